Source: an optimization exercise on an open RTL-to-GDS flow (aim: small area, a short achievable clock period and few clock cycles). Production flows keep margins and buffers that such runs may drop.
RTL that was checked went through simulation tests only; none was proved equivalent to the original.
Order is by start time. A run may have started before the one above it ended, and the first run may already hold edits.
Some runs may be left out. An edit can pass the tests and still lose a function that they never use.
No functional check of the RTL was part of runs 3 to 6, 9, 11 and 12.
The flow treats the clock pin as an ideal source, which a real chip does not have.
Power figures rest on the tool's default switching activity, not on a simulated workload.

File: design/flow/config.mk
export PLATFORM = sky130hd
export DESIGN_NAME = MIPS
export DESIGN_NICKNAME = MIPS
export VERILOG_FILES = /design/flow/design.v
export SDC_FILE = /design/flow/constraint.sdc
export NUM_CORES = 4
export LEC_CHECK = 0
export CAP_MARGIN = 20
export CORE_MARGIN = 2
export CORE_UTILIZATION = 40
export SLEW_MARGIN = 20
export SYNTH_HIERARCHICAL = 1
File: design/flow/constraint.sdc
create_clock -name core_clock -period 24.0 [get_ports {clk}]
set_input_delay 4.8000 -clock core_clock [delete_from_list [all_inputs] [get_ports {clk}]]
set_output_delay 4.8000 -clock core_clock [all_outputs]
set_load 0.01 [all_outputs]
File: design/flow/design.v
module MIPS(clk, reset, imem_addr, imem_data, dmem_addr, dmem_wdata, dmem_we, dmem_rdata);
	input clk, reset;
	output [31:0] imem_addr;
	input [31:0] imem_data;
	output [31:0] dmem_addr, dmem_wdata;
	output dmem_we;
	input [31:0] dmem_rdata;
	reg [29:0] pc;
	reg [31:0] ir;
	reg        v;      
	assign imem_addr = {pc, 2'b00};
	wire [5:0] op = ir[31:26];
	wire [5:0] fn = ir[5:0];
	wire [4:0] rs = ir[25:21];
	wire [4:0] rt = ir[20:16];
	wire [4:0] rd = ir[15:11];
	wire [15:0] imm = ir[15:0];
	wire rtype  = (op == 6'b000000);
	wire i_add  = rtype & (fn == 6'b100000);
	wire i_sub  = rtype & (fn == 6'b100010);
	wire i_slt  = rtype & (fn == 6'b101010);
	wire i_jr   = rtype & (fn == 6'b001000);
	wire i_lw   = (op == 6'b100011);
	wire i_sw   = (op == 6'b101011);
	wire i_bne  = (op == 6'b000101);
	wire i_xori = (op == 6'b001110);
	wire i_j    = (op == 6'b000010);
	reg [31:0] m_res, m_wdata;
	reg [4:0]  m_rd;
	reg        m_we, m_ld;
	reg [31:0] rf [1:31];
	wire [31:0] wdec = 32'b1 << m_rd;      
	wire [31:0] rs_dec = 32'b1 << rs;
	wire [31:0] rt_dec = 32'b1 << rt;
	wire fwa = |(rs_dec[31:1] & wdec[31:1]);
	wire fwb = |(rt_dec[31:1] & wdec[31:1]);
	wire [31:0] sel_a = {rs_dec[31:1] & ~wdec[31:1], fwa};
	wire [31:0] sel_b = {rt_dec[31:1] & ~wdec[31:1], fwb};
	wire [31:0] src [0:31];
	assign src[0] = m_res;
	genvar g, h;
	generate
		for (g = 1; g < 32; g = g + 1) begin : srcs
			assign src[g] = rf[g];
		end
	endgenerate
	wire [31:0] a, b;
	generate
		for (h = 0; h < 32; h = h + 1) begin : rbit
			wire [10:0] ta, tb;
			for (g = 0; g < 10; g = g + 1) begin : grp
				aoi222 ua (.a0(src[3*g][h]), .s0(sel_a[3*g]), .a1(src[3*g+1][h]), .s1(sel_a[3*g+1]),
				           .a2(src[3*g+2][h]), .s2(sel_a[3*g+2]), .y(ta[g]));
				aoi222 ub (.a0(src[3*g][h]), .s0(sel_b[3*g]), .a1(src[3*g+1][h]), .s1(sel_b[3*g+1]),
				           .a2(src[3*g+2][h]), .s2(sel_b[3*g+2]), .y(tb[g]));
			end
			aoi222 ua (.a0(src[30][h]), .s0(sel_a[30]), .a1(src[31][h]), .s1(sel_a[31]),
			           .a2(1'b0), .s2(1'b0), .y(ta[10]));
			aoi222 ub (.a0(src[30][h]), .s0(sel_b[30]), .a1(src[31][h]), .s1(sel_b[31]),
			           .a2(1'b0), .s2(1'b0), .y(tb[10]));
			assign a[h] = ~&ta;
			assign b[h] = ~&tb;
		end
	endgenerate
	wire        use_imm = i_lw | i_sw;
	wire        do_sub  = i_sub | i_slt;
	wire [31:0] sext    = {{16{imm[15]}}, imm};
	wire [31:0] addb    = use_imm ? sext : (do_sub ? ~b : b);
	wire [31:0] sum     = a + addb + {31'b0, do_sub};
	wire        lt      = (a[31] ^ b[31]) ? a[31] : sum[31];
	wire [31:0] res     = i_xori ? (a ^ {16'b0, imm}) :
	                      i_slt  ? {31'b0, lt} : sum;
	wire        wr_reg  = v & (i_add | i_sub | i_slt | i_xori | i_lw);
	wire [4:0]  dst     = rtype ? rd : rt;
	wire        taken   = v & i_bne & (a != b);
	wire [29:0] pc_seq  = pc + 30'd1;
	wire [29:0] pc_br   = pc + {{14{imm[15]}}, imm};
	wire [29:0] pc_next = (v & i_j)  ? {pc[29:26], ir[25:0]} :
	                      (v & i_jr) ? a[31:2] :
	                      taken      ? pc_br : pc_seq;
	always @(posedge clk) begin
		if (reset) begin
			pc <= 30'd0;
			v  <= 1'b0;
			m_we <= 1'b0;
			m_rd <= 5'd0;
		end else begin
			pc <= pc_next;
			v  <= 1'b1;
			m_we <= v & i_sw;
			m_rd <= wr_reg ? dst : 5'd0;
		end
		ir <= imem_data;
		m_res <= res;
		m_wdata <= b;
		m_ld <= i_lw;
	end
	assign dmem_addr  = m_res;
	assign dmem_wdata = m_wdata;
	assign dmem_we    = m_we;
	wire [31:0] wdata = m_ld ? dmem_rdata : m_res;
	integer j;
	always @(posedge clk)
		for (j = 1; j < 32; j = j + 1)
			if (wdec[j]) rf[j] <= wdata;
endmodule
module aoi222(a0, s0, a1, s1, a2, s2, y);
	input a0, s0, a1, s1, a2, s2;
	output y;
	assign y = ~((a0 & s0) | (a1 & s1) | (a2 & s2));
endmodule
File: design/flow/run.sh
#!/bin/bash
# synth_recipe.tcl (not shown) runs the flow's synth.tcl, then flattens the netlist and writes it again
# the make line also repeats each setting of config.mk as NAME=value (left out here)
make -C /OpenROAD-flow-scripts/flow DESIGN_CONFIG=/design/flow/config.mk WORK_HOME=/design/flow/orfs CLKGATE_MAP_FILE= SYNTH_SCRIPT=/design/flow/synth_recipe.tcl finish
==> flow_summary_export.csv, run 1 <==
group,metric,value,unit
run_status,outcome,"finished clean",
floorplan,count_of_standard_cell_rows,127,
clocking,cts_tree,"done",
clocking,post-cts-setup-buffer-count,0,
timing,final.setup.tns,0,ns
power_and_ir_drop,design_power_total,5340,uW
clocking,cts_repair_resize_count,0,
yosys,cell_count_after_synthesis,3200,
clocking,cts_max_path_buffers,3,
floorplan,io-pin-count,163,
timing,slew_headroom,0.244,
yosys,netlist-cell-type-count,77,
routing,postRouteAntennaNets,0,
yosys,syn_area,0.0480,mm2
timing,min_period_over_period,0.413,
power_and_ir_drop,power_per_cell_area,93.4,mW/mm2
timing,finalHoldViolCount,0,
floorplan,die-area,0.123,mm2
routing,wl,197000,um
setup_path,cp_data_required_time,24.67,ns
floorplan,core,0.119,mm2
power_and_ir_drop,combPwrFrac,0.201,
setup_path,critPathMaxStageDelay,0.88,ns
routing,drc,0,
power_and_ir_drop,power_frac_clock,0.327,
power_and_ir_drop,p_int,3730,uW
global_route,grt_antenna_before_repair,7,
power_and_ir_drop,share_seq_of_total_power,0.472,
routing,drtIter0Drc,9616,
setup_path,setup.worst_path.start_class,"flip-flop",
clocking,cts-htree-levels,3,
timing,finClkSkew,0.0557,ns
setup_path,cp.arrival,10.58,ns
global_route,pin_count_of_the_biggest_net_entering_global_routing,46,
timing,final_number_of_setup_violating_endpoints,0,
cells_and_area,most-common-layout-cells,"sky130_fd_sc_hd__edfxtp_1 (992), sky130_fd_sc_hd__a222oi_1 (704), sky130_fd_sc_hd__clkdlybuf4s50_1 (160), sky130_fd_sc_hd__buf_4 (148), sky130_fd_sc_hd__nand4_1 (141)",
timing,finalCriticalPeriod,9.91,ns
power_and_ir_drop,power.ir.vdd_worst,0.0614,mV
cells_and_area,final_layout_size_suffix_gt1_frac,0.122,
global_route,grt_pass1_vias,36102,
setup_path,crit_type,"flip-flop to flip-flop",
timing,clock.fmax,0.101,GHz
floorplan,initial_core_util,0.402,
cells_and_area,mostFrequentLayoutCell,"sky130_fd_sc_hd__edfxtp_1",
routing,vias,38263,
yosys,ys_async_sr_fraction,0,
routing,wl_per_cell,36.5,um
timing,timing_max_transition_violations_final,0,
yosys,syn_warnings,9,
power_and_ir_drop,power_switching,1610,uW
routing,detailedRoute.firstPassIterationCount,15,
global_route,grt_overflow_total,0,
clocking,postCtsHoldBufs,0,
routing,avgViaCountPerCell,7.08,
setup_path,crit_path_frequent_cell,"sky130_fd_sc_hd__buf_4",
placement,hpwl,123000,um
yosys,ys.flop_type,"sky130_fd_sc_hd__edfxtp_1",
cells_and_area,design.final.nets,3816,
cells_and_area,n_fill_cell,10350,
clocking,clock_latency,0.75,ns
power_and_ir_drop,switching_share,0.301,
clocking,cts_sinks,1126,
hold_path,hold_path_class,"flip-flop to flip-flop",
floorplan,floorplan.die.width,350,um
cells_and_area,area_growth,19.1,%
setup_path,setup.worst_path.end_class,"flip-flop",
placement,buffer_ports.inserted,160,
setup_path,path_max_fanout,35,
floorplan,die_height,350,um
timing,timing_worst_slew_pin_value,1.13,ns
global_route,global_routing_usage_summed_across_all_routing_layers,0.312,
placement,finalWeightedCongestion,0.990,
power_and_ir_drop,p_leak,0.0185,uW
setup_path,critPathTopFamily,"simple AND/OR/NAND/NOR gates",
yosys,count_of_state_elements_after_synthesis,1126,
clocking,number_of_buffers_inserted_during_clock_tree_synthesis,115,
yosys,ys_seq_area_frac,0.677,
timing,rsz0062_at_grt,"no",
clocking,clkSlewWorstSetupHoldPaths,0.06,ns
yosys,avgSynthCellArea,15.0,um2
setup_path,critical_path_buf_inv_count,3,
setup_path,slowest_stage,"sky130_fd_sc_hd__nor3_1",
yosys,synth_edf_count,992,
global_route,grt_first_pass_wirelength,271000,um
job,max_cap_violations,0,
clocking,clock_tree.root_cell,"sky130_fd_sc_hd__clkbuf_16",
-- routing by layer --
metal  up-vias  global-route usage  wire [um]
met2      3322               0.467      85400
met1     18920               0.405      70600
met4         6               0.193      13600
met3       548              0.0803      27600
met5         -             0.00785        165
li1      15467                   -          -
-- path summary, 6_finish.rpt --
kind,startpoint,endpoint,slack (ns),cells after the start
max reg2reg,m_rd[3],pc[29],14.09,32
min,ir[7],pc[7],0.53,2
min reg2reg,ir[7],pc[7],0.53,2
max,m_rd[3],pc[29],14.09,32
-- registers in the layout, indices dropped and copies added (netlist names) --
signal and flops:
v 1, m_ld 1, m_res 32, m_we 1, m_rd 5, m_wdata 32, ir 32, rf 992
pc 30
-- Yosys stat by module, one instance, submodules excluded --
module / flip-flops and latches / cells inside / cell area, um2
MIPS: 1126 / 2496 / 40900
aoi222: 0 / 1 / 10.0
-- tightest hold or removal path, delay by kind of cell (launching register included) --
| kind | cells | cell delay (ns) |
|---|---|---|
| simple gates | 1 | 0.07 |
| compound gates | 1 | 0.05 |
| flops | 1 | 0.36 |
-- cell type report --
class | count | area (um2) | area share
clock buffers | 157 | 3170 | 0.0554
well taps | 1612 | 2020 | 0.0353
diodes | 4 | 10.0 | 0.000175
multi-input cells | 2051 | 16000 | 0.280
flip-flops and latches | 1126 | 32500 | 0.568
repair buffers | 308 | 2710 | 0.0475
inverters | 86 | 323 | 0.00565
clock inverters | 60 | 465 | 0.00814
-- Yosys cell counts (4+ instances only) --
cell type                     n  area [um2]
sky130_fd_sc_hd__o211ai_1     8        60.1
sky130_fd_sc_hd__edfxtp_1   992       29800
sky130_fd_sc_hd__or3_1        7        43.8
sky130_fd_sc_hd__o31ai_1      6        45.0
sky130_fd_sc_hd__and2_1      20         125
sky130_fd_sc_hd__nor3_1     170         851
sky130_fd_sc_hd__a221oi_1     4        35.0
sky130_fd_sc_hd__a211oi_1    25         188
sky130_fd_sc_hd__dfxtp_1    134        2680
sky130_fd_sc_hd__or2_2        9        56.3
sky130_fd_sc_hd__o21ai_1      4        20.0
sky130_fd_sc_hd__a21oi_1     85         425
sky130_fd_sc_hd__nor2b_1      6        37.5
sky130_fd_sc_hd__buf_1       12        45.0
sky130_fd_sc_hd__inv_1       86         323
sky130_fd_sc_hd__nand3b_1     5        37.5
sky130_fd_sc_hd__and4_1       5        43.8
sky130_fd_sc_hd__a2111oi_0    5        43.8
sky130_fd_sc_hd__xor2_1      52         455
sky130_fd_sc_hd__nor4_1      13        81.3
sky130_fd_sc_hd__a222oi_1   704        7050
sky130_fd_sc_hd__a31oi_1     10        62.6
sky130_fd_sc_hd__xnor2_1     75         657
sky130_fd_sc_hd__mux2_2      35         394
sky130_fd_sc_hd__and3_1       7        43.8
sky130_fd_sc_hd__ha_1        59         738
sky130_fd_sc_hd__o21a_1      10        75.1
sky130_fd_sc_hd__nor2_1     143         537
sky130_fd_sc_hd__a21o_1      15         113
sky130_fd_sc_hd__nand3_1     73         365
sky130_fd_sc_hd__nand4_1    141         882
sky130_fd_sc_hd__o22ai_1     17         106
sky130_fd_sc_hd__clkbuf_1    50         188
sky130_fd_sc_hd__o21ai_0     60         300
sky130_fd_sc_hd__nand2_1     63         236
sky130_fd_sc_hd__nand2b_1    15        93.8
sky130_fd_sc_hd__mux2i_1      6        60.1
sky130_fd_sc_hd__o21bai_1     8        60.1
-- power by group through the flow --
| stage | sequential (uW) | clock (uW) | combinational [uW] |
|---|---|---|---|
| 5_1_grt | 2520 | 1830 | 1110 |
| 3_5_place_dp | 2560 | 0 | 1030 |
| 4_1_cts | 2520 | 1750 | 1040 |
| 2_1_floorplan | 2530 | 0 | 524 |
| 3_3_place_gp | 2560 | 0 | 1020 |
| 6_report | 2520 | 1750 | 1070 |
-- logic make-up after synthesis --
logic type / Yosys count / synth area share
other: 1 / 0.0000781
AOI/OAI and AO/OA: 1003 / 0.188
adders and majority gates: 62 / 0.0166
DFF: 1126 / 0.677
and+or+nand+nor: 688 / 0.0739
buffers and inverters: 152 / 0.0121
muxes: 41 / 0.00946
xor gates and xnor gates: 127 / 0.0232
-- per-stage QoR --
stage / worst slack (ns) / cells / hold slack (ns) / cell area (um2) / utilization
floorplan: 14.81 / 3329 / 0.456 / 48500 / -
global placement: 14.51 / 5183 / 0.519 / 53500 / 0.448
detailed placement: 14.49 / 5183 / 0.514 / 53500 / 0.448
CTS: 14.49 / 5400 / 0.530 / 57100 / 0.478
global route: 13.84 / 5401 / 0.559 / 57200 / 0.478
finish: 14.09 / 5404 / 0.533 / 57200 / 0.478
Testbench counts, summed over its fixed seeds: cycles 63,693.
==> inputs of run 2 (changes only) <==
==> design/flow/config.mk (replaced) <==
export PLATFORM = sky130hd
export DESIGN_NAME = MIPS
export DESIGN_NICKNAME = MIPS
export VERILOG_FILES = /design/flow/design.v
export SDC_FILE = /design/flow/constraint.sdc
export NUM_CORES = 4
export LEC_CHECK = 0
export CAP_MARGIN = 70
export CORE_MARGIN = 2
export CORE_UTILIZATION = 40
export SLEW_MARGIN = 70
export SYNTH_HIERARCHICAL = 1
==> run 2 against run 1 <==
Compared with the run above:
- still clean on timing, DRC and antenna
- global-route usage grew 0.42 points
- first-iteration DRC count increased by 6.0%
- sequential power is essentially flat
- register-to-register slack improved by 1.1 ns
- via count is 1.7% higher
- final area rose by 3.3%
- setup slack improved by 1.1 ns
- worst hold slack gained 0.0023 ns
- sequential cell count stayed put
- die area unchanged
- highest routed layer is now met4
==> flow_summary_export.csv, run 2 <==
group,metric,value,unit
yosys,ys_seq_area_frac,0.677,
setup_path,setup.worst_path.end_class,"flip-flop",
global_route,grt_pass1_vias,36761,
power_and_ir_drop,power_per_cell_area,92.5,mW/mm2
floorplan,die-area,0.123,mm2
setup_path,ff2ff_path_depth,30,
timing,final.setup.tns,0,ns
setup_path,setup.worst_path.start_class,"flip-flop",
setup_path,critPathMaxStageDelay,0.61,ns
placement,buffer_ports.inserted,160,
yosys,syn_warnings,9,
routing,drtIter0Drc,10194,
routing,wl,200000,um
yosys,synthesized_area_fraction_occupied_by_ao_oa_aoi_and_oai_cells,0.188,
clocking,post-cts-setup-buffer-count,0,
routing,drc,0,
clocking,cts_tree,"done",
placement,finalWeightedCongestion,0.990,
clocking,cts_repair_resize_count,0,
power_and_ir_drop,combPwrFrac,0.210,
cells_and_area,final_area,0.0591,mm2
clocking,cts_sinks,1126,
power_and_ir_drop,power_switching,1640,uW
routing,wl_per_cell,36.4,um
floorplan,initial_core_util,0.402,
job,max_cap_violations,0,
global_route,pin_count_of_the_biggest_net_entering_global_routing,46,
run_status,outcome,"finished clean",
cells_and_area,largest_register_ff_count,992,
timing,final_number_of_setup_violating_endpoints,0,
clocking,clkSlewWorstSetupHoldPaths,0.06,ns
clocking,clock_latency,0.75,ns
setup_path,slowest_stage,"sky130_fd_sc_hd__clkdlybuf4s50_1",
yosys,ys_async_sr_fraction,0,
cells_and_area,mostFrequentLayoutCell,"sky130_fd_sc_hd__edfxtp_1",
yosys,synth_top_area_cell,"sky130_fd_sc_hd__edfxtp_1",
global_route,grt_first_pass_wirelength,275000,um
yosys,count_of_state_elements_after_synthesis,1126,
yosys,synth_top_area_share,0.621,
hold_path,hold_path_class,"flip-flop to flip-flop",
cells_and_area,final_layout_size_suffix_gt1_frac,0.162,
yosys,post_synth_mux_area_share,0.00946,
yosys,yosys.cell_count.top_type,"sky130_fd_sc_hd__edfxtp_1",
yosys,synth_top_family_by_area,"compound AO/OA/AOI/OAI gates",
global_route,global_routing_usage_summed_across_all_routing_layers,0.316,
power_and_ir_drop,p_leak,0.0193,uW
yosys,netlist-cell-type-count,77,
power_and_ir_drop,share_seq_of_total_power,0.461,
setup_path,critPathTopFamily,"simple AND/OR/NAND/NOR gates",
floorplan,die_height,350,um
yosys,syn_area,0.0480,mm2
setup_path,cp.arrival,9.48,ns
global_route,grt_use_met3,0.0881,
cells_and_area,area_growth,23.0,%
yosys,ys.flop_type,"sky130_fd_sc_hd__edfxtp_1",
cells_and_area,top_register,"rf",
global_route,grt_antenna_before_repair,2,
timing,min_period_over_period,0.367,
timing,finalCriticalPeriod,8.80,ns
setup_path,path_max_fanout,34,
routing,avgViaCountPerCell,7.08,
clocking,clock_tree.root_cell,"sky130_fd_sc_hd__clkbuf_16",
global_route,grt_overflow_total,0,
yosys,yosys-top-cells-count,"sky130_fd_sc_hd__edfxtp_1 (992), sky130_fd_sc_hd__a222oi_1 (704), sky130_fd_sc_hd__nor3_1 (170)",
hold_path,min_from,"ir[7]",
setup_path,crit_type,"flip-flop to flip-flop",
floorplan,io-pin-count,163,
yosys,post_synth_main_area_contributors,"sky130_fd_sc_hd__edfxtp_1 (62%), sky130_fd_sc_hd__a222oi_1 (15%), sky130_fd_sc_hd__dfxtp_1 (5.6%)",
clocking,cts_max_path_buffers,3,
timing,timing_max_transition_violations_final,0,
floorplan,count_of_standard_cell_rows,127,
cells_and_area,design.final.nets,3912,
setup_path,setup.reg_to_reg.worst_slack,15.20,ns
power_and_ir_drop,p_int,3820,uW
clocking,postCtsHoldBufs,0,
yosys,synthSimpleGateAreaFrac,0.0739,
power_and_ir_drop,power.ir.vdd_worst,0.0656,mV
timing,clock.fmax,0.114,GHz
routing,detailedRoute.firstPassIterationCount,14,
setup_path,cp_data_required_time,24.67,ns
hold_path,hold_path_end,"pc[7]",
cells_and_area,most-common-layout-cells,"sky130_fd_sc_hd__edfxtp_1 (992), sky130_fd_sc_hd__a222oi_1 (704), sky130_fd_sc_hd__clkdlybuf4s50_1 (166), sky130_fd_sc_hd__nand4_1 (141), sky130_fd_sc_hd__conb_1 (130)",
global_route,grt.met1_usage,0.409,
setup_path,critical_path_buf_inv_count,4,
yosys,cell_count_after_synthesis,3200,
floorplan,core,0.119,mm2
timing,rsz0062_at_grt,"no",
clocking,cts-htree-levels,3,
placement,hpwl,125000,um
routing,vias,38899,
hold_path,count_of_cells_along_the_worst_hold_path,2,
yosys,synth_edf_count,992,
clocking,number_of_buffers_inserted_during_clock_tree_synthesis,115,
placement,placed_cell_area,0.0549,mm2
global_route,global_route.usage.met2,0.470,
yosys,yosys.area_share.adder,0.0166,
routing,postRouteAntennaNets,0,
timing,finalHoldViolCount,0,
yosys,yosys.area_share.xor_xnor,0.0232,
floorplan,floorplan.die.width,350,um
power_and_ir_drop,power_frac_clock,0.329,
power_and_ir_drop,switching_share,0.301,
global_route,grt.busiest_layer,"met2",
timing,finClkSkew,0.0491,ns
setup_path,timing.rr.end,"pc[29]",
setup_path,regToRegStartpoint,"m_rd[0]",
yosys,avgSynthCellArea,15.0,um2
## run 2: cell count changes in the layout (fill, tap and decap cells not counted), sizes merged, moves of 3 or more
| cell | change |
|---|---|
| diode | -3 |
| bufinv | +3 |
| clkdlybuf4s25 | +7 |
| buf | +74 |
| clkdlybuf4s50 | +6 |
## run 2: layer usage
layer	wire length [um]	vias up	share of wire
met3	28300	604	0.14
met2	86700	3487	0.43
li1	-	15672	-
met1	71200	19136	0.36
met5	0	-	0
met4	13600	0	0.068
## run 2: power groups by stage
stage | sequential [uW] | combinational (uW) | clock, uW
floorplan | 2530 | 524 | 0
CTS | 2510 | 1090 | 1800
finish | 2520 | 1150 | 1790
global route | 2520 | 1190 | 1880
global placement | 2560 | 1020 | 0
detailed placement | 2550 | 1080 | 0
## run 2: per-module statistics from Yosys, one instance, submodules excluded
| module | area, um2 | copies in the design |
|---|---|---|
| MIPS | 40900 | 1 |
| aoi222 | 10.0 | 704 |
## run 2: worst max path at each step
stage	from	to	slack [ns]	cells after the start
2_1_floorplan	m_rd[2]	pc[29]	14.81	35
3_3_place_gp	m_rd[3]	pc[29]	14.51	32
3_5_place_dp	m_rd[0]	pc[26]	15.55	31
4_1_cts	m_rd[0]	pc[29]	15.53	30
5_1_grt	m_rd[4]	pc[26]	14.89	37
6_report	m_rd[0]	pc[29]	15.20	30
## run 2: area by class of cell
| class | instances | area, um2 |
|---|---|---|
| fill | 10246 | 60400 |
| antenna | 1 | 2.50 |
| timing repair buffer | 404 | 3940 |
| inverter | 86 | 328 |
| multi-input combinational | 2051 | 16500 |
| clock buffer | 151 | 3180 |
| sequential | 1126 | 32500 |
| clock inverter | 63 | 552 |
| tap | 1612 | 2020 |
## run 2: kinds of logic (layout without fill, tap and decap cells)
family / count (synthesis) / count (layout)
flip-flops: 1126 / 1126
multiplexers: 41 / 41
AND/OR/NAND/NOR: 688 / 688
XOR/XNOR: 127 / 127
AO/OA/AOI/OAI: 1003 / 1003
buffers and inverters: 152 / 704
adder cells (fa/ha/maj): 62 / 62
other: 1 / 131
## run 2: tightest hold or removal path, stage by stage, from the launching register on
cell,delay [ns]
sky130_fd_sc_hd__dfxtp_1,0.36
sky130_fd_sc_hd__nand2_1,0.08
sky130_fd_sc_hd__a21oi_1,0.05
## run 2: per-stage QoR
stage          hold WS [ns]  worst slack (ns)  utilization  instances  power, uW
6_report              0.535             15.20        0.494       5494       5460
4_1_cts               0.533             15.53        0.491       5469       5400
2_1_floorplan         0.456             14.81            -       3329       3050
3_3_place_gp          0.519             14.51        0.448       5183       3580
5_1_grt               0.566             14.89        0.494       5494       5580
3_5_place_dp          0.518             15.55        0.460       5255       3630
==> inputs of run 3 (changes only) <==
==> design/flow/design.v (replaced) <==
module MIPS(clk, reset, imem_addr, imem_data, dmem_addr, dmem_wdata, dmem_we, dmem_rdata);
	input clk, reset;
	output [31:0] imem_addr;
	input [31:0] imem_data;
	output [31:0] dmem_addr, dmem_wdata;
	output dmem_we;
	input [31:0] dmem_rdata;
	reg [29:0] pc;              
	reg [31:0] ir;              
	reg        v;               
	reg [31:0] m_res, m_wdata;  
	reg [4:0]  m_rd;            
	reg        m_we, m_ld;      
	reg [31:0] rf [1:31];       
	assign imem_addr  = {pc, 2'b00};
	assign dmem_addr  = m_res;
	assign dmem_wdata = m_wdata;
	assign dmem_we    = m_we;
	wire [5:0]  op  = ir[31:26];
	wire [5:0]  fn  = ir[5:0];
	wire [4:0]  rs  = ir[25:21];
	wire [4:0]  rt  = ir[20:16];
	wire [4:0]  rd  = ir[15:11];
	wire [15:0] imm = ir[15:0];
	wire rtype  = (op == 6'b000000);
	wire i_add  = rtype & (fn == 6'b100000);
	wire i_sub  = rtype & (fn == 6'b100010);
	wire i_slt  = rtype & (fn == 6'b101010);
	wire i_jr   = rtype & (fn == 6'b001000);
	wire i_lw   = (op == 6'b100011);
	wire i_sw   = (op == 6'b101011);
	wire i_bne  = (op == 6'b000101);
	wire i_xori = (op == 6'b001110);
	wire i_j    = (op == 6'b000010);
	wire [31:0] rs_dec, rt_dec, wdec;
	dec5 drs (.x(rs),   .y(rs_dec));
	dec5 drt (.x(rt),   .y(rt_dec));
	dec5 dwr (.x(m_rd), .y(wdec));
	wire fwa = (rs == m_rd) & (m_rd != 5'd0);
	wire fwb = (rt == m_rd) & (m_rd != 5'd0);
	wire [31:0] sel_a = {rs_dec[31:1] & ~wdec[31:1], fwa};
	wire [31:0] sel_b = {rt_dec[31:1] & ~wdec[31:1], fwb};
	wire [31:0] src [0:31];
	assign src[0] = m_res;
	genvar g, h;
	generate
		for (g = 1; g < 32; g = g + 1) begin : srcs
			assign src[g] = rf[g];
		end
	endgenerate
	wire [31:0] a, b;
	generate
		for (h = 0; h < 32; h = h + 1) begin : rbit
			wire [10:0] ta, tb;
			for (g = 0; g < 11; g = g + 1) begin : grp
				aoi222 ua (.a0(src[3*g][h]), .s0(sel_a[3*g]), .a1(src[3*g+1][h]), .s1(sel_a[3*g+1]),
				           .a2(g < 10 ? src[3*g+2][h] : 1'b0), .s2(g < 10 ? sel_a[3*g+2] : 1'b0), .y(ta[g]));
				aoi222 ub (.a0(src[3*g][h]), .s0(sel_b[3*g]), .a1(src[3*g+1][h]), .s1(sel_b[3*g+1]),
				           .a2(g < 10 ? src[3*g+2][h] : 1'b0), .s2(g < 10 ? sel_b[3*g+2] : 1'b0), .y(tb[g]));
			end
			nand11 ra (.x(ta), .y(a[h]));
			nand11 rb (.x(tb), .y(b[h]));
		end
	endgenerate
	wire [31:0] res;
	alu32 alu (.a(a), .b(b), .imm(imm), .use_imm(i_lw | i_sw), .do_sub(i_sub | i_slt),
	           .is_xori(i_xori), .is_slt(i_slt), .res(res));
	wire ne;
	neq32 cmp (.a(a), .b(b), .ne(ne));
	wire [29:0] pc_seq, pc_br;
	pcadd pca (.pc(pc), .imm(imm), .seq(pc_seq), .br(pc_br));
	wire s_j   = v & i_j;
	wire s_jr  = v & i_jr;
	wire bnev  = v & i_bne;
	wire s_br  = bnev & ne;
	wire s_seq = ~(s_j | s_jr | s_br);
	wire [29:0] pc_next = ({30{s_j}}   & {pc[29:26], ir[25:0]}) |
	                      ({30{s_jr}}  & a[31:2]) |
	                      ({30{s_br}}  & pc_br) |
	                      ({30{s_seq}} & pc_seq);
	wire       wr_reg = v & (i_add | i_sub | i_slt | i_xori | i_lw);
	wire [4:0] dst    = rtype ? rd : rt;
	always @(posedge clk) begin
		if (reset) begin
			pc   <= 30'd0;
			v    <= 1'b0;
			m_we <= 1'b0;
			m_rd <= 5'd0;
		end else begin
			pc   <= pc_next;
			v    <= 1'b1;
			m_we <= v & i_sw;
			m_rd <= wr_reg ? dst : 5'd0;
		end
		ir      <= imem_data;
		m_res   <= res;
		m_wdata <= b;
		m_ld    <= i_lw;
	end
	wire [31:0] wdata = m_ld ? dmem_rdata : m_res;
	integer j;
	always @(posedge clk)
		for (j = 1; j < 32; j = j + 1)
			if (wdec[j]) rf[j] <= wdata;
endmodule
module dec5(x, y);
	input [4:0] x;
	output [31:0] y;
	assign y = 32'b1 << x;
endmodule
module aoi222(a0, s0, a1, s1, a2, s2, y);
	input a0, s0, a1, s1, a2, s2;
	output y;
	assign y = ~((a0 & s0) | (a1 & s1) | (a2 & s2));
endmodule
module nand11(x, y);
	input [10:0] x;
	output y;
	assign y = ~&x;
endmodule
module alu32(a, b, imm, use_imm, do_sub, is_xori, is_slt, res);
	input [31:0] a, b;
	input [15:0] imm;
	input use_imm, do_sub, is_xori, is_slt;
	output [31:0] res;
	wire [31:0] addb = use_imm ? {{16{imm[15]}}, imm} : (do_sub ? ~b : b);
	wire [31:0] sum  = a + addb + {31'b0, do_sub};
	wire        lt   = (a[31] ^ b[31]) ? a[31] : sum[31];
	assign res = is_xori ? {a[31:16], a[15:0] ^ imm} :
	             is_slt  ? {31'b0, lt} : sum;
endmodule
module neq32(a, b, ne);
	input [31:0] a, b;
	output ne;
	assign ne = |(a ^ b);
endmodule
module pcadd(pc, imm, seq, br);
	input [29:0] pc;
	input [15:0] imm;
	output [29:0] seq, br;
	assign seq = pc + 30'd1;
	assign br  = pc + {{14{imm[15]}}, imm};
endmodule
==> run 3 against run 2 <==
Compared with the run above:
- still clean on timing, DRC and antenna
- largest power group unchanged
- via count increased by 1.4%
- final area increased by 1.2%
- critical endpoint is now dmem_addr[29]
- highest routed layer is now met5
- routed wire length increased by 0.29%
==> flow_summary_export.csv, run 3 <==
group,metric,value,unit
cells_and_area,mostFrequentLayoutCell,"sky130_fd_sc_hd__edfxtp_1",
clocking,cts_sinks,1126,
setup_path,path_max_fanout,4,
clocking,clkSlewWorstSetupHoldPaths,0.06,ns
setup_path,critical_path_buf_inv_count,1,
yosys,cell_count_after_synthesis,3317,
setup_path,regToRegStartpoint,"m_rd[3]",
placement,post-place-ws,17.75,ns
clocking,number_of_buffers_inserted_during_clock_tree_synthesis,116,
clocking,clock_latency,0.74,ns
floorplan,core,0.122,mm2
floorplan,io-pin-count,163,
placement,buffer_ports.inserted,160,
power_and_ir_drop,power_per_cell_area,87.6,mW/mm2
floorplan,die_height,354,um
timing,final.setup.tns,0,ns
power_and_ir_drop,combPwrFrac,0.166,
setup_path,cp_data_required_time,19.20,ns
routing,wl,200000,um
power_and_ir_drop,p_leak,0.0194,uW
routing,postRouteAntennaNets,0,
timing,finClkSkew,0.0382,ns
yosys,syn_warnings,9,
timing,min_period_over_period,0.283,
floorplan,floorplan.die.width,354,um
timing,timing_max_transition_violations_final,0,
timing,rsz0062_at_grt,"no",
clocking,cts_tree,"done",
global_route,global_routing_usage_summed_across_all_routing_layers,0.308,
global_route,grt_overflow_total,0,
hold_path,count_of_cells_along_the_worst_hold_path,2,
power_and_ir_drop,power.ir.vdd_worst,0.0824,mV
routing,vias,39449,
setup_path,timing.rr.end,"m_res[24]",
global_route,grt_first_pass_wirelength,276000,um
power_and_ir_drop,switching_share,0.287,
placement,finalWeightedCongestion,0.973,
clocking,cts-htree-levels,3,
global_route,grt_antenna_before_repair,8,
cells_and_area,final_area,0.0597,mm2
power_and_ir_drop,power_switching,1500,uW
setup_path,crit_type,"flip-flop to output pin",
placement,place.detailed.instances,5303,
clocking,cts_max_path_buffers,3,
setup_path,cp_cell_sequence,"clkdlybuf4s50_1",
power_and_ir_drop,p_int,3730,uW
power_and_ir_drop,design_power_total,5230,uW
floorplan,die-area,0.125,mm2
floorplan,initial_core_util,0.403,
clocking,cts_repair_resize_count,0,
routing,detailedRoute.firstPassIterationCount,13,
global_route,grt_pass1_vias,37417,
timing,finalCriticalPeriod,6.80,ns
placement,placed_cell_area,0.0555,mm2
clocking,post-cts-setup-buffer-count,0,
yosys,syn_area,0.0490,mm2
cells_and_area,design.final.nets,3948,
routing,wl_per_cell,36.1,um
clocking,postCtsHoldBufs,0,
routing,drc,0,
power_and_ir_drop,share_seq_of_total_power,0.484,
setup_path,cp.arrival,2.00,ns
job,max_cap_violations,0,
timing,finalHoldViolCount,0,
cells_and_area,most-common-layout-cells,"sky130_fd_sc_hd__edfxtp_1 (992), sky130_fd_sc_hd__a222oi_1 (704), sky130_fd_sc_hd__nand4_1 (183), sky130_fd_sc_hd__clkdlybuf4s50_1 (161), sky130_fd_sc_hd__nand2_1 (134)",
yosys,avgSynthCellArea,14.8,um2
setup_path,setup.reg_to_reg.worst_slack,17.80,ns
cells_and_area,area_growth,21.8,%
setup_path,critPathTopFamily,"buffers and inverters",
run_status,outcome,"finished clean",
timing,postLayoutSetupSlackWorst,17.20,ns
timing,slew_headroom,0.664,
cells_and_area,instances_no_fill,5544,
setup_path,critPathMaxStageDelay,0.68,ns
setup_path,setup.worst_path.start_class,"flip-flop",
hold_path,hold_path_class,"flip-flop to flip-flop",
cells_and_area,largest_register_ff_count,992,
cells_and_area,final_layout_size_suffix_gt1_frac,0.145,
global_route,pin_count_of_the_biggest_net_entering_global_routing,50,
setup_path,setup.worst_path.end_class,"output pin",
power_and_ir_drop,power_frac_clock,0.350,
routing,avgViaCountPerCell,7.12,
timing,final_number_of_setup_violating_endpoints,0,
hold_path,hold_path_end,"m_ld",
setup_path,ff2ff_path_depth,21,
placement,hpwl,120000,um
clocking,clock_tree.root_cell,"sky130_fd_sc_hd__clkbuf_16",
timing,timing_worst_slew_pin_value,0.504,ns
routing,drtIter0Drc,10177,
hold_path,min_from,"ir[31]",
timing,clock.fmax,0.147,GHz
setup_path,slowest_stage,"sky130_fd_sc_hd__clkdlybuf4s50_1",
cells_and_area,top_register,"rf",
floorplan,count_of_standard_cell_rows,128,
## run 3: per-stage QoR
stage | hold slack (ns) | util
after floorplan | 0.474 | -
after global placement | 0.552 | 0.447
after detailed placement | 0.548 | 0.456
after CTS | 0.566 | 0.487
after global routing | 0.599 | 0.491
final | 0.572 | 0.491
## run 3: layout make-up
cell class	instances	area, um2
Antenna cell	1	2.50
Inverter	22	82.6
Sequential cell	1126	32500
Tap cell	1625	2030
Multi-Input combinational cell	2230	17600
Timing Repair Buffer	323	3640
Clock inverter	62	623
Clock buffer	155	3210
Fill cell	10364	62000
## run 3: power by group through the flow
stage | Combinational [uW] | Sequential [uW] | Clock (uW)
finish | 866 | 2530 | 1830
global route | 903 | 2530 | 1910
CTS | 835 | 2520 | 1840
detailed placement | 831 | 2560 | 0
global placement | 800 | 2570 | 0
floorplan | 410 | 2510 | 0
## run 3: how the worst max path moves through the flow
stage	slack, ns	depth (start not counted)	start	end
2_1_floorplan	17.36	19	m_rd[0]	m_res[24]
3_3_place_gp	17.63	21	m_rd[3]	m_res[24]
3_5_place_dp	17.75	5	reset	m_rd[2]
4_1_cts	17.23	1	m_res[29]	dmem_addr[29]
5_1_grt	17.17	1	m_res[29]	dmem_addr[29]
6_report	17.20	1	m_res[29]	dmem_addr[29]
## run 3: layer usage
layer  vias to the layer above  wire length, um  track usage
li1                      15914                -            -
met1                     19524            72000        0.395
met2                      3407            84900        0.444
met3                       598            30400        0.111
met4                         6            13000        0.187
met5                         -               45      0.00453
==> inputs of run 4 (changes only) <==
--- a/design/flow/design.v
+++ b/design/flow/design.v
@@ -32,14 +32,9 @@
 	wire i_bne  = (op == 6'b000101);
 	wire i_xori = (op == 6'b001110);
 	wire i_j    = (op == 6'b000010);
-	wire [31:0] rs_dec, rt_dec, wdec;
-	dec5 drs (.x(rs),   .y(rs_dec));
-	dec5 drt (.x(rt),   .y(rt_dec));
+	reg  [31:0] sel_a, sel_b;
+	wire [31:0] wdec;
 	dec5 dwr (.x(m_rd), .y(wdec));
-	wire fwa = (rs == m_rd) & (m_rd != 5'd0);
-	wire fwb = (rt == m_rd) & (m_rd != 5'd0);
-	wire [31:0] sel_a = {rs_dec[31:1] & ~wdec[31:1], fwa};
-	wire [31:0] sel_b = {rt_dec[31:1] & ~wdec[31:1], fwb};
 	wire [31:0] src [0:31];
 	assign src[0] = m_res;
 	genvar g, h;
@@ -80,6 +75,15 @@
 	                      ({30{s_seq}} & pc_seq);
 	wire       wr_reg = v & (i_add | i_sub | i_slt | i_xori | i_lw);
 	wire [4:0] dst    = rtype ? rd : rt;
+	wire [4:0] rd_n   = wr_reg ? dst : 5'd0;    
+	wire [31:0] nrs_dec, nrt_dec, ndst_dec;
+	dec5 dns (.x(imem_data[25:21]), .y(nrs_dec));
+	dec5 dnt (.x(imem_data[20:16]), .y(nrt_dec));
+	dec5 dnd (.x(rd_n), .y(ndst_dec));
+	wire        fwa_n   = (imem_data[25:21] == rd_n) & (rd_n != 5'd0);
+	wire        fwb_n   = (imem_data[20:16] == rd_n) & (rd_n != 5'd0);
+	wire [31:0] sel_a_n = {nrs_dec[31:1] & ~ndst_dec[31:1], fwa_n};
+	wire [31:0] sel_b_n = {nrt_dec[31:1] & ~ndst_dec[31:1], fwb_n};
 	always @(posedge clk) begin
 		if (reset) begin
 			pc   <= 30'd0;
@@ -90,8 +94,10 @@
 			pc   <= pc_next;
 			v    <= 1'b1;
 			m_we <= v & i_sw;
-			m_rd <= wr_reg ? dst : 5'd0;
+			m_rd <= rd_n;
 		end
+		sel_a   <= sel_a_n;
+		sel_b   <= sel_b_n;
 		ir      <= imem_data;
 		m_res   <= res;
 		m_wdata <= b;
@@ -124,10 +130,44 @@
 	input use_imm, do_sub, is_xori, is_slt;
 	output [31:0] res;
 	wire [31:0] addb = use_imm ? {{16{imm[15]}}, imm} : (do_sub ? ~b : b);
-	wire [31:0] sum  = a + addb + {31'b0, do_sub};
+	wire [31:0] sum;
+	add32 add (.a(a), .b(addb), .cin(do_sub), .s(sum));
 	wire        lt   = (a[31] ^ b[31]) ? a[31] : sum[31];
 	assign res = is_xori ? {a[31:16], a[15:0] ^ imm} :
 	             is_slt  ? {31'b0, lt} : sum;
+endmodule
+module add32(a, b, cin, s);
+	input [31:0] a, b;
+	input cin;
+	output [31:0] s;
+	bkadd #(.N(32)) bk (.a(a), .b(b), .cin(cin), .s(s));
+endmodule
+module bkadd(a, b, cin, s);
+	parameter N = 32;
+	input [N-1:0] a, b;
+	input cin;
+	output [N-1:0] s;
+	wire [N-1:0] g [0:9];
+	wire [N-1:0] p [0:9];
+	assign g[0] = (a & b) | ((a ^ b) & {{(N-1){1'b0}}, cin});
+	assign p[0] = a ^ b;
+	genvar t, i;
+	generate
+		for (t = 1; t <= 9; t = t + 1) begin : lv
+			localparam integer L  = (t <= 5) ? t - 1 : 9 - t;
+			for (i = 0; i < N; i = i + 1) begin : b
+				if ((t <= 5 && ((i + 1) % (2 << L)) == 0) ||
+				    (t > 5 && ((i + 1) % (2 << L)) == (1 << L) && i >= (2 << L))) begin : op
+					assign g[t][i] = g[t-1][i] | (p[t-1][i] & g[t-1][i-(1<<L)]);
+					assign p[t][i] = p[t-1][i] & p[t-1][i-(1<<L)];
+				end else begin : pass
+					assign g[t][i] = g[t-1][i];
+					assign p[t][i] = p[t-1][i];
+				end
+			end
+		end
+	endgenerate
+	assign s = p[0] ^ {g[9][N-2:0], cin};
 endmodule
 module neq32(a, b, ne);
 	input [31:0] a, b;
@@ -138,6 +178,7 @@
 	input [29:0] pc;
 	input [15:0] imm;
 	output [29:0] seq, br;
+	wire [29:0] off = {{14{imm[15]}}, imm};
+	bkadd #(.N(30)) bk (.a(pc), .b(off), .cin(1'b0), .s(br));
 	assign seq = pc + 30'd1;
-	assign br  = pc + {{14{imm[15]}}, imm};
 endmodule
==> run 4 against run 3 <==
Compared with the run above:
- maximum frequency grew 0.73%
- sequential cell count grew 64
- combinational power down 4.2%
- power is 2.2% higher
- clock power increased by 4%
- final area grew 0.59%
- count of clock-buffer cells in the layout is 10 lower
- die area rose by 2.0%
- largest power group unchanged
==> flow_summary_export.csv, run 4 <==
group,metric,value,unit
floorplan,die-area,0.128,mm2
global_route,grt_antenna_before_repair,14,
global_route,grt_overflow_total,0,
setup_path,critPathMaxStageDelay,0.62,ns
power_and_ir_drop,switching_share,0.277,
global_route,pin_count_of_the_biggest_net_entering_global_routing,49,
run_status,outcome,"finished clean",
cells_and_area,top_register,"rf",
global_route,grt_first_pass_wirelength,270000,um
floorplan,die_height,358,um
clocking,cts-htree-levels,3,
setup_path,slowest_stage,"sky130_fd_sc_hd__clkdlybuf4s50_1",
setup_path,setup.worst_path.end_class,"output pin",
power_and_ir_drop,combPwrFrac,0.155,
power_and_ir_drop,p_int,3870,uW
placement,place.detailed.instances,5267,
power_and_ir_drop,power.ir.vdd_worst,0.0635,mV
clocking,clock_tree.root_cell,"sky130_fd_sc_hd__clkbuf_16",
job,max_cap_violations,0,
routing,detailedRoute.firstPassIterationCount,12,
routing,drc,0,
setup_path,crit_type,"flip-flop to output pin",
routing,avgViaCountPerCell,6.97,
cells_and_area,design.final.nets,3912,
clocking,clkSlewWorstSetupHoldPaths,0.06,ns
clocking,cts_max_path_buffers,3,
floorplan,initial_core_util,0.404,
power_and_ir_drop,power_switching,1480,uW
cells_and_area,area_growth,20.0,%
power_and_ir_drop,p_leak,0.0199,uW
placement,buffer_ports.inserted,160,
routing,postRouteAntennaNets,0,
floorplan,core,0.124,mm2
timing,clock.fmax,0.148,GHz
global_route,global_routing_usage_summed_across_all_routing_layers,0.295,
cells_and_area,final_layout_size_suffix_gt1_frac,0.126,
timing,finalCriticalPeriod,6.75,ns
clocking,number_of_buffers_inserted_during_clock_tree_synthesis,118,
clocking,cts_repair_resize_count,0,
clocking,postCtsHoldBufs,0,
setup_path,cp_data_required_time,19.20,ns
cells_and_area,mostFrequentLayoutCell,"sky130_fd_sc_hd__edfxtp_1",
timing,finalHoldViolCount,0,
yosys,cell_count_after_synthesis,3266,
cells_and_area,instances_no_fill,5502,
cells_and_area,most-common-layout-cells,"sky130_fd_sc_hd__edfxtp_1 (992), sky130_fd_sc_hd__a222oi_1 (712), sky130_fd_sc_hd__dfxtp_1 (195), sky130_fd_sc_hd__clkdlybuf4s50_1 (158), sky130_fd_sc_hd__nor2_1 (155)",
yosys,avgSynthCellArea,15.3,um2
yosys,syn_area,0.0501,mm2
cells_and_area,largest_register_ff_count,992,
timing,final_number_of_setup_violating_endpoints,0,
placement,hpwl,115000,um
yosys,syn_warnings,11,
power_and_ir_drop,power_per_cell_area,89.0,mW/mm2
setup_path,cp.arrival,1.95,ns
floorplan,floorplan.die.width,358,um
timing,min_period_over_period,0.281,
power_and_ir_drop,share_seq_of_total_power,0.487,
clocking,cts_tree,"done",
global_route,grt_pass1_vias,36423,
routing,vias,38352,
timing,timing_max_transition_violations_final,0,
power_and_ir_drop,power_frac_clock,0.358,
routing,drtIter0Drc,9270,
setup_path,critPathTopFamily,"buffers and inverters",
clocking,clock_latency,0.75,ns
routing,wl_per_cell,35.5,um
clocking,post-cts-setup-buffer-count,0,
power_and_ir_drop,design_power_total,5350,uW
setup_path,critical_path_buf_inv_count,1,
timing,final.setup.tns,0,ns
timing,rsz0062_at_grt,"no",
routing,wl,196000,um
setup_path,setup.worst_path.start_class,"flip-flop",
clocking,cts_sinks,1190,
floorplan,io-pin-count,163,
setup_path,cp_cell_sequence,"clkdlybuf4s50_1",
setup_path,path_max_fanout,4,
cells_and_area,n_fill_cell,10644,
placement,finalWeightedCongestion,0.926,
hold_path,hold_path_class,"flip-flop to flip-flop",
timing,finClkSkew,0.0340,ns
floorplan,count_of_standard_cell_rows,129,
[run 4: power by group through the flow]
| stage | combinational [uW] | sequential (uW) | clock [uW] |
|---|---|---|---|
| floorplan | 365 | 2630 | 0 |
| global placement | 755 | 2650 | 0 |
| detailed placement | 792 | 2640 | 0 |
| CTS | 795 | 2600 | 1920 |
| global route | 866 | 2600 | 2000 |
| finish | 830 | 2600 | 1910 |
[run 4: routing by layer]
metal / up-vias / part of all wire / track usage
li1: 15572 / - / -
met4: 8 / 0.050 / 0.151
met3: 494 / 0.15 / 0.0811
met5: - / 0.00022 / 0
met2: 3162 / 0.44 / 0.445
met1: 19116 / 0.36 / 0.391
[run 4: final cells by class]
cell class | count | area [um2] | area share
Clock inverter | 79 | 888 | 0.0148
Antenna cell | 3 | 7.51 | 0.000125
Sequential cell | 1190 | 33800 | 0.562
Inverter | 56 | 210 | 0.00350
Timing Repair Buffer | 303 | 3260 | 0.0543
Multi-Input combinational cell | 2089 | 16800 | 0.279
Clock buffer | 145 | 3120 | 0.0520
Tap cell | 1637 | 2050 | 0.0341
[run 4: worst paths after layout]
check | end | start | slack (ns) | depth (start not counted)
worst max-delay path | dmem_addr[25] | m_res[25] | 17.25 | 1
worst min-delay path | pc[21] | ir[21] | 0.49 | 2
worst max register to register | m_res[0] | sel_b[17] | 17.92 | 22
worst min register to register | pc[21] | ir[21] | 0.49 | 2
[run 4: through the flow]
step / setup slack [ns] / utilization / cell area, um2 / hold slack (ns)
after global placement: 17.34 / 0.444 / 55100 / 0.479
after CTS: 17.25 / 0.484 / 59900 / 0.490
after global routing: 17.24 / 0.485 / 60100 / 0.518
after floorplan: 18.24 / - / 50500 / 0.441
final: 17.25 / 0.485 / 60100 / 0.490
after detailed placement: 17.34 / 0.451 / 55900 / 0.480
==> inputs of run 5 (changes only) <==
==> design/flow/flow/run.sh (new file) <==
#!/bin/bash
set -euo pipefail
bash standard.sh BUFFER_PORTS_ARGS="-buffer_cell sky130_fd_sc_hd__buf_4" finish > standard_flow.log 2>&1
==> design/flow/standard.sh (new file) <==
#!/bin/bash
# synth_recipe.tcl (not shown) runs the flow's synth.tcl, then flattens the netlist and writes it again
# the make line also repeats each setting of config.mk as NAME=value (left out here)
make -C /OpenROAD-flow-scripts/flow DESIGN_CONFIG=/design/flow/config.mk WORK_HOME=/design/flow/orfs CLKGATE_MAP_FILE= SYNTH_SCRIPT=/design/flow/synth_recipe.tcl "${@:-finish}"
removed: design/flow/run.sh
==> run 5 against run 4 <==
Compared with the run above:
- still clean on timing, DRC and antenna
- non-clock buffer count decreased by 6
- combinational power decreased by 2.9%
- synthesized area unchanged
- core utilization decreased by 0.19 points
- via count increased by 0.35%
- setup slack improved by 0.41 ns
- global-route usage increased by 0.19 points
- routed wire length increased by 0.30%
- sequential share of layout area increased by 0.22 points
- clock power increased by 3%
- sequential cell count unchanged
- sequential power about the same
- critical path type unchanged
- largest cell class unchanged
==> flow_summary_export.csv, run 5 <==
group,metric,value,unit
timing,finalCriticalPeriod,6.33,ns
job,max_cap_violations,0,
run_status,outcome,"finished clean",
floorplan,initial_core_util,0.404,
power_and_ir_drop,power_per_cell_area,89.8,mW/mm2
floorplan,die_height,358,um
cells_and_area,top_register,"rf",
floorplan,floorplan.die.width,358,um
timing,finalHoldViolCount,0,
cells_and_area,most-common-layout-cells,"sky130_fd_sc_hd__edfxtp_1 (992), sky130_fd_sc_hd__a222oi_1 (712), sky130_fd_sc_hd__dfxtp_1 (196), sky130_fd_sc_hd__buf_4 (183), sky130_fd_sc_hd__nor2_1 (155)",
routing,postRouteAntennaNets,0,
setup_path,critical_path_buf_inv_count,1,
floorplan,count_of_standard_cell_rows,129,
placement,hpwl,115000,um
cells_and_area,n_fill_cell,10620,
timing,min_period_over_period,0.264,
clocking,cts_sinks,1190,
global_route,grt_first_pass_wirelength,270000,um
setup_path,setup.worst_path.start_class,"flip-flop",
timing,final_number_of_setup_violating_endpoints,0,
global_route,global_routing_usage_summed_across_all_routing_layers,0.297,
routing,drc,0,
cells_and_area,design.final.nets,3920,
timing,rsz0062_at_grt,"no",
setup_path,path_max_fanout,8,
global_route,grt_pass1_vias,36606,
clocking,clock_latency,0.78,ns
floorplan,core,0.124,mm2
clocking,postCtsHoldBufs,0,
floorplan,die-area,0.128,mm2
power_and_ir_drop,combPwrFrac,0.150,
power_and_ir_drop,p_int,3860,uW
clocking,cts_max_path_buffers,3,
yosys,syn_area,0.0501,mm2
clocking,cts-htree-levels,4,
timing,postLayoutSetupSlackWorst,17.67,ns
clocking,post-cts-setup-buffer-count,0,
hold_path,hold_path_class,"flip-flop to flip-flop",
timing,finClkSkew,0.0300,ns
routing,wl_per_cell,35.6,um
timing,clock.fmax,0.158,GHz
timing,timing_max_transition_violations_final,0,
setup_path,cp_data_required_time,19.20,ns
routing,avgViaCountPerCell,6.98,
power_and_ir_drop,power_switching,1510,uW
routing,wl,196000,um
cells_and_area,register_area,0.0338,mm2
clocking,number_of_buffers_inserted_during_clock_tree_synthesis,132,
setup_path,critPathTopFamily,"flip-flops",
timing,final.setup.tns,0,ns
clocking,clkSlewWorstSetupHoldPaths,0.06,ns
cells_and_area,final_layout_size_suffix_gt1_frac,0.166,
setup_path,crit_type,"flip-flop to output pin",
setup_path,critPathMaxStageDelay,0.57,ns
power_and_ir_drop,p_leak,0.0202,uW
placement,buffer_ports.inserted,160,
routing,drtIter0Drc,9320,
cells_and_area,instances_no_fill,5512,
clocking,cts_repair_resize_count,0,
global_route,grt_overflow_total,0,
routing,vias,38486,
setup_path,cp.arrival,1.53,ns
placement,finalWeightedCongestion,0.914,
cells_and_area,mostFrequentLayoutCell,"sky130_fd_sc_hd__edfxtp_1",
setup_path,slowest_stage,"sky130_fd_sc_hd__dfxtp_1",
setup_path,cp_cell_sequence,"buf_4",
placement,place.detailed.instances,5260,
clocking,cts_tree,"done",
global_route,pin_count_of_the_biggest_net_entering_global_routing,39,
cells_and_area,multi_input_area,0.0168,mm2
yosys,avgSynthCellArea,15.3,um2
power_and_ir_drop,power.ir.vdd_worst,0.0770,mV
clocking,clock_tree.root_cell,"sky130_fd_sc_hd__clkbuf_16",
yosys,syn_warnings,11,
power_and_ir_drop,power_frac_clock,0.365,
placement,post-place-ws,17.95,ns
cells_and_area,largest_register_ff_count,992,
power_and_ir_drop,share_seq_of_total_power,0.485,
setup_path,setup.worst_path.end_class,"output pin",
global_route,grt_antenna_before_repair,24,
routing,detailedRoute.firstPassIterationCount,11,
cells_and_area,area_growth,19.5,%
floorplan,io-pin-count,163,
power_and_ir_drop,switching_share,0.281,
yosys,cell_count_after_synthesis,3266,
run 5: cell type report:
cell class                      count  area share
Clock buffer                      166      0.0590
Tap cell                         1637      0.0342
Antenna cell                        5    0.000209
Multi-Input combinational cell   2089       0.281
Timing Repair Buffer              297      0.0480
Inverter                           56     0.00351
Sequential cell                  1190       0.564
Clock inverter                     72      0.0105
run 5: path summary, 6_finish.rpt:
path	slack (ns)	cells after the start	to	startpoint
setup reg to reg	17.91	22	m_res[0]	sel_b[6]
hold reg to reg	0.52	2	pc[21]	ir[21]
hold / removal	0.52	2	pc[21]	ir[21]
setup / recovery	17.67	1	imem_addr[6]	pc[4]
run 5: power groups by stage:
| stage | Sequential (uW) | Clock [uW] | Combinational (uW) |
|---|---|---|---|
| 3_3_place_gp | 2650 | 0 | 735 |
| 4_1_cts | 2600 | 1970 | 773 |
| 2_1_floorplan | 2630 | 0 | 365 |
| 5_1_grt | 2610 | 2050 | 842 |
| 6_report | 2610 | 1960 | 806 |
| 3_5_place_dp | 2640 | 0 | 770 |
run 5: layer usage:
layer | vias to the layer above | global-route usage | part of all wire
li1 | 15588 | - | -
met1 | 19090 | 0.386 | 0.36
met2 | 3215 | 0.445 | 0.44
met3 | 579 | 0.0872 | 0.14
met4 | 14 | 0.171 | 0.056
met5 | - | 0 | 0.00044
run 5: metrics by stage:
step	cell area [um2]	power [uW]	util	hold WS [ns]
floorplan	50500	3000	-	0.441
global placement	54600	3380	0.441	0.495
detailed placement	55500	3420	0.447	0.499
CTS	59600	5350	0.481	0.508
global route	59800	5500	0.483	0.530
finish	59800	5370	0.483	0.518
==> inputs of run 6 (changes only) <==
--- a/design/flow/design.v
+++ b/design/flow/design.v
@@ -6,14 +6,16 @@
 	output dmem_we;
 	input [31:0] dmem_rdata;
 	reg [29:0] pc;              
+	reg [29:0] pcn;             
 	reg [31:0] ir;              
 	reg        v;               
 	reg [31:0] m_res, m_wdata;  
+	reg [31:0] m_addr;          
 	reg [4:0]  m_rd;            
 	reg        m_we, m_ld;      
 	reg [31:0] rf [1:31];       
 	assign imem_addr  = {pc, 2'b00};
-	assign dmem_addr  = m_res;
+	assign dmem_addr  = m_addr;
 	assign dmem_wdata = m_wdata;
 	assign dmem_we    = m_we;
 	wire [5:0]  op  = ir[31:26];
@@ -46,15 +48,15 @@
 	wire [31:0] a, b;
 	generate
 		for (h = 0; h < 32; h = h + 1) begin : rbit
-			wire [10:0] ta, tb;
-			for (g = 0; g < 11; g = g + 1) begin : grp
+			wire [9:0] ta, tb;
+			for (g = 0; g < 10; g = g + 1) begin : grp
 				aoi222 ua (.a0(src[3*g][h]), .s0(sel_a[3*g]), .a1(src[3*g+1][h]), .s1(sel_a[3*g+1]),
-				           .a2(g < 10 ? src[3*g+2][h] : 1'b0), .s2(g < 10 ? sel_a[3*g+2] : 1'b0), .y(ta[g]));
+				           .a2(src[3*g+2][h]), .s2(sel_a[3*g+2]), .y(ta[g]));
 				aoi222 ub (.a0(src[3*g][h]), .s0(sel_b[3*g]), .a1(src[3*g+1][h]), .s1(sel_b[3*g+1]),
-				           .a2(g < 10 ? src[3*g+2][h] : 1'b0), .s2(g < 10 ? sel_b[3*g+2] : 1'b0), .y(tb[g]));
+				           .a2(src[3*g+2][h]), .s2(sel_b[3*g+2]), .y(tb[g]));
 			end
-			nand11 ra (.x(ta), .y(a[h]));
-			nand11 rb (.x(tb), .y(b[h]));
+			rdtail ra (.t(ta), .a0(src[30][h]), .s0(sel_a[30]), .a1(src[31][h]), .s1(sel_a[31]), .y(a[h]));
+			rdtail rb (.t(tb), .a0(src[30][h]), .s0(sel_b[30]), .a1(src[31][h]), .s1(sel_b[31]), .y(b[h]));
 		end
 	endgenerate
 	wire [31:0] res;
@@ -63,13 +65,14 @@
 	wire ne;
 	neq32 cmp (.a(a), .b(b), .ne(ne));
 	wire [29:0] pc_seq, pc_br;
-	pcadd pca (.pc(pc), .imm(imm), .seq(pc_seq), .br(pc_br));
+	wire [29:0] pci = ~pcn;
+	pcadd pca (.pc(pci), .imm(imm), .seq(pc_seq), .br(pc_br));
 	wire s_j   = v & i_j;
 	wire s_jr  = v & i_jr;
 	wire bnev  = v & i_bne;
 	wire s_br  = bnev & ne;
 	wire s_seq = ~(s_j | s_jr | s_br);
-	wire [29:0] pc_next = ({30{s_j}}   & {pc[29:26], ir[25:0]}) |
+	wire [29:0] pc_next = ({30{s_j}}   & {pci[29:26], ir[25:0]}) |
 	                      ({30{s_jr}}  & a[31:2]) |
 	                      ({30{s_br}}  & pc_br) |
 	                      ({30{s_seq}} & pc_seq);
@@ -87,11 +90,15 @@
 	always @(posedge clk) begin
 		if (reset) begin
 			pc   <= 30'd0;
+			pcn  <= ~30'd0;
+			m_addr <= 32'd0;
 			v    <= 1'b0;
 			m_we <= 1'b0;
 			m_rd <= 5'd0;
 		end else begin
 			pc   <= pc_next;
+			pcn  <= ~pc_next;
+			m_addr <= res;
 			v    <= 1'b1;
 			m_we <= v & i_sw;
 			m_rd <= rd_n;
@@ -119,10 +126,11 @@
 	output y;
 	assign y = ~((a0 & s0) | (a1 & s1) | (a2 & s2));
 endmodule
-module nand11(x, y);
-	input [10:0] x;
+module rdtail(t, a0, s0, a1, s1, y);
+	input [9:0] t;
+	input a0, s0, a1, s1;
 	output y;
-	assign y = ~&x;
+	assign y = ~&t | (a0 & s0) | (a1 & s1);
 endmodule
 module alu32(a, b, imm, use_imm, do_sub, is_xori, is_slt, res);
 	input [31:0] a, b;
@@ -140,34 +148,37 @@
 	input [31:0] a, b;
 	input cin;
 	output [31:0] s;
-	bkadd #(.N(32)) bk (.a(a), .b(b), .cin(cin), .s(s));
+	wire [31:0] p = a ^ b;
+	wire [31:0] c;
+	bkprefix #(.N(32)) pf (.g(a & b), .p(p), .cin(cin), .c(c));
+	assign s = p ^ c;
 endmodule
-module bkadd(a, b, cin, s);
+module bkprefix(g, p, cin, c);
 	parameter N = 32;
-	input [N-1:0] a, b;
+	input [N-1:0] g, p;
 	input cin;
-	output [N-1:0] s;
-	wire [N-1:0] g [0:9];
-	wire [N-1:0] p [0:9];
-	assign g[0] = (a & b) | ((a ^ b) & {{(N-1){1'b0}}, cin});
-	assign p[0] = a ^ b;
+	output [N-1:0] c;
+	wire [N:0] gg [0:11];
+	wire [N:0] pp [0:11];
+	assign gg[0] = {g, cin};
+	assign pp[0] = {p, 1'b0};
 	genvar t, i;
 	generate
-		for (t = 1; t <= 9; t = t + 1) begin : lv
-			localparam integer L  = (t <= 5) ? t - 1 : 9 - t;
-			for (i = 0; i < N; i = i + 1) begin : b
-				if ((t <= 5 && ((i + 1) % (2 << L)) == 0) ||
-				    (t > 5 && ((i + 1) % (2 << L)) == (1 << L) && i >= (2 << L))) begin : op
-					assign g[t][i] = g[t-1][i] | (p[t-1][i] & g[t-1][i-(1<<L)]);
-					assign p[t][i] = p[t-1][i] & p[t-1][i-(1<<L)];
+		for (t = 1; t <= 11; t = t + 1) begin : lv
+			localparam integer L = (t <= 6) ? t - 1 : 11 - t;
+			for (i = 0; i <= N; i = i + 1) begin : b
+				if ((t <= 6 && ((i + 1) % (2 << L)) == 0) ||
+				    (t > 6 && ((i + 1) % (2 << L)) == (1 << L) && i >= (2 << L))) begin : op
+					assign gg[t][i] = gg[t-1][i] | (pp[t-1][i] & gg[t-1][i-(1<<L)]);
+					assign pp[t][i] = pp[t-1][i] & pp[t-1][i-(1<<L)];
 				end else begin : pass
-					assign g[t][i] = g[t-1][i];
-					assign p[t][i] = p[t-1][i];
+					assign gg[t][i] = gg[t-1][i];
+					assign pp[t][i] = pp[t-1][i];
 				end
 			end
 		end
 	endgenerate
-	assign s = p[0] ^ {g[9][N-2:0], cin};
+	assign c = gg[11][N-1:0];
 endmodule
 module neq32(a, b, ne);
 	input [31:0] a, b;
@@ -179,6 +190,9 @@
 	input [15:0] imm;
 	output [29:0] seq, br;
 	wire [29:0] off = {{14{imm[15]}}, imm};
-	bkadd #(.N(30)) bk (.a(pc), .b(off), .cin(1'b0), .s(br));
+	wire [29:0] p = pc ^ off;
+	wire [29:0] c;
+	bkprefix #(.N(30)) pf (.g(pc & off), .p(p), .cin(1'b0), .c(c));
+	assign br = p ^ c;
 	assign seq = pc + 30'd1;
 endmodule
==> design/flow/flow/run.sh (replaced) <==
#!/bin/bash
set -euo pipefail
bash standard.sh BUFFER_PORTS_ARGS="-buffer_cell sky130_fd_sc_hd__buf_2" finish > standard_flow.log 2>&1
==> design/flow/config.mk (replaced) <==
export PLATFORM = sky130hd
export DESIGN_NAME = MIPS
export DESIGN_NICKNAME = MIPS
export VERILOG_FILES = /design/flow/design.v
export SDC_FILE = /design/flow/constraint.sdc
export NUM_CORES = 4
export LEC_CHECK = 0
export CAP_MARGIN = 50
export CORE_MARGIN = 2
export CORE_UTILIZATION = 40
export CTS_CLUSTER_DIAMETER = 100
export CTS_CLUSTER_SIZE = 25
export SLEW_MARGIN = 50
export SYNTH_HIERARCHICAL = 1
==> run 6 against run 5 <==
Compared with the run above:
- count of clock-buffer cells in the layout fell by 70
- critical endpoint is now dmem_addr[1]
- power fell by 12%
- first-iteration DRC count rose by 5.7%
- sequential power rose by 5%
- highest routed layer unchanged
- setup slack got worse by 0.037 ns
- final cell count fell by 0.15%
- largest cell class unchanged
- register-to-register slack improved by 0.26 ns
==> flow_summary_export.csv, run 6 <==
group,metric,value,unit
run_status,outcome,"finished clean",
clocking,clkSlewWorstSetupHoldPaths,0.10,ns
power_and_ir_drop,power.ir.vdd_worst,0.0749,mV
power_and_ir_drop,power_frac_clock,0.254,
routing,wl,209000,um
clocking,post-cts-setup-buffer-count,0,
clocking,clock_tree.root_cell,"sky130_fd_sc_hd__clkbuf_16",
timing,finalHoldViolCount,0,
global_route,grt_overflow_total,0,
clocking,cts_max_path_buffers,3,
timing,finalCriticalPeriod,6.37,ns
floorplan,core,0.129,mm2
cells_and_area,largest_register_ff_count,992,
clocking,cts_sinks,1252,
timing,timing_max_transition_violations_final,0,
routing,avgViaCountPerCell,7.13,
timing,timing_worst_slew_pin_value,0.844,ns
routing,vias,39234,
cells_and_area,design.final.nets,3838,
power_and_ir_drop,share_seq_of_total_power,0.580,
timing,clock.fmax,0.157,GHz
job,max_cap_violations,0,
floorplan,die_height,364,um
setup_path,cp_cell_sequence,"buf_2",
cells_and_area,finalCoreUtilization,0.447,
routing,detailedRoute.firstPassIterationCount,13,
floorplan,io-pin-count,163,
global_route,pin_count_of_the_biggest_net_entering_global_routing,97,
placement,buffer_ports.inserted,160,
routing,wl_per_cell,38.0,um
floorplan,floorplan.die.width,364,um
hold_path,hold_path_class,"flip-flop to flip-flop",
clocking,cts_tree,"done",
clocking,postCtsHoldBufs,0,
setup_path,cp_data_required_time,19.20,ns
routing,drc,0,
placement,finalWeightedCongestion,0.900,
routing,drtIter0Drc,9855,
routing,postRouteAntennaNets,0,
cells_and_area,mostFrequentLayoutCell,"sky130_fd_sc_hd__edfxtp_1",
setup_path,critPathMaxStageDelay,0.59,ns
power_and_ir_drop,power_per_cell_area,82.0,mW/mm2
placement,hpwl,120000,um
global_route,global_routing_usage_summed_across_all_routing_layers,0.305,
yosys,avgSynthCellArea,15.1,um2
yosys,syn_area,0.0518,mm2
timing,finClkSkew,0.0740,ns
cells_and_area,final_layout_size_suffix_gt1_frac,0.147,
clocking,cts-htree-levels,2,
cells_and_area,most-common-layout-cells,"sky130_fd_sc_hd__edfxtp_1 (992), sky130_fd_sc_hd__a222oi_1 (640), sky130_fd_sc_hd__nand2_1 (224), sky130_fd_sc_hd__dfxtp_1 (223), sky130_fd_sc_hd__nor2_1 (160)",
setup_path,setup.worst_path.start_class,"flip-flop",
floorplan,count_of_standard_cell_rows,132,
timing,min_period_over_period,0.265,
global_route,grt_first_pass_wirelength,283000,um
floorplan,die-area,0.132,mm2
setup_path,setup.worst_path.end_class,"output pin",
clocking,cts_repair_resize_count,0,
yosys,syn_warnings,11,
cells_and_area,top_register,"rf",
cells_and_area,final_area,0.0576,mm2
floorplan,initial_core_util,0.402,
global_route,grt_antenna_before_repair,8,
clocking,clock_latency,0.77,ns
setup_path,crit_type,"flip-flop to output pin",
placement,placed_cell_area,0.0557,mm2
power_and_ir_drop,combPwrFrac,0.166,
setup_path,critPathTopFamily,"flip-flops",
power_and_ir_drop,p_int,3340,uW
setup_path,critical_path_buf_inv_count,1,
power_and_ir_drop,power_switching,1380,uW
setup_path,path_max_fanout,1,
power_and_ir_drop,switching_share,0.292,
timing,rsz0062_at_grt,"no",
setup_path,cp.arrival,1.57,ns
timing,final_number_of_setup_violating_endpoints,0,
yosys,cell_count_after_synthesis,3428,
global_route,grt_pass1_vias,36968,
clocking,number_of_buffers_inserted_during_clock_tree_synthesis,59,
cells_and_area,area_growth,11.3,%
timing,final.setup.tns,0,ns
timing,slew_headroom,0.437,
power_and_ir_drop,p_leak,0.0197,uW
setup_path,slowest_stage,"sky130_fd_sc_hd__dfxtp_1",
-- run 6: power by group through the flow --
stage | Combinational [uW] | Sequential [uW] | Clock, uW
after global placement | 743 | 2780 | 0
after detailed placement | 749 | 2780 | 0
after floorplan | 393 | 2750 | 0
after CTS | 753 | 2730 | 1210
after global routing | 811 | 2740 | 1280
final | 785 | 2740 | 1200
-- run 6: worst paths after layout --
kind	end	cells after the start	from	slack (ns)
worst min-delay path	m_we	2	v	0.54
worst max-delay path	dmem_addr[1]	1	m_addr[1]	17.63
worst max register to register	m_addr[28]	18	sel_b[12]	18.17
worst min register to register	m_we	2	v	0.54
-- run 6: per-layer routing --
layer  part of all wire  track usage  vias up
met5           0.000053            0        -
met4              0.068        0.180        2
li1                   -            -    15629
met1               0.36        0.399    19500
met3               0.16        0.101      585
met2               0.42        0.442     3518
-- run 6: layout make-up --
| type | count | area, um2 |
|---|---|---|
| fill | 11407 | 71300 |
| sequential | 1252 | 35000 |
| multi-input combinational | 2076 | 16600 |
| tap | 1742 | 2180 |
| timing repair buffer | 282 | 1860 |
| clock buffer | 96 | 1620 |
| clock inverter | 13 | 201 |
| inverter | 38 | 143 |
| antenna | 5 | 12.5 |
-- run 6: metrics by stage --
stage / hold slack, ns / setup slack [ns] / power (uW) / std cells
after floorplan: 0.473 / 18.29 / 3140 / 3430
after global placement: 0.529 / 17.90 / 3520 / 5381
after detailed placement: 0.530 / 18.12 / 3530 / 5386
after CTS: 0.545 / 17.70 / 4690 / 5495
after global routing: 0.574 / 17.66 / 4830 / 5499
final: 0.537 / 17.63 / 4720 / 5504
-- run 6: worst reg2reg max path, stage by stage, from the launching register on --
cell	delay, ns
sky130_fd_sc_hd__dfxtp_1	0.32
sky130_fd_sc_hd__buf_4	0.30
sky130_fd_sc_hd__a222oi_1	0.51
sky130_fd_sc_hd__nand4_1	0.45
sky130_fd_sc_hd__or4_4	0.67
sky130_fd_sc_hd__xnor2_1	0.52
sky130_fd_sc_hd__o21ai_1	0.12
sky130_fd_sc_hd__ha_1	0.37
sky130_fd_sc_hd__a21oi_1	0.16
sky130_fd_sc_hd__o21ai_0	0.11
sky130_fd_sc_hd__a32oi_1	0.51
sky130_fd_sc_hd__a211oi_1	0.19
sky130_fd_sc_hd__o21ai_0	0.31
sky130_fd_sc_hd__nand2_1	0.17
sky130_fd_sc_hd__a21o_1	0.22
sky130_fd_sc_hd__xor2_1	0.12
sky130_fd_sc_hd__nand2b_1	0.06
sky130_fd_sc_hd__o21ai_0	0.48
sky130_fd_sc_hd__nor2b_1	0.21
==> inputs of run 7 (changes only) <==
--- a/design/flow/design.v
+++ b/design/flow/design.v
@@ -6,16 +6,14 @@
 	output dmem_we;
 	input [31:0] dmem_rdata;
 	reg [29:0] pc;              
-	reg [29:0] pcn;             
 	reg [31:0] ir;              
 	reg        v;               
 	reg [31:0] m_res, m_wdata;  
-	reg [31:0] m_addr;          
 	reg [4:0]  m_rd;            
 	reg        m_we, m_ld;      
 	reg [31:0] rf [1:31];       
 	assign imem_addr  = {pc, 2'b00};
-	assign dmem_addr  = m_addr;
+	assign dmem_addr  = m_res;
 	assign dmem_wdata = m_wdata;
 	assign dmem_we    = m_we;
 	wire [5:0]  op  = ir[31:26];
@@ -65,14 +63,13 @@
 	wire ne;
 	neq32 cmp (.a(a), .b(b), .ne(ne));
 	wire [29:0] pc_seq, pc_br;
-	wire [29:0] pci = ~pcn;
-	pcadd pca (.pc(pci), .imm(imm), .seq(pc_seq), .br(pc_br));
+	pcadd pca (.pc(pc), .imm(imm), .seq(pc_seq), .br(pc_br));
 	wire s_j   = v & i_j;
 	wire s_jr  = v & i_jr;
 	wire bnev  = v & i_bne;
 	wire s_br  = bnev & ne;
 	wire s_seq = ~(s_j | s_jr | s_br);
-	wire [29:0] pc_next = ({30{s_j}}   & {pci[29:26], ir[25:0]}) |
+	wire [29:0] pc_next = ({30{s_j}}   & {pc[29:26], ir[25:0]}) |
 	                      ({30{s_jr}}  & a[31:2]) |
 	                      ({30{s_br}}  & pc_br) |
 	                      ({30{s_seq}} & pc_seq);
@@ -90,15 +87,11 @@
 	always @(posedge clk) begin
 		if (reset) begin
 			pc   <= 30'd0;
-			pcn  <= ~30'd0;
-			m_addr <= 32'd0;
 			v    <= 1'b0;
 			m_we <= 1'b0;
 			m_rd <= 5'd0;
 		end else begin
 			pc   <= pc_next;
-			pcn  <= ~pc_next;
-			m_addr <= res;
 			v    <= 1'b1;
 			m_we <= v & i_sw;
 			m_rd <= rd_n;
==> run 7 against run 6 <==
Compared with the run above:
- still clean on timing, DRC and antenna
- sequential share of layout area barely moved
- global-route usage barely moved
- final area fell by 3.6%
- count of clock-buffer cells in the layout fell by 2
- worst hold slack improved by 0.0081 ns
==> flow_summary_export.csv, run 7 <==
group,metric,value,unit
yosys,syn_area,0.0500,mm2
timing,finalCriticalPeriod,6.41,ns
routing,drtIter0Drc,9888,
setup_path,crit_type,"flip-flop to output pin",
job,max_cap_violations,0,
timing,finalHoldViolCount,0,
setup_path,cp_cell_sequence,"buf_2",
setup_path,path_max_fanout,4,
cells_and_area,largest_register_ff_count,992,
routing,detailedRoute.firstPassIterationCount,12,
global_route,grt_antenna_before_repair,6,
placement,hpwl,115000,um
setup_path,cp_data_required_time,19.20,ns
timing,min_period_over_period,0.267,
clocking,clock_tree.root_cell,"sky130_fd_sc_hd__clkbuf_16",
cells_and_area,area_growth,11.1,%
power_and_ir_drop,power.ir.vdd_worst,0.0890,mV
timing,rsz0062_at_grt,"no",
timing,whs,0.545,ns
clocking,clock_latency,0.73,ns
floorplan,io-pin-count,163,
yosys,cell_count_after_synthesis,3261,
hold_path,hold_path_class,"flip-flop to flip-flop",
routing,detailroute.wirelength.met3,33400,um
timing,slew_headroom,0.461,
global_route,pin_count_of_the_biggest_net_entering_global_routing,50,
clocking,cts-htree-levels,2,
clocking,cts_max_path_buffers,3,
clocking,clkSlewWorstSetupHoldPaths,0.12,ns
run_status,outcome,"finished clean",
timing,clock.fmax,0.156,GHz
timing,finClkSkew,0.0463,ns
global_route,global_routing_usage_summed_across_all_routing_layers,0.305,
setup_path,setup.worst_path.end_class,"output pin",
timing,timing_max_transition_violations_final,0,
routing,drc,0,
floorplan,core,0.124,mm2
setup_path,cp.arrival,1.61,ns
clocking,number_of_buffers_inserted_during_clock_tree_synthesis,54,
cells_and_area,final_layout_size_suffix_gt1_frac,0.151,
cells_and_area,top_register,"rf",
placement,buffer_ports.inserted,160,
setup_path,slowest_stage,"sky130_fd_sc_hd__dfxtp_1",
clocking,cts_sinks,1190,
clocking,postCtsHoldBufs,0,
floorplan,count_of_standard_cell_rows,129,
cells_and_area,design.final.nets,3667,
placement,finalWeightedCongestion,0.922,
setup_path,setup.worst_path.start_class,"flip-flop",
setup_path,critical_path_buf_inv_count,1,
floorplan,die-area,0.128,mm2
yosys,avgSynthCellArea,15.3,um2
global_route,grt_overflow_total,0,
routing,vias,38035,
cells_and_area,antennaDiodeCount,0,
floorplan,initial_core_util,0.404,
setup_path,critPathMaxStageDelay,0.66,ns
global_route,grt_first_pass_wirelength,274000,um
timing,final_number_of_setup_violating_endpoints,0,
routing,wl_met1,73400,um
timing,timing_worst_slew_pin_value,0.809,ns
yosys,syn_warnings,11,
power_and_ir_drop,p_leak,0.0186,uW
cells_and_area,mostFrequentLayoutCell,"sky130_fd_sc_hd__edfxtp_1",
power_and_ir_drop,power_per_cell_area,80.7,mW/mm2
global_route,grt_pass1_vias,35422,
clocking,cts_tree,"done",
cells_and_area,most-common-layout-cells,"sky130_fd_sc_hd__edfxtp_1 (992), sky130_fd_sc_hd__a222oi_1 (648), sky130_fd_sc_hd__nand2_1 (167), sky130_fd_sc_hd__dfxtp_1 (162)",
clocking,post-cts-setup-buffer-count,0,
floorplan,die_height,358,um
routing,wl,203000,um
routing,highest-signal-layer,"met4",
routing,postRouteAntennaNets,0,
setup_path,critPathTopFamily,"flip-flops",
routing,met2RoutedLength,83600,um
floorplan,floorplan.die.width,358,um
timing,final.setup.tns,0,ns
routing,wl_per_cell,38.8,um
routing,avgViaCountPerCell,7.29,
clocking,cts_repair_resize_count,0,
[run 7: area by class of cell]
type | count | area (um2)
sequential | 1190 | 33800
timing repair buffer | 281 | 1890
clock buffer | 94 | 1510
multi-input combinational | 2004 | 16200
inverter | 7 | 26.3
tap | 1637 | 2050
fill | 10879 | 68200
clock inverter | 7 | 121
[run 7: per-stage QoR]
stage / total power (uW) / instance area [um2] / cells / util / setup WS, ns
floorplan: 3010 / 50000 / 3263 / - / 18.24
global placement: 3370 / 53600 / 5107 / 0.433 / 17.85
detailed placement: 3380 / 53800 / 5113 / 0.434 / 17.88
CTS: 4450 / 55400 / 5214 / 0.448 / 17.65
global route: 4580 / 55600 / 5220 / 0.449 / 17.58
finish: 4480 / 55600 / 5220 / 0.449 / 17.59
[run 7: worst paths after layout]
check	startpoint	end	slack, ns	cells past startpoint
max	m_res[7]	dmem_addr[7]	17.59	1
min reg2reg	pc[29]	pc[29]	0.55	2
min	pc[29]	pc[29]	0.55	2
max reg2reg	sel_b[12]	m_res[0]	18.67	18
[run 7: routing by layer]
layer | vias up | GRT usage
met5 | - | 0
met4 | 0 | 0.160
met3 | 552 | 0.0976
met2 | 3576 | 0.431
met1 | 18769 | 0.417
li1 | 15138 | -
[run 7: power by group]
group          internal (uW)  total, uW  switching [uW]
clock network            441       1110             667
registers               2530       2630            94.2
logic                    192        746             554
Testbench counts for the RTL of run 7, summed over its fixed seeds: cycles 63,693.
==> inputs of run 8 (changes only) <==
==> design/flow/flow/run.sh (replaced) <==
#!/bin/bash
set -euo pipefail
bash standard.sh BUFFER_PORTS_ARGS="-buffer_cell sky130_fd_sc_hd__buf_2" \
  POST_CTS_TCL="$PWD/flow/upsize_out.tcl" finish > standard_flow.log 2>&1
==> design/flow/flow/upsize_out.tcl (new file) <==
# POST_CTS hook: the flip-flops that drive output ports (through their port
# buffers) get the strongest drive of their cell type, since their wires to
# the pins are long; then the placement is legalized again.
proc net_driver_inst {net} {
  foreach it [$net getITerms] {
    if {[$it isOutputSignal]} { return [$it getInst] }
  }
  return ""
}
set n 0
set block [ord::get_db_block]
foreach bt [$block getBTerms] {
  if {[$bt getIoType] ne "OUTPUT"} { continue }
  set buf [net_driver_inst [$bt getNet]]
  if {$buf eq ""} { continue }
  foreach it [$buf getITerms] {
    if {![$it isInputSignal]} { continue }
    set src [net_driver_inst [$it getNet]]
    if {$src eq ""} { continue }
    set ref [[$src getMaster] getName]
    if {[regexp {^sky130_fd_sc_hd__dfxtp_[12]$} $ref]} {
      replace_cell [$src getName] sky130_fd_sc_hd__dfxtp_4
      incr n
    }
  }
}
puts "upsize_out: $n output flip-flops upsized"
detailed_placement
check_placement -verbose
--- a/design/flow/config.mk
+++ b/design/flow/config.mk
@@ -7,8 +7,9 @@
 export LEC_CHECK = 0
 export CAP_MARGIN = 50
 export CORE_MARGIN = 2
-export CORE_UTILIZATION = 40
+export CORE_UTILIZATION = 60
 export CTS_CLUSTER_DIAMETER = 100
 export CTS_CLUSTER_SIZE = 25
+export PLACE_DENSITY = 0.72
 export SLEW_MARGIN = 50
 export SYNTH_HIERARCHICAL = 1
==> run 8 against run 7 <==
Compared with the run above:
- still clean
- maximum frequency increased by 4.0%
- final cell count down 11%
- synthesized area unchanged
- final area fell by 0.57%
- power fell by 1.1%
- die area fell by 33%
- critical endpoint is now dmem_addr[13]
- largest cell class unchanged
- largest power group unchanged
- highest routed layer is now met5
==> flow_summary_export.csv, run 8 <==
group,metric,value,unit
timing,slew_headroom,0.420,
yosys,cell_count_after_synthesis,3261,
global_route,pin_count_of_the_biggest_net_entering_global_routing,50,
floorplan,floorplan.die.width,293,um
yosys,avgSynthCellArea,15.3,um2
timing,clock.fmax,0.162,GHz
timing,timing_worst_slew_pin_value,0.868,ns
cells_and_area,top_register,"rf",
setup_path,setup.worst_path.end_class,"output pin",
setup_path,worst_setup_path_startpoint,"m_res[13]",
routing,wl,210000,um
timing,whs,0.531,ns
cells_and_area,final_layout_size_suffix_gt1_frac,0.169,
yosys,syn_area,0.0500,mm2
timing,finalCriticalPeriod,6.17,ns
clocking,cts_sinks,1190,
clocking,clkSlewWorstSetupHoldPaths,0.10,ns
clocking,cts_tree,"done",
cells_and_area,design.final.nets,3674,
floorplan,io-pin-count,163,
setup_path,critPathMaxStageDelay,0.48,ns
cells_and_area,area_growth,10.5,%
routing,avgViaCountPerCell,8.74,
power_and_ir_drop,p_leak,0.0187,uW
timing,final_number_of_setup_violating_endpoints,0,
run_status,outcome,"finished clean",
placement,buffer_ports.inserted,160,
hold_path,min_from,"pc[29]",
timing,timing_max_transition_violations_final,0,
yosys,syn_warnings,11,
floorplan,core,0.0822,mm2
setup_path,ff2ff_path_depth,17,
routing,vias,40777,
power_and_ir_drop,power.ir.vdd_worst,0.126,mV
timing,rsz0062_at_grt,"no",
setup_path,total_number_of_cells_along_the_worst_setup_path,1,
placement,finalWeightedCongestion,0.957,
floorplan,die-area,0.0856,mm2
routing,postRouteAntennaNets,0,
floorplan,die_height,293,um
hold_path,hold_path_class,"flip-flop to flip-flop",
global_route,global_routing_usage_summed_across_all_routing_layers,0.475,
setup_path,setup.worst_path.start_class,"flip-flop",
setup_path,cp.arrival,1.37,ns
global_route,grt_antenna_before_repair,7,
setup_path,setup.reg_to_reg.worst_slack,18.38,ns
routing,drc,0,
setup_path,critical_path.endpoint,"dmem_addr[13]",
cells_and_area,mostFrequentLayoutCell,"sky130_fd_sc_hd__edfxtp_1",
cells_and_area,largest_register_ff_count,992,
floorplan,initial_core_util,0.608,
clocking,clock_latency,0.71,ns
timing,final.setup.tns,0,ns
setup_path,crit_type,"flip-flop to output pin",
setup_path,regToRegStartpoint,"ir[26]",
setup_path,timing.rr.end,"m_res[0]",
routing,wl_per_cell,45.0,um
setup_path,path_max_fanout,4,
setup_path,slowest_stage,"sky130_fd_sc_hd__dfxtp_4",
timing,finalHoldViolCount,0,
placement,hpwl,115000,um
routing,drtIter0Drc,13159,
setup_path,critical_path_buf_inv_count,1,
setup_path,critPathTopFamily,"flip-flops",
timing,min_period_over_period,0.257,
global_route,grt_pass1_vias,38982,
job,max_cap_violations,0,
cells_and_area,n_fill_cell,5734,
floorplan,count_of_standard_cell_rows,105,
power_and_ir_drop,power_per_cell_area,80.2,mW/mm2
timing,finClkSkew,0.0422,ns
cells_and_area,most-common-layout-cells,"sky130_fd_sc_hd__edfxtp_1 (992), sky130_fd_sc_hd__a222oi_1 (648), sky130_fd_sc_hd__nand2_1 (167), sky130_fd_sc_hd__nor2_1 (160), sky130_fd_sc_hd__buf_2 (160)",
global_route,grt_overflow_total,0,
routing,detailedRoute.firstPassIterationCount,17,
global_route,grt_first_pass_wirelength,284000,um
setup_path,cp_data_required_time,19.20,ns
setup_path,cp_cell_sequence,"buf_2",
-- run 8: how the worst min path moves through the flow --
stage             end  slack (ns)  cells after the start
5_1_grt        pc[29]        0.56                      2
3_5_place_dp   pc[29]        0.53                      2
2_1_floorplan  pc[21]        0.44                      2
3_3_place_gp   pc[29]        0.51                      2
6_report       pc[29]        0.53                      2
-- run 8: metrics by stage --
step	area (um2)	std cells	setup slack (ns)	total power, uW	utilization
after floorplan	50000	3263	18.24	3010	-
after global placement	52900	4546	17.85	3290	0.644
after detailed placement	53200	4556	17.88	3320	0.647
after global routing	55200	4659	17.88	4500	0.672
final	55200	4663	17.83	4430	0.672
-- run 8: routing by layer --
layer	wire, um	up-vias	part of all wire	GRT usage
li1	-	15165	-	-
met1	63000	19288	0.30	0.590
met2	83800	5113	0.40	0.656
met3	44400	1199	0.21	0.232
met4	18400	12	0.088	0.318
met5	333	-	0.0016	0.00908
-- run 8: report_power, final --
group	switching, uW	internal (uW)	total (uW)
clock	651	434	1080
sequential	85.0	2550	2640
combinational	518	194	712
total	1250	3180	4430
-- run 8: final cells by class --
| class | count | area, um2 | share of cell area |
|---|---|---|---|
| diodes | 4 | 10.0 | 0.000181 |
| well taps | 1070 | 1340 | 0.0242 |
| multi-input cells | 2004 | 16200 | 0.293 |
| clock buffers | 92 | 1490 | 0.0270 |
| flip-flops and latches | 1190 | 34100 | 0.617 |
| repair buffers | 288 | 2020 | 0.0365 |
| inverters | 7 | 26.3 | 0.000476 |
| clock inverters | 8 | 81.3 | 0.00147 |
==> inputs of run 9 (changes only) <==
--- a/design/flow/design.v
+++ b/design/flow/design.v
@@ -32,9 +32,15 @@
 	wire i_bne  = (op == 6'b000101);
 	wire i_xori = (op == 6'b001110);
 	wire i_j    = (op == 6'b000010);
-	reg  [31:0] sel_a, sel_b;
-	wire [31:0] wdec;
-	dec5 dwr (.x(m_rd), .y(wdec));
+	wire [31:0] rs_dec, rt_dec, wdec, mdec;
+	dec5 drs (.x(rs),   .y(rs_dec));
+	dec5 drt (.x(rt),   .y(rt_dec));
+	dec5 dwr (.x(m_rd), .y(wdec));    
+	dec5n dmr (.x(m_rd), .y(mdec));   
+	wire fwa = (rs == m_rd) & (m_rd != 5'd0);
+	wire fwb = (rt == m_rd) & (m_rd != 5'd0);
+	wire [31:0] sel_a = {rs_dec[31:1] & mdec[31:1], fwa};
+	wire [31:0] sel_b = {rt_dec[31:1] & mdec[31:1], fwb};
 	wire [31:0] src [0:31];
 	assign src[0] = m_res;
 	genvar g, h;
@@ -75,15 +81,6 @@
 	                      ({30{s_seq}} & pc_seq);
 	wire       wr_reg = v & (i_add | i_sub | i_slt | i_xori | i_lw);
 	wire [4:0] dst    = rtype ? rd : rt;
-	wire [4:0] rd_n   = wr_reg ? dst : 5'd0;    
-	wire [31:0] nrs_dec, nrt_dec, ndst_dec;
-	dec5 dns (.x(imem_data[25:21]), .y(nrs_dec));
-	dec5 dnt (.x(imem_data[20:16]), .y(nrt_dec));
-	dec5 dnd (.x(rd_n), .y(ndst_dec));
-	wire        fwa_n   = (imem_data[25:21] == rd_n) & (rd_n != 5'd0);
-	wire        fwb_n   = (imem_data[20:16] == rd_n) & (rd_n != 5'd0);
-	wire [31:0] sel_a_n = {nrs_dec[31:1] & ~ndst_dec[31:1], fwa_n};
-	wire [31:0] sel_b_n = {nrt_dec[31:1] & ~ndst_dec[31:1], fwb_n};
 	always @(posedge clk) begin
 		if (reset) begin
 			pc   <= 30'd0;
@@ -94,10 +91,8 @@
 			pc   <= pc_next;
 			v    <= 1'b1;
 			m_we <= v & i_sw;
-			m_rd <= rd_n;
+			m_rd <= wr_reg ? dst : 5'd0;
 		end
-		sel_a   <= sel_a_n;
-		sel_b   <= sel_b_n;
 		ir      <= imem_data;
 		m_res   <= res;
 		m_wdata <= b;
@@ -113,6 +108,11 @@
 	input [4:0] x;
 	output [31:0] y;
 	assign y = 32'b1 << x;
+endmodule
+module dec5n(x, y);
+	input [4:0] x;
+	output [31:0] y;
+	assign y = ~(32'b1 << x);
 endmodule
 module aoi222(a0, s0, a1, s1, a2, s2, y);
 	input a0, s0, a1, s1, a2, s2;
--- a/design/flow/config.mk
+++ b/design/flow/config.mk
@@ -7,9 +7,8 @@
 export LEC_CHECK = 0
 export CAP_MARGIN = 50
 export CORE_MARGIN = 2
-export CORE_UTILIZATION = 60
+export CORE_UTILIZATION = 40
 export CTS_CLUSTER_DIAMETER = 100
 export CTS_CLUSTER_SIZE = 25
-export PLACE_DENSITY = 0.72
 export SLEW_MARGIN = 50
 export SYNTH_HIERARCHICAL = 1
==> run 9 against run 8 <==
Compared with the run above:
- still clean on timing, DRC and antenna
- non-clock buffer count is 10 lower
- sequential power is 4% lower
- clock skew is 0.035 ns higher
- clock power hardly changed
- sequential cell count is 64 lower
- global-route usage is 17 points lower
- critical path type is now flip-flop to flip-flop
- critical endpoint is now m_res[0]
- largest cell class unchanged
==> flow_summary_export.csv, run 9 <==
group,metric,value,unit
setup_path,setup.reg_to_reg.worst_slack,17.46,ns
setup_path,timing.rr.end,"m_res[0]",
setup_path,setup.worst_path.end_class,"flip-flop",
power_and_ir_drop,power_frac_clock,0.247,
floorplan,initial_core_util,0.404,
cells_and_area,instances_no_fill,5090,
routing,wl_per_cell,38.4,um
yosys,cell_count_after_synthesis,3163,
hold_path,hold_path_class,"flip-flop to flip-flop",
power_and_ir_drop,combPwrFrac,0.174,
setup_path,path_max_fanout,32,
hold_path,min_from,"ir[29]",
timing,min_period_over_period,0.272,
run_status,outcome,"finished clean",
yosys,syn_warnings,11,
routing,detailedRoute.firstPassIterationCount,14,
routing,avgViaCountPerCell,7.32,
power_and_ir_drop,power_per_cell_area,80.8,mW/mm2
power_and_ir_drop,switching_share,0.297,
cells_and_area,final_area,0.0543,mm2
global_route,pin_count_of_the_biggest_net_entering_global_routing,49,
hold_path,hold_path_end,"m_we",
floorplan,count_of_standard_cell_rows,127,
clocking,clock_latency,0.76,ns
placement,placed_cell_area,0.0522,mm2
power_and_ir_drop,share_seq_of_total_power,0.578,
floorplan,io-pin-count,163,
global_route,grt_overflow_total,0,
cells_and_area,most-common-layout-cells,"sky130_fd_sc_hd__edfxtp_1 (992), sky130_fd_sc_hd__a222oi_1 (640), sky130_fd_sc_hd__nand4_1 (182), sky130_fd_sc_hd__nand2_1 (176), sky130_fd_sc_hd__buf_2 (160)",
setup_path,ff2ff_path_depth,22,
routing,detailroute.wirelength.met3,28700,um
setup_path,cp_cell_sequence,"nor2b_1, nand2_1, and2_2, buf_4, a222oi_1, nand4_1, or4_4, xor2_1, nor2_1, nor2_1, ha_1, inv_1, nor4_1, a32oi_1, a211oi_1, o21ai_0, a31o_2, a21oi_1, xor2_1, nor2_1, o211ai_1, a22o_1",
routing,met2RoutedLength,84200,um
job,max_cap_violations,0,
placement,place.detailed.instances,4989,
routing,drc,0,
floorplan,core,0.120,mm2
timing,rsz0062_at_grt,"no",
setup_path,crit_type,"flip-flop to flip-flop",
cells_and_area,design.final.nets,3563,
power_and_ir_drop,power_switching,1300,uW
routing,postRouteAntennaNets,0,
timing,finalHoldViolCount,0,
global_route,global_routing_usage_summed_across_all_routing_layers,0.301,
cells_and_area,top_register,"rf",
placement,hpwl,114000,um
power_and_ir_drop,p_leak,0.0180,uW
placement,buffer_ports.inserted,160,
routing,wl,195000,um
timing,timing_worst_slew_pin_value,0.785,ns
setup_path,cp_data_required_time,24.69,ns
cells_and_area,largest_register_ff_count,992,
routing,highest-signal-layer,"met5",
setup_path,critPathMaxStageDelay,0.65,ns
setup_path,critPathTopFamily,"simple AND/OR/NAND/NOR gates",
setup_path,setup.worst_path.start_class,"flip-flop",
setup_path,regToRegStartpoint,"m_rd[4]",
cells_and_area,final_layout_size_suffix_gt1_frac,0.182,
power_and_ir_drop,design_power_total,4390,uW
yosys,syn_area,0.0486,mm2
timing,final.setup.tns,0,ns
clocking,cts_sinks,1126,
global_route,grt_pass1_vias,34634,
routing,wl_met1,71300,um
timing,whs,0.573,ns
floorplan,die-area,0.124,mm2
cells_and_area,antennaDiodeCount,0,
hold_path,count_of_cells_along_the_worst_hold_path,1,
setup_path,cp.arrival,7.23,ns
placement,finalWeightedCongestion,0.993,
global_route,grt_antenna_before_repair,9,
timing,clock.fmax,0.153,GHz
routing,drtIter0Drc,9964,
setup_path,crit_path_frequent_cell,"sky130_fd_sc_hd__nor2_1",
cells_and_area,area_growth,11.8,%
cells_and_area,mostFrequentLayoutCell,"sky130_fd_sc_hd__edfxtp_1",
yosys,avgSynthCellArea,15.4,um2
clocking,cts_tree,"done",
timing,finalCriticalPeriod,6.54,ns
routing,vias,37272,
timing,finClkSkew,0.0775,ns
floorplan,floorplan.die.width,352,um
power_and_ir_drop,p_int,3080,uW
global_route,grt_first_pass_wirelength,267000,um
timing,slew_headroom,0.476,
timing,final_number_of_setup_violating_endpoints,0,
timing,timing_max_transition_violations_final,0,
setup_path,slowest_stage,"sky130_fd_sc_hd__or4_4",
clocking,clkSlewWorstSetupHoldPaths,0.11,ns
setup_path,critical_path_buf_inv_count,2,
floorplan,die_height,352,um
power_and_ir_drop,power.ir.vdd_worst,0.101,mV
-- run 9: per-layer routing --
| layer | global-route usage | vias to the layer above |
|---|---|---|
| met2 | 0.448 | 3363 |
| met1 | 0.403 | 18645 |
| met4 | 0.148 | 4 |
| met3 | 0.0839 | 447 |
| met5 | 0 | - |
| li1 | - | 14813 |
-- run 9: how the worst max path moves through the flow --
stage / from / end / depth (start not counted)
2_1_floorplan: m_rd[1] / m_res[26] / 18
3_3_place_gp: m_rd[1] / m_res[0] / 22
3_5_place_dp: m_rd[4] / m_res[0] / 22
5_1_grt: m_rd[4] / m_res[0] / 22
6_report: m_rd[4] / m_res[0] / 22
-- run 9: power by group through the flow --
stage | Combinational, uW | Sequential [uW] | Clock (uW)
after floorplan | 378 | 2510 | 0
final | 765 | 2540 | 1080
after global routing | 789 | 2540 | 1150
after detailed placement | 730 | 2550 | 0
after global placement | 723 | 2560 | 0
-- run 9: layout make-up --
cell class	count	area, um2
timing repair buffer	278	1760
clock inverter	9	139
clock buffer	89	1480
inverter	6	22.5
sequential	1126	32800
fill	10631	65800
tap	1612	2020
multi-input combinational	1970	16100
-- run 9: metrics by stage --
step | worst slack, ns | utilization
6_report | 17.46 | 0.452
5_1_grt | 17.25 | 0.452
3_5_place_dp | 17.80 | 0.435
3_3_place_gp | 17.92 | 0.434
2_1_floorplan | 17.92 | -
==> inputs of run 10 (changes only) <==
--- a/design/flow/design.v
+++ b/design/flow/design.v
@@ -32,15 +32,9 @@
 	wire i_bne  = (op == 6'b000101);
 	wire i_xori = (op == 6'b001110);
 	wire i_j    = (op == 6'b000010);
-	wire [31:0] rs_dec, rt_dec, wdec, mdec;
-	dec5 drs (.x(rs),   .y(rs_dec));
-	dec5 drt (.x(rt),   .y(rt_dec));
-	dec5 dwr (.x(m_rd), .y(wdec));    
-	dec5n dmr (.x(m_rd), .y(mdec));   
-	wire fwa = (rs == m_rd) & (m_rd != 5'd0);
-	wire fwb = (rt == m_rd) & (m_rd != 5'd0);
-	wire [31:0] sel_a = {rs_dec[31:1] & mdec[31:1], fwa};
-	wire [31:0] sel_b = {rt_dec[31:1] & mdec[31:1], fwb};
+	reg  [31:0] sel_a, sel_b;
+	wire [31:0] wdec;
+	dec5 dwr (.x(m_rd), .y(wdec));
 	wire [31:0] src [0:31];
 	assign src[0] = m_res;
 	genvar g, h;
@@ -81,6 +75,15 @@
 	                      ({30{s_seq}} & pc_seq);
 	wire       wr_reg = v & (i_add | i_sub | i_slt | i_xori | i_lw);
 	wire [4:0] dst    = rtype ? rd : rt;
+	wire [4:0] rd_n   = wr_reg ? dst : 5'd0;    
+	wire [31:0] nrs_dec, nrt_dec, ndst_dec;
+	dec5 dns (.x(imem_data[25:21]), .y(nrs_dec));
+	dec5 dnt (.x(imem_data[20:16]), .y(nrt_dec));
+	dec5 dnd (.x(rd_n), .y(ndst_dec));
+	wire        fwa_n   = (imem_data[25:21] == rd_n) & (rd_n != 5'd0);
+	wire        fwb_n   = (imem_data[20:16] == rd_n) & (rd_n != 5'd0);
+	wire [31:0] sel_a_n = {nrs_dec[31:1] & ~ndst_dec[31:1], fwa_n};
+	wire [31:0] sel_b_n = {nrt_dec[31:1] & ~ndst_dec[31:1], fwb_n};
 	always @(posedge clk) begin
 		if (reset) begin
 			pc   <= 30'd0;
@@ -91,8 +94,10 @@
 			pc   <= pc_next;
 			v    <= 1'b1;
 			m_we <= v & i_sw;
-			m_rd <= wr_reg ? dst : 5'd0;
+			m_rd <= rd_n;
 		end
+		sel_a   <= sel_a_n;
+		sel_b   <= sel_b_n;
 		ir      <= imem_data;
 		m_res   <= res;
 		m_wdata <= b;
@@ -108,11 +113,6 @@
 	input [4:0] x;
 	output [31:0] y;
 	assign y = 32'b1 << x;
-endmodule
-module dec5n(x, y);
-	input [4:0] x;
-	output [31:0] y;
-	assign y = ~(32'b1 << x);
 endmodule
 module aoi222(a0, s0, a1, s1, a2, s2, y);
 	input a0, s0, a1, s1, a2, s2;
==> run 10 against run 9 <==
Compared with the run above:
- still clean on timing, DRC and antenna
- die area increased by 2.9%
- setup slack improved by 0.36 ns
- worst hold slack got worse by 0.039 ns
- largest cell class unchanged
- largest power group unchanged
==> flow_summary_export.csv, run 10 <==
group,metric,value,unit
yosys,avgSynthCellArea,15.3,um2
timing,finalCriticalPeriod,6.18,ns
placement,hpwl,115000,um
placement,finalWeightedCongestion,0.922,
floorplan,initial_core_util,0.404,
global_route,grt_first_pass_wirelength,274000,um
yosys,syn_area,0.0500,mm2
cells_and_area,most-common-layout-cells,"sky130_fd_sc_hd__edfxtp_1 (992), sky130_fd_sc_hd__a222oi_1 (648), sky130_fd_sc_hd__nand2_1 (167), sky130_fd_sc_hd__nor2_1 (160), sky130_fd_sc_hd__buf_2 (160)",
floorplan,count_of_standard_cell_rows,129,
timing,rsz0062_at_grt,"no",
routing,vias,38007,
run_status,outcome,"finished clean",
floorplan,die_height,358,um
timing,finClkSkew,0.0514,ns
job,max_cap_violations,0,
timing,postLayoutSetupSlackWorst,17.82,ns
global_route,global_routing_usage_summed_across_all_routing_layers,0.305,
hold_path,hold_path_class,"flip-flop to flip-flop",
routing,drtIter0Drc,9521,
timing,timing_worst_slew_pin_value,0.822,ns
power_and_ir_drop,power.ir.vdd_worst,0.0886,mV
global_route,pin_count_of_the_biggest_net_entering_global_routing,50,
yosys,cell_count_after_synthesis,3261,
setup_path,worst_setup_path_startpoint,"m_res[30]",
cells_and_area,top_register,"rf",
setup_path,ff2ff_path_depth,17,
setup_path,cp_data_required_time,19.20,ns
setup_path,critPathTopFamily,"flip-flops",
setup_path,cp.arrival,1.38,ns
cells_and_area,mostFrequentLayoutCell,"sky130_fd_sc_hd__edfxtp_1",
hold_path,hold_path_end,"pc[29]",
setup_path,path_max_fanout,4,
cells_and_area,largest_register_ff_count,992,
placement,place.detailed.instances,5113,
timing,timing_max_transition_violations_final,0,
cells_and_area,area_growth,11.9,%
routing,wl,203000,um
setup_path,setup.worst_path.end_class,"output pin",
setup_path,critical_path_buf_inv_count,1,
placement,buffer_ports.inserted,160,
setup_path,timing.rr.end,"m_res[0]",
routing,detailedRoute.firstPassIterationCount,14,
cells_and_area,instances_no_fill,5225,
clocking,cts_sinks,1190,
floorplan,core,0.124,mm2
setup_path,regToRegStartpoint,"ir[2]",
setup_path,setup.worst_path.start_class,"flip-flop",
clocking,cts_tree,"done",
clocking,clkSlewWorstSetupHoldPaths,0.12,ns
timing,slew_headroom,0.452,
clocking,clock_latency,0.73,ns
setup_path,slowest_stage,"sky130_fd_sc_hd__dfxtp_4",
floorplan,die-area,0.128,mm2
cells_and_area,final_layout_size_suffix_gt1_frac,0.177,
global_route,grt_antenna_before_repair,5,
timing,finalHoldViolCount,0,
floorplan,floorplan.die.width,358,um
power_and_ir_drop,power_per_cell_area,80.5,mW/mm2
timing,clock.fmax,0.162,GHz
hold_path,count_of_cells_along_the_worst_hold_path,2,
setup_path,critPathMaxStageDelay,0.41,ns
setup_path,cp_cell_sequence,"buf_2",
setup_path,crit_type,"flip-flop to output pin",
hold_path,min_from,"pc[29]",
global_route,grt_pass1_vias,35554,
floorplan,io-pin-count,163,
power_and_ir_drop,p_leak,0.0187,uW
placement,post-place-ws,17.88,ns
routing,wl_per_cell,38.8,um
cells_and_area,design.final.nets,3668,
routing,drc,0,
global_route,grt_overflow_total,0,
yosys,syn_warnings,11,
timing,final_number_of_setup_violating_endpoints,0,
setup_path,setup.reg_to_reg.worst_slack,18.66,ns
timing,final.setup.tns,0,ns
routing,postRouteAntennaNets,0,
timing,min_period_over_period,0.258,
routing,avgViaCountPerCell,7.27,
==> run 10: area by class of cell <==
type                    instances  area [um2]
fillers                     10851       67900
flip-flops and latches       1190       34200
multi-input cells            2004       16200
well taps                    1637        2050
repair buffers                282        1900
clock buffers                  94        1510
clock inverters                 7         121
inverters                       7        26.3
diodes                          4        10.0
==> run 10: worst max-delay path by stage <==
stage | to | slack (ns) | depth (start not counted)
floorplan | sel_a[0] | 18.24 | 5
global placement | sel_a[0] | 17.85 | 6
detailed placement | sel_b[0] | 17.88 | 6
global route | dmem_addr[30] | 17.81 | 1
finish | dmem_addr[30] | 17.82 | 1
==> run 10: power breakdown <==
group / internal (uW) / switching (uW) / total (uW)
registers: 2550 / 93.5 / 2650
logic: 193 / 553 / 746
clock network: 441 / 668 / 1110
==> run 10: per-stage QoR <==
stage                     utilization  hold WS [ns]  power [uW]  instance area, um2
after floorplan                     -         0.441        3010               50000
after global placement          0.433         0.529        3370               53600
after detailed placement        0.434         0.543        3380               53800
after global routing            0.452         0.551        4600               55900
final                           0.452         0.534        4500               55900
==> run 10: metal layers <==
layer | routed length (um) | part of all wire | vias up | global-route usage
li1 | - | - | 15151 | -
met1 | 73300 | 0.36 | 18797 | 0.414
met2 | 83400 | 0.41 | 3507 | 0.431
met3 | 33100 | 0.16 | 550 | 0.100
met4 | 12600 | 0.062 | 2 | 0.163
met5 | 130 | 0.00064 | - | 0.00704
Testbench counts for the RTL of run 10, summed over its fixed seeds: cycles 63,693.
==> inputs of run 11 (changes only) <==
--- a/design/flow/design.v
+++ b/design/flow/design.v
@@ -16,6 +16,7 @@
 	assign dmem_addr  = m_res;
 	assign dmem_wdata = m_wdata;
 	assign dmem_we    = m_we;
+	genvar g, h;
 	wire [5:0]  op  = ir[31:26];
 	wire [5:0]  fn  = ir[5:0];
 	wire [4:0]  rs  = ir[25:21];
@@ -32,12 +33,22 @@
 	wire i_bne  = (op == 6'b000101);
 	wire i_xori = (op == 6'b001110);
 	wire i_j    = (op == 6'b000010);
-	reg  [31:0] sel_a, sel_b;
+	reg  [3:0]  a_hi, b_hi;
+	reg  [7:0]  a_lo, b_lo;
+	reg         a_fw, b_fw;
+	wire [31:0] sel_a, sel_b;
+	assign sel_a[0] = a_fw;
+	assign sel_b[0] = b_fw;
+	generate
+		for (g = 1; g < 32; g = g + 1) begin : sels
+			assign sel_a[g] = a_hi[g >> 3] & a_lo[g & 7] & ~a_fw;
+			assign sel_b[g] = b_hi[g >> 3] & b_lo[g & 7] & ~b_fw;
+		end
+	endgenerate
 	wire [31:0] wdec;
 	dec5 dwr (.x(m_rd), .y(wdec));
 	wire [31:0] src [0:31];
 	assign src[0] = m_res;
-	genvar g, h;
 	generate
 		for (g = 1; g < 32; g = g + 1) begin : srcs
 			assign src[g] = rf[g];
@@ -76,14 +87,8 @@
 	wire       wr_reg = v & (i_add | i_sub | i_slt | i_xori | i_lw);
 	wire [4:0] dst    = rtype ? rd : rt;
 	wire [4:0] rd_n   = wr_reg ? dst : 5'd0;    
-	wire [31:0] nrs_dec, nrt_dec, ndst_dec;
-	dec5 dns (.x(imem_data[25:21]), .y(nrs_dec));
-	dec5 dnt (.x(imem_data[20:16]), .y(nrt_dec));
-	dec5 dnd (.x(rd_n), .y(ndst_dec));
 	wire        fwa_n   = (imem_data[25:21] == rd_n) & (rd_n != 5'd0);
 	wire        fwb_n   = (imem_data[20:16] == rd_n) & (rd_n != 5'd0);
-	wire [31:0] sel_a_n = {nrs_dec[31:1] & ~ndst_dec[31:1], fwa_n};
-	wire [31:0] sel_b_n = {nrt_dec[31:1] & ~ndst_dec[31:1], fwb_n};
 	always @(posedge clk) begin
 		if (reset) begin
 			pc   <= 30'd0;
@@ -96,8 +101,12 @@
 			m_we <= v & i_sw;
 			m_rd <= rd_n;
 		end
-		sel_a   <= sel_a_n;
-		sel_b   <= sel_b_n;
+		a_hi    <= 4'b1 << imem_data[25:24];
+		a_lo    <= 8'b1 << imem_data[23:21];
+		b_hi    <= 4'b1 << imem_data[20:19];
+		b_lo    <= 8'b1 << imem_data[18:16];
+		a_fw    <= fwa_n;
+		b_fw    <= fwb_n;
 		ir      <= imem_data;
 		m_res   <= res;
 		m_wdata <= b;
--- a/design/flow/flow/upsize_out.tcl
+++ b/design/flow/flow/upsize_out.tcl
@@ -1,6 +1,7 @@
 # POST_CTS hook: the flip-flops that drive output ports (through their port
-# buffers) get the strongest drive of their cell type, since their wires to
-# the pins are long; then the placement is legalized again.
+# buffers) get the strongest drive of their cell type, and the output port
+# buffers a stronger buffer, since the wires to the pins are long; then the
+# placement is legalized again.
 proc net_driver_inst {net} {
   foreach it [$net getITerms] {
     if {[$it isOutputSignal]} { return [$it getInst] }
@@ -13,6 +14,9 @@
   if {[$bt getIoType] ne "OUTPUT"} { continue }
   set buf [net_driver_inst [$bt getNet]]
   if {$buf eq ""} { continue }
+  if {[[$buf getMaster] getName] eq "sky130_fd_sc_hd__buf_2"} {
+    replace_cell [$buf getName] sky130_fd_sc_hd__buf_4
+  }
   foreach it [$buf getITerms] {
     if {![$it isInputSignal]} { continue }
     set src [net_driver_inst [$it getNet]]
==> run 11 against run 10 <==
Compared with the run above:
- synthesized cell count is 5.3% lower
- worst hold slack worse by 0.0037 ns
- largest cell class unchanged
- final area shrank 2.5%
==> flow_summary_export.csv, run 11 <==
group,metric,value,unit
job,max_cap_violations,0,
power_and_ir_drop,share_seq_of_total_power,0.585,
floorplan,core,0.121,mm2
global_route,grt_pass1_vias,32689,
global_route,grt_antenna_before_repair,6,
cells_and_area,register_area,0.0334,mm2
timing,final.setup.tns,0,ns
timing,timing_worst_slew_pin_value,0.751,ns
cells_and_area,most-common-layout-cells,"sky130_fd_sc_hd__edfxtp_1 (992), sky130_fd_sc_hd__a222oi_1 (670), sky130_fd_sc_hd__buf_4 (204), sky130_fd_sc_hd__nand4_1 (151), sky130_fd_sc_hd__nand2_1 (142)",
timing,timing_max_transition_violations_final,0,
power_and_ir_drop,power_switching,1280,uW
setup_path,crit_type,"flip-flop to flip-flop",
yosys,avgSynthCellArea,15.8,um2
routing,wl_per_cell,35.8,um
floorplan,initial_core_util,0.402,
routing,drtIter0Drc,9174,
setup_path,cp.arrival,6.92,ns
routing,avgViaCountPerCell,7.07,
cells_and_area,n_fill_cell,10720,
setup_path,setup.worst_path.start_class,"flip-flop",
global_route,pin_count_of_the_biggest_net_entering_global_routing,49,
floorplan,die-area,0.125,mm2
cells_and_area,top_register,"rf",
timing,finalHoldViolCount,0,
floorplan,floorplan.die.width,353,um
cells_and_area,instances_no_fill,5034,
setup_path,setup.worst_path.end_class,"flip-flop",
timing,min_period_over_period,0.262,
timing,finalCriticalPeriod,6.28,ns
floorplan,io-pin-count,163,
yosys,cell_count_after_synthesis,3089,
power_and_ir_drop,power_per_cell_area,80.9,mW/mm2
timing,finClkSkew,0.0551,ns
placement,buffer_ports.inserted,160,
cells_and_area,largest_register_ff_count,992,
cells_and_area,final_layout_size_suffix_gt1_frac,0.177,
global_route,grt_first_pass_wirelength,248000,um
power_and_ir_drop,p_leak,0.0182,uW
power_and_ir_drop,combPwrFrac,0.173,
run_status,outcome,"finished clean",
setup_path,cp_data_required_time,24.63,ns
placement,finalWeightedCongestion,1.00,
timing,slew_headroom,0.494,
clocking,clkSlewWorstSetupHoldPaths,0.10,ns
cells_and_area,mostFrequentLayoutCell,"sky130_fd_sc_hd__edfxtp_1",
timing,rsz0062_at_grt,"no",
cells_and_area,area_growth,12.1,%
cells_and_area,multi_input_area,0.0156,mm2
global_route,grt.met1_usage,0.383,
routing,postRouteAntennaNets,0,
clocking,cts_sinks,1152,
cells_and_area,design.final.nets,3491,
timing,clock.fmax,0.159,GHz
power_and_ir_drop,power_frac_clock,0.242,
power_and_ir_drop,switching_share,0.289,
clocking,clock_latency,0.73,ns
floorplan,count_of_standard_cell_rows,128,
global_route,grt_overflow_total,0,
global_route,global_route.usage.met2,0.412,
power_and_ir_drop,p_int,3140,uW
routing,drc,0,
placement,place.detailed.instances,4931,
setup_path,path_max_fanout,41,
hold_path,hold_path_class,"flip-flop to flip-flop",
placement,hpwl,109000,um
global_route,grt_use_met3,0.0571,
yosys,syn_warnings,11,
yosys,syn_area,0.0487,mm2
routing,wl,180000,um
global_route,grt.busiest_layer,"met2",
routing,vias,35574,
clocking,cts_tree,"done",
routing,detailedRoute.firstPassIterationCount,12,
global_route,global_routing_usage_summed_across_all_routing_layers,0.276,
power_and_ir_drop,power.ir.vdd_worst,0.104,mV
floorplan,die_height,353,um
timing,final_number_of_setup_violating_endpoints,0,
==> run 11: worst max-delay path: stages, from the launching register on <==
cell,delay (ns)
sky130_fd_sc_hd__dfxtp_4,0.77
sky130_fd_sc_hd__nor2b_1,0.19
sky130_fd_sc_hd__and2_1,0.20
sky130_fd_sc_hd__buf_4,0.32
sky130_fd_sc_hd__a222oi_1,0.43
sky130_fd_sc_hd__nand4_1,0.40
sky130_fd_sc_hd__or4_4,0.63
sky130_fd_sc_hd__xnor2_1,0.15
sky130_fd_sc_hd__o21ai_1,0.07
sky130_fd_sc_hd__ha_1,0.40
sky130_fd_sc_hd__a21oi_1,0.10
sky130_fd_sc_hd__o21ai_0,0.60
sky130_fd_sc_hd__a22oi_1,0.29
sky130_fd_sc_hd__a211oi_1,0.34
sky130_fd_sc_hd__o21ai_0,0.18
sky130_fd_sc_hd__a31o_2,0.25
sky130_fd_sc_hd__a21oi_1,0.19
sky130_fd_sc_hd__xor2_1,0.27
sky130_fd_sc_hd__nor2_1,0.07
sky130_fd_sc_hd__o211ai_1,0.16
sky130_fd_sc_hd__a22o_1,0.16
==> run 11: routing by layer <==
metal | part of all wire | vias up
met5 | 0.00078 | -
met4 | 0.056 | 6
met3 | 0.14 | 348
met2 | 0.43 | 2892
met1 | 0.37 | 17723
li1 | - | 14605
==> run 11: path summary, 6_finish.rpt <==
kind	startpoint	endpoint	slack, ns	depth (start not counted)
max	b_fw	m_res[0]	17.72	20
min	ir[23]	pc[23]	0.53	2
max reg2reg	b_fw	m_res[0]	17.72	20
min reg2reg	ir[23]	pc[23]	0.53	2
==> run 11: stage by stage <==
| step | hold slack (ns) | cell area (um2) | power, uW | util | setup WS (ns) |
|---|---|---|---|---|---|
| 2_1_floorplan | 0.481 | 48700 | 2940 | - | 18.31 |
| 3_3_place_gp | 0.510 | 52300 | 3320 | 0.431 | 17.80 |
| 3_5_place_dp | 0.512 | 52400 | 3320 | 0.432 | 18.08 |
| 5_1_grt | 0.591 | 54600 | 4520 | 0.450 | 17.54 |
| 6_report | 0.530 | 54600 | 4420 | 0.450 | 17.72 |
==> run 11: power by group through the flow <==
| stage | Sequential, uW | Clock [uW] | Combinational (uW) |
|---|---|---|---|
| 3_3_place_gp | 2600 | 0 | 712 |
| 3_5_place_dp | 2600 | 0 | 719 |
| 2_1_floorplan | 2560 | 0 | 381 |
| 5_1_grt | 2590 | 1140 | 796 |
| 6_report | 2580 | 1070 | 763 |
==> run 11: cell type report <==
cell class | count | share of cell area
Timing Repair Buffer | 272 | 0.0349
Sequential cell | 1152 | 0.611
Inverter | 11 | 0.000757
Clock inverter | 7 | 0.00174
Multi-Input combinational cell | 1872 | 0.287
Tap cell | 1625 | 0.0373
Clock buffer | 91 | 0.0273
Antenna cell | 4 | 0.000183
==> inputs of run 12 (changes only) <==
--- a/design/flow/design.v
+++ b/design/flow/design.v
@@ -68,13 +68,13 @@
 			rdtail rb (.t(tb), .a0(src[30][h]), .s0(sel_b[30]), .a1(src[31][h]), .s1(sel_b[31]), .y(b[h]));
 		end
 	endgenerate
-	wire [31:0] res;
-	alu32 alu (.a(a), .b(b), .imm(imm), .use_imm(i_lw | i_sw), .do_sub(i_sub | i_slt),
-	           .is_xori(i_xori), .is_slt(i_slt), .res(res));
+	wire [31:0] res, sum;
+	alu32 alu (.a(i_bne ? {2'b00, pc} : a), .b(b), .imm(imm), .use_imm(i_lw | i_sw | i_bne),
+	           .do_sub(i_sub | i_slt), .is_xori(i_xori), .is_slt(i_slt), .res(res), .sum(sum));
 	wire ne;
 	neq32 cmp (.a(a), .b(b), .ne(ne));
-	wire [29:0] pc_seq, pc_br;
-	pcadd pca (.pc(pc), .imm(imm), .seq(pc_seq), .br(pc_br));
+	wire [29:0] pc_seq = pc + 30'd1;
+	wire [29:0] pc_br  = sum[29:0];
 	wire s_j   = v & i_j;
 	wire s_jr  = v & i_jr;
 	wire bnev  = v & i_bne;
@@ -134,13 +134,12 @@
 	output y;
 	assign y = ~&t | (a0 & s0) | (a1 & s1);
 endmodule
-module alu32(a, b, imm, use_imm, do_sub, is_xori, is_slt, res);
+module alu32(a, b, imm, use_imm, do_sub, is_xori, is_slt, res, sum);
 	input [31:0] a, b;
 	input [15:0] imm;
 	input use_imm, do_sub, is_xori, is_slt;
-	output [31:0] res;
+	output [31:0] res, sum;
 	wire [31:0] addb = use_imm ? {{16{imm[15]}}, imm} : (do_sub ? ~b : b);
-	wire [31:0] sum;
 	add32 add (.a(a), .b(addb), .cin(do_sub), .s(sum));
 	wire        lt   = (a[31] ^ b[31]) ? a[31] : sum[31];
 	assign res = is_xori ? {a[31:16], a[15:0] ^ imm} :
@@ -187,14 +186,3 @@
 	output ne;
 	assign ne = |(a ^ b);
 endmodule
-module pcadd(pc, imm, seq, br);
-	input [29:0] pc;
-	input [15:0] imm;
-	output [29:0] seq, br;
-	wire [29:0] off = {{14{imm[15]}}, imm};
-	wire [29:0] p = pc ^ off;
-	wire [29:0] c;
-	bkprefix #(.N(30)) pf (.g(pc & off), .p(p), .cin(1'b0), .c(c));
-	assign br = p ^ c;
-	assign seq = pc + 30'd1;
-endmodule
==> run 12 against run 11 <==
Compared with the run above:
- non-clock buffer count is 8 higher
- largest power group unchanged
- setup slack worse by 0.087 ns
- die area is 1.1% lower
- clock skew is 0.0038 ns higher
- routed wire length is 7.1% higher
- power is 1.6% higher
- sequential share of layout area is 0.53 points higher
- worst hold slack better by 0.033 ns
- largest cell class unchanged
- final area is 0.87% lower
==> flow_summary_export.csv, run 12 <==
group,metric,value,unit
setup_path,path_max_fanout,41,
cells_and_area,design.final.nets,3374,
floorplan,die-area,0.123,mm2
setup_path,crit_type,"flip-flop to flip-flop",
hold_path,hold_path_class,"flip-flop to flip-flop",
clocking,clock_latency,0.72,ns
global_route,grt_antenna_before_repair,4,
timing,clock.fmax,0.157,GHz
placement,hpwl,111000,um
timing,whs,0.563,ns
yosys,syn_warnings,10,
yosys,syn_area,0.0482,mm2
routing,drc,0,
placement,post-place-ws,17.63,ns
routing,wl_met1,68800,um
power_and_ir_drop,p_leak,0.0176,uW
setup_path,regToRegStartpoint,"a_fw",
power_and_ir_drop,power.ir.vdd_worst,0.0791,mV
clocking,cts_sinks,1152,
power_and_ir_drop,power_per_cell_area,82.9,mW/mm2
hold_path,count_of_cells_along_the_worst_hold_path,2,
global_route,pin_count_of_the_biggest_net_entering_global_routing,49,
timing,final.setup.tns,0,ns
yosys,cell_count_after_synthesis,3004,
routing,met2RoutedLength,81000,um
routing,detailroute.wirelength.met3,31400,um
global_route,global_routing_usage_summed_across_all_routing_layers,0.302,
yosys,avgSynthCellArea,16.0,um2
routing,wl_per_cell,39.1,um
placement,finalWeightedCongestion,0.901,
routing,postRouteAntennaNets,0,
floorplan,core,0.120,mm2
routing,highest-signal-layer,"met5",
setup_path,cp_data_required_time,24.59,ns
timing,slew_headroom,0.468,
routing,wl,193000,um
setup_path,setup.reg_to_reg.worst_slack,17.63,ns
timing,timing_worst_slew_pin_value,0.798,ns
cells_and_area,top_register,"rf",
floorplan,count_of_standard_cell_rows,127,
placement,buffer_ports.inserted,160,
timing,final_number_of_setup_violating_endpoints,0,
setup_path,setup.worst_path.start_class,"flip-flop",
cells_and_area,largest_register_ff_count,992,
timing,postLayoutSetupSlackWorst,17.63,ns
timing,finalCriticalPeriod,6.37,ns
routing,vias,36134,
setup_path,cp.arrival,6.96,ns
timing,min_period_over_period,0.265,
cells_and_area,most-common-layout-cells,"sky130_fd_sc_hd__edfxtp_1 (992), sky130_fd_sc_hd__a222oi_1 (670), sky130_fd_sc_hd__buf_4 (195), sky130_fd_sc_hd__nand4_1 (147), sky130_fd_sc_hd__nand2_1 (115)",
routing,avgViaCountPerCell,7.32,
cells_and_area,finalCoreUtilization,0.452,
job,max_cap_violations,0,
floorplan,floorplan.die.width,351,um
timing,finalHoldViolCount,0,
cells_and_area,area_growth,12.3,%
setup_path,setup.worst_path.end_class,"flip-flop",
timing,timing_max_transition_violations_final,0,
hold_path,hold_path_end,"m_rd[4]",
routing,detailedRoute.firstPassIterationCount,13,
timing,rsz0062_at_grt,"no",
placement,place.detailed.instances,4829,
setup_path,timing.rr.end,"m_res[0]",
cells_and_area,mostFrequentLayoutCell,"sky130_fd_sc_hd__edfxtp_1",
setup_path,ff2ff_path_depth,20,
cells_and_area,final_layout_size_suffix_gt1_frac,0.189,
clocking,cts_tree,"done",
global_route,grt_pass1_vias,34019,
floorplan,initial_core_util,0.403,
floorplan,io-pin-count,163,
global_route,grt_first_pass_wirelength,261000,um
global_route,grt_overflow_total,0,
clocking,clkSlewWorstSetupHoldPaths,0.10,ns
hold_path,min_from,"ir[20]",
floorplan,die_height,351,um
run_status,outcome,"finished clean",
cells_and_area,instances_no_fill,4933,
routing,drtIter0Drc,10301,
timing,finClkSkew,0.0589,ns
-- run 12: routing by layer --
metal	GRT usage	vias to the layer above
met4	0.160	4
met3	0.104	490
li1	-	14325
met5	0.000392	-
met2	0.438	3220
met1	0.398	18095
-- run 12: worst max-delay path by stage --
stage	startpoint	end	slack (ns)	cells after the start
2_1_floorplan	imem_data[16]	b_fw	18.25	4
3_3_place_gp	imem_data[17]	b_fw	17.61	5
3_5_place_dp	imem_data[17]	b_fw	17.63	5
5_1_grt	a_fw	m_res[0]	17.45	20
6_report	a_fw	m_res[0]	17.63	20
-- run 12: layout make-up --
type	count	area [um2]
fill	10530	65600
timing repair buffer	280	2050
inverter	6	22.5
sequential	1152	33400
multi-input combinational	1782	15000
antenna	2	5.00
clock inverter	7	154
clock buffer	92	1470
tap	1612	2020
-- run 12: where the power goes --
group          total (uW)  switching, uW  internal, uW
sequential           2620            126          2490
clock                1090            642           450
combinational         777            562           215
-- run 12: worst max-delay path, cell delays in order (launching register included) --
cell	delay, ns
sky130_fd_sc_hd__dfxtp_2	0.33
sky130_fd_sc_hd__buf_4	0.57
sky130_fd_sc_hd__nor2b_1	0.17
sky130_fd_sc_hd__and2_1	0.21
sky130_fd_sc_hd__buf_4	0.30
sky130_fd_sc_hd__a222oi_1	0.51
sky130_fd_sc_hd__nand4_1	0.46
sky130_fd_sc_hd__or4_4	0.60
sky130_fd_sc_hd__mux2_2	0.31
sky130_fd_sc_hd__ha_1	0.39
sky130_fd_sc_hd__nand3_1	0.12
sky130_fd_sc_hd__nor4_1	0.29
sky130_fd_sc_hd__a32oi_1	0.12
sky130_fd_sc_hd__a211oi_1	0.32
sky130_fd_sc_hd__o21ai_0	0.16
sky130_fd_sc_hd__a31o_2	0.23
sky130_fd_sc_hd__a21oi_1	0.17
sky130_fd_sc_hd__xor2_1	0.27
sky130_fd_sc_hd__nor2_1	0.07
sky130_fd_sc_hd__o211ai_1	0.21
sky130_fd_sc_hd__a22o_1	0.40
-- run 12: metrics by stage --
step / cell area (um2) / power, uW
floorplan: 48200 / 2950
global placement: 51600 / 3350
detailed placement: 51800 / 3350
global route: 54100 / 4580
finish: 54100 / 4490
==> inputs of run 13 (changes only) <==
--- a/design/flow/design.v
+++ b/design/flow/design.v
@@ -41,8 +41,8 @@
 	assign sel_b[0] = b_fw;
 	generate
 		for (g = 1; g < 32; g = g + 1) begin : sels
-			assign sel_a[g] = a_hi[g >> 3] & a_lo[g & 7] & ~a_fw;
-			assign sel_b[g] = b_hi[g >> 3] & b_lo[g & 7] & ~b_fw;
+			assign sel_a[g] = a_hi[g >> 3] & a_lo[g & 7];
+			assign sel_b[g] = b_hi[g >> 3] & b_lo[g & 7];
 		end
 	endgenerate
 	wire [31:0] wdec;
@@ -68,13 +68,13 @@
 			rdtail rb (.t(tb), .a0(src[30][h]), .s0(sel_b[30]), .a1(src[31][h]), .s1(sel_b[31]), .y(b[h]));
 		end
 	endgenerate
-	wire [31:0] res, sum;
-	alu32 alu (.a(i_bne ? {2'b00, pc} : a), .b(b), .imm(imm), .use_imm(i_lw | i_sw | i_bne),
-	           .do_sub(i_sub | i_slt), .is_xori(i_xori), .is_slt(i_slt), .res(res), .sum(sum));
+	wire [31:0] res;
+	alu32 alu (.a(a), .b(b), .imm(imm), .use_imm(i_lw | i_sw), .do_sub(i_sub | i_slt),
+	           .is_xori(i_xori), .is_slt(i_slt), .res(res));
 	wire ne;
 	neq32 cmp (.a(a), .b(b), .ne(ne));
-	wire [29:0] pc_seq = pc + 30'd1;
-	wire [29:0] pc_br  = sum[29:0];
+	wire [29:0] pc_seq, pc_br;
+	pcadd pca (.pc(pc), .imm(imm), .seq(pc_seq), .br(pc_br));
 	wire s_j   = v & i_j;
 	wire s_jr  = v & i_jr;
 	wire bnev  = v & i_bne;
@@ -102,9 +102,9 @@
 			m_rd <= rd_n;
 		end
 		a_hi    <= 4'b1 << imem_data[25:24];
-		a_lo    <= 8'b1 << imem_data[23:21];
+		a_lo    <= (8'b1 << imem_data[23:21]) & {8{~fwa_n}};
 		b_hi    <= 4'b1 << imem_data[20:19];
-		b_lo    <= 8'b1 << imem_data[18:16];
+		b_lo    <= (8'b1 << imem_data[18:16]) & {8{~fwb_n}};
 		a_fw    <= fwa_n;
 		b_fw    <= fwb_n;
 		ir      <= imem_data;
@@ -134,12 +134,13 @@
 	output y;
 	assign y = ~&t | (a0 & s0) | (a1 & s1);
 endmodule
-module alu32(a, b, imm, use_imm, do_sub, is_xori, is_slt, res, sum);
+module alu32(a, b, imm, use_imm, do_sub, is_xori, is_slt, res);
 	input [31:0] a, b;
 	input [15:0] imm;
 	input use_imm, do_sub, is_xori, is_slt;
-	output [31:0] res, sum;
+	output [31:0] res;
 	wire [31:0] addb = use_imm ? {{16{imm[15]}}, imm} : (do_sub ? ~b : b);
+	wire [31:0] sum;
 	add32 add (.a(a), .b(addb), .cin(do_sub), .s(sum));
 	wire        lt   = (a[31] ^ b[31]) ? a[31] : sum[31];
 	assign res = is_xori ? {a[31:16], a[15:0] ^ imm} :
@@ -151,17 +152,17 @@
 	output [31:0] s;
 	wire [31:0] p = a ^ b;
 	wire [31:0] c;
-	bkprefix #(.N(32)) pf (.g(a & b), .p(p), .cin(cin), .c(c));
+	bkprefix #(.N(32)) pf (.a(a), .b(b), .p(p), .cin(cin), .c(c));
 	assign s = p ^ c;
 endmodule
-module bkprefix(g, p, cin, c);
+module bkprefix(a, b, p, cin, c);
 	parameter N = 32;
-	input [N-1:0] g, p;
+	input [N-1:0] a, b, p;
 	input cin;
 	output [N-1:0] c;
 	wire [N:0] gg [0:11];
 	wire [N:0] pp [0:11];
-	assign gg[0] = {g, cin};
+	assign gg[0] = {a & b, cin};
 	assign pp[0] = {p, 1'b0};
 	genvar t, i;
 	generate
@@ -186,3 +187,14 @@
 	output ne;
 	assign ne = |(a ^ b);
 endmodule
+module pcadd(pc, imm, seq, br);
+	input [29:0] pc;
+	input [15:0] imm;
+	output [29:0] seq, br;
+	wire [29:0] off = {{14{imm[15]}}, imm};
+	wire [29:0] p = pc ^ off;
+	wire [29:0] c;
+	bkprefix #(.N(30)) pf (.a(pc), .b(off), .p(p), .cin(1'b0), .c(c));
+	assign br = p ^ c;
+	assign seq = pc + 30'd1;
+endmodule
==> run 13 against run 12 <==
Compared with the run above:
- final area grew 2.2%
- power down 0.19%
- final cell count increased by 2.6%
- global-route usage decreased by 1.7 points
- non-clock buffer count unchanged
- register-to-register slack improved by 0.48 ns
- count of clock-buffer cells in the layout increased by 1
- die area increased by 2.2%
- largest cell class unchanged
- largest power group unchanged
==> flow_summary_export.csv, run 13 <==
group,metric,value,unit
floorplan,die_height,355,um
routing,postRouteAntennaNets,0,
setup_path,critPathTopFamily,"flip-flops",
setup_path,setup.worst_path.start_class,"flip-flop",
power_and_ir_drop,design_power_total,4480,uW
timing,rsz0062_at_grt,"no",
job,max_cap_violations,0,
floorplan,io-pin-count,163,
routing,wl,187000,um
cells_and_area,area_growth,12.2,%
timing,finalHoldViolCount,0,
placement,finalWeightedCongestion,0.959,
setup_path,critPathMaxStageDelay,0.46,ns
setup_path,total_number_of_cells_along_the_worst_setup_path,1,
setup_path,worst_setup_path_startpoint,"m_res[28]",
yosys,syn_warnings,11,
setup_path,critical_path_buf_inv_count,1,
cells_and_area,mostFrequentLayoutCell,"sky130_fd_sc_hd__edfxtp_1",
hold_path,hold_path_class,"flip-flop to flip-flop",
setup_path,timing.rr.end,"m_res[0]",
power_and_ir_drop,switching_share,0.290,
cells_and_area,design.final.nets,3456,
power_and_ir_drop,power_switching,1300,uW
global_route,grt_pass1_vias,34221,
timing,timing_worst_slew_pin_value,0.778,ns
setup_path,ff2ff_path_depth,19,
power_and_ir_drop,power_per_cell_area,81.0,mW/mm2
cells_and_area,largest_register_ff_count,992,
timing,finalCriticalPeriod,6.14,ns
routing,detailedRoute.firstPassIterationCount,12,
setup_path,cp_data_required_time,19.20,ns
clocking,cts_sinks,1152,
global_route,global_routing_usage_summed_across_all_routing_layers,0.285,
setup_path,setup.reg_to_reg.worst_slack,18.11,ns
placement,hpwl,109000,um
yosys,cell_count_after_synthesis,3113,
routing,avgViaCountPerCell,7.21,
routing,vias,36481,
timing,timing_max_transition_violations_final,0,
yosys,syn_area,0.0493,mm2
power_and_ir_drop,combPwrFrac,0.177,
timing,final.setup.tns,0,ns
cells_and_area,top_register,"rf",
global_route,grt_overflow_total,0,
setup_path,setup.worst_path.end_class,"output pin",
run_status,outcome,"finished clean",
floorplan,initial_core_util,0.404,
floorplan,count_of_standard_cell_rows,128,
clocking,clock_latency,0.72,ns
hold_path,min_from,"ir[23]",
hold_path,hold_path_end,"pc[23]",
power_and_ir_drop,power_frac_clock,0.247,
timing,final_number_of_setup_violating_endpoints,0,
placement,buffer_ports.inserted,160,
setup_path,cp_cell_sequence,"buf_4",
timing,finClkSkew,0.0514,ns
setup_path,cp.arrival,1.34,ns
setup_path,path_max_fanout,4,
clocking,cts_tree,"done",
global_route,pin_count_of_the_biggest_net_entering_global_routing,49,
global_route,grt_first_pass_wirelength,258000,um
power_and_ir_drop,p_leak,0.0182,uW
routing,drc,0,
setup_path,regToRegStartpoint,"b_lo[5]",
floorplan,die-area,0.126,mm2
timing,min_period_over_period,0.256,
cells_and_area,final_layout_size_suffix_gt1_frac,0.183,
global_route,grt_antenna_before_repair,9,
timing,slew_headroom,0.481,
power_and_ir_drop,share_seq_of_total_power,0.576,
power_and_ir_drop,power.ir.vdd_worst,0.0722,mV
floorplan,core,0.122,mm2
clocking,clkSlewWorstSetupHoldPaths,0.11,ns
routing,wl_per_cell,36.9,um
floorplan,floorplan.die.width,355,um
hold_path,count_of_cells_along_the_worst_hold_path,2,
timing,clock.fmax,0.163,GHz
cells_and_area,most-common-layout-cells,"sky130_fd_sc_hd__edfxtp_1 (992), sky130_fd_sc_hd__a222oi_1 (670), sky130_fd_sc_hd__buf_4 (208), sky130_fd_sc_hd__nand2_1 (155), sky130_fd_sc_hd__nand4_1 (145)",
yosys,avgSynthCellArea,15.8,um2
setup_path,crit_type,"flip-flop to output pin",
setup_path,slowest_stage,"sky130_fd_sc_hd__dfxtp_4",
routing,drtIter0Drc,9170,
power_and_ir_drop,p_int,3180,uW
[run 13: how the worst max path moves through the flow]
stage | end
detailed placement | b_lo[7]
global placement | b_lo[7]
floorplan | b_lo[4]
finish | dmem_addr[28]
global route | dmem_addr[28]
[run 13: stage by stage]
stage	setup WS (ns)	hold WS, ns	cells	area [um2]	utilization
floorplan	17.76	0.481	3115	49300	-
global placement	17.66	0.497	4950	52900	0.433
detailed placement	17.66	0.503	4955	53000	0.434
global route	17.87	0.533	5059	55300	0.453
finish	17.86	0.533	5062	55300	0.453
[run 13: routing by layer]
metal	track usage	vias to the layer above	wire length, um
met3	0.0653	402	27200
li1	-	14733	-
met2	0.419	3091	79800
met4	0.143	8	10600
met1	0.396	18247	69300
met5	0	-	51
[run 13: power by group through the flow]
stage | logic [uW] | registers, uW | clock network (uW)
after detailed placement | 751 | 2600 | 0
after global routing | 830 | 2580 | 1180
after floorplan | 418 | 2560 | 0
final | 795 | 2580 | 1100
after global placement | 740 | 2600 | 0
[run 13: final cells by class]
class | instances | area, um2
well taps | 1625 | 2030
repair buffers | 280 | 2020
clock buffers | 93 | 1520
clock inverters | 8 | 141
diodes | 3 | 7.51
fillers | 10788 | 66800
inverters | 15 | 56.3
flip-flops and latches | 1152 | 33400
multi-input cells | 1886 | 16200
Testbench counts for the RTL of run 13, summed over its fixed seeds: cycles 63,693.
==> inputs of run 14 (changes only) <==
--- a/design/flow/design.v
+++ b/design/flow/design.v
@@ -68,13 +68,13 @@
 			rdtail rb (.t(tb), .a0(src[30][h]), .s0(sel_b[30]), .a1(src[31][h]), .s1(sel_b[31]), .y(b[h]));
 		end
 	endgenerate
-	wire [31:0] res;
-	alu32 alu (.a(a), .b(b), .imm(imm), .use_imm(i_lw | i_sw), .do_sub(i_sub | i_slt),
-	           .is_xori(i_xori), .is_slt(i_slt), .res(res));
+	wire [31:0] res, sum;
+	alu32 alu (.a(i_bne ? {2'b00, pc} : a), .b(b), .imm(imm), .use_imm(i_lw | i_sw | i_bne),
+	           .do_sub(i_sub | i_slt), .is_xori(i_xori), .is_slt(i_slt), .res(res), .sum(sum));
 	wire ne;
 	neq32 cmp (.a(a), .b(b), .ne(ne));
-	wire [29:0] pc_seq, pc_br;
-	pcadd pca (.pc(pc), .imm(imm), .seq(pc_seq), .br(pc_br));
+	wire [29:0] pc_seq = pc + 30'd1;
+	wire [29:0] pc_br  = sum[29:0];
 	wire s_j   = v & i_j;
 	wire s_jr  = v & i_jr;
 	wire bnev  = v & i_bne;
@@ -134,13 +134,12 @@
 	output y;
 	assign y = ~&t | (a0 & s0) | (a1 & s1);
 endmodule
-module alu32(a, b, imm, use_imm, do_sub, is_xori, is_slt, res);
+module alu32(a, b, imm, use_imm, do_sub, is_xori, is_slt, res, sum);
 	input [31:0] a, b;
 	input [15:0] imm;
 	input use_imm, do_sub, is_xori, is_slt;
-	output [31:0] res;
+	output [31:0] res, sum;
 	wire [31:0] addb = use_imm ? {{16{imm[15]}}, imm} : (do_sub ? ~b : b);
-	wire [31:0] sum;
 	add32 add (.a(a), .b(addb), .cin(do_sub), .s(sum));
 	wire        lt   = (a[31] ^ b[31]) ? a[31] : sum[31];
 	assign res = is_xori ? {a[31:16], a[15:0] ^ imm} :
@@ -187,14 +186,3 @@
 	output ne;
 	assign ne = |(a ^ b);
 endmodule
-module pcadd(pc, imm, seq, br);
-	input [29:0] pc;
-	input [15:0] imm;
-	output [29:0] seq, br;
-	wire [29:0] off = {{14{imm[15]}}, imm};
-	wire [29:0] p = pc ^ off;
-	wire [29:0] c;
-	bkprefix #(.N(30)) pf (.a(pc), .b(off), .p(p), .cin(1'b0), .c(c));
-	assign br = p ^ c;
-	assign seq = pc + 30'd1;
-endmodule
==> run 14 against run 13 <==
Compared with the run above:
- still clean on timing, DRC and antenna
- sequential share of layout area is 1.1 points higher
- synthesized cell count decreased by 3.4%
- sequential power about the same
- non-clock buffer count down 7
- count of clock-buffer cells in the layout shrank 3
- clock power down 4%
- maximum frequency fell by 1.1%
- first-iteration DRC count grew 9.8%
- largest power group unchanged
==> flow_summary_export.csv, run 14 <==
group,metric,value,unit
run_status,outcome,"finished clean",
job,max_cap_violations,0,
power_and_ir_drop,power_per_cell_area,82.7,mW/mm2
floorplan,core,0.120,mm2
cells_and_area,final_area,0.0542,mm2
routing,vias,36141,
placement,finalWeightedCongestion,0.912,
floorplan,floorplan.die.width,352,um
global_route,grt_antenna_before_repair,8,
setup_path,setup.worst_path.start_class,"flip-flop",
routing,detailedRoute.firstPassIterationCount,14,
cells_and_area,most-common-layout-cells,"sky130_fd_sc_hd__edfxtp_1 (992), sky130_fd_sc_hd__a222oi_1 (670), sky130_fd_sc_hd__buf_4 (200), sky130_fd_sc_hd__nand4_1 (149), sky130_fd_sc_hd__nand2_1 (137)",
placement,post-place-ws,17.50,ns
setup_path,critPathMaxStageDelay,0.49,ns
setup_path,setup.worst_path.end_class,"output pin",
timing,slew_headroom,0.476,
placement,buffer_ports.inserted,160,
floorplan,io-pin-count,163,
yosys,syn_area,0.0485,mm2
global_route,grt_pass1_vias,33879,
placement,place.detailed.instances,4831,
routing,postRouteAntennaNets,0,
cells_and_area,final_layout_size_suffix_gt1_frac,0.188,
clocking,clkSlewWorstSetupHoldPaths,0.11,ns
yosys,avgSynthCellArea,16.1,um2
cells_and_area,register_area,0.0333,mm2
setup_path,slowest_stage,"sky130_fd_sc_hd__dfxtp_4",
clocking,cts_tree,"done",
setup_path,timing.rr.end,"pc[20]",
cells_and_area,area_growth,11.9,%
setup_path,path_max_fanout,4,
clocking,cts_sinks,1152,
routing,drc,0,
timing,finalHoldViolCount,0,
clocking,clock_latency,0.74,ns
placement,placed_cell_area,0.0521,mm2
setup_path,critical_path_buf_inv_count,1,
setup_path,total_number_of_cells_along_the_worst_setup_path,1,
cells_and_area,design.final.nets,3341,
setup_path,cp.arrival,1.41,ns
placement,hpwl,111000,um
setup_path,cp_cell_sequence,"buf_4",
setup_path,ff2ff_path_depth,18,
timing,timing_worst_slew_pin_value,0.786,ns
cells_and_area,multi_input_area,0.0154,mm2
yosys,syn_warnings,10,
timing,finalCriticalPeriod,6.21,ns
global_route,pin_count_of_the_biggest_net_entering_global_routing,49,
timing,rsz0062_at_grt,"no",
timing,min_period_over_period,0.259,
floorplan,initial_core_util,0.404,
floorplan,die_height,352,um
setup_path,cp_data_required_time,19.20,ns
global_route,grt_overflow_total,0,
cells_and_area,largest_register_ff_count,992,
floorplan,die-area,0.124,mm2
setup_path,critical_path.endpoint,"dmem_addr[0]",
routing,wl,193000,um
routing,drtIter0Drc,10070,
cells_and_area,mostFrequentLayoutCell,"sky130_fd_sc_hd__edfxtp_1",
timing,final_number_of_setup_violating_endpoints,0,
timing,clock.fmax,0.161,GHz
power_and_ir_drop,p_leak,0.0175,uW
timing,postLayoutSetupSlackWorst,17.79,ns
setup_path,crit_type,"flip-flop to output pin",
routing,wl_per_cell,39.0,um
setup_path,setup.reg_to_reg.worst_slack,18.26,ns
timing,finClkSkew,0.0687,ns
global_route,grt_first_pass_wirelength,263000,um
yosys,cell_count_after_synthesis,3008,
routing,avgViaCountPerCell,7.32,
cells_and_area,instances_no_fill,4936,
setup_path,regToRegStartpoint,"b_hi[1]",
setup_path,worst_setup_path_startpoint,"m_res[0]",
timing,final.setup.tns,0,ns
floorplan,count_of_standard_cell_rows,127,
setup_path,critPathTopFamily,"flip-flops",
cells_and_area,n_fill_cell,10586,
timing,timing_max_transition_violations_final,0,
hold_path,hold_path_class,"flip-flop to flip-flop",
global_route,global_routing_usage_summed_across_all_routing_layers,0.298,
power_and_ir_drop,power.ir.vdd_worst,0.0958,mV
cells_and_area,top_register,"rf",
-- run 14: how the worst min path moves through the flow --
stage | startpoint | endpoint | depth (start not counted)
finish | ir[29] | m_we | 2
global placement | ir[29] | m_we | 2
floorplan | ir[16] | m_rd[0] | 2
global route | ir[29] | m_we | 2
detailed placement | ir[29] | m_we | 2
-- run 14: where the power goes --
part | total [uW] | internal, uW | leakage, uW | switching (uW)
combinational | 835 | 248 | 0.00648 | 587
sequential | 2590 | 2490 | 0.0103 | 103
clock | 1060 | 418 | 0.000721 | 639
total | 4490 | 3160 | 0.0175 | 1330
-- run 14: per-stage QoR --
| step | util | hold slack (ns) | total power, uW |
|---|---|---|---|
| floorplan | - | 0.495 | 2990 |
| global placement | 0.433 | 0.552 | 3380 |
| detailed placement | 0.434 | 0.560 | 3380 |
| global route | 0.451 | 0.602 | 4580 |
| finish | 0.452 | 0.581 | 4490 |
-- run 14: layout make-up --
class | count | share of cell area
antenna | 8 | 0.000369
clock buffer | 90 | 0.0266
clock inverter | 6 | 0.00143
inverter | 12 | 0.000830
multi-input combinational | 1783 | 0.283
sequential | 1152 | 0.615
tap | 1612 | 0.0372
timing repair buffer | 273 | 0.0356
-- run 14: tightest hold or removal path, delay by kind of cell (launching register included) --
family	cells	cell delay, ns
DFF	1	0.41
and+or+nand+nor	2	0.14
-- run 14: routing by layer --
| layer | wire (um) | GRT usage |
|---|---|---|
| met5 | 234 | 0.00154 |
| met4 | 11900 | 0.163 |
| met2 | 79000 | 0.419 |
| met3 | 32500 | 0.109 |
| met1 | 69200 | 0.399 |
Testbench counts for the RTL of run 14, summed over its fixed seeds: cycles 63,693.

==> re-timing with driven ports <==
No port has a modelled driver above. Below, the same layouts with a new extraction and two added sets of constraints. Step 1 (the two cells are an assumption about what drives the block):
set clk [get_ports {clk}]
set_driving_cell -lib_cell sky130_fd_sc_hd__clkbuf_16 $clk
set_driving_cell -lib_cell sky130_fd_sc_hd__buf_2 [delete_from_list [all_inputs] $clk]
Step 2 times the ports against the registers' clock, not the clock port: input delays grow and output delays shrink by t, the midpoint of the rising clock arrivals with the driver on. Three values: ideal, step 1, step 2; two values: the first two.
run | shift t [ns] | setup slack, ns | worst register clock-pin slew, ns | worst data-port slew with drivers (ns) | cell pins on the clock port's net
run 1 | 0.797 | 14.090 / 14.090 / 14.090 | 0.07 / 0.07 | 0.09 | 1
run 2 | 0.801 | 15.196 / 15.196 / 15.196 | 0.07 / 0.07 | 0.09 | 1
run 3 | 0.801 | 17.202 / 17.121 / 17.694 | 0.07 / 0.07 | 0.12 | 1
run 4 | 0.807 | 17.251 / 17.175 / 17.469 | 0.07 / 0.07 | 0.04 | 1
run 5 | 0.843 | 17.665 / 17.588 / 17.905 | 0.07 / 0.07 | 0.05 | 1
run 6 | 0.817 | 17.629 / 17.544 / 18.071 | 0.12 / 0.12 | 0.05 | 1
run 7 | 0.776 | 17.589 / 17.516 / 17.867 | 0.12 / 0.12 | 0.05 | 1
run 8 | 0.760 | 17.834 / 17.761 / 17.846 | 0.11 / 0.11 | 0.18 | 1
run 9 | 0.791 | 17.463 / 17.463 / 17.463 | 0.11 / 0.11 | 0.07 | 1
run 10 | 0.781 | 17.818 / 17.743 / 17.851 | 0.12 / 0.12 | 0.05 | 1
run 11 | 0.776 | 17.718 / 17.718 / 17.718 | 0.11 / 0.11 | 0.08 | 1
run 12 | 0.769 | 17.631 / 17.631 / 17.513 | 0.11 / 0.11 | 0.17 | 1
run 13 | 0.772 | 17.861 / 17.784 / 17.623 | 0.11 / 0.11 | 0.17 | 1
run 14 | 0.781 | 17.793 / 17.714 / 17.466 | 0.11 / 0.11 | 0.07 | 1
After both steps setup and hold are still met in every run listed. For run 14, which loses most, drivers alone change the setup slack by -0.079 ns; drivers and shift together by -0.327 ns.
